This is an optimization exercise on Yosys and OpenROAD, whose aim is small area, not a production implementation. At most, simulation tests tie the RTL to the original design; equivalence was not proved. The runs stand in the order in which they began. Some may have run side by side, so a run need not build on the results above it, and the first need not be the original design. The series may have gaps, and a smaller design here may also do less where the tests do not look. For runs 1, 4 to 6 and 19 to 23, only the layout was checked, not whether the RTL still works. Power figures rest on the tool's default switching activity, not on a simulated workload. The clock port is modelled as an ideal driver; clocking choices that lean on that would not hold on a real chip.

==> flow/run.sh <==
#!/bin/bash
# synth_recipe.tcl (not shown) runs the flow's synth.tcl, then flattens the netlist and writes it again
# the make line also repeats each setting of config.mk as NAME=value (left out here)
make -C /OpenROAD-flow-scripts/flow DESIGN_CONFIG=/design/flow/config.mk WORK_HOME=/design/flow/orfs CLKGATE_MAP_FILE= SYNTH_SCRIPT=/design/flow/synth_recipe.tcl finish
==> flow/config.mk <==
export PLATFORM = sky130hd
export DESIGN_NAME = voices
export DESIGN_NICKNAME = voices
export VERILOG_FILES = /design/flow/design.v
export SDC_FILE = /design/flow/constraint.sdc
export NUM_CORES = 4
export LEC_CHECK = 0
export CAP_MARGIN = 20
export CORE_MARGIN = 2
export CORE_UTILIZATION = 40
export SLEW_MARGIN = 20
==> flow/constraint.sdc <==
create_clock -name core_clock -period 20.0 [get_ports {clk}]
set_input_delay 4.0000 -clock core_clock [delete_from_list [all_inputs] [get_ports {clk}]]
set_output_delay 4.0000 -clock core_clock [all_outputs]
set_load 0.01 [all_outputs]
==> flow/design.v <==
module voices (
    input  logic        clk,
    input  logic        rst_n,
    input  logic        sample_strobe,
    input  logic [63:0] freq_in,
    input  logic [47:0] pulse_width_in,
    input  logic [31:0] wave_ctrl_in,
    input  logic [15:0] attack_in,
    input  logic [15:0] decay_in,
    input  logic [15:0] sustain_in,
    input  logic [15:0] release_in,
    output logic [15:0] left_out,
    output logic [15:0] right_out
);
logic [15:0] freq        [0:3];
logic [11:0] pulse_width [0:3];
logic [7:0]  wave_ctrl   [0:3];
logic [3:0]  attack      [0:3];
logic [3:0]  decay       [0:3];
logic [3:0]  sustain     [0:3];
logic [3:0]  release_rate[0:3];
genvar r;
generate
    for (r = 0; r < 4; r++) begin : regs
        assign freq[r]         = freq_in       [r*16 +: 16];
        assign pulse_width[r]  = pulse_width_in[r*12 +: 12];
        assign wave_ctrl[r]    = wave_ctrl_in  [r*8  +: 8];
        assign attack[r]       = attack_in     [r*4  +: 4];
        assign decay[r]        = decay_in      [r*4  +: 4];
        assign sustain[r]      = sustain_in    [r*4  +: 4];
        assign release_rate[r] = release_in    [r*4  +: 4];
    end
endgenerate
logic [31:0] v_phase_acc  [0:3];
logic [22:0] v_lfsr       [0:3];
logic [2:0]  v_adsr_state [0:3];
logic [7:0]  v_envelope   [0:3];
logic [12:0] v_rate_cnt   [0:3];
logic        v_gate_prev  [0:3];
logic [15:0] v_out        [0:3];
typedef enum logic [2:0] {
    SEQ_IDLE    = 3'd0,
    SEQ_LOAD    = 3'd1,
    SEQ_OSC     = 3'd2,
    SEQ_ADSR    = 3'd3,
    SEQ_MUL     = 3'd4,
    SEQ_SAVE    = 3'd5,
    SEQ_MIX     = 3'd6
} seq_state_t;
seq_state_t seq_state;
logic [1:0]  voice_idx;      
logic        processing;     
logic [31:0] w_phase_acc;
logic [22:0] w_lfsr;
logic [2:0]  w_adsr_state;
logic [7:0]  w_envelope;
logic [12:0] w_rate_cnt;
logic        w_gate_prev;
logic [15:0] w_freq;
logic [11:0] w_pw;
logic [7:0]  w_wc;
logic [3:0]  w_attack;
logic [3:0]  w_decay;
logic [3:0]  w_sustain;
logic [3:0]  w_release;
logic [32:0] acc_sum;
logic        phase_overflow;
assign acc_sum       = {1'b0, w_phase_acc} + {1'b0, {w_freq, 16'h0}};
assign phase_overflow = acc_sum[32];
logic [11:0] wave_saw;
logic [11:0] wave_tri;
logic [11:0] wave_pulse;
logic [11:0] wave_noise;
logic [11:0] wave_sine;
assign wave_saw   = w_phase_acc[31:20];
assign wave_tri   = w_phase_acc[31] ? (12'hFFF - {1'b0, w_phase_acc[30:20]})
                                     : {1'b0, w_phase_acc[30:20]};
assign wave_pulse = (w_phase_acc[31:20] >= w_pw) ? 12'hFFF : 12'h000;
logic [22:0] lfsr_next;
assign lfsr_next = phase_overflow ? {w_lfsr[21:0], w_lfsr[22] ^ w_lfsr[17]}
                                  : w_lfsr;
assign wave_noise = {w_lfsr[20], w_lfsr[18], w_lfsr[14], w_lfsr[11],
                     w_lfsr[9],  w_lfsr[5],  w_lfsr[2],  w_lfsr[0],
                     4'b0000};
logic [1:0]  sine_q;
logic [3:0]  sine_idx;
logic [10:0] sine_lut;
assign sine_q   = w_phase_acc[31:30];
assign sine_idx = w_phase_acc[29:26];
always_comb begin
    case (sine_idx)
        4'd0:  sine_lut = 11'd0;
        4'd1:  sine_lut = 11'd201;
        4'd2:  sine_lut = 11'd399;
        4'd3:  sine_lut = 11'd594;
        4'd4:  sine_lut = 11'd783;
        4'd5:  sine_lut = 11'd965;
        4'd6:  sine_lut = 11'd1137;
        4'd7:  sine_lut = 11'd1299;
        4'd8:  sine_lut = 11'd1447;
        4'd9:  sine_lut = 11'd1582;
        4'd10: sine_lut = 11'd1702;
        4'd11: sine_lut = 11'd1805;
        4'd12: sine_lut = 11'd1891;
        4'd13: sine_lut = 11'd1959;
        4'd14: sine_lut = 11'd2008;
        4'd15: sine_lut = 11'd2037;
        default: sine_lut = 11'd0;
    endcase
end
always_comb begin
    case (sine_q)
        2'd0: wave_sine = 12'd2048 + {1'b0, sine_lut};
        2'd1: wave_sine = 12'd4095 - {1'b0, sine_lut};
        2'd2: wave_sine = 12'd2048 - {1'b0, sine_lut};
        2'd3: wave_sine = 12'd1    + {1'b0, sine_lut};
        default: wave_sine = 12'd2048;
    endcase
end
logic [11:0] waveform_combined;
logic        any_wave;
assign any_wave = w_wc[7] | w_wc[6] | w_wc[5] | w_wc[4] | w_wc[3];
assign waveform_combined = !any_wave          ? 12'h000 :
                           (w_wc[5] ? wave_saw   : 12'hFFF) &
                           (w_wc[4] ? wave_tri   : 12'hFFF) &
                           (w_wc[6] ? wave_pulse : 12'hFFF) &
                           (w_wc[7] ? wave_noise : 12'hFFF) &
                           (w_wc[3] ? wave_sine  : 12'hFFF);
logic [15:0] osc_out;
assign osc_out = {waveform_combined, 4'b0000} - 16'h8000;
localparam ADSR_IDLE    = 3'd0;
localparam ADSR_ATTACK  = 3'd1;
localparam ADSR_DECAY   = 3'd2;
localparam ADSR_SUSTAIN = 3'd3;
localparam ADSR_RELEASE = 3'd4;
logic gate_cur;
logic gate_rise;
logic gate_fall;
assign gate_cur  = w_wc[0];
assign gate_rise = gate_cur & ~w_gate_prev;
assign gate_fall = ~gate_cur & w_gate_prev;
logic [7:0] sustain_level;
assign sustain_level = {w_sustain, w_sustain};
logic [12:0] attack_rate;
logic [12:0] dr_rate;
always_comb begin
    case (w_attack)
        4'd0:  attack_rate = 13'd1;
        4'd1:  attack_rate = 13'd2;
        4'd2:  attack_rate = 13'd3;
        4'd3:  attack_rate = 13'd4;
        4'd4:  attack_rate = 13'd7;
        4'd5:  attack_rate = 13'd10;
        4'd6:  attack_rate = 13'd13;
        4'd7:  attack_rate = 13'd15;
        4'd8:  attack_rate = 13'd19;
        4'd9:  attack_rate = 13'd47;
        4'd10: attack_rate = 13'd94;
        4'd11: attack_rate = 13'd150;
        4'd12: attack_rate = 13'd188;
        4'd13: attack_rate = 13'd562;
        4'd14: attack_rate = 13'd938;
        4'd15: attack_rate = 13'd1500;
        default: attack_rate = 13'd1;
    endcase
end
always_comb begin
    logic [3:0] dr_sel;
    dr_sel = (w_adsr_state == ADSR_DECAY) ? w_decay : w_release;
    case (dr_sel)
        4'd0:  dr_rate = 13'd1;
        4'd1:  dr_rate = 13'd4;
        4'd2:  dr_rate = 13'd9;
        4'd3:  dr_rate = 13'd14;
        4'd4:  dr_rate = 13'd21;
        4'd5:  dr_rate = 13'd32;
        4'd6:  dr_rate = 13'd38;
        4'd7:  dr_rate = 13'd45;
        4'd8:  dr_rate = 13'd56;
        4'd9:  dr_rate = 13'd141;
        4'd10: dr_rate = 13'd281;
        4'd11: dr_rate = 13'd450;
        4'd12: dr_rate = 13'd562;
        4'd13: dr_rate = 13'd1688;
        4'd14: dr_rate = 13'd2812;
        4'd15: dr_rate = 13'd4500;
        default: dr_rate = 13'd1;
    endcase
end
logic [12:0] current_rate;
always_comb begin
    case (w_adsr_state)
        ADSR_ATTACK:  current_rate = attack_rate;
        ADSR_DECAY:   current_rate = dr_rate;
        ADSR_RELEASE: current_rate = dr_rate;
        default:      current_rate = 13'd1;
    endcase
end
logic signed [23:0] mul_result;
assign mul_result = $signed(osc_out) * $signed({1'b0, w_envelope});
integer v;
always @(posedge clk) begin
    if (!rst_n) begin
        seq_state <= SEQ_IDLE;
        voice_idx <= 2'd0;
        left_out  <= 16'h0;
        right_out <= 16'h0;
        for (v = 0; v < 4; v = v + 1) begin
            v_phase_acc [v] <= 32'h0;
            v_lfsr      [v] <= 23'h7FFFFF;
            v_adsr_state[v] <= ADSR_IDLE;
            v_envelope  [v] <= 8'h0;
            v_rate_cnt  [v] <= 13'h0;
            v_gate_prev [v] <= 1'b0;
            v_out       [v] <= 16'h0;
        end
        w_phase_acc  <= 32'h0;
        w_lfsr       <= 23'h7FFFFF;
        w_adsr_state <= ADSR_IDLE;
        w_envelope   <= 8'h0;
        w_rate_cnt   <= 13'h0;
        w_gate_prev  <= 1'b0;
        w_freq       <= 16'h0;
        w_pw         <= 12'h0;
        w_wc         <= 8'h0;
        w_attack     <= 4'h0;
        w_decay      <= 4'h0;
        w_sustain    <= 4'h0;
        w_release    <= 4'h0;
    end else begin
        case (seq_state)
            SEQ_IDLE: begin
                if (sample_strobe) begin
                    voice_idx <= 2'd0;
                    seq_state <= SEQ_LOAD;
                end
            end
            SEQ_LOAD: begin
                w_phase_acc  <= v_phase_acc [voice_idx];
                w_lfsr       <= v_lfsr      [voice_idx];
                w_adsr_state <= v_adsr_state[voice_idx];
                w_envelope   <= v_envelope  [voice_idx];
                w_rate_cnt   <= v_rate_cnt  [voice_idx];
                w_gate_prev  <= v_gate_prev [voice_idx];
                w_freq       <= freq        [voice_idx];
                w_pw         <= pulse_width [voice_idx];
                w_wc         <= wave_ctrl   [voice_idx];
                w_attack     <= attack      [voice_idx];
                w_decay      <= decay       [voice_idx];
                w_sustain    <= sustain     [voice_idx];
                w_release    <= release_rate[voice_idx];
                seq_state    <= SEQ_OSC;
            end
            SEQ_OSC: begin
                if (w_wc[1] && 1'b0) begin   
                    w_phase_acc <= 32'h0;
                end else begin
                    w_phase_acc <= acc_sum[31:0];
                end
                w_lfsr    <= lfsr_next;
                seq_state <= SEQ_ADSR;
            end
            SEQ_ADSR: begin
                if (gate_rise || (w_adsr_state == ADSR_IDLE && gate_cur)) begin
                    w_adsr_state <= ADSR_ATTACK;
                    w_rate_cnt   <= 13'h0;
                end else if (gate_fall) begin
                    w_adsr_state <= ADSR_RELEASE;
                    w_rate_cnt   <= 13'h0;
                end else begin
                    case (w_adsr_state)
                        ADSR_IDLE: begin
                            w_envelope <= 8'h0;
                        end
                        ADSR_ATTACK: begin
                            if (w_envelope == 8'hFF) begin
                                w_adsr_state <= ADSR_DECAY;
                                w_rate_cnt   <= 13'h0;
                            end else if (w_rate_cnt >= current_rate - 1) begin
                                w_rate_cnt <= 13'h0;
                                w_envelope <= w_envelope + 8'h1;
                            end else begin
                                w_rate_cnt <= w_rate_cnt + 13'h1;
                            end
                        end
                        ADSR_DECAY: begin
                            if (w_envelope <= sustain_level) begin
                                w_adsr_state <= ADSR_SUSTAIN;
                            end else if (w_rate_cnt >= current_rate - 1) begin
                                w_rate_cnt <= 13'h0;
                                w_envelope <= w_envelope - 8'h1;
                            end else begin
                                w_rate_cnt <= w_rate_cnt + 13'h1;
                            end
                        end
                        ADSR_SUSTAIN: begin
                            w_envelope <= sustain_level;
                        end
                        ADSR_RELEASE: begin
                            if (w_envelope == 8'h0) begin
                                w_adsr_state <= ADSR_IDLE;
                            end else if (w_rate_cnt >= current_rate - 1) begin
                                w_rate_cnt <= 13'h0;
                                w_envelope <= w_envelope - 8'h1;
                            end else begin
                                w_rate_cnt <= w_rate_cnt + 13'h1;
                            end
                        end
                        default: w_adsr_state <= ADSR_IDLE;
                    endcase
                end
                w_gate_prev <= gate_cur;
                seq_state   <= SEQ_MUL;
            end
            SEQ_MUL: begin
                v_phase_acc [voice_idx] <= w_phase_acc;
                v_lfsr      [voice_idx] <= w_lfsr;
                v_adsr_state[voice_idx] <= w_adsr_state;
                v_envelope  [voice_idx] <= w_envelope;
                v_rate_cnt  [voice_idx] <= w_rate_cnt;
                v_gate_prev [voice_idx] <= w_gate_prev;
                v_out       [voice_idx] <= mul_result[23:8];
                seq_state               <= SEQ_SAVE;
            end
            SEQ_SAVE: begin
                if (voice_idx == 2'd3) begin
                    seq_state <= SEQ_MIX;
                end else begin
                    voice_idx <= voice_idx + 2'd1;
                    seq_state <= SEQ_LOAD;
                end
            end
            SEQ_MIX: begin
                logic signed [17:0] mix;
                mix = $signed({{2{v_out[0][15]}}, v_out[0]}) +
                      $signed({{2{v_out[1][15]}}, v_out[1]}) +
                      $signed({{2{v_out[2][15]}}, v_out[2]}) +
                      $signed({{2{v_out[3][15]}}, v_out[3]});
                left_out  <= mix[17:2];
                right_out <= mix[17:2];
                seq_state <= SEQ_IDLE;
            end
            default: seq_state <= SEQ_IDLE;
        endcase
    end
end
endmodule
==> flow_metrics.py, run 1 <==
metrics = {
    "sta": {
        "slew_headroom_pct": 24.9,
        "fin_worst_skew_ns": 0.0205,
        "setup_violations": 0,
        "fin_crit_ns": 8.14,
        "period_share_pct": 40.7,
        "hold_viol_final": 0,
        "rsz0062_at_grt": "no",
        "drv_slew": 0,
        "max_freq_ghz": 0.123,
        "tightestPinTransition_ns": 1.12,
        "tns_ns": 0,
    },
    "placement": {
        "port_buffers": 234,
        "post-dp-hpwl_um": 56100,
        "post_dp_cell_area_um2": 33100,
        "gp_congestion": 0.891,
        "placed_cells": 4001,
    },
    "global_routing": {
        "grt_usage_pct": 21.8,
        "antenna_found_initial": 2,
        "grt_max_degree": 101,
        "top_usage_layer": "met2",
        "grt.overflow.total": 0,
        "grt_pass1_vias": 23900,
        "grt_pass1_wl_um": 133000,
        "met2_usage_pct": 37.6,
        "gr-usage-met1_pct": 27.8,
        "met3_usage_pct": 3.19,
    },
    "setup_path": {
        "crit_path_max_fanout": 16,
        "cpMostUsedCell": "inv_1",
        "cp_cell_sequence": "ha_1 -> inv_1 -> o221ai_1 -> a22oi_1 -> a221o_1 -> a21oi_1 -> nand3_1 -> fa_1 -> inv_1 -> fa_1 -> ha_1 -> inv_1 -> fa_1 -> inv_1 -> ha_1 -> a21o_1 -> a21o_1 -> a2111oi_0 -> o21ai_0 -> o211ai_1 -> a31oi_1 -> o21ai_0 -> nor3b_1",
        "slowest_stage": "dfxtp_1",
        "cp.required_ns": 20.43,
        "worstSetupPathType": "reg -> reg",
        "crit_path_start_kind": "flip-flop",
        "endpoint_kind": "flip-flop",
        "max_stage_delay_ns": 0.71,
        "cp.arrival_ns": 8.57,
    },
    "die": {
        "core_um2": 74300,
        "start_util_pct": 40.4,
        "ioPinCount": 243,
        "die_x_um": 278,
        "die_h_um": 278,
        "row_count": 100,
        "dieArea_um2": 77200,
    },
    "clocking": {
        "ctsHoldBuffers": 0,
        "cts_buffers": 56,
        "clockRootBuffer": "clkbuf_16",
        "path_clk_slew_ns": 0.06,
        "cts_setup_buffers": 0,
        "clock_sinks": 479,
        "cts_tree": "done",
        "clock_latency_ns": 0.62,
        "cts_max_path_buffers": 3,
        "cts_max_level": 2,
        "postCtsResizedCells": 0,
    },
    "logic_synthesis": {
        "synthDistinctLibCells": 91,
        "syn_avg_cell_area_um2": 10.1,
        "synth_warnings": 8,
        "yosysMostFrequentCell": "nand2_1",
        "synth_top_area_share_pct": 31.7,
        "synth_seq_area_share_pct": 42.5,
        "synthFlopType": "edfxtp_1",
        "synth.area.top_cells": "edfxtp_1, dfxtp_1, fa_1",
        "syn-cell-area_um2": 30000,
        "synth_seq_cells": 479,
        "synth-edff-count": 317,
        "synthArstFlopShare_pct": 0,
        "synth_area_leader_cell": "edfxtp_1",
        "syn-num-nets": 3422,
        "syn_inst": 2963,
        "synthTopCellsByCount": "nand2_1, edfxtp_1, nor2_1",
    },
    "cells_and_area": {
        "nFillCells": 7015,
        "syn2layout_area_growth_pct": 16.5,
        "final_net_count": 3549,
        "finalNonFillerCells": 4107,
        "drive_gt1_share_pct": 10.3,
        "multiInputGateArea_um2": 15700,
        "final_util_pct": 47.0,
        "seqCellArea_um2": 12800,
        "final_area_um2": 35000,
    },
    "detailed_routing": {
        "drt_iter0_drc": 2079,
        "ant_nets": 0,
        "dr.pass1.iters": 7,
        "via_per_inst": 5.67,
        "num_vias": 23300,
        "drc": 0,
        "wl_per_cell_um": 20.6,
        "drt_wl_total_um": 84400,
    },
    "hold_path": {
        "hold_path_class": "reg -> reg",
    },
    "pwr": {
        "ir_drop_uv": 63.9,
        "p_clk_share_pct": 37.9,
        "power.density_nw_per_um2": 78.5,
        "p_sw_uw": 818,
        "p_seq_share_pct": 41.8,
        "combinationalPowerShare_pct": 20.3,
        "p_leak_nw": 12.9,
        "p_int_mw": 1.93,
        "switching_share_pct": 29.8,
        "p_total_mw": 2.75,
    },
    "run_status": {
        "outcome": "complete, no violations",
    },
    "flow_run": {
        "maxCapViolations": 0,
    },
}
final timing paths:
path / slack (ns) / endpoint / cells after the start / from
max: 11.86 / v_out[3][15] / 23 / w_phase_acc[31]
min: 0.45 / w_pw[10] / 2 / w_pw[10]
max reg2reg: 11.86 / v_out[3][15] / 23 / w_phase_acc[31]
min reg2reg: 0.45 / w_pw[10] / 2 / w_pw[10]
critical path: cells and delay by family, from the launching register on:
kind / cells / cell delay, ns
compound gates: 11 / 3.47
simple gates: 2 / 0.47
buf+inv: 4 / 0.48
flops: 1 / 0.71
fa+ha+maj: 6 / 2.81
state kept, by name (all words and copies together), names as in the netlist, 16 cells and up, named ones only:
| signal | cells |
|---|---|
| v_out | 64 |
| v_phase_acc | 64 |
| v_rate_cnt | 52 |
| right_out | 16 |
| v_lfsr | 92 |
| w_freq | 16 |
| w_phase_acc | 16 |
| w_lfsr | 23 |
| v_envelope | 32 |
stage by stage:
step	worst slack, ns	hold WS, ns
floorplan	12.82	0.432
global placement	11.64	0.447
detailed placement	11.61	0.448
CTS	11.97	0.454
global route	11.18	0.478
finish	11.86	0.450
final cells by class:
class                      instances  share of cell area [%]
antenna                            1                 0.00716
clock buffer                      73                    4.52
clock inverter                    32                   0.859
inverter                         203                    2.18
multi-input combinational       2080                    45.0
sequential                       479                    36.5
tap                              969                    3.47
timing repair buffer             270                    7.46
placed cells by master, fill, tap and decap left out, types with 27 or more instances in the layout:
master | synthesis | final
a21oi_1 | 160 | 159
a222oi_1 | 50 | 50
and2_1 | 144 | 144
and3_1 | 38 | 38
buf_4 | 18 | 36
clkbuf_16 | 0 | 59
clkdlybuf4s50_1 | 0 | 233
dfxtp_1 | 162 | 160
edfxtp_1 | 317 | 317
fa_1 | 111 | 111
ha_1 | 137 | 133
inv_1 | 201 | 200
mux4_2 | 64 | 64
nand2_1 | 333 | 329
nand2b_1 | 46 | 46
nand3_1 | 92 | 89
nor2_1 | 222 | 221
o211ai_1 | 27 | 27
o21ai_0 | 132 | 132
or2_2 | 80 | 80
xnor2_1 | 29 | 29
kinds of logic after synthesis:
family / synth area share (%)
compound gates: 13.7
xor+xnor: 1.46
fa+ha+maj: 13.1
buf+inv: 5.41
flops: 42.5
mux: 5.80
simple gates: 18.0
per-layer routing:
layer,part of all wire (%),vias to the layer above
met4,3.1,0
li1,-,10900
met5,0,-
met1,42,11600
met3,5.1,154
met2,49,632
power groups by stage:
stage	sequential (mW)	combinational, mW	clock (mW)
floorplan	1.14	0.404	0
global placement	1.16	0.544	0
detailed placement	1.17	0.556	0
CTS	1.15	0.560	1.06
global route	1.15	0.628	1.10
finish	1.15	0.559	1.04
==> run 2, diff against run 1 <==
==> flow/design.v (replaced) <==
module voices (
    input  logic        clk,
    input  logic        rst_n,
    input  logic        sample_strobe,
    input  logic [63:0] freq_in,
    input  logic [47:0] pulse_width_in,
    input  logic [31:0] wave_ctrl_in,
    input  logic [15:0] attack_in,
    input  logic [15:0] decay_in,
    input  logic [15:0] sustain_in,
    input  logic [15:0] release_in,
    output logic [15:0] left_out,
    output logic [15:0] right_out
);
logic [6:0] t;           
logic       run;         
logic [2:0] kb;          
logic       fresh;       
wire [4:0] u = t[4:0];
wire last = run & (kb == 3'd6) & (u == 5'd5);
wire b1 = run & (kb >= 3'd1) & (kb <= 3'd4);
wire b2 = run & (kb >= 3'd2) & (kb <= 3'd5);
wire b3 = run & (kb >= 3'd3);
wire [1:0] v1 = t[6:5];            
wire [1:0] v2 = t[6:5] - 2'd1;     
always_ff @(posedge clk) begin
    if (!rst_n) begin
        t     <= 7'd0;
        run   <= 1'b0;
        fresh <= 1'b1;
    end else begin
        t <= t + 7'd1;
        if (!run) begin
            if (sample_strobe) begin
                run <= 1'b1;
                kb  <= 3'd0;
            end
        end else begin
            if (u == 5'd31) kb <= kb + 3'd1;
            if (last) begin
                run   <= 1'b0;
                fresh <= 1'b0;
            end
        end
    end
end
logic [127:0] X, Y;
logic xin17, xin25, yin1, yin17;    
always_ff @(posedge clk) begin
    X <= {X[126:25], xin25, X[23:17], xin17, X[15:0], X[127]};
    Y <= {Y[126:17], yin17, Y[15:1], yin1, Y[127]};
end
wire y0  = Y[0]  & ~fresh;
wire y1  = Y[1]  & ~fresh;
wire y2  = Y[2]  & ~fresh;
wire y16 = Y[16] & ~fresh;
wire x8  = X[8]  & ~fresh;
wire x16 = X[16] & ~fresh;
wire x2  = X[2]  | fresh;
wire x7  = X[7]  | fresh;
wire x24 = X[24] | fresh;
wire [3:0] sus_v = sustain_in[4*v1 +: 4];
wire       ss    = sus_v[u[1:0]];                  
wire       gate  = wave_ctrl_in[8*v1];
wire [3:0] att_v = attack_in[4*v1 +: 4];
wire [3:0] dec_v = decay_in[4*v1 +: 4];
wire [3:0] rel_v = release_in[4*v1 +: 4];
wire [15:0] frq_v = freq_in[16*v1 +: 16];
wire [11:0] pw_v  = pulse_width_in[12*v2 +: 12];
wire [7:0]  wc_v  = wave_ctrl_in[8*v2 +: 8];
logic [2:0] st;          
logic       ge;          
logic       cmpe;        
logic       cyc, cye;    
function automatic logic [12:0] attack_k(input logic [3:0] c);
    case (c)
        4'd0:  attack_k = 13'd0;
        4'd1:  attack_k = 13'd1;
        4'd2:  attack_k = 13'd2;
        4'd3:  attack_k = 13'd3;
        4'd4:  attack_k = 13'd6;
        4'd5:  attack_k = 13'd9;
        4'd6:  attack_k = 13'd12;
        4'd7:  attack_k = 13'd14;
        4'd8:  attack_k = 13'd18;
        4'd9:  attack_k = 13'd46;
        4'd10: attack_k = 13'd93;
        4'd11: attack_k = 13'd149;
        4'd12: attack_k = 13'd187;
        4'd13: attack_k = 13'd561;
        4'd14: attack_k = 13'd937;
        default: attack_k = 13'd1499;
    endcase
endfunction
function automatic logic [12:0] dr_k(input logic [3:0] c);
    case (c)
        4'd0:  dr_k = 13'd0;
        4'd1:  dr_k = 13'd3;
        4'd2:  dr_k = 13'd8;
        4'd3:  dr_k = 13'd13;
        4'd4:  dr_k = 13'd20;
        4'd5:  dr_k = 13'd31;
        4'd6:  dr_k = 13'd37;
        4'd7:  dr_k = 13'd44;
        4'd8:  dr_k = 13'd55;
        4'd9:  dr_k = 13'd140;
        4'd10: dr_k = 13'd280;
        4'd11: dr_k = 13'd449;
        4'd12: dr_k = 13'd561;
        4'd13: dr_k = 13'd1687;
        4'd14: dr_k = 13'd2811;
        default: dr_k = 13'd4499;
    endcase
endfunction
wire [12:0] kval = st[0] ? dr_k(st[2] ? dec_v : rel_v) : attack_k(att_v);
logic kbit;
always_comb begin
    case (u)
        5'd3:  kbit = kval[0];
        5'd4:  kbit = kval[1];
        5'd5:  kbit = kval[2];
        5'd6:  kbit = kval[3];
        5'd7:  kbit = kval[4];
        5'd8:  kbit = kval[5];
        5'd9:  kbit = kval[6];
        5'd10: kbit = kval[7];
        5'd11: kbit = kval[8];
        5'd12: kbit = kval[9];
        5'd13: kbit = kval[10];
        5'd14: kbit = kval[11];
        default: kbit = kval[12];
    endcase
end
wire gp    = st[2];
wire nogt  = ~(gate ^ gp);                  
wire clr   = ~nogt | ge | cmpe;             
wire step  = nogt & ~cmpe & ge & (st[0] | (st[2] & ~st[1]));
wire inc   = step & ~st[0];
wire setss = nogt & st[1];
logic [2:0] nst;
always_comb begin
    if (!gp) nst = gate ? 3'b100 : ((st[0] & ~cmpe) ? 3'b001 : 3'b000);
    else if (!gate) nst = 3'b001;
    else if (st[1]) nst = 3'b110;
    else nst = cmpe ? (st[0] ? 3'b110 : 3'b101) : st;
end
wire gef = (u == 5'd3) ? 1'b1 : ge;
wire cef = (u == 5'd8) ? 1'b1 : cmpe;
wire cyc_i = (u == 5'd19) ? 1'b1 : cyc;
wire cye_i = (u == 5'd16) ? 1'b1 : cye;
always_ff @(posedge clk) begin
    if (b1 & (u == 5'd2)) st <= {y0, y1, y2};
    if (b1 & (u >= 5'd3) & (u <= 5'd15))
        ge <= (y0 & ~kbit) | (~(y0 ^ kbit) & gef);
    if (b1 & (u >= 5'd8) & (u <= 5'd15))
        cmpe <= ~st[0] ? (cef & x8) :
                st[2]  ? ((~x8 & ss) | (~(x8 ^ ss) & cef)) :
                         (cef & ~x8);
    cyc <= cyc_i & y16;
    cye <= cye_i & ~(x16 ^ inc);
end
always_comb begin
    yin17 = Y[16];
    if (b1 & (u >= 5'd16) & (u <= 5'd18))
        yin17 = (u[1:0] == 2'd0) ? nst[0] : (u[1:0] == 2'd1) ? nst[1] : nst[2];
    else if (b1 & (u >= 5'd19))
        yin17 = ~clr & (y16 ^ cyc_i);
end
always_comb begin
    xin17 = X[16];
    if (b1 & (u >= 5'd16) & (u <= 5'd23))
        xin17 = setss ? ss : (step ? (x16 ^ cye_i) : x16);
end
logic pc, ovf, dly;
wire fbit = frq_v[u[3:0]];
wire pci  = (u == 5'd16) ? 1'b0 : pc;
wire pco  = (y0 & fbit) | (y0 & pci) | (fbit & pci);
always_comb begin
    yin1 = Y[0];
    if (b1 & u[4]) yin1 = y0 ^ fbit ^ pci;
end
always_ff @(posedge clk) begin
    pc  <= pco;
    if (b1 & (u == 5'd31)) ovf <= pco;
    dly <= x24;
end
always_comb begin
    xin25 = X[24];
    if (b2 & (u <= 5'd22))
        xin25 = ~ovf ? x24 : (u == 5'd0) ? (x2 ^ x7) : dly;
end
logic       pulse;       
logic [5:0] ph;          
logic [7:0] env;         
wire pwb = pw_v[u[3:0]];
wire puf = (u == 5'd0) ? 1'b1 : pulse;
always_ff @(posedge clk) begin
    if (b2 & (u <= 5'd11))
        pulse <= (Y[12] & ~pwb) | (~(Y[12] ^ pwb) & puf);
    if (b2 & (u >= 5'd6) & (u <= 5'd11))
        ph <= {Y[12], ph[5:1]};
    if (b2 & (u <= 5'd7))
        env <= {X[32], env[7:1]};
end
wire       mul = b2 & u[4] & (u[3:0] <= 4'd11);
wire [3:0] wi  = u[3:0];
wire       top = (wi == 4'd11);
function automatic logic [10:0] sine_lut(input logic [3:0] i);
    case (i)
        4'd0:  sine_lut = 11'd0;
        4'd1:  sine_lut = 11'd201;
        4'd2:  sine_lut = 11'd399;
        4'd3:  sine_lut = 11'd594;
        4'd4:  sine_lut = 11'd783;
        4'd5:  sine_lut = 11'd965;
        4'd6:  sine_lut = 11'd1137;
        4'd7:  sine_lut = 11'd1299;
        4'd8:  sine_lut = 11'd1447;
        4'd9:  sine_lut = 11'd1582;
        4'd10: sine_lut = 11'd1702;
        4'd11: sine_lut = 11'd1805;
        4'd12: sine_lut = 11'd1891;
        4'd13: sine_lut = 11'd1959;
        4'd14: sine_lut = 11'd2008;
        default: sine_lut = 11'd2037;
    endcase
endfunction
wire [10:0] lut = sine_lut(ph[3:0]);
wire        lb  = lut[wi];
logic       sf;           
wire        sfi = (wi == 4'd0) ? ph[4] : sf;
always_ff @(posedge clk) sf <= ph[4] ? (sfi & lb) : (sfi | lb);
wire sine  = top ? (ph[5] ? (~ph[4] & ~sfi) : 1'b1)
                 : (lb ^ (ph[5] ? sfi : ph[4]));
wire saw   = Y[28];
wire trw   = top ? ph[5] : (saw ^ ph[5]);
logic noise;
always_comb begin
    case (wi)
        4'd4:  noise = X[44];
        4'd5:  noise = X[43];
        4'd6:  noise = X[41];
        4'd7:  noise = X[38];
        4'd8:  noise = X[37];
        4'd9:  noise = X[35];
        4'd10: noise = X[32];
        4'd11: noise = X[31];
        default: noise = 1'b0;
    endcase
end
wire wave = (|wc_v[7:3]) & (~wc_v[5] | saw) & (~wc_v[4] | trw) &
            (~wc_v[6] | pulse) & (~wc_v[7] | noise) & (~wc_v[3] | sine);
wire sbit = mul & (top ? ~wave : wave);
logic [7:0] acc;
wire       neg = sbit & top;
wire [7:0] xb  = {8{sbit}} & (env ^ {8{top}});
logic [8:0] cy;
logic [7:0] sm;
always_comb begin
    cy[0] = neg;
    for (int k = 0; k < 8; k++) begin
        sm[k]   = acc[k] ^ xb[k] ^ cy[k];
        cy[k+1] = (acc[k] & xb[k]) | (acc[k] & cy[k]) | (xb[k] & cy[k]);
    end
end
wire arith = (b2 & (u >= 5'd28)) | (b3 & (u <= 5'd3));
always_ff @(posedge clk) acc <= {arith ? acc[7] : (cy[8] ^ neg), sm[7:1]};
wire pbit = sm[0];
logic [17:0] mix;
logic        mc;
wire mixw  = (b2 & (u >= 5'd20)) | (b3 & (u <= 5'd5));
wire first = (kb == 3'd2) | ((kb == 3'd3) & (u <= 5'd5));
wire mm    = ~first & mix[0];
wire mci   = (u == 5'd20) ? 1'b0 : mc;
always_ff @(posedge clk) begin
    mc <= (pbit & mm) | (pbit & mci) | (mm & mci);
    if (!rst_n) mix[17:2] <= 16'h0;
    else if (mixw) mix <= {pbit ^ mm ^ mci, mix[17:1]};
end
assign left_out  = mix[17:2];
assign right_out = mix[17:2];
endmodule
==> flow_metrics.py, run 2 <==
metrics = {
    "pwr": {
        "power.density_nw_per_um2": 87.2,
        "p_clk_share_pct": 40.8,
        "switching_share_pct": 21.0,
        "p_total_mw": 1.32,
        "combinationalPowerShare_pct": 7.3,
        "p_int_mw": 1.04,
        "ir_drop_uv": 57.7,
        "p_sw_uw": 278,
        "p_seq_share_pct": 51.8,
        "p_leak_nw": 5.79,
    },
    "die": {
        "die_h_um": 175,
        "die_x_um": 175,
        "dieArea_um2": 30700,
        "ioPinCount": 243,
        "row_count": 62,
        "core_um2": 28800,
        "start_util_pct": 40.7,
    },
    "setup_path": {
        "path_buf_inv": 2,
        "cp.required_ns": 20.28,
        "cp-startpoint": "wave_ctrl_in[20]",
        "endpoint_kind": "flip-flop",
        "cpMostUsedCell": "fa_1",
        "r2r-start": "t[0]",
        "worstSetupPathType": "in -> reg",
        "slowest_stage": "or4_1",
        "cpLargestDelayFamily": "adder cells",
        "crit_path_start_kind": "input port",
        "max_stage_delay_ns": 0.53,
        "cp.arrival_ns": 9.42,
        "crit_path_max_fanout": 8,
        "cp_cell_sequence": "clkdlybuf4s50_1 -> mux4_2 -> or4_1 -> nor2_1 -> a211o_1 -> nor3_1 -> o21ai_1 -> mux2_2 -> fa_1 -> inv_1 -> fa_1 -> fa_1 -> fa_1 -> fa_1 -> fa_1 -> fa_1 -> fa_1 -> xnor2_1",
    },
    "placement": {
        "post_dp_cell_area_um2": 14200,
        "placed_cells": 1440,
        "pre_cts_ws_ns": 10.28,
        "port_buffers": 234,
        "gp_congestion": 0.844,
        "post-dp-hpwl_um": 19000,
    },
    "global_routing": {
        "grt_pass1_vias": 7459,
        "met2_usage_pct": 28.3,
        "antenna_found_initial": 1,
        "grt_max_degree": 52,
        "gr-usage-met1_pct": 21.1,
        "grt_usage_pct": 16.6,
        "grt.overflow.total": 0,
        "top_usage_layer": "met2",
        "grt_pass1_wl_um": 40100,
        "met3_usage_pct": 3.83,
    },
    "cells_and_area": {
        "final_area_um2": 15200,
        "drive_gt1_share_pct": 11.7,
        "syn2layout_area_growth_pct": 29.4,
        "largestRegisters": "X x128, Y x128, mix x18",
        "final_net_count": 1344,
        "finalNonFillerCells": 1495,
        "final_util_pct": 52.7,
        "final_common_cell": "dfxtp_1",
        "nFillCells": 2460,
        "final_cell_mix": "dfxtp_1, clkdlybuf4s50_1, mux4_2, mux2i_1, nand2_1",
    },
    "logic_synthesis": {
        "synth_seq_area_share_pct": 59.0,
        "yosysMostFrequentCell": "dfxtp_1",
        "synthArstFlopShare_pct": 0,
        "synth_warnings": 1,
        "synth.area.top_cells": "dfxtp_1, mux4_2, edfxtp_1",
        "synth_seq_cells": 332,
        "synthTopCellsByCount": "dfxtp_1, mux4_2, mux2i_1",
        "syn_avg_cell_area_um2": 13.3,
        "syn-cell-area_um2": 11700,
        "syn_inst": 883,
        "synth_area_leader_cell": "dfxtp_1",
        "syn-num-nets": 1140,
        "synth-edff-count": 27,
        "synth_top_area_share_pct": 52.1,
        "synthFlopType": "dfxtp_1",
        "synthDistinctLibCells": 65,
    },
    "detailed_routing": {
        "ant_nets": 0,
        "drt_wl_total_um": 25500,
        "dr.pass1.iters": 5,
        "num_vias": 7250,
        "drt_iter0_drc": 255,
        "drc": 0,
        "via_per_inst": 4.85,
        "wl_per_cell_um": 17.1,
    },
    "sta": {
        "rsz0062_at_grt": "no",
        "slew_headroom_pct": 34.8,
        "tightestPinTransition_ns": 0.976,
        "hold_viol_final": 0,
        "finalWorstSetupSlack_ns": 10.86,
        "whs_ns": 0.325,
        "tns_ns": 0,
        "period_share_pct": 45.7,
        "max_freq_ghz": 0.109,
        "drv_slew": 0,
        "fin_crit_ns": 9.14,
        "setup_violations": 0,
        "fin_worst_skew_ns": 0.0116,
    },
    "clocking": {
        "cts_max_path_buffers": 3,
        "clockRootBuffer": "clkbuf_16",
        "cts_buffers": 29,
        "cts_max_level": 1,
        "postCtsResizedCells": 0,
        "cts_tree": "done",
        "cts_setup_buffers": 0,
        "path_clk_slew_ns": 0.06,
        "clock_sinks": 332,
        "clock_latency_ns": 0.55,
        "ctsHoldBuffers": 0,
    },
    "run_status": {
        "outcome": "complete, no violations",
    },
    "flow_run": {
        "maxCapViolations": 0,
    },
    "hold_path": {
        "holdCritStartpoint": "X[48]",
        "hold_path_class": "reg -> reg",
    },
}
## run 2: power groups by stage
stage | logic [mW] | registers, mW | clock network [mW]
floorplan | 0.0451 | 0.698 | 0
global placement | 0.0962 | 0.701 | 0
finish | 0.0972 | 0.686 | 0.540
CTS | 0.0979 | 0.686 | 0.555
global route | 0.105 | 0.686 | 0.582
detailed placement | 0.0976 | 0.701 | 0
## run 2: cell type report
| type | instances | area (um^2) | area share, % |
|---|---|---|---|
| inverter | 34 | 128 | 0.841 |
| clock inverter | 12 | 91.3 | 0.602 |
| antenna | 1 | 2.50 | 0.0165 |
| tap | 384 | 480 | 3.17 |
| timing repair buffer | 242 | 2400 | 15.8 |
| multi-input combinational | 448 | 4280 | 28.2 |
| sequential | 332 | 6920 | 45.6 |
| clock buffer | 42 | 866 | 5.71 |
## run 2: logic make-up (layout without fill, tap and decap cells)
group / Yosys count / after routing / share of synthesized area (%)
DFF: 332 / 332 / 59.0
and+or+nand+nor: 168 / 168 / 7.47
AOI/OAI and AO/OA: 111 / 111 / 6.23
muxes: 111 / 111 / 16.3
buffers and inverters: 103 / 330 / 4.62
adders and majority gates: 46 / 46 / 5.55
xor gates and xnor gates: 12 / 12 / 0.896
other: 0 / 1 / 0
## run 2: final timing paths
kind,cells past startpoint,slack [ns],end
max,18,10.86,acc[7]
min,0,0.32,X[49]
max reg2reg,18,13.18,acc[7]
min reg2reg,0,0.32,X[49]
## run 2: metal layers
| metal | share of wire (%) | vias to the layer above | wire, um |
|---|---|---|---|
| met5 | 0 | - | 0 |
| li1 | - | 3515 | - |
| met3 | 5.7 | 37 | 1450 |
| met1 | 44 | 3494 | 11200 |
| met4 | 2.0 | 0 | 507 |
| met2 | 49 | 204 | 12400 |
==> run 3, diff against run 2 <==
--- a/flow/config.mk
+++ b/flow/config.mk
@@ -5,7 +5,9 @@
 export SDC_FILE = /design/flow/constraint.sdc
 export NUM_CORES = 4
 export LEC_CHECK = 0
+export ABC_AREA = 1
 export CAP_MARGIN = 20
 export CORE_MARGIN = 2
 export CORE_UTILIZATION = 40
+export CTS_BUF_LIST = sky130_fd_sc_hd__clkbuf_2 sky130_fd_sc_hd__clkbuf_4
 export SLEW_MARGIN = 20
==> flow_metrics.py, run 3 <==
metrics = {
    "logic_synthesis": {
        "synth.area.top_cells": "dfxtp_1, nand2_1, edfxtp_1",
        "synth_area_leader_cell": "dfxtp_1",
        "synth-edff-count": 27,
        "syn-num-nets": 1642,
        "syn_avg_cell_area_um2": 8.87,
        "synth_seq_area_share_pct": 56.3,
        "syn-cell-area_um2": 12300,
        "synth_seq_cells": 332,
        "synth_warnings": 1,
        "synthArstFlopShare_pct": 0,
        "synth_top_area_share_pct": 49.7,
        "syn_inst": 1385,
        "synthFlopType": "dfxtp_1",
        "yosysMostFrequentCell": "dfxtp_1",
        "synthDistinctLibCells": 49,
        "synthTopCellsByCount": "dfxtp_1, nand2_1, nor2_1",
    },
    "setup_path": {
        "max_stage_delay_ns": 0.46,
        "worstSetupPathType": "in -> reg",
        "cp.arrival_ns": 8.72,
        "crit_path_max_fanout": 2,
        "cpMostUsedCell": "fa_1",
        "slowest_stage": "clkdlybuf4s50_1",
        "reg2reg_slack_ns": 13.84,
        "crit_path_start_kind": "input port",
        "endpoint_kind": "flip-flop",
        "cp.required_ns": 20.42,
        "cp_cell_sequence": "clkdlybuf4s50_1 -> nand2_1 -> nand2_1 -> nand2_1 -> nand3_1 -> nor2_1 -> nand3b_1 -> nand3_1 -> nor2_1 -> nand3_1 -> nand4_1 -> fa_1 -> inv_1 -> fa_1 -> fa_1 -> fa_1 -> fa_1 -> fa_1 -> fa_1 -> fa_1 -> nand2_1 -> nand2_1",
    },
    "cells_and_area": {
        "final_net_count": 1884,
        "largestRegisters": "X x128, Y x128, mix x18",
        "syn2layout_area_growth_pct": 27.7,
        "final_cell_mix": "dfxtp_1, nand2_1, clkdlybuf4s50_1, nor2_1, inv_1",
        "nFillCells": 2898,
        "final_common_cell": "dfxtp_1",
        "drive_gt1_share_pct": 10.3,
    },
    "clocking": {
        "cts_tree": "done",
        "cts_setup_buffers": 0,
        "clockRootBuffer": "clkbuf_4",
        "clock_sinks": 332,
        "postCtsResizedCells": 0,
        "path_clk_slew_ns": 0.07,
        "ctsHoldBuffers": 0,
        "cts_max_path_buffers": 3,
        "clock_latency_ns": 0.67,
        "cts_max_level": 3,
        "cts_buffers": 79,
    },
    "sta": {
        "fin_crit_ns": 8.30,
        "tightestPinTransition_ns": 0.851,
        "hold_viol_final": 0,
        "fin_worst_skew_ns": 0.0375,
        "period_share_pct": 41.5,
        "max_freq_ghz": 0.120,
        "rsz0062_at_grt": "no",
        "whs_ns": 0.306,
        "tns_ns": 0,
        "slew_headroom_pct": 43.1,
        "drv_slew": 0,
        "setup_violations": 0,
    },
    "detailed_routing": {
        "drt_iter0_drc": 607,
        "wl_per_cell_um": 15.0,
        "via_per_inst": 4.71,
        "drt_wl_total_um": 31300,
        "num_vias": 9826,
        "ant_nets": 0,
        "drc": 0,
        "dr.pass1.iters": 5,
    },
    "die": {
        "start_util_pct": 40.4,
        "row_count": 64,
        "die_x_um": 179,
        "dieArea_um2": 32100,
        "die_h_um": 179,
        "ioPinCount": 243,
        "core_um2": 30400,
    },
    "global_routing": {
        "grt_pass1_vias": 9497,
        "grt.overflow.total": 0,
        "grt_max_degree": 70,
        "grt_pass1_wl_um": 48800,
        "antenna_found_initial": 1,
        "grt_usage_pct": 19.5,
    },
    "placement": {
        "port_buffers": 234,
        "gp_congestion": 0.867,
        "post-dp-hpwl_um": 22100,
    },
    "run_status": {
        "outcome": "complete, no violations",
    },
    "pwr": {
        "p_leak_nw": 6.98,
        "ir_drop_uv": 76.2,
        "power.density_nw_per_um2": 85.5,
    },
    "hold_path": {
        "hold_path_class": "reg -> reg",
    },
    "flow_run": {
        "maxCapViolations": 0,
    },
}
run 3: cell type report:
class                           instances  area [um^2]  share of cell area [%]
Sequential cell                       332         6920                    44.1
Antenna cell                            2         5.00                  0.0319
Tap cell                              396          495                    3.16
Clock buffer                          124          931                    5.94
Inverter                              144          546                    3.48
Clock inverter                         17         96.3                   0.614
Timing Repair Buffer                  238         2370                    15.1
Multi-Input combinational cell        832         4320                    27.5
run 3: path summary, 6_finish.rpt:
kind	startpoint	end	cells past startpoint
worst max-delay path	wave_ctrl_in[19]	acc[7]	22
worst min register to register	X[11]	X[12]	0
worst max register to register	t[6]	acc[7]	23
worst min-delay path	X[11]	X[12]	0
run 3: worst max-delay path, delay by kind of cell:
kind,cells,cell delay [ns]
adders and majority gates,8,2.91
buffers and inverters,2,0.51
and+or+nand+nor,12,1.30
run 3: report_power, final:
| part | leakage (nW) | internal [mW] | switching (mW) |
|---|---|---|---|
| logic | 3.63 | 0.0627 | 0.0518 |
| registers | 2.73 | 0.684 | 0.00917 |
| clock network | 0.612 | 0.285 | 0.248 |
run 3: cells by family after synthesis:
group,Yosys count,share of synthesized area (%)
adder cells (fa/ha/maj),46,5.30
flip-flops,332,56.3
XOR/XNOR,11,0.846
AO/OA/AOI/OAI,197,9.26
buffers and inverters,221,8.55
AND/OR/NAND/NOR,578,19.7
run 3: stage by stage:
stage / cells / area (um^2) / setup slack, ns / utilization (%) / power [mW]
floorplan: 1385 / 12300 / 12.03 / - / 0.760
global placement: 1942 / 14600 / 11.04 / 48.1 / 0.819
detailed placement: 1942 / 14600 / 10.99 / 48.1 / 0.821
CTS: 2083 / 15700 / 11.72 / 51.5 / 1.36
global route: 2085 / 15700 / 11.39 / 51.5 / 1.41
finish: 2085 / 15700 / 11.70 / 51.5 / 1.34
run 3: per-layer routing:
metal,share of wire (%),global-route usage [%]
met1,47,25.9
met2,43,30.8
met3,7.7,5.11
met4,1.9,6.38
met5,0,0
==> run 4, diff against run 3 <==
--- a/flow/design.v
+++ b/flow/design.v
@@ -17,12 +17,26 @@
 logic [2:0] kb;          
 logic       fresh;       
 wire [4:0] u = t[4:0];
+function automatic logic win(input logic [4:0] x, input integer lo, input integer hi);
+    logic [31:0] m;
+    integer k;
+    for (k = 0; k < 32; k = k + 1) m[k] = (k >= lo) && (k <= hi);
+    win = m[x];
+endfunction
 wire last = run & (kb == 3'd6) & (u == 5'd5);
-wire b1 = run & (kb >= 3'd1) & (kb <= 3'd4);
-wire b2 = run & (kb >= 3'd2) & (kb <= 3'd5);
-wire b3 = run & (kb >= 3'd3);
+logic b1, b2, b3;
+always_comb begin
+    case (kb)
+        3'd1:    {b1, b2, b3} = {run, 1'b0, 1'b0};
+        3'd2:    {b1, b2, b3} = {run, run, 1'b0};
+        3'd3,
+        3'd4:    {b1, b2, b3} = {run, run, run};
+        3'd5:    {b1, b2, b3} = {1'b0, run, run};
+        3'd6:    {b1, b2, b3} = {1'b0, 1'b0, run};
+        default: {b1, b2, b3} = 3'b000;
+    endcase
+end
 wire [1:0] v1 = t[6:5];            
-wire [1:0] v2 = t[6:5] - 2'd1;     
 always_ff @(posedge clk) begin
     if (!rst_n) begin
         t     <= 7'd0;
@@ -66,8 +80,16 @@
 wire [3:0] dec_v = decay_in[4*v1 +: 4];
 wire [3:0] rel_v = release_in[4*v1 +: 4];
 wire [15:0] frq_v = freq_in[16*v1 +: 16];
-wire [11:0] pw_v  = pulse_width_in[12*v2 +: 12];
-wire [7:0]  wc_v  = wave_ctrl_in[8*v2 +: 8];
+logic [11:0] pw_v;
+logic [7:0]  wc_v;
+always_comb begin
+    case (v1)
+        2'd0:    begin pw_v = pulse_width_in[47:36]; wc_v = wave_ctrl_in[31:24]; end
+        2'd1:    begin pw_v = pulse_width_in[11:0];  wc_v = wave_ctrl_in[7:0];   end
+        2'd2:    begin pw_v = pulse_width_in[23:12]; wc_v = wave_ctrl_in[15:8];  end
+        default: begin pw_v = pulse_width_in[35:24]; wc_v = wave_ctrl_in[23:16]; end
+    endcase
+end
 logic [2:0] st;          
 logic       ge;          
 logic       cmpe;        
@@ -150,9 +172,9 @@
 wire cye_i = (u == 5'd16) ? 1'b1 : cye;
 always_ff @(posedge clk) begin
     if (b1 & (u == 5'd2)) st <= {y0, y1, y2};
-    if (b1 & (u >= 5'd3) & (u <= 5'd15))
+    if (b1 & win(u, 3, 15))
         ge <= (y0 & ~kbit) | (~(y0 ^ kbit) & gef);
-    if (b1 & (u >= 5'd8) & (u <= 5'd15))
+    if (b1 & win(u, 8, 15))
         cmpe <= ~st[0] ? (cef & x8) :
                 st[2]  ? ((~x8 & ss) | (~(x8 ^ ss) & cef)) :
                          (cef & ~x8);
@@ -161,14 +183,14 @@
 end
 always_comb begin
     yin17 = Y[16];
-    if (b1 & (u >= 5'd16) & (u <= 5'd18))
+    if (b1 & win(u, 16, 18))
         yin17 = (u[1:0] == 2'd0) ? nst[0] : (u[1:0] == 2'd1) ? nst[1] : nst[2];
-    else if (b1 & (u >= 5'd19))
+    else if (b1 & win(u, 19, 31))
         yin17 = ~clr & (y16 ^ cyc_i);
 end
 always_comb begin
     xin17 = X[16];
-    if (b1 & (u >= 5'd16) & (u <= 5'd23))
+    if (b1 & win(u, 16, 23))
         xin17 = setss ? ss : (step ? (x16 ^ cye_i) : x16);
 end
 logic pc, ovf, dly;
@@ -186,7 +208,7 @@
 end
 always_comb begin
     xin25 = X[24];
-    if (b2 & (u <= 5'd22))
+    if (b2 & win(u, 0, 22))
         xin25 = ~ovf ? x24 : (u == 5'd0) ? (x2 ^ x7) : dly;
 end
 logic       pulse;       
@@ -195,14 +217,14 @@
 wire pwb = pw_v[u[3:0]];
 wire puf = (u == 5'd0) ? 1'b1 : pulse;
 always_ff @(posedge clk) begin
-    if (b2 & (u <= 5'd11))
+    if (b2 & win(u, 0, 11))
         pulse <= (Y[12] & ~pwb) | (~(Y[12] ^ pwb) & puf);
-    if (b2 & (u >= 5'd6) & (u <= 5'd11))
+    if (b2 & win(u, 6, 11))
         ph <= {Y[12], ph[5:1]};
-    if (b2 & (u <= 5'd7))
+    if (b2 & win(u, 0, 7))
         env <= {X[32], env[7:1]};
 end
-wire       mul = b2 & u[4] & (u[3:0] <= 4'd11);
+wire       mul = b2 & win(u, 16, 27);
 wire [3:0] wi  = u[3:0];
 wire       top = (wi == 4'd11);
 function automatic logic [10:0] sine_lut(input logic [3:0] i);
@@ -263,13 +285,13 @@
         cy[k+1] = (acc[k] & xb[k]) | (acc[k] & cy[k]) | (xb[k] & cy[k]);
     end
 end
-wire arith = (b2 & (u >= 5'd28)) | (b3 & (u <= 5'd3));
+wire arith = (b2 & win(u, 28, 31)) | (b3 & win(u, 0, 3));
 always_ff @(posedge clk) acc <= {arith ? acc[7] : (cy[8] ^ neg), sm[7:1]};
 wire pbit = sm[0];
 logic [17:0] mix;
 logic        mc;
-wire mixw  = (b2 & (u >= 5'd20)) | (b3 & (u <= 5'd5));
-wire first = (kb == 3'd2) | ((kb == 3'd3) & (u <= 5'd5));
+wire mixw  = (b2 & win(u, 20, 31)) | (b3 & win(u, 0, 5));
+wire first = (kb == 3'd2) | ((kb == 3'd3) & win(u, 0, 5));
 wire mm    = ~first & mix[0];
 wire mci   = (u == 5'd20) ? 1'b0 : mc;
 always_ff @(posedge clk) begin
==> flow/config.mk (replaced) <==
export PLATFORM = sky130hd
export DESIGN_NAME = voices
export DESIGN_NICKNAME = voices
export VERILOG_FILES = /design/flow/design.v
export SDC_FILE = /design/flow/constraint.sdc
export NUM_CORES = 4
export LEC_CHECK = 0
export CAP_MARGIN = 20
export CORE_MARGIN = 2
export CORE_UTILIZATION = 40
export SLEW_MARGIN = 20
==> flow_metrics.py, run 4 <==
metrics = {
    "setup_path": {
        "reg2reg_slack_ns": 13.32,
        "cp.arrival_ns": 9.50,
        "worstSetupPathType": "in -> reg",
        "crit_path_start_kind": "input port",
        "crit_path_max_fanout": 10,
        "cp.required_ns": 20.28,
        "endpoint_kind": "flip-flop",
    },
    "clocking": {
        "clock_latency_ns": 0.54,
        "cts_max_level": 1,
        "cts_max_path_buffers": 3,
        "ctsHoldBuffers": 0,
        "cts_tree": "done",
        "clockRootBuffer": "clkbuf_16",
        "path_clk_slew_ns": 0.06,
        "cts_buffers": 28,
        "cts_setup_buffers": 0,
        "postCtsResizedCells": 0,
        "clock_sinks": 332,
    },
    "logic_synthesis": {
        "synth_seq_area_share_pct": 59.5,
        "synthTopCellsByCount": "dfxtp_1, mux4_2, mux2i_1",
        "syn-cell-area_um2": 11600,
        "synth_top_area_share_pct": 52.5,
        "synth_seq_cells": 332,
        "synthArstFlopShare_pct": 0,
        "synthFlopType": "dfxtp_1",
        "syn-num-nets": 1153,
        "syn_inst": 895,
        "yosysMostFrequentCell": "dfxtp_1",
        "synth.area.top_cells": "dfxtp_1, mux4_2, edfxtp_1",
        "synth_area_leader_cell": "dfxtp_1",
        "synth_warnings": 1,
        "syn_avg_cell_area_um2": 13.0,
        "synth-edff-count": 27,
        "synthDistinctLibCells": 60,
    },
    "placement": {
        "port_buffers": 234,
        "post-dp-hpwl_um": 19100,
        "gp_congestion": 0.892,
    },
    "detailed_routing": {
        "drc": 0,
        "via_per_inst": 4.85,
        "num_vias": 7286,
        "drt_wl_total_um": 25800,
        "dr.pass1.iters": 5,
        "drt_iter0_drc": 555,
        "ant_nets": 0,
        "wl_per_cell_um": 17.2,
    },
    "sta": {
        "period_share_pct": 46.1,
        "tightestPinTransition_ns": 0.986,
        "max_freq_ghz": 0.108,
        "drv_slew": 0,
        "rsz0062_at_grt": "no",
        "fin_worst_skew_ns": 0.0115,
        "setup_violations": 0,
        "hold_viol_final": 0,
        "whs_ns": 0.320,
        "slew_headroom_pct": 34.1,
        "tns_ns": 0,
        "fin_crit_ns": 9.23,
    },
    "pwr": {
        "power.density_nw_per_um2": 89.5,
        "ir_drop_uv": 66.1,
        "p_leak_nw": 5.79,
    },
    "global_routing": {
        "grt_pass1_wl_um": 41200,
        "grt_max_degree": 52,
        "grt_pass1_vias": 7464,
        "grt_usage_pct": 17.1,
        "grt.overflow.total": 0,
        "antenna_found_initial": 1,
    },
    "cells_and_area": {
        "syn2layout_area_growth_pct": 30.0,
        "multiInputGateArea_um2": 4180,
        "final_cell_mix": "dfxtp_1, clkdlybuf4s50_1, mux4_2, mux2i_1, nand2_1",
        "drive_gt1_share_pct": 11.2,
        "largestRegisters": "X x128, Y x128, mix x18",
        "seqCellArea_um2": 6920,
        "nFillCells": 2450,
        "final_net_count": 1354,
        "final_common_cell": "dfxtp_1",
    },
    "die": {
        "dieArea_um2": 30500,
        "ioPinCount": 243,
        "row_count": 62,
        "die_h_um": 175,
        "die_x_um": 175,
        "core_um2": 28700,
        "start_util_pct": 40.5,
    },
    "hold_path": {
        "hold_path_class": "reg -> reg",
    },
    "flow_run": {
        "maxCapViolations": 0,
    },
    "run_status": {
        "outcome": "complete, no violations",
    },
}
==> run 4: through the flow <==
step / util [%] / area [um^2] / setup WS, ns / std cells / total power, mW
global placement: 49.1 / 14100 / 10.21 / 1450 / 0.795
floorplan: - / 11600 / 11.16 / 895 / 0.740
finish: 52.7 / 15100 / 10.77 / 1502 / 1.35
CTS: 52.7 / 15100 / 10.75 / 1501 / 1.37
detailed placement: 49.1 / 14100 / 10.17 / 1450 / 0.795
global route: 52.7 / 15100 / 10.45 / 1501 / 1.40
==> run 4: final cells by class <==
class / count / area share [%]
clock inverter: 10 / 1.14
sequential: 332 / 45.8
timing repair buffer: 243 / 15.9
clock buffer: 41 / 5.55
tap: 384 / 3.18
antenna: 1 / 0.0165
multi-input combinational: 460 / 27.6
inverter: 31 / 0.769
==> run 4: layer usage <==
layer	vias to the layer above	routed length (um)	track usage, %
met3	46	989	2.36
met4	0	614	4.38
met5	-	0	0
met1	3519	12500	25.1
li1	3531	-	-
met2	190	11600	26.7
==> run 4: cell families (layout without fill, tap and decap cells) <==
family | count (synthesis) | count (layout) | synth area share, %
muxes | 106 | 106 | 14.8
and+or+nand+nor | 170 | 170 | 7.39
DFF | 332 | 332 | 59.5
xor gates and xnor gates | 10 | 10 | 0.753
AOI/OAI and AO/OA | 127 | 127 | 7.20
other | 0 | 1 | 0
buffers and inverters | 103 | 325 | 4.68
adders and majority gates | 47 | 47 | 5.70
==> run 4: final timing paths <==
check	from	endpoint	cells past startpoint
max reg2reg	t[1]	acc[7]	18
min reg2reg	Y[5]	Y[6]	0
min	Y[5]	Y[6]	0
max	wave_ctrl_in[5]	acc[7]	18
==> run 4: power breakdown <==
group | internal [mW] | total, mW | switching, mW
clock | 0.344 | 0.573 | 0.229
combinational | 0.0601 | 0.0960 | 0.0359
sequential | 0.678 | 0.685 | 0.00623
total | 1.08 | 1.35 | 0.271
==> run 4: worst max-delay path, cell delays in order <==
cell and delay [ns]:
clkdlybuf4s50_1 0.52, mux4_2 0.54, a21oi_1 0.15, nor2_1 0.05, a221o_1 0.26, a211oi_1 0.26
a2111o_1 0.44, mux2_2 0.25, fa_1 0.16, inv_1 0.05, fa_1 0.37, fa_1 0.39
fa_1 0.39, fa_1 0.39, fa_1 0.38, fa_1 0.39, fa_1 0.38, xnor2_1 0.13
==> run 5, diff against run 4 <==
--- a/flow/config.mk
+++ b/flow/config.mk
@@ -8,4 +8,6 @@
 export CAP_MARGIN = 20
 export CORE_MARGIN = 2
 export CORE_UTILIZATION = 40
+export CTS_BUF_LIST = sky130_fd_sc_hd__clkbuf_4 sky130_fd_sc_hd__clkbuf_8
+export CTS_CLUSTER_SIZE = 20
 export SLEW_MARGIN = 20
==> flow_metrics.py, run 5 <==
metrics = {
    "pwr": {
        "ir_drop_uv": 48.8,
        "switching_share_pct": 21.0,
        "combinationalPowerShare_pct": 7.3,
        "p_int_mw": 1.04,
        "p_clk_share_pct": 40.9,
        "p_leak_nw": 5.82,
        "p_seq_share_pct": 51.9,
        "p_total_mw": 1.32,
        "p_sw_uw": 277,
        "power.density_nw_per_um2": 87.4,
    },
    "setup_path": {
        "endpoint_kind": "flip-flop",
        "worstSetupPathType": "in -> reg",
        "slowest_stage": "mux4_2",
        "cp_cell_sequence": "clkdlybuf4s50_1 -> mux4_2 -> a21oi_1 -> nor2_1 -> a221o_1 -> a211oi_1 -> a2111o_1 -> mux2_2 -> fa_1 -> inv_1 -> fa_1 -> fa_1 -> fa_1 -> fa_1 -> fa_1 -> fa_1 -> fa_1 -> xnor2_1",
        "crit_path_start_kind": "input port",
        "cpMostUsedCell": "fa_1",
        "worst-r2r-cell-count": 18,
        "crit_path_max_fanout": 10,
        "cp.required_ns": 20.29,
        "max_stage_delay_ns": 0.55,
        "cp.arrival_ns": 9.51,
    },
    "cells_and_area": {
        "final_cell_mix": "dfxtp_1, clkdlybuf4s50_1, mux4_2, clkbuf_8, mux2i_1",
        "final_net_count": 1372,
        "nFillCells": 2472,
        "drive_gt1_share_pct": 14.0,
        "final_area_um2": 15100,
        "final_util_pct": 52.7,
        "final_common_cell": "dfxtp_1",
        "syn2layout_area_growth_pct": 30.0,
        "largestRegisters": "X x128, Y x128, mix x18",
    },
    "global_routing": {
        "grt_usage_pct": 17.3,
        "grt.overflow.total": 0,
        "grt_pass1_wl_um": 41500,
        "grt_pass1_vias": 7599,
        "antenna_found_initial": 1,
        "grt_max_degree": 52,
    },
    "detailed_routing": {
        "top_layer_used": "met4",
        "met2WireLength_um": 11700,
        "drt_wl_total_um": 26000,
        "via_per_inst": 4.79,
        "ant_nets": 0,
        "drc": 0,
        "wl_per_cell_um": 16.9,
        "wl_met1_um": 12600,
        "wl_met3_um": 1080,
        "num_vias": 7363,
        "drt_iter0_drc": 501,
        "dr.pass1.iters": 5,
    },
    "logic_synthesis": {
        "syn_inst": 895,
        "syn_avg_cell_area_um2": 13.0,
        "syn-num-nets": 1153,
        "synthDistinctLibCells": 60,
        "synthFlopType": "dfxtp_1",
        "synth_seq_area_share_pct": 59.5,
        "synth_area_leader_cell": "dfxtp_1",
        "synthArstFlopShare_pct": 0,
        "syn-cell-area_um2": 11600,
        "synth.area.top_cells": "dfxtp_1, mux4_2, edfxtp_1",
        "synth_warnings": 1,
        "synth-edff-count": 27,
        "yosysMostFrequentCell": "dfxtp_1",
        "synth_top_area_share_pct": 52.5,
        "synthTopCellsByCount": "dfxtp_1, mux4_2, mux2i_1",
        "synth_seq_cells": 332,
    },
    "flow_run": {
        "maxCapViolations": 0,
    },
    "die": {
        "start_util_pct": 40.5,
        "ioPinCount": 243,
        "core_um2": 28700,
        "row_count": 62,
        "die_h_um": 175,
        "die_x_um": 175,
        "dieArea_um2": 30500,
    },
    "clocking": {
        "clock_latency_ns": 0.54,
        "cts_max_path_buffers": 3,
        "clock_sinks": 332,
        "cts_buffers": 46,
        "path_clk_slew_ns": 0.07,
        "postCtsResizedCells": 0,
        "cts_setup_buffers": 0,
        "clockRootBuffer": "clkbuf_8",
        "cts_max_level": 2,
        "ctsHoldBuffers": 0,
        "cts_tree": "done",
    },
    "sta": {
        "tns_ns": 0,
        "setup_violations": 0,
        "drv_slew": 0,
        "tightestPinTransition_ns": 0.967,
        "max_freq_ghz": 0.108,
        "rsz0062_at_grt": "no",
        "hold_viol_final": 0,
        "fin_crit_ns": 9.23,
        "fin_worst_skew_ns": 0.0160,
        "period_share_pct": 46.1,
        "slew_headroom_pct": 35.4,
    },
    "run_status": {
        "outcome": "complete, no violations",
    },
    "placement": {
        "port_buffers": 234,
        "post-dp-hpwl_um": 19100,
        "gp_congestion": 0.892,
        "post_dp_cell_area_um2": 14100,
    },
    "hold_path": {
        "holdPathStages": 0,
        "hold_path_class": "reg -> reg",
    },
}
==> run 5: cells by family (layout without fill, tap and decap cells) <==
logic type      Yosys count  after routing  share of synthesized area, %
compound gates          127            127                          7.20
xor+xnor                 10             10                         0.753
fa+ha+maj                47             47                          5.70
buf+inv                 103            359                          4.68
flops                   332            332                          59.5
mux                     106            106                          14.8
other cells               0              1                             0
simple gates            170            170                          7.39
==> run 5: final cells by class <==
class,count,area [um^2],area share [%]
clock buffer,72,866,5.73
antenna,1,2.50,0.0166
multi-input combinational,460,4180,27.7
inverter,31,116,0.770
timing repair buffer,243,2410,15.9
tap,384,480,3.18
clock inverter,13,136,0.902
sequential,332,6920,45.8
==> run 5: worst paths after layout <==
| kind | from | endpoint | slack (ns) |
|---|---|---|---|
| worst max-delay path | wave_ctrl_in[5] | acc[7] | 10.77 |
| worst min register to register | X[51] | X[52] | 0.31 |
| worst min-delay path | X[51] | X[52] | 0.31 |
| worst max register to register | t[1] | acc[7] | 13.31 |
==> run 5: power groups by stage <==
stage                     Clock (mW)  Sequential, mW  Combinational [mW]
after floorplan                    0           0.696              0.0434
after global placement             0           0.699              0.0951
after detailed placement           0           0.700              0.0957
after CTS                      0.558           0.685              0.0963
after global routing           0.587           0.686               0.104
final                          0.540           0.685              0.0961
==> run 5: layer usage <==
layer  vias up  global-route usage, %
met4         0                   5.42
met2       192                   26.5
li1       3579                      -
met1      3551                   25.0
met3        41                   3.13
met5         -                      0
==> run 5: through the flow <==
stage               cells  hold slack (ns)  setup WS, ns
global placement     1450            0.310         10.21
global route         1535            0.301         10.46
CTS                  1535            0.309         10.76
finish               1536            0.309         10.77
detailed placement   1450            0.312         10.17
floorplan             895            0.310         11.16
==> run 5: critical path, delay by kind of cell <==
kind,cells,cell delay [ns]
buffers and inverters,2,0.57
xor gates and xnor gates,1,0.13
and+or+nand+nor,1,0.05
AOI/OAI and AO/OA,4,1.12
adders and majority gates,8,2.85
muxes,2,0.80
==> run 6, diff against run 5 <==
--- a/flow/config.mk
+++ b/flow/config.mk
@@ -8,6 +8,7 @@
 export CAP_MARGIN = 20
 export CORE_MARGIN = 2
 export CORE_UTILIZATION = 40
-export CTS_BUF_LIST = sky130_fd_sc_hd__clkbuf_4 sky130_fd_sc_hd__clkbuf_8
-export CTS_CLUSTER_SIZE = 20
+export CTS_BUF_LIST = sky130_fd_sc_hd__clkbuf_16
+export CTS_CLUSTER_DIAMETER = 100
+export CTS_CLUSTER_SIZE = 30
 export SLEW_MARGIN = 20
==> flow_metrics.py, run 6 <==
metrics = {
    "run_status": {
        "outcome": "complete, no violations",
    },
    "setup_path": {
        "path_buf_inv": 2,
        "worst-r2r-cell-count": 18,
        "cpLargestDelayFamily": "adder cells",
        "worstSetupPathType": "in -> reg",
        "reg2reg_slack_ns": 13.31,
        "r2r-start": "t[1]",
        "cp_cell_sequence": "clkdlybuf4s50_1 -> mux4_2 -> a21oi_1 -> nor2_1 -> a221o_1 -> a211oi_1 -> a2111o_1 -> mux2_2 -> fa_1 -> inv_1 -> fa_1 -> fa_1 -> fa_1 -> fa_1 -> fa_1 -> fa_1 -> fa_1 -> xnor2_1",
        "r2r_end": "acc[7]",
        "cpMostUsedCell": "fa_1",
        "crit_path_start_kind": "input port",
        "cp.arrival_ns": 9.51,
        "crit_path_max_fanout": 10,
        "slowest_stage": "mux4_2",
        "max_stage_delay_ns": 0.54,
        "cp.required_ns": 20.25,
        "endpoint_kind": "flip-flop",
    },
    "detailed_routing": {
        "via_per_inst": 4.84,
        "drc": 0,
        "drt_iter0_drc": 622,
        "dr.pass1.iters": 4,
        "drt_wl_total_um": 25300,
        "ant_nets": 0,
        "wl_per_cell_um": 17.2,
        "num_vias": 7137,
    },
    "hold_path": {
        "holdPathStages": 0,
        "holdCritStartpoint": "Y[21]",
        "hold_path_class": "reg -> reg",
        "min_to": "Y[22]",
    },
    "global_routing": {
        "grt_max_degree": 52,
        "antenna_found_initial": 1,
        "grt_usage_pct": 16.8,
        "grt.overflow.total": 0,
        "grt_pass1_vias": 7254,
        "grt_pass1_wl_um": 40400,
    },
    "clocking": {
        "clock_latency_ns": 0.50,
        "cts_setup_buffers": 0,
        "path_clk_slew_ns": 0.11,
        "cts_max_level": 1,
        "cts_max_path_buffers": 3,
        "cts_tree": "done",
        "cts_buffers": 15,
        "clock_sinks": 332,
        "ctsHoldBuffers": 0,
        "postCtsResizedCells": 0,
        "clockRootBuffer": "clkbuf_16",
    },
    "cells_and_area": {
        "syn2layout_area_growth_pct": 25.1,
        "final_cell_mix": "dfxtp_1, clkdlybuf4s50_1, mux4_2, mux2i_1, nand2_1",
        "antenna_cells": 0,
        "final_net_count": 1341,
        "drive_gt1_share_pct": 8.72,
        "finalNonFillerCells": 1474,
        "largestRegisters": "X x128, Y x128, mix x18",
        "final_common_cell": "dfxtp_1",
    },
    "die": {
        "die_x_um": 175,
        "core_um2": 28700,
        "start_util_pct": 40.5,
        "die_h_um": 175,
        "dieArea_um2": 30500,
        "ioPinCount": 243,
        "row_count": 62,
    },
    "sta": {
        "hold_viol_final": 0,
        "tightestPinTransition_ns": 0.984,
        "drv_slew": 0,
        "max_freq_ghz": 0.108,
        "fin_crit_ns": 9.26,
        "slew_headroom_pct": 34.2,
        "rsz0062_at_grt": "no",
        "period_share_pct": 46.3,
        "fin_worst_skew_ns": 0.0371,
        "setup_violations": 0,
        "tns_ns": 0,
    },
    "placement": {
        "placed_cells": 1450,
        "post-dp-hpwl_um": 19100,
        "port_buffers": 234,
        "gp_congestion": 0.892,
    },
    "logic_synthesis": {
        "synth_top_area_share_pct": 52.5,
        "synthArstFlopShare_pct": 0,
        "synth_area_leader_cell": "dfxtp_1",
        "syn-num-nets": 1153,
        "syn_inst": 895,
        "syn-cell-area_um2": 11600,
        "syn_avg_cell_area_um2": 13.0,
        "synth_warnings": 1,
        "yosysMostFrequentCell": "dfxtp_1",
        "synthDistinctLibCells": 60,
        "synthFlopType": "dfxtp_1",
        "synthTopCellsByCount": "dfxtp_1, mux4_2, mux2i_1",
        "synth_seq_cells": 332,
        "synth.area.top_cells": "dfxtp_1, mux4_2, edfxtp_1",
        "synth-edff-count": 27,
        "synth_seq_area_share_pct": 59.5,
    },
    "pwr": {
        "power.density_nw_per_um2": 76.7,
        "p_leak_nw": 5.53,
        "ir_drop_uv": 44.8,
    },
    "flow_run": {
        "maxCapViolations": 0,
    },
}
-- run 6: cell types whose count changed in the layout (fill, tap and decap cells not counted), sizes merged --
cell and change:
diode -1, bufinv -2, clkinv -6, clkbuf -57, clkinvlp -2, inv +6
-- run 6: logic make-up (layout without fill, tap and decap cells) --
kind of cell    after synthesis  in the layout  synth area share, %
flops                       332            332                 59.5
simple gates                170            170                 7.39
compound gates              127            127                 7.20
mux                         106            106                 14.8
buf+inv                     103            298                 4.68
fa+ha+maj                    47             47                 5.70
xor+xnor                     10             10                0.753
-- run 6: power by group --
group / leakage [nW] / switching (mW) / internal, mW
Sequential: 2.73 / 0.00616 / 0.678
Clock: 0.238 / 0.193 / 0.142
Combinational: 2.56 / 0.0358 / 0.0601
Total: 5.53 / 0.235 / 0.880
-- run 6: worst max path at each step --
stage / startpoint / endpoint / cells after the start
final: wave_ctrl_in[5] / acc[7] / 18
after global routing: wave_ctrl_in[5] / acc[7] / 18
after CTS: wave_ctrl_in[5] / acc[7] / 18
after detailed placement: wave_ctrl_in[5] / acc[7] / 18
after global placement: wave_ctrl_in[5] / acc[7] / 18
after floorplan: wave_ctrl_in[20] / acc[7] / 16
-- run 6: layout make-up --
cell class                      instances  area, um^2
Tap cell                              384         480
Multi-Input combinational cell        460        4180
Timing Repair Buffer                  243        2410
Inverter                               31         116
Sequential cell                       332        6920
Clock inverter                          9        65.1
Clock buffer                           15         375
Fill cell                            2501       14200
-- run 6: routing by layer --
layer  GRT usage, %  routed length [um]  up-vias
met5              0                   0        -
met4           3.51                 531        0
met3           2.03                 891       35
met2           26.2               11400      149
met1           25.0               12500     3462
li1               -                   -     3491
-- run 6: through the flow --
step / worst slack, ns / power, mW / hold slack (ns) / utilization (%) / area [um^2]
after CTS: 10.72 / 1.13 / 0.306 / 50.7 / 14500
after floorplan: 11.16 / 0.740 / 0.310 / - / 11600
final: 10.74 / 1.12 / 0.303 / 50.7 / 14500
after global routing: 10.42 / 1.16 / 0.308 / 50.7 / 14500
after detailed placement: 10.17 / 0.795 / 0.312 / 49.1 / 14100
after global placement: 10.21 / 0.795 / 0.310 / 49.1 / 14100
-- run 6: worst register-to-register path, delay by kind of cell (launching register included) --
kind,cells,cell delay [ns]
simple gates,2,0.50
flops,1,0.54
mux,2,0.53
compound gates,1,0.65
fa+ha+maj,9,3.56
buf+inv,2,0.44
xor+xnor,2,0.23
==> run 7, diff against run 6 <==
--- a/flow/design.v
+++ b/flow/design.v
@@ -134,25 +134,21 @@
         default: dr_k = 13'd4499;
     endcase
 endfunction
-wire [12:0] kval = st[0] ? dr_k(st[2] ? dec_v : rel_v) : attack_k(att_v);
-logic kbit;
-always_comb begin
-    case (u)
-        5'd3:  kbit = kval[0];
-        5'd4:  kbit = kval[1];
-        5'd5:  kbit = kval[2];
-        5'd6:  kbit = kval[3];
-        5'd7:  kbit = kval[4];
-        5'd8:  kbit = kval[5];
-        5'd9:  kbit = kval[6];
-        5'd10: kbit = kval[7];
-        5'd11: kbit = kval[8];
-        5'd12: kbit = kval[9];
-        5'd13: kbit = kval[10];
-        5'd14: kbit = kval[11];
-        default: kbit = kval[12];
-    endcase
-end
+function automatic logic [255:0] ktab(input logic dr);
+    logic [255:0] m;
+    logic [12:0]  k;
+    integer c, b;
+    for (c = 0; c < 16; c = c + 1) begin
+        k = dr ? dr_k(c[3:0]) : attack_k(c[3:0]);
+        for (b = 0; b < 16; b = b + 1)
+            m[c*16 + b] = (b >= 3) ? k[b - 3] : 1'b0;
+    end
+    ktab = m;
+endfunction
+localparam logic [255:0] KATT = ktab(1'b0);
+localparam logic [255:0] KDR  = ktab(1'b1);
+wire [3:0] drc  = st[2] ? dec_v : rel_v;
+wire       kbit = st[0] ? KDR[{drc, u[3:0]}] : KATT[{att_v, u[3:0]}];
 wire gp    = st[2];
 wire nogt  = ~(gate ^ gp);                  
 wire clr   = ~nogt | ge | cmpe;             
@@ -173,10 +169,10 @@
 always_ff @(posedge clk) begin
     if (b1 & (u == 5'd2)) st <= {y0, y1, y2};
     if (b1 & win(u, 3, 15))
-        ge <= (y0 & ~kbit) | (~(y0 ^ kbit) & gef);
+        ge <= (y0 & ~kbit) | (y0 & gef) | (~kbit & gef);
     if (b1 & win(u, 8, 15))
         cmpe <= ~st[0] ? (cef & x8) :
-                st[2]  ? ((~x8 & ss) | (~(x8 ^ ss) & cef)) :
+                st[2]  ? ((~x8 & ss) | (~x8 & cef) | (ss & cef)) :
                          (cef & ~x8);
     cyc <= cyc_i & y16;
     cye <= cye_i & ~(x16 ^ inc);
@@ -218,7 +214,7 @@
 wire puf = (u == 5'd0) ? 1'b1 : pulse;
 always_ff @(posedge clk) begin
     if (b2 & win(u, 0, 11))
-        pulse <= (Y[12] & ~pwb) | (~(Y[12] ^ pwb) & puf);
+        pulse <= (Y[12] & ~pwb) | (Y[12] & puf) | (~pwb & puf);
     if (b2 & win(u, 6, 11))
         ph <= {Y[12], ph[5:1]};
     if (b2 & win(u, 0, 7))
@@ -247,8 +243,19 @@
         default: sine_lut = 11'd2037;
     endcase
 endfunction
-wire [10:0] lut = sine_lut(ph[3:0]);
-wire        lb  = lut[wi];
+function automatic logic [255:0] stab();
+    logic [255:0] m;
+    logic [10:0]  l;
+    integer c, b;
+    for (c = 0; c < 16; c = c + 1) begin
+        l = sine_lut(c[3:0]);
+        for (b = 0; b < 16; b = b + 1)
+            m[c*16 + b] = (b <= 10) ? l[b] : 1'b0;
+    end
+    stab = m;
+endfunction
+localparam logic [255:0] STAB = stab();
+wire        lb  = STAB[{ph[3:0], wi}];
 logic       sf;           
 wire        sfi = (wi == 4'd0) ? ph[4] : sf;
 always_ff @(posedge clk) sf <= ph[4] ? (sfi & lb) : (sfi | lb);
--- a/flow/config.mk
+++ b/flow/config.mk
@@ -8,7 +8,7 @@
 export CAP_MARGIN = 20
 export CORE_MARGIN = 2
 export CORE_UTILIZATION = 40
-export CTS_BUF_LIST = sky130_fd_sc_hd__clkbuf_16
-export CTS_CLUSTER_DIAMETER = 100
-export CTS_CLUSTER_SIZE = 30
+export CTS_BUF_LIST = sky130_fd_sc_hd__clkbuf_8
+export CTS_CLUSTER_DIAMETER = 60
+export CTS_CLUSTER_SIZE = 18
 export SLEW_MARGIN = 20
==> flow_metrics.py, run 7 <==
metrics = {
    "clocking": {
        "cts_setup_buffers": 0,
        "cts_tree": "done",
        "postCtsResizedCells": 0,
        "path_clk_slew_ns": 0.10,
        "clockRootBuffer": "clkbuf_8",
        "clock_latency_ns": 0.56,
        "cts_max_level": 1,
        "clock_sinks": 321,
        "cts_max_path_buffers": 3,
        "cts_buffers": 22,
        "ctsHoldBuffers": 0,
    },
    "logic_synthesis": {
        "synth.area.top_cells": "dfxtp_1, mux4_2, edfxtp_1",
        "synthDistinctLibCells": 69,
        "synth_seq_area_share_pct": 59.5,
        "syn-cell-area_um2": 11200,
        "synth_seq_cells": 321,
        "synthArstFlopShare_pct": 0,
        "syn_avg_cell_area_um2": 13.1,
        "synth_warnings": 1,
        "synthTopCellsByCount": "dfxtp_1, mux4_2, nand2_1",
        "syn-num-nets": 1099,
        "syn_inst": 858,
        "yosysMostFrequentCell": "dfxtp_1",
        "synth-edff-count": 27,
        "synth_area_leader_cell": "dfxtp_1",
        "synthFlopType": "dfxtp_1",
        "synth_top_area_share_pct": 52.3,
    },
    "cells_and_area": {
        "largestRegisters": "X x128, Y x128, mix x18",
        "nFillCells": 2429,
        "final_common_cell": "dfxtp_1",
        "final_util_pct": 50.8,
        "final_net_count": 1292,
        "final_area_um2": 14100,
        "drive_gt1_share_pct": 10.0,
        "final_cell_mix": "dfxtp_1, clkdlybuf4s50_1, mux4_2, nand2_1, mux2i_1",
        "antenna_cells": 0,
        "syn2layout_area_growth_pct": 25.0,
    },
    "sta": {
        "fin_crit_ns": 9.14,
        "setup_violations": 0,
        "whs_ns": 0.320,
        "tightestPinTransition_ns": 1.03,
        "max_freq_ghz": 0.109,
        "rsz0062_at_grt": "no",
        "slew_headroom_pct": 30.6,
        "tns_ns": 0,
        "fin_worst_skew_ns": 0.0410,
        "period_share_pct": 45.7,
        "hold_viol_final": 0,
        "drv_slew": 0,
    },
    "setup_path": {
        "endpoint_kind": "flip-flop",
        "reg2reg_slack_ns": 13.13,
        "cp.arrival_ns": 9.42,
        "r2r_end": "acc[7]",
        "r2r-start": "t[0]",
        "worstSetupPathType": "in -> reg",
        "cp-startpoint": "wave_ctrl_in[6]",
        "crit_path_max_fanout": 10,
        "cp.required_ns": 20.28,
        "cp-endpoint": "acc[7]",
        "worst-r2r-cell-count": 19,
        "crit_path_start_kind": "input port",
    },
    "detailed_routing": {
        "num_vias": 7094,
        "drc": 0,
        "dr.pass1.iters": 5,
        "ant_nets": 0,
        "wl_per_cell_um": 18.5,
        "drt_iter0_drc": 474,
        "drt_wl_total_um": 26600,
        "via_per_inst": 4.94,
    },
    "placement": {
        "post-dp-hpwl_um": 19200,
        "gp_congestion": 0.865,
        "post_dp_cell_area_um2": 13700,
        "port_buffers": 234,
    },
    "die": {
        "dieArea_um2": 29500,
        "ioPinCount": 243,
        "die_h_um": 172,
        "core_um2": 27700,
        "start_util_pct": 40.6,
        "die_x_um": 172,
        "row_count": 61,
    },
    "global_routing": {
        "grt_usage_pct": 18.3,
        "grt.overflow.total": 0,
        "grt_pass1_wl_um": 41500,
        "grt_pass1_vias": 7146,
        "antenna_found_initial": 0,
        "grt_max_degree": 43,
    },
    "run_status": {
        "outcome": "complete, no violations",
    },
    "pwr": {
        "power.density_nw_per_um2": 75.8,
        "ir_drop_uv": 52.3,
        "p_total_mw": 1.07,
        "p_leak_nw": 5.23,
    },
    "flow_run": {
        "maxCapViolations": 0,
    },
    "hold_path": {
        "hold_path_class": "reg -> reg",
    },
}
-- run 7: changes by cell type after synthesis, moves of 6 or more --
cell      before  now
nand2b_1       3    9
o31ai_1        8    2
ha_1          37   20
o211ai_1       1    7
o22ai_1        0    9
nand3_1        8   14
dfxtp_1      305  294
nor2_1        41   23
mux2i_1       47   37
a21oi_1       31   24
-- run 7: where the power goes --
group / switching, mW / internal (mW) / leakage, nW
Clock: 0.190 / 0.105 / 0.206
Sequential: 0.00398 / 0.656 / 2.63
Combinational: 0.0461 / 0.0638 / 2.39
Total: 0.240 / 0.825 / 5.23
-- run 7: kinds of logic (layout without fill, tap and decap cells) --
logic type / count (synthesis) / in the layout / synth area share (%)
adders and majority gates: 31 / 31 / 4.09
and+or+nand+nor: 163 / 163 / 7.53
xor gates and xnor gates: 9 / 9 / 0.767
AOI/OAI and AO/OA: 133 / 133 / 8.30
buffers and inverters: 102 / 302 / 4.80
DFF: 321 / 321 / 59.5
muxes: 99 / 99 / 15.0
-- run 7: worst min path at each step --
stage / start / to / slack, ns / cells past startpoint
detailed placement: X[36] / X[37] / 0.31 / 0
global route: X[69] / X[70] / 0.32 / 0
finish: Y[63] / Y[64] / 0.32 / 0
CTS: X[69] / X[70] / 0.31 / 0
global placement: Y[18] / Y[19] / 0.31 / 0
floorplan: X[127] / X[0] / 0.31 / 0
-- run 7: layer usage --
metal / wire, um / track usage [%] / vias to the layer above
met4: 529 / 4.13 / 0
li1: - / - / 3406
met5: 0 / 0 / -
met2: 11500 / 27.2 / 210
met1: 13100 / 27.9 / 3431
met3: 1460 / 3.13 / 47
-- run 7: area by class of cell --
class,instances,area (um^2),area share [%]
Inverter,30,113,0.801
Clock inverter,9,61.3,0.436
Sequential cell,321,6700,47.6
Multi-Input combinational cell,435,4020,28.6
Tap cell,378,473,3.36
Clock buffer,22,303,2.15
Timing Repair Buffer,241,2390,17.0
-- run 7: metrics by stage --
stage | worst slack (ns) | cells
after CTS | 10.84 | 1436
after floorplan | 11.14 | 858
after global placement | 10.36 | 1405
final | 10.86 | 1436
after detailed placement | 10.29 | 1405
after global routing | 10.65 | 1436
-- run 7: critical path: stages --
cell,delay [ns]
clkdlybuf4s50_1,0.39
mux4_1,0.54
inv_1,0.08
o22ai_1,0.10
a2111oi_4,0.62
a211o_1,0.45
o22a_1,0.21
fa_1,0.16
inv_1,0.05
fa_1,0.37
fa_1,0.38
fa_1,0.39
fa_1,0.38
fa_1,0.39
fa_1,0.38
fa_1,0.38
xnor2_1,0.14
==> run 8, diff against run 7 <==
--- a/flow/config.mk
+++ b/flow/config.mk
@@ -8,7 +8,7 @@
 export CAP_MARGIN = 20
 export CORE_MARGIN = 2
 export CORE_UTILIZATION = 40
-export CTS_BUF_LIST = sky130_fd_sc_hd__clkbuf_8
-export CTS_CLUSTER_DIAMETER = 60
-export CTS_CLUSTER_SIZE = 18
+export CTS_BUF_LIST = sky130_fd_sc_hd__clkbuf_16
+export CTS_CLUSTER_DIAMETER = 100
+export CTS_CLUSTER_SIZE = 30
 export SLEW_MARGIN = 20
==> flow_metrics.py, run 8 <==
metrics = {
    "logic_synthesis": {
        "synthDistinctLibCells": 69,
        "synth-edff-count": 27,
        "synthFlopType": "dfxtp_1",
        "synth.area.top_cells": "dfxtp_1, mux4_2, edfxtp_1",
        "synth_top_area_share_pct": 52.3,
        "syn-cell-area_um2": 11200,
        "synthTopCellsByCount": "dfxtp_1, mux4_2, nand2_1",
        "synth_seq_area_share_pct": 59.5,
        "synth_seq_cells": 321,
        "syn_inst": 858,
        "synthArstFlopShare_pct": 0,
        "synth_area_leader_cell": "dfxtp_1",
        "syn-num-nets": 1099,
        "synth_warnings": 1,
        "syn_avg_cell_area_um2": 13.1,
        "yosysMostFrequentCell": "dfxtp_1",
    },
    "detailed_routing": {
        "via_per_inst": 4.95,
        "wl_per_cell_um": 18.4,
        "ant_nets": 0,
        "drt_iter0_drc": 522,
        "drt_wl_total_um": 26200,
        "dr.pass1.iters": 5,
        "num_vias": 7055,
        "drc": 0,
    },
    "cells_and_area": {
        "antenna_cells": 0,
        "largestRegisters": "X x128, Y x128, mix x18",
        "final_common_cell": "dfxtp_1",
        "drive_gt1_share_pct": 9.18,
        "nFillCells": 2413,
        "final_cell_mix": "dfxtp_1, clkdlybuf4s50_1, mux4_2, nand2_1, mux2i_1",
        "multiInputGateArea_um2": 4020,
        "final_net_count": 1284,
        "syn2layout_area_growth_pct": 25.3,
        "seqCellArea_um2": 6700,
        "final_area_um2": 14100,
    },
    "global_routing": {
        "grt.overflow.total": 0,
        "grt_usage_pct": 18.1,
        "grt_pass1_wl_um": 41100,
        "antenna_found_initial": 0,
        "grt_pass1_vias": 7054,
        "grt_max_degree": 43,
    },
    "sta": {
        "max_freq_ghz": 0.109,
        "setup_violations": 0,
        "period_share_pct": 46.0,
        "tns_ns": 0,
        "rsz0062_at_grt": "no",
        "fin_crit_ns": 9.19,
        "drv_slew": 0,
        "fin_worst_skew_ns": 0.0165,
        "slew_headroom_pct": 28.1,
        "hold_viol_final": 0,
        "tightestPinTransition_ns": 1.07,
    },
    "setup_path": {
        "cp.required_ns": 20.23,
        "cp.arrival_ns": 9.43,
        "endpoint_kind": "flip-flop",
        "worstSetupPathType": "in -> reg",
        "crit_path_max_fanout": 10,
        "reg2reg_slack_ns": 13.14,
        "crit_path_start_kind": "input port",
    },
    "clocking": {
        "cts_tree": "done",
        "clock_latency_ns": 0.48,
        "cts_max_path_buffers": 3,
        "postCtsResizedCells": 0,
        "clock_sinks": 321,
        "cts_setup_buffers": 0,
        "path_clk_slew_ns": 0.11,
        "cts_max_level": 1,
        "ctsHoldBuffers": 0,
        "cts_buffers": 14,
        "clockRootBuffer": "clkbuf_16",
    },
    "die": {
        "start_util_pct": 40.6,
        "die_x_um": 172,
        "core_um2": 27700,
        "ioPinCount": 243,
        "row_count": 61,
        "die_h_um": 172,
        "dieArea_um2": 29500,
    },
    "pwr": {
        "power.density_nw_per_um2": 77.2,
        "p_int_uw": 858,
        "combinationalPowerShare_pct": 10.1,
        "p_sw_uw": 231,
        "p_seq_share_pct": 60.7,
        "switching_share_pct": 21.2,
        "ir_drop_uv": 70.7,
        "p_clk_share_pct": 29.2,
        "p_leak_nw": 5.23,
    },
    "placement": {
        "port_buffers": 234,
        "post_dp_cell_area_um2": 13700,
        "gp_congestion": 0.865,
        "post-dp-hpwl_um": 19200,
    },
    "hold_path": {
        "hold_path_class": "reg -> reg",
    },
    "run_status": {
        "outcome": "complete, no violations",
    },
    "flow_run": {
        "maxCapViolations": 0,
    },
}
run 8: path summary, 6_finish.rpt:
check,from,endpoint,cells past startpoint
hold reg to reg,X[26],X[27],0
hold / removal,X[26],X[27],0
setup / recovery,wave_ctrl_in[6],acc[7],17
setup reg to reg,t[0],acc[7],19
run 8: power groups by stage:
stage | Sequential (mW) | Combinational [mW] | Clock (mW)
floorplan | 0.674 | 0.0515 | 0
global placement | 0.675 | 0.108 | 0
detailed placement | 0.675 | 0.109 | 0
CTS | 0.660 | 0.109 | 0.331
global route | 0.662 | 0.118 | 0.355
finish | 0.660 | 0.110 | 0.318
run 8: area by class of cell:
class | count | area share (%)
Clock inverter | 4 | 0.160
Inverter | 30 | 0.799
Sequential cell | 321 | 47.5
Clock buffer | 15 | 2.66
Multi-Input combinational cell | 435 | 28.5
Timing Repair Buffer | 241 | 17.0
Tap cell | 378 | 3.35
run 8: routing by layer:
layer | vias to the layer above | GRT usage [%] | wire length [um]
li1 | 3388 | - | -
met2 | 198 | 27.0 | 11400
met4 | 0 | 3.61 | 436
met3 | 33 | 2.85 | 1430
met5 | - | 0 | 0
met1 | 3436 | 27.8 | 13000
run 8: per-stage QoR:
stage	utilization, %	total power, mW	hold slack [ns]	setup slack, ns	cells
after global routing	50.9	1.13	0.334	10.61	1424
after detailed placement	49.4	0.784	0.312	10.29	1405
final	50.9	1.09	0.328	10.81	1424
after global placement	49.4	0.782	0.310	10.36	1405
after CTS	50.9	1.10	0.327	10.81	1424
after floorplan	-	0.725	0.310	11.14	858
run 8: cells by family (layout without fill, tap and decap cells):
family	Yosys count	in the layout	share of synthesized area, %
multiplexers	99	99	15.0
AND/OR/NAND/NOR	163	163	7.53
XOR/XNOR	9	9	0.767
AO/OA/AOI/OAI	133	133	8.30
buffers and inverters	102	290	4.80
flip-flops	321	321	59.5
adder cells (fa/ha/maj)	31	31	4.09
run 8: worst max-delay path, cell delays in order:
cell	delay, ns
clkdlybuf4s50_1	0.39
mux4_1	0.54
inv_1	0.08
o22ai_1	0.10
a2111oi_4	0.63
a211o_1	0.45
o22a_1	0.21
fa_1	0.16
inv_1	0.05
fa_1	0.37
fa_1	0.38
fa_1	0.39
fa_1	0.38
fa_1	0.39
fa_1	0.38
fa_1	0.39
xnor2_1	0.13
==> run 9, diff against run 8 <==
==> flow/flow/run.sh (new file) <==
#!/bin/bash
# Standard ORFS layout, with the port buffers made of the smallest buffer cell.
set -euo pipefail
export BUFFER_PORTS_ARGS="-buffer_cell sky130_fd_sc_hd__buf_1"
bash standard.sh finish > standard.log 2>&1
==> flow/standard.sh (new file) <==
#!/bin/bash
# synth_recipe.tcl (not shown) runs the flow's synth.tcl, then flattens the netlist and writes it again
# the make line also repeats each setting of config.mk as NAME=value (left out here)
make -C /OpenROAD-flow-scripts/flow DESIGN_CONFIG=/design/flow/config.mk WORK_HOME=/design/flow/orfs CLKGATE_MAP_FILE= SYNTH_SCRIPT=/design/flow/synth_recipe.tcl "${@:-finish}"
removed: flow/run.sh
==> flow_metrics.py, run 9 <==
metrics = {
    "run_status": {
        "outcome": "complete, no violations",
    },
    "detailed_routing": {
        "drc": 0,
        "ant_nets": 0,
        "drt_wl_total_um": 24800,
        "dr.pass1.iters": 5,
        "via_per_inst": 5.02,
        "wl_per_cell_um": 17.3,
        "drt_iter0_drc": 613,
        "num_vias": 7174,
    },
    "clocking": {
        "cts_setup_buffers": 0,
        "cts_tree": "done",
        "ctsHoldBuffers": 0,
        "path_clk_slew_ns": 0.11,
        "cts_max_level": 1,
        "clock_sinks": 321,
        "cts_buffers": 14,
        "clockRootBuffer": "clkbuf_16",
        "clock_latency_ns": 0.49,
        "postCtsResizedCells": 0,
        "cts_max_path_buffers": 3,
    },
    "die": {
        "ioPinCount": 243,
        "start_util_pct": 40.6,
        "die_h_um": 172,
        "dieArea_um2": 29500,
        "die_x_um": 172,
        "core_um2": 27700,
        "row_count": 61,
    },
    "logic_synthesis": {
        "synthDistinctLibCells": 69,
        "synthTopCellsByCount": "dfxtp_1, mux4_2, nand2_1",
        "synthFlopType": "dfxtp_1",
        "synth_seq_area_share_pct": 59.5,
        "syn-num-nets": 1099,
        "synth_top_area_share_pct": 52.3,
        "synth.area.top_cells": "dfxtp_1, mux4_2, edfxtp_1",
        "synthArstFlopShare_pct": 0,
        "synth_seq_cells": 321,
        "synth_warnings": 1,
        "syn_inst": 858,
        "syn-cell-area_um2": 11200,
        "synth_area_leader_cell": "dfxtp_1",
        "yosysMostFrequentCell": "dfxtp_1",
        "syn_avg_cell_area_um2": 13.1,
        "synth-edff-count": 27,
    },
    "cells_and_area": {
        "drive_gt1_share_pct": 9.32,
        "largestRegisters": "X x128, Y x128, mix x18",
        "final_common_cell": "dfxtp_1",
        "final_net_count": 1287,
        "seqCellArea_um2": 6700,
        "final_cell_mix": "dfxtp_1, buf_1, mux4_2, nand2_1, mux2i_1",
        "multiInputGateArea_um2": 4020,
        "nFillCells": 2561,
        "syn2layout_area_growth_pct": 12.6,
    },
    "global_routing": {
        "grt_pass1_vias": 7157,
        "antenna_found_initial": 1,
        "grt.overflow.total": 0,
        "grt_pass1_wl_um": 39400,
        "grt_max_degree": 43,
        "grt_usage_pct": 17.2,
    },
    "placement": {
        "post-dp-hpwl_um": 17700,
        "gp_congestion": 0.874,
        "port_buffers": 234,
    },
    "setup_path": {
        "worst-r2r-cell-count": 19,
        "worstSetupPathType": "in -> reg",
        "r2r_end": "acc[7]",
        "endpoint_kind": "flip-flop",
        "cp.required_ns": 20.24,
        "cp.arrival_ns": 9.16,
        "cp-endpoint": "acc[7]",
        "r2r-start": "t[0]",
        "reg2reg_slack_ns": 13.09,
        "crit_path_max_fanout": 10,
        "crit_path_start_kind": "input port",
        "cp-startpoint": "wave_ctrl_in[5]",
    },
    "pwr": {
        "power.density_nw_per_um2": 84.1,
        "p_sw_uw": 233,
        "p_leak_nw": 4.62,
        "p_seq_share_pct": 62.0,
        "p_int_uw": 832,
        "p_clk_share_pct": 30.0,
        "combinationalPowerShare_pct": 8.0,
        "switching_share_pct": 21.9,
        "ir_drop_uv": 45.9,
    },
    "flow_run": {
        "maxCapViolations": 0,
    },
    "sta": {
        "hold_viol_final": 0,
        "whs_ns": 0.323,
        "fin_crit_ns": 8.92,
        "setup_violations": 0,
        "fin_worst_skew_ns": 0.0122,
        "slew_headroom_pct": 32.0,
        "period_share_pct": 44.6,
        "drv_slew": 0,
        "rsz0062_at_grt": "no",
        "tightestPinTransition_ns": 1.00,
        "max_freq_ghz": 0.112,
        "tns_ns": 0,
    },
    "hold_path": {
        "hold_path_class": "reg -> reg",
    },
}
-- run 9: cell counts after synthesis --
No cell type changed its count.
-- run 9: power groups by stage --
| stage | clock network [mW] | logic [mW] | registers, mW |
|---|---|---|---|
| after detailed placement | 0 | 0.0835 | 0.675 |
| after floorplan | 0 | 0.0515 | 0.674 |
| after CTS | 0.328 | 0.0842 | 0.660 |
| final | 0.320 | 0.0853 | 0.660 |
| after global placement | 0 | 0.0823 | 0.675 |
| after global routing | 0.354 | 0.0931 | 0.662 |
-- run 9: how the worst min path moves through the flow --
stage	cells after the start	to	startpoint	slack (ns)
3_3_place_gp	0	Y[26]	Y[25]	0.31
5_1_grt	0	Y[34]	Y[33]	0.33
2_1_floorplan	0	X[0]	X[127]	0.31
4_1_cts	0	Y[34]	Y[33]	0.32
6_report	0	Y[12]	Y[11]	0.32
3_5_place_dp	0	X[109]	X[108]	0.31
-- run 9: kinds of logic (layout without fill, tap and decap cells) --
family,count (synthesis),after routing,share of synthesized area (%)
mux,99,99,15.0
compound gates,133,133,8.30
flops,321,321,59.5
buf+inv,102,295,4.80
fa+ha+maj,31,31,4.09
simple gates,163,163,7.53
other cells,0,1,0
xor+xnor,9,9,0.767
-- run 9: per-stage QoR --
step | area [um^2] | total power [mW] | util [%] | std cells | worst slack, ns
2_1_floorplan | 11200 | 0.725 | - | 858 | 11.14
3_3_place_gp | 12300 | 0.757 | 44.2 | 1408 | 10.61
6_report | 12700 | 1.07 | 45.7 | 1430 | 11.08
3_5_place_dp | 12300 | 0.758 | 44.2 | 1408 | 10.57
4_1_cts | 12700 | 1.07 | 45.7 | 1429 | 11.09
5_1_grt | 12700 | 1.11 | 45.7 | 1429 | 10.83
-- run 9: critical path: stages --
cell,delay (ns)
buf_1,0.07
mux4_1,0.55
inv_1,0.08
o22ai_1,0.10
a2111oi_4,0.61
a211o_1,0.48
o22a_1,0.22
fa_1,0.17
inv_1,0.05
fa_1,0.37
fa_1,0.38
fa_1,0.39
fa_1,0.39
fa_1,0.39
fa_1,0.38
fa_1,0.39
xnor2_1,0.13
-- run 9: final cells by class --
cell class,instances,share of cell area (%)
Multi-Input combinational cell,435,31.7
Tap cell,378,3.74
Antenna cell,1,0.0198
Inverter,30,0.889
Sequential cell,321,52.9
Timing Repair Buffer,244,7.53
Clock buffer,15,2.96
Clock inverter,6,0.217
-- run 9: per-layer routing --
metal | GRT usage, % | share of wire [%]
met1 | 27.0 | 51
met2 | 23.9 | 41
met3 | 3.43 | 7.0
met4 | 4.09 | 1.5
met5 | 0 | 0
==> run 10, diff against run 9 <==
--- a/flow/config.mk
+++ b/flow/config.mk
@@ -8,7 +8,7 @@
 export CAP_MARGIN = 20
 export CORE_MARGIN = 2
 export CORE_UTILIZATION = 40
-export CTS_BUF_LIST = sky130_fd_sc_hd__clkbuf_16
-export CTS_CLUSTER_DIAMETER = 100
-export CTS_CLUSTER_SIZE = 30
+export CTS_BUF_LIST = sky130_fd_sc_hd__clkbuf_8
+export CTS_CLUSTER_DIAMETER = 60
+export CTS_CLUSTER_SIZE = 18
 export SLEW_MARGIN = 20
==> flow_metrics.py, run 10 <==
metrics = {
    "flow_run": {
        "maxCapViolations": 0,
    },
    "placement": {
        "post-dp-hpwl_um": 17700,
        "port_buffers": 234,
        "gp_congestion": 0.874,
        "post_dp_cell_area_um2": 12300,
        "pre_cts_ws_ns": 10.57,
    },
    "logic_synthesis": {
        "synthFlopType": "dfxtp_1",
        "syn_inst": 858,
        "synth_seq_area_share_pct": 59.5,
        "yosysMostFrequentCell": "dfxtp_1",
        "synth_seq_cells": 321,
        "synth_warnings": 1,
        "syn_avg_cell_area_um2": 13.1,
        "synthArstFlopShare_pct": 0,
        "synthTopCellsByCount": "dfxtp_1, mux4_2, nand2_1",
        "synth_area_leader_cell": "dfxtp_1",
        "synth.area.top_cells": "dfxtp_1, mux4_2, edfxtp_1",
        "syn-num-nets": 1099,
        "synth_top_area_share_pct": 52.3,
        "synthDistinctLibCells": 69,
        "synth-edff-count": 27,
        "syn-cell-area_um2": 11200,
    },
    "setup_path": {
        "reg2reg_slack_ns": 13.11,
        "worst-r2r-cell-count": 19,
        "endpoint_kind": "flip-flop",
        "r2r-start": "t[0]",
        "worstSetupPathType": "in -> reg",
        "crit_path_start_kind": "input port",
        "crit_path_max_fanout": 10,
        "r2r_end": "acc[7]",
        "cp-endpoint": "acc[7]",
        "cp.required_ns": 20.29,
        "cp.arrival_ns": 9.15,
        "cp-startpoint": "wave_ctrl_in[5]",
    },
    "cells_and_area": {
        "final_common_cell": "dfxtp_1",
        "largestRegisters": "X x128, Y x128, mix x18",
        "drive_gt1_share_pct": 10.2,
        "syn2layout_area_growth_pct": 12.4,
        "final_cell_mix": "dfxtp_1, buf_1, mux4_2, nand2_1, mux2i_1",
        "final_net_count": 1295,
        "final_area_um2": 12600,
        "final_util_pct": 45.6,
    },
    "sta": {
        "tns_ns": 0,
        "fin_worst_skew_ns": 0.0387,
        "period_share_pct": 44.3,
        "max_freq_ghz": 0.113,
        "rsz0062_at_grt": "no",
        "tightestPinTransition_ns": 1.00,
        "drv_slew": 0,
        "setup_violations": 0,
        "finalWorstSetupSlack_ns": 11.14,
        "fin_crit_ns": 8.86,
        "slew_headroom_pct": 32.7,
        "hold_viol_final": 0,
    },
    "detailed_routing": {
        "drt_wl_total_um": 24800,
        "ant_nets": 0,
        "wl_per_cell_um": 17.2,
        "via_per_inst": 5.01,
        "drc": 0,
        "num_vias": 7217,
        "dr.pass1.iters": 5,
        "drt_iter0_drc": 529,
    },
    "clocking": {
        "cts_max_level": 1,
        "cts_max_path_buffers": 3,
        "cts_setup_buffers": 0,
        "cts_buffers": 22,
        "clockRootBuffer": "clkbuf_8",
        "postCtsResizedCells": 0,
        "clock_latency_ns": 0.56,
        "path_clk_slew_ns": 0.11,
        "clock_sinks": 321,
        "ctsHoldBuffers": 0,
        "cts_tree": "done",
    },
    "pwr": {
        "p_leak_nw": 4.62,
        "p_int_uw": 812,
        "p_clk_share_pct": 29.0,
        "power.density_nw_per_um2": 83.0,
        "switching_share_pct": 22.7,
        "p_sw_uw": 238,
        "combinationalPowerShare_pct": 8.1,
        "p_seq_share_pct": 62.9,
        "ir_drop_uv": 61.0,
    },
    "run_status": {
        "outcome": "complete, no violations",
    },
    "die": {
        "dieArea_um2": 29500,
        "ioPinCount": 243,
        "row_count": 61,
        "start_util_pct": 40.6,
        "die_h_um": 172,
        "die_x_um": 172,
        "core_um2": 27700,
    },
    "global_routing": {
        "grt_pass1_wl_um": 39400,
        "grt_max_degree": 43,
        "grt.overflow.total": 0,
        "grt_pass1_vias": 7243,
        "grt_usage_pct": 17.2,
        "antenna_found_initial": 1,
    },
    "hold_path": {
        "hold_path_class": "reg -> reg",
    },
}
[run 10: cell counts after synthesis]
No cell type changed its count.
[run 10: power by group through the flow]
stage	Clock, mW	Combinational, mW	Sequential [mW]
final	0.305	0.0852	0.660
after global routing	0.342	0.0931	0.662
after CTS	0.316	0.0841	0.660
after detailed placement	0	0.0835	0.675
after global placement	0	0.0823	0.675
after floorplan	0	0.0515	0.674
[run 10: cell families after synthesis]
group                      count (synthesis)  share of synthesized area (%)
DFF                                      321                           59.5
and+or+nand+nor                          163                           7.53
AOI/OAI and AO/OA                        133                           8.30
buffers and inverters                    102                           4.80
muxes                                     99                           15.0
adders and majority gates                 31                           4.09
xor gates and xnor gates                   9                          0.767
[run 10: area by class of cell]
cell class	count	area, um^2
inverter	30	113
multi-input combinational	435	4020
tap	378	473
fill	2572	15100
sequential	321	6700
clock buffer	22	303
clock inverter	9	82.6
timing repair buffer	244	953
antenna	1	2.50
[run 10: layer usage]
| layer | routed length [um] | global-route usage [%] | share of wire [%] |
|---|---|---|---|
| met3 | 1810 | 3.82 | 7.3 |
| met5 | 0 | 0 | 0 |
| met2 | 10100 | 23.9 | 41 |
| met4 | 369 | 4.24 | 1.5 |
| met1 | 12500 | 26.7 | 51 |
[run 10: how the worst min path moves through the flow]
stage                       from  endpoint  slack (ns)  depth (start not counted)
final                      X[42]     X[43]        0.32                          0
after global routing       Y[61]     Y[62]        0.32                          0
after CTS                  Y[61]     Y[62]        0.30                          0
after detailed placement  X[108]    X[109]        0.31                          0
after global placement     Y[25]     Y[26]        0.31                          0
after floorplan           X[127]      X[0]        0.31                          0
[run 10: critical path, stage by stage]
cell and delay [ns]:
buf_1 0.07, mux4_1 0.55, inv_1 0.08, o22ai_1 0.10, a2111oi_4 0.61, a211o_1 0.48
o22a_1 0.22, fa_1 0.17, inv_1 0.05, fa_1 0.37, fa_1 0.38, fa_1 0.39
fa_1 0.39, fa_1 0.39, fa_1 0.38, fa_1 0.38, xnor2_1 0.13
[run 10: stage by stage]
step	power, mW	cells	hold slack [ns]
2_1_floorplan	0.725	858	0.310
3_3_place_gp	0.757	1408	0.310
3_5_place_dp	0.758	1408	0.312
4_1_cts	1.06	1439	0.301
5_1_grt	1.10	1439	0.323
6_report	1.05	1440	0.316
==> run 11, diff against run 10 <==
--- a/flow/config.mk
+++ b/flow/config.mk
@@ -7,8 +7,8 @@
 export LEC_CHECK = 0
 export CAP_MARGIN = 20
 export CORE_MARGIN = 2
-export CORE_UTILIZATION = 40
+export CORE_UTILIZATION = 60
 export CTS_BUF_LIST = sky130_fd_sc_hd__clkbuf_8
-export CTS_CLUSTER_DIAMETER = 60
-export CTS_CLUSTER_SIZE = 18
+export CTS_CLUSTER_DIAMETER = 40
+export CTS_CLUSTER_SIZE = 20
 export SLEW_MARGIN = 20
==> flow_metrics.py, run 11 <==
metrics = {
    "hold_path": {
        "hold_path_class": "reg -> reg",
        "holdPathStages": 0,
    },
    "detailed_routing": {
        "via_per_inst": 5.39,
        "drc": 0,
        "num_vias": 7077,
        "drt_wl_total_um": 22700,
        "drt_iter0_drc": 515,
        "wl_per_cell_um": 17.3,
        "ant_nets": 0,
        "dr.pass1.iters": 5,
    },
    "sta": {
        "slew_headroom_pct": 31.6,
        "max_freq_ghz": 0.114,
        "tightestPinTransition_ns": 1.01,
        "tns_ns": 0,
        "rsz0062_at_grt": "no",
        "drv_slew": 0,
        "fin_worst_skew_ns": 0.0365,
        "setup_violations": 0,
        "fin_crit_ns": 8.76,
        "hold_viol_final": 0,
        "period_share_pct": 43.8,
        "whs_ns": 0.322,
    },
    "pwr": {
        "p_leak_nw": 4.73,
        "power.density_nw_per_um2": 89.4,
        "ir_drop_uv": 61.6,
    },
    "setup_path": {
        "crit_path_start_kind": "input port",
        "endpoint_kind": "flip-flop",
        "path_buf_inv": 3,
        "cpLargestDelayFamily": "adder cells",
        "cp_cell_sequence": "buf_1 -> mux4_1 -> inv_1 -> o22ai_1 -> a2111oi_4 -> a211o_1 -> o22a_1 -> fa_1 -> inv_1 -> fa_1 -> fa_1 -> fa_1 -> fa_1 -> fa_1 -> fa_1 -> fa_1 -> xnor2_1",
        "worst-r2r-cell-count": 19,
        "max_stage_delay_ns": 0.61,
        "worstSetupPathType": "in -> reg",
        "crit_cells": 17,
        "cp.arrival_ns": 9.08,
        "crit_path_max_fanout": 10,
        "slowest_stage": "a2111oi_4",
        "cpMostUsedCell": "fa_1",
        "cp.required_ns": 20.32,
    },
    "logic_synthesis": {
        "synth_area_leader_cell": "dfxtp_1",
        "synth_seq_area_share_pct": 59.5,
        "synthArstFlopShare_pct": 0,
        "syn_avg_cell_area_um2": 13.1,
        "yosysMostFrequentCell": "dfxtp_1",
        "syn-num-nets": 1099,
        "synth.area.top_cells": "dfxtp_1, mux4_2, edfxtp_1",
        "synth_top_area_share_pct": 52.3,
        "synth_seq_cells": 321,
        "synth-edff-count": 27,
        "syn_inst": 858,
        "synthDistinctLibCells": 69,
        "synthFlopType": "dfxtp_1",
        "synthTopCellsByCount": "dfxtp_1, mux4_2, nand2_1",
        "synth_warnings": 1,
        "syn-cell-area_um2": 11200,
    },
    "global_routing": {
        "grt_pass1_wl_um": 36300,
        "grt_pass1_vias": 7011,
        "grt_max_degree": 44,
        "grt.overflow.total": 0,
        "antenna_found_initial": 0,
        "grt_usage_pct": 23.2,
    },
    "cells_and_area": {
        "syn2layout_area_growth_pct": 13.0,
        "drive_gt1_share_pct": 12.0,
        "final_area_um2": 12700,
        "final_net_count": 1300,
        "antenna_cells": 0,
        "final_common_cell": "dfxtp_1",
        "largestRegisters": "X x128, Y x128, mix x18",
        "final_cell_mix": "dfxtp_1, buf_1, mux4_2, nand2_1, mux2i_1",
        "finalNonFillerCells": 1313,
        "nFillCells": 1426,
    },
    "die": {
        "core_um2": 18600,
        "ioPinCount": 243,
        "die_h_um": 141,
        "die_x_um": 141,
        "dieArea_um2": 19900,
        "start_util_pct": 60.5,
        "row_count": 50,
    },
    "clocking": {
        "cts_tree": "done",
        "cts_setup_buffers": 0,
        "clock_sinks": 321,
        "cts_max_path_buffers": 3,
        "cts_max_level": 1,
        "path_clk_slew_ns": 0.10,
        "postCtsResizedCells": 0,
        "cts_buffers": 28,
        "clock_latency_ns": 0.58,
        "ctsHoldBuffers": 0,
        "clockRootBuffer": "clkbuf_8",
    },
    "placement": {
        "post-dp-hpwl_um": 15800,
        "placed_cells": 1263,
        "gp_congestion": 0.916,
        "port_buffers": 234,
        "post_dp_cell_area_um2": 12100,
    },
    "run_status": {
        "outcome": "complete, no violations",
    },
    "flow_run": {
        "maxCapViolations": 0,
    },
}
==> run 11: final timing paths <==
kind	startpoint	end	slack (ns)
worst min-delay path	X[3]	X[4]	0.32
worst max register to register	t[1]	acc[7]	13.28
worst min register to register	X[3]	X[4]	0.32
worst max-delay path	wave_ctrl_in[6]	acc[7]	11.24
==> run 11: cells by family (layout without fill, tap and decap cells) <==
group | count (synthesis) | count (layout) | share of synthesized area, %
AO/OA/AOI/OAI | 133 | 133 | 8.30
XOR/XNOR | 9 | 9 | 0.767
adder cells (fa/ha/maj) | 31 | 31 | 4.09
buffers and inverters | 102 | 323 | 4.80
flip-flops | 321 | 321 | 59.5
multiplexers | 99 | 99 | 15.0
AND/OR/NAND/NOR | 163 | 163 | 7.53
==> run 11: power by group <==
part	switching (mW)	total (mW)	internal, mW
Clock	0.236	0.396	0.160
Sequential	0.00421	0.660	0.656
Combinational	0.0431	0.0812	0.0381
==> run 11: cell type report <==
class	instances	area, um^2	area share (%)
multi-input combinational	435	4020	31.6
tap	234	293	2.30
clock buffer	30	413	3.25
clock inverter	20	229	1.80
inverter	30	113	0.886
sequential	321	6700	52.7
timing repair buffer	243	946	7.44
==> run 11: through the flow <==
stage	power, mW	setup slack, ns	util (%)
floorplan	0.725	11.14	-
global placement	0.754	10.69	65.0
detailed placement	0.755	10.63	65.0
CTS	1.15	11.23	68.4
global route	1.19	10.99	68.4
finish	1.14	11.24	68.4
==> run 11: routing by layer <==
metal  share of wire, %  global-route usage [%]  routed length (um)
met5                  0                       0                   0
met1                 46                    33.5               10500
met4                2.2                    7.00                 488
met2                 45                    36.1               10200
met3                6.4                    4.11                1450
==> run 12, diff against run 11 <==
--- a/flow/design.v
+++ b/flow/design.v
@@ -303,9 +303,8 @@
 wire mci   = (u == 5'd20) ? 1'b0 : mc;
 always_ff @(posedge clk) begin
     mc <= (pbit & mm) | (pbit & mci) | (mm & mci);
-    if (!rst_n) mix[17:2] <= 16'h0;
-    else if (mixw) mix <= {pbit ^ mm ^ mci, mix[17:1]};
+    if (mixw) mix <= {pbit ^ mm ^ mci, mix[17:1]};
 end
-assign left_out  = mix[17:2];
-assign right_out = mix[17:2];
+assign left_out  = mix[17:2] & {16{~fresh}};
+assign right_out = mix[17:2] & {16{~fresh}};
 endmodule
==> flow/flow/run.sh (replaced) <==
#!/bin/bash
# Standard ORFS layout, with the port buffers made of the smallest buffer cell
# and a clock tree of clkbuf_8 cells without dummy loads.
set -euo pipefail
export BUFFER_PORTS_ARGS="-buffer_cell sky130_fd_sc_hd__buf_1"
export CTS_ARGS="-sink_clustering_enable -repair_clock_nets -buf_list sky130_fd_sc_hd__clkbuf_8 -sink_clustering_size 18 -sink_clustering_max_diameter 60 -dont_use_dummy_load"
bash standard.sh finish > standard.log 2>&1
--- a/flow/config.mk
+++ b/flow/config.mk
@@ -7,8 +7,8 @@
 export LEC_CHECK = 0
 export CAP_MARGIN = 20
 export CORE_MARGIN = 2
-export CORE_UTILIZATION = 60
+export CORE_UTILIZATION = 40
 export CTS_BUF_LIST = sky130_fd_sc_hd__clkbuf_8
-export CTS_CLUSTER_DIAMETER = 40
-export CTS_CLUSTER_SIZE = 20
+export CTS_CLUSTER_DIAMETER = 60
+export CTS_CLUSTER_SIZE = 18
 export SLEW_MARGIN = 20
==> flow_metrics.py, run 12 <==
metrics = {
    "run_status": {
        "outcome": "complete, no violations",
    },
    "detailed_routing": {
        "drc": 0,
        "top_layer_used": "met4",
        "ant_nets": 0,
        "drt_iter0_drc": 488,
        "wl_met1_um": 11400,
        "dr.pass1.iters": 5,
        "wl_per_cell_um": 16.5,
        "wl_met3_um": 1280,
        "met2WireLength_um": 10400,
        "num_vias": 7030,
        "via_per_inst": 4.96,
        "drt_wl_total_um": 23400,
    },
    "clocking": {
        "path_clk_slew_ns": 0.11,
        "cts_max_path_buffers": 3,
        "cts_setup_buffers": 0,
        "postCtsResizedCells": 0,
        "clock_latency_ns": 0.53,
        "cts_buffers": 21,
        "clockRootBuffer": "clkbuf_8",
        "ctsHoldBuffers": 0,
        "cts_tree": "done",
        "clock_sinks": 321,
        "cts_max_level": 1,
    },
    "sta": {
        "period_share_pct": 43.3,
        "slew_headroom_pct": 28.7,
        "drv_slew": 0,
        "tightestPinTransition_ns": 1.06,
        "fin_crit_ns": 8.67,
        "tns_ns": 0,
        "max_freq_ghz": 0.115,
        "fin_worst_skew_ns": 0.0212,
        "rsz0062_at_grt": "no",
        "setup_violations": 0,
        "hold_viol_final": 0,
    },
    "logic_synthesis": {
        "synth-simple-area-share_pct": 7.59,
        "synthXorXnorAreaFrac_pct": 0.626,
        "syn_avg_cell_area_um2": 13.4,
        "syn-num-nets": 1076,
        "synth_compound_area_share_pct": 7.77,
        "synthDistinctLibCells": 65,
        "synthTopCellsByCount": "dfxtp_1, mux4_2, edfxtp_1",
        "synth_seq_area_share_pct": 61.3,
        "synth_seq_cells": 321,
        "synth_area_leader_cell": "dfxtp_1",
        "synth_warnings": 1,
        "yosysMostFrequentCell": "dfxtp_1",
        "synthArstFlopShare_pct": 0,
        "synth_mux_area_share_pct": 14.7,
        "synth_top_family_by_area": "multiplexers",
        "syn_inst": 835,
        "synth-edff-count": 43,
        "synthAdderAreaFrac_pct": 4.22,
        "synthFlopType": "dfxtp_1",
        "syn-cell-area_um2": 11200,
        "synth.area.top_cells": "dfxtp_1, edfxtp_1, mux4_2",
        "synth_top_area_share_pct": 49.7,
    },
    "placement": {
        "port_buffers": 234,
        "post_dp_cell_area_um2": 12300,
        "gp_congestion": 0.864,
        "post-dp-hpwl_um": 16600,
    },
    "setup_path": {
        "worstSetupPathType": "in -> reg",
        "reg2reg_slack_ns": 12.63,
        "cp-endpoint": "acc[7]",
        "cp-startpoint": "wave_ctrl_in[19]",
        "crit_path_start_kind": "input port",
        "r2r-start": "t[0]",
        "cp.required_ns": 20.29,
        "cp.arrival_ns": 8.95,
        "worst-r2r-cell-count": 20,
        "r2r_end": "acc[7]",
        "endpoint_kind": "flip-flop",
        "crit_path_max_fanout": 8,
    },
    "cells_and_area": {
        "final_area_um2": 12600,
        "nFillCells": 2592,
        "antenna_cells": 0,
        "seqCellArea_um2": 6860,
        "largestRegisters": "X x128, Y x128, mix x18",
        "final_util_pct": 45.6,
        "drive_gt1_share_pct": 9.24,
        "syn2layout_area_growth_pct": 12.5,
        "final_net_count": 1282,
        "final_cell_mix": "dfxtp_1, buf_1, mux4_2, edfxtp_1, nand2_1",
        "multiInputGateArea_um2": 3920,
        "final_common_cell": "dfxtp_1",
    },
    "global_routing": {
        "antenna_found_initial": 0,
        "grt.overflow.total": 0,
        "grt_pass1_vias": 6740,
        "grt_usage_pct": 16.0,
        "grt_pass1_wl_um": 36700,
        "grt_max_degree": 51,
    },
    "die": {
        "die_x_um": 171,
        "row_count": 61,
        "core_um2": 27600,
        "ioPinCount": 243,
        "dieArea_um2": 29300,
        "die_h_um": 171,
        "start_util_pct": 40.5,
    },
    "pwr": {
        "combinationalPowerShare_pct": 7.6,
        "p_leak_nw": 4.54,
        "p_int_uw": 794,
        "switching_share_pct": 21.8,
        "p_sw_uw": 221,
        "power.density_nw_per_um2": 80.6,
        "ir_drop_uv": 66.7,
        "p_clk_share_pct": 26.4,
        "p_seq_share_pct": 66.0,
    },
    "flow_run": {
        "maxCapViolations": 0,
    },
    "hold_path": {
        "hold_path_class": "reg -> reg",
    },
}
run 12: changes by cell type after synthesis, moves of 4 or more:
cell | previous run | this run
nor2_1 | 23 | 34
nand2b_1 | 9 | 5
mux2i_1 | 37 | 32
o22ai_1 | 9 | 1
nand3_1 | 14 | 9
buf_4 | 33 | 21
dfxtp_1 | 294 | 278
mux4_2 | 49 | 44
edfxtp_1 | 27 | 43
run 12: final cells by class:
cell class	count	area share, %
sequential	321	54.5
multi-input combinational	427	31.2
timing repair buffer	241	7.40
tap	378	3.76
clock buffer	21	2.30
inverter	29	0.865
run 12: worst max-delay path, cell delays in order:
cell	delay, ns
buf_1	0.07
mux4_2	0.51
or4_1	0.55
o211a_1	0.26
o2111ai_1	0.26
mux2_2	0.29
fa_1	0.16
inv_1	0.05
fa_1	0.37
fa_1	0.38
fa_1	0.38
fa_1	0.39
fa_1	0.39
fa_1	0.39
fa_1	0.38
xnor2_1	0.13
run 12: how the worst min path moves through the flow:
stage | startpoint | end | slack, ns | cells past startpoint
CTS | X[111] | X[112] | 0.31 | 0
detailed placement | X[20] | X[21] | 0.31 | 0
global route | X[111] | X[112] | 0.33 | 0
floorplan | X[127] | X[0] | 0.31 | 0
finish | X[111] | X[112] | 0.32 | 0
global placement | X[75] | X[76] | 0.31 | 0
run 12: logic make-up (layout without fill, tap and decap cells):
group,count (synthesis),after routing
simple gates,166,166
flops,321,321
xor+xnor,8,8
compound gates,126,126
buf+inv,87,291
fa+ha+maj,32,32
mux,95,95
run 12: metal layers:
layer  track usage (%)  vias up
met1              24.0     3397
met2              24.3      203
li1                  -     3390
met3              2.72       40
met4              3.46        0
met5                 0        -
run 12: power by group through the flow:
stage	sequential [mW]	clock [mW]	combinational, mW
after floorplan	0.681	0	0.0483
final	0.669	0.268	0.0772
after global routing	0.671	0.307	0.0850
after global placement	0.684	0	0.0752
after detailed placement	0.684	0	0.0766
after CTS	0.670	0.281	0.0770
run 12: metrics by stage:
step	total power, mW	hold slack [ns]	cells	worst slack [ns]
global route	1.06	0.332	1417	11.17
global placement	0.759	0.310	1396	10.77
detailed placement	0.761	0.312	1396	10.74
CTS	1.03	0.312	1417	11.32
floorplan	0.729	0.310	835	11.14
finish	1.01	0.322	1417	11.33
==> run 13, diff against run 12 <==
==> flow/flow/run.sh (replaced) <==
#!/bin/bash
# Standard ORFS layout, with the port buffers made of the smallest buffer cell
# and a clock tree of clkbuf_8 cells without dummy loads.
set -euo pipefail
export BUFFER_PORTS_ARGS="-buffer_cell sky130_fd_sc_hd__buf_1"
export CTS_ARGS="-sink_clustering_enable -repair_clock_nets -buf_list sky130_fd_sc_hd__clkbuf_16 -sink_clustering_size 36 -sink_clustering_max_diameter 80 -dont_use_dummy_load"
bash standard.sh finish > standard.log 2>&1
==> flow_metrics.py, run 13 <==
metrics = {
    "global_routing": {
        "grt_usage_pct": 15.8,
        "antenna_found_initial": 0,
        "grt_pass1_wl_um": 36200,
        "grt_pass1_vias": 6618,
        "grt.overflow.total": 0,
        "grt_max_degree": 51,
    },
    "cells_and_area": {
        "antenna_cells": 0,
        "final_common_cell": "dfxtp_1",
        "final_area_um2": 12600,
        "final_cell_mix": "dfxtp_1, buf_1, mux4_2, edfxtp_1, nand2_1",
        "final_util_pct": 45.6,
        "drive_gt1_share_pct": 8.45,
        "syn2layout_area_growth_pct": 12.6,
        "largestRegisters": "X x128, Y x128, mix x18",
        "nFillCells": 2586,
        "final_net_count": 1273,
    },
    "die": {
        "core_um2": 27600,
        "die_x_um": 171,
        "die_h_um": 171,
        "ioPinCount": 243,
        "start_util_pct": 40.5,
        "row_count": 61,
        "dieArea_um2": 29300,
    },
    "detailed_routing": {
        "drt_wl_total_um": 23200,
        "drt_iter0_drc": 465,
        "num_vias": 6968,
        "ant_nets": 0,
        "drc": 0,
        "wl_per_cell_um": 16.5,
        "via_per_inst": 4.95,
        "dr.pass1.iters": 5,
    },
    "setup_path": {
        "cp-startpoint": "wave_ctrl_in[19]",
        "endpoint_kind": "flip-flop",
        "crit_path_start_kind": "input port",
        "cp.required_ns": 20.24,
        "slowest_stage": "or4_1",
        "cp_cell_sequence": "buf_1 -> mux4_2 -> or4_1 -> o211a_1 -> o2111ai_1 -> mux2_2 -> fa_1 -> inv_1 -> fa_1 -> fa_1 -> fa_1 -> fa_1 -> fa_1 -> fa_1 -> fa_1 -> xnor2_1",
        "cp.arrival_ns": 8.95,
        "cpLargestDelayFamily": "adder cells",
        "r2r_end": "acc[7]",
        "worst-r2r-cell-count": 20,
        "reg2reg_slack_ns": 12.60,
        "crit_path_max_fanout": 8,
        "r2r-start": "t[0]",
        "max_stage_delay_ns": 0.55,
        "worstSetupPathType": "in -> reg",
        "path_buf_inv": 2,
        "cpMostUsedCell": "fa_1",
    },
    "flow_run": {
        "maxCapViolations": 0,
    },
    "hold_path": {
        "holdPathStages": 0,
        "hold_path_class": "reg -> reg",
        "min_to": "X[78]",
        "holdCritStartpoint": "X[77]",
    },
    "logic_synthesis": {
        "syn-num-nets": 1076,
        "synth_seq_cells": 321,
        "synth_area_leader_cell": "dfxtp_1",
        "synth.area.top_cells": "dfxtp_1, edfxtp_1, mux4_2",
        "syn_inst": 835,
        "yosysMostFrequentCell": "dfxtp_1",
        "synth_warnings": 1,
        "synth_top_area_share_pct": 49.7,
        "synthDistinctLibCells": 65,
        "synth_seq_area_share_pct": 61.3,
        "syn-cell-area_um2": 11200,
        "synthArstFlopShare_pct": 0,
        "synth-edff-count": 43,
        "syn_avg_cell_area_um2": 13.4,
        "synthFlopType": "dfxtp_1",
        "synthTopCellsByCount": "dfxtp_1, mux4_2, edfxtp_1",
    },
    "pwr": {
        "p_int_uw": 809,
        "switching_share_pct": 21.1,
        "p_clk_share_pct": 27.2,
        "combinationalPowerShare_pct": 7.5,
        "power.density_nw_per_um2": 81.5,
        "p_sw_uw": 217,
        "p_leak_nw": 4.54,
        "ir_drop_uv": 85.2,
        "p_seq_share_pct": 65.3,
    },
    "clocking": {
        "clock_latency_ns": 0.48,
        "clockRootBuffer": "clkbuf_16",
        "cts_max_path_buffers": 3,
        "ctsHoldBuffers": 0,
        "path_clk_slew_ns": 0.12,
        "cts_tree": "done",
        "cts_max_level": 1,
        "clock_sinks": 321,
        "cts_setup_buffers": 0,
        "cts_buffers": 12,
        "postCtsResizedCells": 0,
    },
    "sta": {
        "tightestPinTransition_ns": 1.09,
        "setup_violations": 0,
        "tns_ns": 0,
        "rsz0062_at_grt": "no",
        "drv_slew": 0,
        "fin_worst_skew_ns": 0.0216,
        "fin_crit_ns": 8.71,
        "period_share_pct": 43.5,
        "hold_viol_final": 0,
        "max_freq_ghz": 0.115,
        "slew_headroom_pct": 27.1,
    },
    "run_status": {
        "outcome": "complete, no violations",
    },
    "placement": {
        "post-dp-hpwl_um": 16600,
        "port_buffers": 234,
        "gp_congestion": 0.864,
        "post_dp_cell_area_um2": 12300,
    },
}
[run 13: changes by cell type in the layout (fill, tap and decap cells not counted)]
cell and change:
clkbuf_16 +12, clkbuf_8 -21
[run 13: kinds of logic (layout without fill, tap and decap cells)]
family / Yosys count / count (layout) / share of synthesized area (%)
adder cells (fa/ha/maj): 32 / 32 / 4.22
multiplexers: 95 / 95 / 14.7
buffers and inverters: 87 / 282 / 3.82
AO/OA/AOI/OAI: 126 / 126 / 7.77
AND/OR/NAND/NOR: 166 / 166 / 7.59
XOR/XNOR: 8 / 8 / 0.626
flip-flops: 321 / 321 / 61.3
[run 13: metrics by stage]
step / setup WS, ns / power (mW) / hold slack, ns / instances
2_1_floorplan: 11.14 / 0.729 / 0.310 / 835
4_1_cts: 11.24 / 1.04 / 0.338 / 1408
5_1_grt: 11.11 / 1.07 / 0.341 / 1408
3_5_place_dp: 10.74 / 0.761 / 0.312 / 1396
6_report: 11.29 / 1.03 / 0.334 / 1408
3_3_place_gp: 10.77 / 0.759 / 0.310 / 1396
[run 13: worst max-delay path by stage]
stage,endpoint,slack (ns),depth (start not counted)
after detailed placement,acc[7],10.74,16
after floorplan,acc[7],11.14,15
after global placement,acc[7],10.77,16
after CTS,acc[7],11.24,16
final,acc[7],11.29,16
after global routing,acc[7],11.11,16
[run 13: final cells by class]
class | instances | area, um^2 | area share, %
Sequential cell | 321 | 6860 | 54.5
Multi-Input combinational cell | 427 | 3920 | 31.1
Timing Repair Buffer | 241 | 931 | 7.39
Tap cell | 378 | 473 | 3.75
Clock buffer | 12 | 300 | 2.38
Inverter | 29 | 109 | 0.864
[run 13: per-layer routing]
metal | share of wire (%) | wire (um) | up-vias | global-route usage [%]
met3 | 4.3 | 999 | 25 | 2.42
met2 | 44 | 10300 | 180 | 24.1
li1 | - | - | 3378 | -
met1 | 50 | 11600 | 3385 | 23.9
met4 | 1.3 | 306 | 0 | 2.87
met5 | 0 | 0 | - | 0
[run 13: power by group through the flow]
stage	Combinational (mW)	Clock, mW	Sequential [mW]
after floorplan	0.0483	0	0.681
after global placement	0.0752	0	0.684
after detailed placement	0.0766	0	0.684
after CTS	0.0770	0.289	0.670
after global routing	0.0850	0.311	0.671
final	0.0772	0.279	0.670
==> run 14, diff against run 13 <==
==> flow/flow/run.sh (replaced) <==
#!/bin/bash
# Standard ORFS layout, with the port buffers made of the smallest buffer cell
# and a clock tree of clkbuf_8 cells without dummy loads.
set -euo pipefail
export BUFFER_PORTS_ARGS="-buffer_cell sky130_fd_sc_hd__buf_1"
export CTS_ARGS="-sink_clustering_enable -repair_clock_nets -buf_list sky130_fd_sc_hd__clkbuf_4 -sink_clustering_size 10 -sink_clustering_max_diameter 40 -dont_use_dummy_load"
bash standard.sh finish > standard.log 2>&1
==> flow_metrics.py, run 14 <==
metrics = {
    "run_status": {
        "outcome": "complete, no violations",
    },
    "cells_and_area": {
        "final_net_count": 1299,
        "largestRegisters": "X x128, Y x128, mix x18",
        "seqCellArea_um2": 6860,
        "final_common_cell": "dfxtp_1",
        "syn2layout_area_growth_pct": 12.5,
        "multiInputGateArea_um2": 3920,
        "final_area_um2": 12600,
        "drive_gt1_share_pct": 10.7,
        "nFillCells": 2592,
        "final_cell_mix": "dfxtp_1, buf_1, mux4_2, edfxtp_1, nand2_1",
    },
    "clocking": {
        "cts_setup_buffers": 0,
        "cts_buffers": 38,
        "clock_sinks": 321,
        "path_clk_slew_ns": 0.10,
        "cts_max_level": 2,
        "cts_max_path_buffers": 3,
        "clock_latency_ns": 0.63,
        "clockRootBuffer": "clkbuf_4",
        "ctsHoldBuffers": 0,
        "postCtsResizedCells": 0,
        "cts_tree": "done",
    },
    "setup_path": {
        "max_stage_delay_ns": 0.55,
        "worstSetupPathType": "in -> reg",
        "reg2reg_slack_ns": 12.54,
        "cp.required_ns": 20.33,
        "crit_path_max_fanout": 8,
        "cp_cell_sequence": "buf_1 -> mux4_2 -> or4_1 -> o211a_1 -> o2111ai_1 -> mux2_2 -> fa_1 -> inv_1 -> fa_1 -> fa_1 -> fa_1 -> fa_1 -> fa_1 -> fa_1 -> fa_1 -> xnor2_1",
        "cp-endpoint": "acc[7]",
        "endpoint_kind": "flip-flop",
        "slowest_stage": "or4_1",
        "crit_path_start_kind": "input port",
        "r2r_end": "acc[7]",
        "cp-startpoint": "wave_ctrl_in[19]",
        "cpMostUsedCell": "fa_1",
        "cp.arrival_ns": 8.95,
        "worst-r2r-cell-count": 20,
        "r2r-start": "t[0]",
    },
    "flow_run": {
        "maxCapViolations": 0,
    },
    "global_routing": {
        "grt_pass1_wl_um": 37000,
        "grt_pass1_vias": 6935,
        "grt_usage_pct": 16.2,
        "antenna_found_initial": 1,
        "grt_max_degree": 51,
        "grt.overflow.total": 0,
    },
    "detailed_routing": {
        "dr.pass1.iters": 5,
        "ant_nets": 0,
        "via_per_inst": 5.01,
        "drc": 0,
        "drt_iter0_drc": 398,
        "num_vias": 7193,
        "wl_per_cell_um": 16.4,
        "drt_wl_total_um": 23600,
    },
    "logic_synthesis": {
        "synthTopCellsByCount": "dfxtp_1, mux4_2, edfxtp_1",
        "synth_area_leader_cell": "dfxtp_1",
        "syn-cell-area_um2": 11200,
        "syn-num-nets": 1076,
        "synth_warnings": 1,
        "synthArstFlopShare_pct": 0,
        "syn_inst": 835,
        "synthDistinctLibCells": 65,
        "synthFlopType": "dfxtp_1",
        "synth_seq_cells": 321,
        "synth.area.top_cells": "dfxtp_1, edfxtp_1, mux4_2",
        "synth-edff-count": 43,
        "synth_top_area_share_pct": 49.7,
        "yosysMostFrequentCell": "dfxtp_1",
        "synth_seq_area_share_pct": 61.3,
        "syn_avg_cell_area_um2": 13.4,
    },
    "die": {
        "start_util_pct": 40.5,
        "core_um2": 27600,
        "ioPinCount": 243,
        "row_count": 61,
        "die_h_um": 171,
        "dieArea_um2": 29300,
        "die_x_um": 171,
    },
    "sta": {
        "rsz0062_at_grt": "no",
        "fin_worst_skew_ns": 0.0603,
        "tns_ns": 0,
        "setup_violations": 0,
        "period_share_pct": 43.1,
        "finalWorstSetupSlack_ns": 11.38,
        "drv_slew": 0,
        "slew_headroom_pct": 27.8,
        "max_freq_ghz": 0.116,
        "hold_viol_final": 0,
        "whs_ns": 0.298,
        "tightestPinTransition_ns": 1.08,
        "fin_crit_ns": 8.62,
    },
    "placement": {
        "pre_cts_ws_ns": 10.74,
        "post_dp_cell_area_um2": 12300,
        "post-dp-hpwl_um": 16600,
        "port_buffers": 234,
        "gp_congestion": 0.864,
    },
    "hold_path": {
        "hold_path_class": "reg -> reg",
    },
    "pwr": {
        "p_leak_nw": 4.57,
        "power.density_nw_per_um2": 80.4,
        "ir_drop_uv": 54.5,
    },
}
==> run 14: cell count changes in the layout (fill, tap and decap cells not counted) <==
cell       previous run  this run
clkbuf_4              0        38
clkbuf_16            12         0
diode_2               0         1
==> run 14: critical path: cells and delay by family <==
kind	cells	cell delay [ns]
adder cells (fa/ha/maj)	8	2.84
buffers and inverters	2	0.11
multiplexers	2	0.80
AND/OR/NAND/NOR	1	0.55
XOR/XNOR	1	0.13
AO/OA/AOI/OAI	2	0.51
==> run 14: cell families (layout without fill, tap and decap cells) <==
kind of cell,count (synthesis),in the layout,synth area share (%)
xor+xnor,8,8,0.626
other cells,0,1,0
mux,95,95,14.7
flops,321,321,61.3
simple gates,166,166,7.59
buf+inv,87,308,3.82
fa+ha+maj,32,32,4.22
compound gates,126,126,7.77
==> run 14: metal layers <==
layer / global-route usage, % / vias to the layer above / part of all wire [%]
met5: 0 / - / 0
met2: 24.4 / 213 / 44
met4: 3.94 / 0 / 1.4
met1: 23.9 / 3514 / 49
li1: - / 3434 / -
met3: 3.34 / 32 / 5.4
==> run 14: power by group <==
group	total (mW)	internal, mW	switching, mW
registers	0.669	0.663	0.00649
clock network	0.265	0.0882	0.177
logic	0.0774	0.0362	0.0412
total	1.01	0.787	0.225
==> run 14: layout make-up <==
| cell class | count | area share (%) |
|---|---|---|
| Timing Repair Buffer | 241 | 7.40 |
| Clock buffer | 38 | 2.27 |
| Tap cell | 378 | 3.76 |
| Multi-Input combinational cell | 427 | 31.2 |
| Antenna cell | 1 | 0.0199 |
| Sequential cell | 321 | 54.5 |
| Inverter | 29 | 0.865 |
==> run 14: how the worst min path moves through the flow <==
stage / startpoint / to / depth (start not counted)
after CTS: Y[10] / Y[11] / 0
after detailed placement: X[20] / X[21] / 0
after global placement: X[75] / X[76] / 0
after floorplan: X[127] / X[0] / 0
after global routing: X[52] / X[53] / 0
final: X[52] / X[53] / 0
==> run 14: per-stage QoR <==
step,util [%],cells,total power [mW]
3_5_place_dp,44.5,1396,0.761
3_3_place_gp,44.5,1396,0.759
2_1_floorplan,-,835,0.729
4_1_cts,45.5,1434,1.03
5_1_grt,45.5,1435,1.06
6_report,45.5,1435,1.01
==> run 15, diff against run 14 <==
==> flow/flow/run.sh (replaced) <==
#!/bin/bash
# Standard ORFS layout with three changes:
#  - after floorplanning, the logic between the registers is remapped for area
#    (OpenROAD restructure, flow/rmp.tcl),
#  - the port buffers are made of the smallest buffer cell,
#  - the clock tree is built of clkbuf_8 cells without dummy loads.
set -euo pipefail
W=$(pwd)
python3 flow/dontuse_lib.py "$FLOW_HOME/platforms/sky130hd/config.mk" \
  "$FLOW_HOME/platforms/sky130hd/lib/sky130_fd_sc_hd__tt_025C_1v80.lib" "$W/rmp.lib" > dontuse_lib.log 2>&1
export RMP_LIB="$W/rmp.lib"
export POST_FLOORPLAN_TCL="$W/flow/rmp.tcl"
export BUFFER_PORTS_ARGS="-buffer_cell sky130_fd_sc_hd__buf_1"
export CTS_ARGS="-sink_clustering_enable -repair_clock_nets -buf_list sky130_fd_sc_hd__clkbuf_8 -sink_clustering_size 18 -sink_clustering_max_diameter 60 -dont_use_dummy_load"
bash standard.sh finish > standard.log 2>&1
==> flow/flow/dontuse_lib.py (new file) <==
"""Copy a liberty file without the cells the platform marks don't-use.

usage: dontuse_lib.py PLATFORM_CONFIG_MK IN_LIB OUT_LIB
"""
import re
import sys

cfg, src, dst = sys.argv[1:4]
text = open(cfg).read()
m = re.search(r"export DONT_USE_CELLS \+= \\\n((?:.*\\\n)*.*\n)", text)
names = set(re.findall(r"sky130_\w+", m.group(1)))
lib = open(src).read()
out = []
pos = 0
dropped = 0
for cm in re.finditer(r'\n\s*cell\s*\(\s*"?(\w+)"?\s*\)\s*\{', lib):
    if cm.group(1) not in names or cm.start() < pos:
        continue
    # find the matching closing brace
    depth = 0
    i = cm.end() - 1
    while True:
        c = lib[i]
        if c == "{":
            depth += 1
        elif c == "}":
            depth -= 1
            if depth == 0:
                break
        i += 1
    out.append(lib[pos:cm.start()])
    pos = i + 1
    dropped += 1
out.append(lib[pos:])
open(dst, "w").write("".join(out))
print(f"dropped {dropped} of {len(names)} don't-use cells")
==> flow/flow/rmp.tcl (new file) <==
# Area recovery on the synthesized logic, after floorplanning (POST_FLOORPLAN_TCL).
# The registers are left as they are; only the logic between them is remapped,
# with a liberty file that leaves out the platform's don't-use cells.
restructure -liberty_file $::env(RMP_LIB) -target area \
  -tielo_port sky130_fd_sc_hd__conb_1/LO -tiehi_port sky130_fd_sc_hd__conb_1/HI \
  -work_dir $::env(OBJECTS_DIR) -abc_logfile $::env(LOG_DIR)/2_1_restructure_abc.log
==> flow_metrics.py, run 15 <==
metrics = {
    "detailed_routing": {
        "drt_iter0_drc": 575,
        "via_per_inst": 5.24,
        "num_vias": 8031,
        "ant_nets": 0,
        "dr.pass1.iters": 7,
        "wl_per_cell_um": 16.8,
        "drc": 0,
        "drt_wl_total_um": 25800,
    },
    "sta": {
        "fin_crit_ns": 8.77,
        "tns_ns": 0,
        "tightestPinTransition_ns": 0.929,
        "period_share_pct": 43.8,
        "max_freq_ghz": 0.114,
        "whs_ns": 0.284,
        "hold_viol_final": 0,
        "drv_slew": 0,
        "fin_worst_skew_ns": 0.0372,
        "slew_headroom_pct": 38.1,
        "rsz0062_at_grt": "no",
        "finalWorstSetupSlack_ns": 11.23,
        "setup_violations": 0,
    },
    "clocking": {
        "cts_setup_buffers": 0,
        "clock_sinks": 321,
        "postCtsResizedCells": 0,
        "path_clk_slew_ns": 0.11,
        "clock_latency_ns": 0.52,
        "ctsHoldBuffers": 0,
        "cts_buffers": 22,
        "clockRootBuffer": "clkbuf_8",
        "cts_tree": "done",
        "cts_max_path_buffers": 3,
        "cts_max_level": 1,
    },
    "logic_synthesis": {
        "synth_seq_cells": 321,
        "synth.area.top_cells": "dfxtp_1, edfxtp_1, mux4_2",
        "syn_avg_cell_area_um2": 13.4,
        "synthFlopType": "dfxtp_1",
        "synthTopCellsByCount": "dfxtp_1, mux4_2, edfxtp_1",
        "synth-edff-count": 43,
        "syn-num-nets": 1076,
        "synth_seq_area_share_pct": 61.3,
        "synthArstFlopShare_pct": 0,
        "synthDistinctLibCells": 65,
        "synth_warnings": 1,
        "synth_top_area_share_pct": 49.7,
        "syn-cell-area_um2": 11200,
        "synth_area_leader_cell": "dfxtp_1",
        "yosysMostFrequentCell": "dfxtp_1",
        "syn_inst": 835,
    },
    "setup_path": {
        "worstSetupPathType": "in -> reg",
        "cp.arrival_ns": 9.05,
        "crit_path_start_kind": "input port",
        "cp.required_ns": 20.28,
        "crit_path_max_fanout": 8,
        "endpoint_kind": "flip-flop",
    },
    "die": {
        "die_h_um": 171,
        "dieArea_um2": 29300,
        "row_count": 61,
        "core_um2": 27600,
        "start_util_pct": 40.5,
        "die_x_um": 171,
        "ioPinCount": 243,
    },
    "pwr": {
        "combinationalPowerShare_pct": 9.8,
        "p_seq_share_pct": 64.5,
        "ir_drop_uv": 44.6,
        "p_sw_uw": 241,
        "p_int_uw": 815,
        "switching_share_pct": 22.8,
        "p_total_mw": 1.06,
        "power.density_nw_per_um2": 87.3,
        "p_clk_share_pct": 25.7,
        "p_leak_nw": 4.07,
    },
    "flow_run": {
        "maxCapViolations": 0,
    },
    "cells_and_area": {
        "final_net_count": 1367,
        "final_cell_mix": "dfxtp_1, buf_1, nor2_1, clkinv_1, o221ai_1",
        "finalNonFillerCells": 1532,
        "drive_gt1_share_pct": 3.38,
        "seqCellArea_um2": 6860,
        "multiInputGateArea_um2": 3240,
        "final_common_cell": "dfxtp_1",
        "antenna_cells": 0,
        "syn2layout_area_growth_pct": 8.11,
        "final_util_pct": 43.8,
        "nFillCells": 2646,
        "largestRegisters": "X x128, Y x128, mix x18",
        "final_area_um2": 12100,
    },
    "placement": {
        "gp_congestion": 0.882,
        "placed_cells": 1510,
        "post_dp_cell_area_um2": 11800,
        "pre_cts_ws_ns": 10.61,
        "post-dp-hpwl_um": 18000,
        "port_buffers": 234,
    },
    "global_routing": {
        "grt_pass1_wl_um": 38400,
        "grt_usage_pct": 16.7,
        "grt_max_degree": 71,
        "antenna_found_initial": 0,
        "grt_pass1_vias": 7350,
        "grt.overflow.total": 0,
    },
    "run_status": {
        "outcome": "complete, no violations",
    },
    "hold_path": {
        "hold_path_class": "reg -> reg",
    },
}
==> run 15: cell counts after synthesis <==
Identical to the previous run, type by type.
==> run 15: worst max-delay path: stages <==
cell and delay, ns:
buf_1 0.07, a221oi_1 0.29, nor2_1 0.15, a22o_1 0.25
or4_1 0.54, nor4_1 0.55, clkinv_1 0.38, a21o_1 0.27
o21ai_0 0.13, nor2_1 0.06, o21ai_0 0.27, nor2_1 0.08
o21ai_0 0.26, nor2_1 0.08, o21ai_0 0.26, nor2_1 0.08
o21ai_0 0.25, nor2_1 0.08, o21ai_0 0.24, nor2_1 0.08
o21ai_0 0.29, nor2_1 0.09, o21a_1 0.18, a2bb2oi_1 0.12
==> run 15: logic make-up after synthesis <==
| group | after synthesis | synth area share, % |
|---|---|---|
| xor gates and xnor gates | 8 | 0.626 |
| DFF | 321 | 61.3 |
| and+or+nand+nor | 166 | 7.59 |
| muxes | 95 | 14.7 |
| buffers and inverters | 87 | 3.82 |
| AOI/OAI and AO/OA | 126 | 7.77 |
| adders and majority gates | 32 | 4.22 |
==> run 15: power by group through the flow <==
stage	logic (mW)	registers [mW]	clock network [mW]
6_report	0.104	0.682	0.271
5_1_grt	0.116	0.684	0.311
4_1_cts	0.103	0.682	0.286
3_5_place_dp	0.103	0.696	0
3_3_place_gp	0.101	0.696	0
2_1_floorplan	0.0483	0.681	0
==> run 15: worst paths after layout <==
kind | start | endpoint | slack [ns] | cells past startpoint
setup / recovery | wave_ctrl_in[22] | acc[7] | 11.23 | 24
hold / removal | Y[34] | Y[35] | 0.28 | 0
setup reg to reg | t[0] | acc[7] | 13.29 | 27
hold reg to reg | Y[34] | Y[35] | 0.28 | 0
==> run 15: area by class of cell <==
type                            count  area share (%)
Timing Repair Buffer              247            8.07
Multi-Input combinational cell    499            26.8
Clock buffer                       22            2.50
Sequential cell                   321            56.7
Tap cell                          378            3.91
Inverter                           65            2.02
==> run 15: metal layers <==
metal | GRT usage, % | vias up | wire, um
met5 | 0 | - | 0
met4 | 9.14 | 0 | 1340
met3 | 2.88 | 65 | 1860
met2 | 28.2 | 345 | 11600
met1 | 20.4 | 3700 | 11000
li1 | - | 3921 | -
==> run 16, diff against run 15 <==
==> flow/config.mk (replaced) <==
export PLATFORM = sky130hd
export DESIGN_NAME = voices
export DESIGN_NICKNAME = voices
export VERILOG_FILES = /design/flow/design.v
export SDC_FILE = /design/flow/constraint.sdc
export NUM_CORES = 4
export LEC_CHECK = 0
export CAP_MARGIN = 10
export CORE_MARGIN = 2
export CORE_UTILIZATION = 40
export GPL_TIMING_DRIVEN = 0
export SLEW_MARGIN = 10
==> flow_metrics.py, run 16 <==
metrics = {
    "clocking": {
        "path_clk_slew_ns": 0.10,
        "clockRootBuffer": "clkbuf_8",
        "clock_sinks": 321,
        "clock_latency_ns": 0.53,
        "cts_setup_buffers": 0,
        "cts_max_level": 1,
        "cts_max_path_buffers": 3,
        "postCtsResizedCells": 0,
        "ctsHoldBuffers": 0,
        "cts_buffers": 22,
        "cts_tree": "done",
    },
    "die": {
        "die_x_um": 171,
        "core_um2": 27600,
        "row_count": 61,
        "die_h_um": 171,
        "ioPinCount": 243,
        "start_util_pct": 40.5,
        "dieArea_um2": 29300,
    },
    "logic_synthesis": {
        "synth_top_area_share_pct": 49.7,
        "synthFlopType": "dfxtp_1",
        "synth-edff-count": 43,
        "syn-num-nets": 1076,
        "synth_seq_area_share_pct": 61.3,
        "synthDistinctLibCells": 65,
        "syn-cell-area_um2": 11200,
        "synthTopCellsByCount": "dfxtp_1, mux4_2, edfxtp_1",
        "synth.area.top_cells": "dfxtp_1, edfxtp_1, mux4_2",
        "yosysMostFrequentCell": "dfxtp_1",
        "synth_warnings": 1,
        "synthArstFlopShare_pct": 0,
        "synth_seq_cells": 321,
        "synth_area_leader_cell": "dfxtp_1",
        "syn_avg_cell_area_um2": 13.4,
        "syn_inst": 835,
    },
    "placement": {
        "pre_cts_ws_ns": 10.51,
        "port_buffers": 234,
        "post-dp-hpwl_um": 17900,
        "gp_congestion": 0.886,
        "post_dp_cell_area_um2": 11800,
    },
    "hold_path": {
        "hold_path_class": "reg -> reg",
        "holdPathStages": 0,
    },
    "setup_path": {
        "worst-r2r-cell-count": 26,
        "cpMostUsedCell": "nor2_1",
        "crit_cells": 24,
        "crit_path_start_kind": "input port",
        "cpLargestDelayFamily": "compound AO/OA/AOI/OAI gates",
        "max_stage_delay_ns": 0.58,
        "cp.required_ns": 20.23,
        "crit_path_max_fanout": 8,
        "cp.arrival_ns": 9.19,
        "path_buf_inv": 2,
        "endpoint_kind": "flip-flop",
        "worstSetupPathType": "in -> reg",
        "slowest_stage": "nor4_1",
        "cp_cell_sequence": "buf_1 -> a221oi_1 -> nor2_1 -> a22o_1 -> or4_1 -> nor4_1 -> clkinv_1 -> a21o_1 -> o21ai_0 -> nor2_1 -> o21ai_0 -> nor2_1 -> o21ai_0 -> nor2_1 -> o21ai_0 -> nor2_1 -> o21ai_0 -> nor2_1 -> o21ai_0 -> nor2_1 -> o21ai_0 -> nor2_1 -> o21a_1 -> a2bb2oi_1",
    },
    "detailed_routing": {
        "dr.pass1.iters": 6,
        "drt_iter0_drc": 531,
        "ant_nets": 0,
        "wl_per_cell_um": 16.4,
        "num_vias": 8117,
        "drt_wl_total_um": 25400,
        "via_per_inst": 5.26,
        "drc": 0,
    },
    "cells_and_area": {
        "final_area_um2": 12200,
        "final_net_count": 1379,
        "final_util_pct": 44.0,
        "final_common_cell": "dfxtp_1",
        "largestRegisters": "X x128, Y x128, mix x18",
        "syn2layout_area_growth_pct": 8.60,
        "final_cell_mix": "dfxtp_1, buf_1, nor2_1, clkinv_1, o221ai_1",
        "antenna_cells": 0,
        "drive_gt1_share_pct": 2.74,
    },
    "global_routing": {
        "grt_pass1_wl_um": 37700,
        "grt_pass1_vias": 7376,
        "grt_usage_pct": 16.2,
        "grt_max_degree": 85,
        "antenna_found_initial": 0,
        "grt.overflow.total": 0,
    },
    "pwr": {
        "ir_drop_uv": 53.0,
        "p_int_uw": 815,
        "combinationalPowerShare_pct": 9.4,
        "p_leak_nw": 4.07,
        "p_seq_share_pct": 64.7,
        "p_sw_uw": 244,
        "switching_share_pct": 23.0,
        "p_clk_share_pct": 25.9,
        "power.density_nw_per_um2": 87.1,
    },
    "sta": {
        "setup_violations": 0,
        "slew_headroom_pct": 19.0,
        "max_freq_ghz": 0.112,
        "hold_viol_final": 0,
        "period_share_pct": 44.8,
        "fin_worst_skew_ns": 0.0548,
        "tightestPinTransition_ns": 1.21,
        "drv_slew": 0,
        "finalWorstSetupSlack_ns": 11.04,
        "rsz0062_at_grt": "no",
        "tns_ns": 0,
        "fin_crit_ns": 8.96,
    },
    "flow_run": {
        "maxCapViolations": 0,
    },
    "run_status": {
        "outcome": "complete, no violations",
    },
}
[run 16: cell types whose count changed in the layout (fill, tap and decap cells not counted), sizes merged]
cell / before / now
clkinv: 64 / 65
buf: 247 / 259
inv: 1 / 0
[run 16: power groups by stage]
stage          logic, mW  clock network, mW  registers [mW]
6_report          0.0998              0.274           0.685
5_1_grt            0.112              0.311           0.687
4_1_cts           0.0995              0.289           0.685
3_5_place_dp      0.0987                  0           0.700
3_3_place_gp      0.0966                  0           0.700
2_1_floorplan     0.0483                  0           0.681
[run 16: layer usage]
layer	vias to the layer above	part of all wire [%]	GRT usage (%)
met4	0	4.9	8.36
met2	345	46	27.5
met1	3759	43	20.2
met5	-	0	0
met3	73	6.7	2.30
li1	3940	-	-
[run 16: worst paths after layout]
check | start | end | slack [ns]
worst max register to register | t[0] | acc[7] | 11.62
worst max-delay path | wave_ctrl_in[22] | acc[7] | 11.04
worst min-delay path | X[59] | X[60] | 0.32
worst min register to register | X[59] | X[60] | 0.32
[run 16: worst reg2reg max path, cell delays in order, from the launching register on]
cell       delay (ns)
dfxtp_2          0.82
clkinv_1         1.05
nor2_1           0.85
clkinv_1         0.42
nor2_1           0.32
o21ai_0          0.12
o311a_1          0.11
or4_1            0.57
nor4_1           0.58
clkinv_1         0.39
a21o_1           0.26
o21ai_0          0.14
nor2_1           0.07
o21ai_0          0.27
nor2_1           0.08
o21ai_0          0.29
nor2_1           0.08
o21ai_0          0.26
nor2_1           0.08
o21ai_0          0.29
nor2_1           0.08
o21ai_0          0.25
nor2_1           0.08
o21ai_0          0.26
nor2_1           0.09
o21a_1           0.18
a2bb2oi_1        0.12
[run 16: area by class of cell]
type | count | area [um^2]
Inverter | 65 | 246
Fill cell | 2689 | 15500
Multi-Input combinational cell | 499 | 3240
Sequential cell | 321 | 6860
Clock buffer | 22 | 303
Tap cell | 378 | 473
Buffer | 22 | 82.6
Timing Repair Buffer | 237 | 941
[run 16: cell families after synthesis]
kind of cell | after synthesis | synth area share (%)
AND/OR/NAND/NOR | 166 | 7.59
multiplexers | 95 | 14.7
AO/OA/AOI/OAI | 126 | 7.77
adder cells (fa/ha/maj) | 32 | 4.22
flip-flops | 321 | 61.3
XOR/XNOR | 8 | 0.626
buffers and inverters | 87 | 3.82
[run 16: metrics by stage]
stage,power (mW),hold slack (ns),cells
final,1.06,0.315,1544
after detailed placement,0.798,0.312,1522
after floorplan,0.729,0.310,835
after global routing,1.11,0.310,1544
after CTS,1.07,0.311,1544
after global placement,0.797,0.310,1519
==> run 17, diff against run 16 <==
--- a/flow/flow/rmp.tcl
+++ b/flow/flow/rmp.tcl
@@ -4,3 +4,6 @@
 restructure -liberty_file $::env(RMP_LIB) -target area \
   -tielo_port sky130_fd_sc_hd__conb_1/LO -tiehi_port sky130_fd_sc_hd__conb_1/HI \
   -work_dir $::env(OBJECTS_DIR) -abc_logfile $::env(LOG_DIR)/2_1_restructure_abc.log
+restructure -liberty_file $::env(RMP_LIB) -target area \
+  -tielo_port sky130_fd_sc_hd__conb_1/LO -tiehi_port sky130_fd_sc_hd__conb_1/HI \
+  -work_dir $::env(OBJECTS_DIR) -abc_logfile $::env(LOG_DIR)/2_1_restructure2_abc.log
==> flow/config.mk (replaced) <==
export PLATFORM = sky130hd
export DESIGN_NAME = voices
export DESIGN_NICKNAME = voices
export VERILOG_FILES = /design/flow/design.v
export SDC_FILE = /design/flow/constraint.sdc
export NUM_CORES = 4
export LEC_CHECK = 0
export CAP_MARGIN = 20
export CORE_MARGIN = 2
export CORE_UTILIZATION = 40
export CTS_BUF_LIST = sky130_fd_sc_hd__clkbuf_8
export CTS_CLUSTER_DIAMETER = 60
export CTS_CLUSTER_SIZE = 18
export SLEW_MARGIN = 20
==> flow_metrics.py, run 17 <==
metrics = {
    "logic_synthesis": {
        "syn_avg_cell_area_um2": 13.4,
        "synthAdderAreaFrac_pct": 4.22,
        "synth-simple-area-share_pct": 7.59,
        "syn-num-nets": 1076,
        "synthArstFlopShare_pct": 0,
        "synthXorXnorAreaFrac_pct": 0.626,
        "synth_warnings": 1,
        "synth_compound_area_share_pct": 7.77,
        "synth_seq_cells": 321,
        "syn_inst": 835,
        "yosysMostFrequentCell": "dfxtp_1",
        "syn-cell-area_um2": 11200,
        "synthFlopType": "dfxtp_1",
        "synthTopCellsByCount": "dfxtp_1, mux4_2, edfxtp_1",
        "synth_seq_area_share_pct": 61.3,
        "synth-edff-count": 43,
        "synth_area_leader_cell": "dfxtp_1",
        "synth_top_family_by_area": "multiplexers",
        "synth.area.top_cells": "dfxtp_1, edfxtp_1, mux4_2",
        "synth_top_area_share_pct": 49.7,
        "synthDistinctLibCells": 65,
        "synth_mux_area_share_pct": 14.7,
    },
    "setup_path": {
        "cp_cell_sequence": "buf_1 -> o221ai_1 -> nand2_1 -> a22oi_1 -> o2111ai_1 -> nor4_1 -> clkinv_1 -> a21o_1 -> o21ai_0 -> nor2_1 -> o21ai_0 -> nor2_1 -> o21ai_0 -> nor2_1 -> o21ai_0 -> nor2_1 -> o21ai_0 -> nor2_1 -> o21ai_0 -> nor2_1 -> o21ai_0 -> nor2_1 -> o21a_1 -> a2bb2oi_1",
        "endpoint_kind": "flip-flop",
        "max_stage_delay_ns": 0.50,
        "cp.required_ns": 20.26,
        "worstSetupPathType": "in -> reg",
        "cp.arrival_ns": 8.41,
        "reg2reg_slack_ns": 13.43,
        "crit_path_start_kind": "input port",
        "crit_path_max_fanout": 8,
        "slowest_stage": "nor4_1",
    },
    "flow_run": {
        "maxCapViolations": 0,
    },
    "sta": {
        "drv_slew": 0,
        "tightestPinTransition_ns": 1.01,
        "period_share_pct": 40.7,
        "fin_crit_ns": 8.15,
        "fin_worst_skew_ns": 0.0726,
        "slew_headroom_pct": 32.8,
        "hold_viol_final": 0,
        "rsz0062_at_grt": "no",
        "tns_ns": 0,
        "whs_ns": 0.303,
        "setup_violations": 0,
        "max_freq_ghz": 0.123,
    },
    "die": {
        "row_count": 61,
        "start_util_pct": 40.5,
        "ioPinCount": 243,
        "dieArea_um2": 29300,
        "die_x_um": 171,
        "die_h_um": 171,
        "core_um2": 27600,
    },
    "detailed_routing": {
        "drc": 0,
        "num_vias": 8027,
        "drt_wl_total_um": 24800,
        "ant_nets": 0,
        "drt_iter0_drc": 454,
        "dr.pass1.iters": 5,
        "via_per_inst": 5.22,
        "wl_per_cell_um": 16.1,
    },
    "global_routing": {
        "grt_max_degree": 88,
        "grt_usage_pct": 16.1,
        "grt_pass1_vias": 7526,
        "antenna_found_initial": 1,
        "grt_pass1_wl_um": 37700,
        "grt.overflow.total": 0,
    },
    "clocking": {
        "cts_buffers": 23,
        "cts_setup_buffers": 0,
        "clock_latency_ns": 0.55,
        "cts_max_path_buffers": 3,
        "postCtsResizedCells": 0,
        "path_clk_slew_ns": 0.10,
        "ctsHoldBuffers": 0,
        "cts_tree": "done",
        "cts_max_level": 1,
        "clockRootBuffer": "clkbuf_8",
        "clock_sinks": 321,
    },
    "placement": {
        "port_buffers": 234,
        "post_dp_cell_area_um2": 11800,
        "post-dp-hpwl_um": 17100,
        "gp_congestion": 0.886,
    },
    "run_status": {
        "outcome": "complete, no violations",
    },
    "cells_and_area": {
        "largestRegisters": "X x128, Y x128, mix x18",
        "final_cell_mix": "dfxtp_1, buf_1, nor2_1, o221ai_1, clkinv_1",
        "final_area_um2": 12100,
        "drive_gt1_share_pct": 3.45,
        "syn2layout_area_growth_pct": 8.14,
        "final_common_cell": "dfxtp_1",
        "nFillCells": 2690,
        "final_net_count": 1371,
    },
    "pwr": {
        "ir_drop_uv": 50.8,
        "power.density_nw_per_um2": 88.0,
        "p_leak_nw": 4.08,
    },
    "hold_path": {
        "hold_path_class": "reg -> reg",
    },
}
-- run 17: metrics by stage --
step | std cells | util [%] | power (mW) | worst slack (ns)
6_report | 1538 | 43.8 | 1.06 | 11.85
5_1_grt | 1536 | 43.8 | 1.12 | 11.18
4_1_cts | 1536 | 43.8 | 1.08 | 11.85
3_5_place_dp | 1513 | 42.6 | 0.796 | 11.29
3_3_place_gp | 1513 | 42.6 | 0.794 | 11.35
2_1_floorplan | 835 | - | 0.729 | 11.14
-- run 17: path summary, 6_finish.rpt --
check | from | to | depth (start not counted)
hold reg to reg | X[52] | X[53] | 0
setup reg to reg | t[1] | acc[7] | 30
hold / removal | X[52] | X[53] | 0
setup / recovery | wave_ctrl_in[13] | acc[7] | 24
-- run 17: final cells by class --
type / instances / area (um^2) / area share (%)
tap: 378 / 473 / 3.91
antenna: 2 / 5.00 / 0.0414
multi-input combinational: 499 / 3220 / 26.6
clock buffer: 23 / 317 / 2.62
sequential: 321 / 6860 / 56.7
timing repair buffer: 246 / 968 / 8.00
inverter: 69 / 259 / 2.14
-- run 17: cell families after synthesis --
logic type	Yosys count
muxes	95
buffers and inverters	87
AOI/OAI and AO/OA	126
adders and majority gates	32
DFF	321
and+or+nand+nor	166
xor gates and xnor gates	8
-- run 17: critical path, delay by kind of cell --
kind / cells / cell delay, ns
and+or+nand+nor: 9 / 1.19
buffers and inverters: 2 / 0.42
AOI/OAI and AO/OA: 13 / 2.79
-- run 17: layer usage --
metal  global-route usage, %  share of wire, %  vias to the layer above
met5                       0                 0                        -
met4                    6.71               3.6                        0
met3                    3.08               7.2                       60
met2                    27.4                46                      319
met1                    19.9                44                     3725
li1                        -                 -                     3923
-- run 17: report_power, final --
group	total [mW]	switching [mW]	internal, mW
Sequential	0.680	0.00754	0.672
Clock	0.283	0.179	0.103
Combinational	0.102	0.0601	0.0420
Total	1.06	0.247	0.818
==> run 18, diff against run 17 <==
==> flow/flow/rmp.tcl (replaced) <==
# Area recovery on the synthesized logic, after floorplanning (POST_FLOORPLAN_TCL).
# The registers are left as they are; only the logic between them is remapped,
# with a liberty file that leaves out the platform's don't-use cells.
restructure -liberty_file $::env(RMP_LIB) -target area \
  -tielo_port sky130_fd_sc_hd__conb_1/LO -tiehi_port sky130_fd_sc_hd__conb_1/HI \
  -work_dir $::env(OBJECTS_DIR) -abc_logfile $::env(LOG_DIR)/2_1_restructure_abc.log
==> flow/config.mk (replaced) <==
export PLATFORM = sky130hd
export DESIGN_NAME = voices
export DESIGN_NICKNAME = voices
export VERILOG_FILES = /design/flow/design.v
export SDC_FILE = /design/flow/constraint.sdc
export NUM_CORES = 4
export LEC_CHECK = 0
export ABC_AREA = 1
export CAP_MARGIN = 20
export CORE_MARGIN = 2
export CORE_UTILIZATION = 40
export SLEW_MARGIN = 20
==> flow_metrics.py, run 18 <==
metrics = {
    "logic_synthesis": {
        "syn-cell-area_um2": 11300,
        "synth_seq_cells": 321,
        "syn-num-nets": 1401,
        "synth-edff-count": 43,
        "synthArstFlopShare_pct": 0,
        "synth_seq_area_share_pct": 60.6,
        "synthDistinctLibCells": 55,
        "syn_avg_cell_area_um2": 9.76,
        "synth.area.top_cells": "dfxtp_1, edfxtp_1, nand2_1",
        "synthTopCellsByCount": "dfxtp_1, nand2_1, inv_1",
        "synth_area_leader_cell": "dfxtp_1",
        "yosysMostFrequentCell": "dfxtp_1",
        "synth_warnings": 1,
        "syn_inst": 1160,
        "synth_top_area_share_pct": 49.2,
        "synthFlopType": "dfxtp_1",
    },
    "cells_and_area": {
        "final_area_um2": 11900,
        "final_net_count": 1340,
        "final_common_cell": "dfxtp_1",
        "multiInputGateArea_um2": 2970,
        "drive_gt1_share_pct": 3.46,
        "nFillCells": 2709,
        "seqCellArea_um2": 6860,
        "final_util_pct": 42.6,
        "syn2layout_area_growth_pct": 4.75,
        "largestRegisters": "X x128, Y x128, mix x18",
        "final_cell_mix": "dfxtp_1, buf_1, nor2_1, clkinv_1, o21ai_0",
        "finalNonFillerCells": 1506,
    },
    "sta": {
        "drv_slew": 0,
        "max_freq_ghz": 0.113,
        "tns_ns": 0,
        "whs_ns": 0.280,
        "fin_crit_ns": 8.85,
        "setup_violations": 0,
        "rsz0062_at_grt": "no",
        "tightestPinTransition_ns": 1.08,
        "hold_viol_final": 0,
        "fin_worst_skew_ns": 0.0811,
        "period_share_pct": 44.2,
        "slew_headroom_pct": 27.4,
        "finalWorstSetupSlack_ns": 11.15,
    },
    "setup_path": {
        "crit_cells": 27,
        "cp-endpoint": "acc[7]",
        "slowest_stage": "a2111oi_0",
        "worst-r2r-cell-count": 33,
        "cp-startpoint": "wave_ctrl_in[15]",
        "r2r-start": "t[1]",
        "path_buf_inv": 2,
        "max_stage_delay_ns": 0.64,
        "r2r_end": "acc[7]",
        "cp.arrival_ns": 9.08,
        "crit_path_max_fanout": 8,
        "cp.required_ns": 20.24,
        "endpoint_kind": "flip-flop",
        "crit_path_start_kind": "input port",
        "reg2reg_slack_ns": 12.34,
        "worstSetupPathType": "in -> reg",
        "cpLargestDelayFamily": "compound AO/OA/AOI/OAI gates",
    },
    "placement": {
        "post-dp-hpwl_um": 20600,
        "port_buffers": 234,
        "gp_congestion": 0.960,
        "placed_cells": 1482,
        "pre_cts_ws_ns": 10.70,
        "post_dp_cell_area_um2": 11500,
    },
    "pwr": {
        "ir_drop_uv": 54.4,
        "p_leak_nw": 4.11,
        "p_total_mw": 1.02,
        "power.density_nw_per_um2": 85.8,
    },
    "hold_path": {
        "holdPathStages": 0,
        "hold_path_class": "reg -> reg",
    },
    "detailed_routing": {
        "num_vias": 7842,
        "dr.pass1.iters": 5,
        "drc": 0,
        "ant_nets": 0,
        "drt_wl_total_um": 29200,
        "drt_iter0_drc": 623,
        "wl_per_cell_um": 19.4,
        "via_per_inst": 5.21,
    },
    "global_routing": {
        "grt_usage_pct": 19.0,
        "grt_pass1_wl_um": 41800,
        "grt.overflow.total": 0,
        "grt_pass1_vias": 7125,
        "grt_max_degree": 41,
        "antenna_found_initial": 1,
    },
    "clocking": {
        "clockRootBuffer": "clkbuf_8",
        "cts_tree": "done",
        "path_clk_slew_ns": 0.10,
        "clock_sinks": 321,
        "cts_setup_buffers": 0,
        "ctsHoldBuffers": 0,
        "cts_buffers": 23,
        "clock_latency_ns": 0.55,
        "cts_max_level": 1,
        "postCtsResizedCells": 0,
        "cts_max_path_buffers": 3,
    },
    "die": {
        "dieArea_um2": 29700,
        "die_h_um": 172,
        "start_util_pct": 40.6,
        "die_x_um": 172,
        "core_um2": 27900,
        "row_count": 61,
        "ioPinCount": 243,
    },
    "flow_run": {
        "maxCapViolations": 0,
    },
    "run_status": {
        "outcome": "complete, no violations",
    },
}
## run 18: per-layer routing
layer | global-route usage [%] | part of all wire, % | vias up
met4 | 11.9 | 6.7 | 0
met3 | 5.38 | 9.5 | 93
met2 | 29.9 | 43 | 350
met1 | 23.0 | 41 | 3667
li1 | - | - | 3732
met5 | 0 | 0 | -
## run 18: kinds of logic (layout without fill, tap and decap cells)
group	count (synthesis)	in the layout	share of synthesized area, %
AND/OR/NAND/NOR	489	179	19.4
buffers and inverters	166	343	7.03
AO/OA/AOI/OAI	143	276	8.14
other	0	1	0
adder cells (fa/ha/maj)	30	0	3.98
XOR/XNOR	11	5	0.851
multiplexers	0	3	0
flip-flops	321	321	60.6
## run 18: area by class of cell
class	instances	area share [%]
Inverter	75	2.37
Clock buffer	23	2.67
Antenna cell	1	0.0211
Multi-Input combinational cell	463	25.0
Sequential cell	321	57.8
Timing Repair Buffer	245	8.10
Tap cell	378	3.99
## run 18: worst register-to-register path, delay by kind of cell, from the launching register on
kind | cells | cell delay, ns
flip-flops | 1 | 0.51
buffers and inverters | 4 | 1.07
XOR/XNOR | 2 | 0.25
AND/OR/NAND/NOR | 11 | 2.29
AO/OA/AOI/OAI | 16 | 3.26
## run 18: how the worst min path moves through the flow
stage	start	end	slack, ns
global route	X[86]	X[87]	0.27
global placement	X[34]	X[35]	0.31
CTS	X[86]	X[87]	0.28
floorplan	X[127]	X[0]	0.31
finish	X[86]	X[87]	0.28
detailed placement	X[47]	X[48]	0.31
## run 18: power by group
| group | total, mW | internal (mW) | switching, mW |
|---|---|---|---|
| clock | 0.280 | 0.103 | 0.177 |
| sequential | 0.665 | 0.660 | 0.00467 |
| combinational | 0.0715 | 0.0273 | 0.0441 |
==> run 19, diff against run 18 <==
--- a/flow/design.v
+++ b/flow/design.v
@@ -149,21 +149,23 @@
 localparam logic [255:0] KDR  = ktab(1'b1);
 wire [3:0] drc  = st[2] ? dec_v : rel_v;
 wire       kbit = st[0] ? KDR[{drc, u[3:0]}] : KATT[{att_v, u[3:0]}];
+wire cmpv  = cmpe ^ ~st[0];
 wire gp    = st[2];
 wire nogt  = ~(gate ^ gp);                  
-wire clr   = ~nogt | ge | cmpe;             
-wire step  = nogt & ~cmpe & ge & (st[0] | (st[2] & ~st[1]));
+wire clr   = ~nogt | ge | cmpv;             
+wire step  = nogt & ~cmpv & ge & (st[0] | (st[2] & ~st[1]));
 wire inc   = step & ~st[0];
 wire setss = nogt & st[1];
 logic [2:0] nst;
 always_comb begin
-    if (!gp) nst = gate ? 3'b100 : ((st[0] & ~cmpe) ? 3'b001 : 3'b000);
+    if (!gp) nst = gate ? 3'b100 : ((st[0] & ~cmpv) ? 3'b001 : 3'b000);
     else if (!gate) nst = 3'b001;
     else if (st[1]) nst = 3'b110;
-    else nst = cmpe ? (st[0] ? 3'b110 : 3'b101) : st;
+    else nst = cmpv ? (st[0] ? 3'b110 : 3'b101) : st;
 end
 wire gef = (u == 5'd3) ? 1'b1 : ge;
 wire cef = (u == 5'd8) ? 1'b1 : cmpe;
+wire cx  = st[0] ? (st[2] & ss) : (u[2:0] != 3'd0);
 wire cyc_i = (u == 5'd19) ? 1'b1 : cyc;
 wire cye_i = (u == 5'd16) ? 1'b1 : cye;
 always_ff @(posedge clk) begin
@@ -171,9 +173,7 @@
     if (b1 & win(u, 3, 15))
         ge <= (y0 & ~kbit) | (y0 & gef) | (~kbit & gef);
     if (b1 & win(u, 8, 15))
-        cmpe <= ~st[0] ? (cef & x8) :
-                st[2]  ? ((~x8 & ss) | (~x8 & cef) | (ss & cef)) :
-                         (cef & ~x8);
+        cmpe <= (~x8 & cx) | (~x8 & cef) | (cx & cef);
     cyc <= cyc_i & y16;
     cye <= cye_i & ~(x16 ^ inc);
 end
==> flow_metrics.py, run 19 <==
metrics = {
    "placement": {
        "gp_congestion": 0.874,
        "port_buffers": 234,
        "post-dp-hpwl_um": 17500,
        "post_dp_cell_area_um2": 11500,
    },
    "detailed_routing": {
        "num_vias": 7780,
        "via_per_inst": 5.15,
        "drt_iter0_drc": 646,
        "drc": 0,
        "wl_per_cell_um": 16.3,
        "ant_nets": 0,
        "dr.pass1.iters": 9,
        "drt_wl_total_um": 24700,
    },
    "global_routing": {
        "grt.overflow.total": 0,
        "grt_usage_pct": 15.9,
        "grt_pass1_wl_um": 36500,
        "grt_max_degree": 37,
        "grt_pass1_vias": 6933,
        "antenna_found_initial": 1,
    },
    "die": {
        "die_h_um": 171,
        "dieArea_um2": 29400,
        "core_um2": 27700,
        "ioPinCount": 243,
        "start_util_pct": 40.4,
        "row_count": 61,
        "die_x_um": 171,
    },
    "setup_path": {
        "crit_path_start_kind": "input port",
        "cp.required_ns": 20.24,
        "worstSetupPathType": "in -> reg",
        "endpoint_kind": "flip-flop",
        "crit_path_max_fanout": 8,
        "cp.arrival_ns": 9.16,
    },
    "sta": {
        "rsz0062_at_grt": "no",
        "hold_viol_final": 0,
        "drv_slew": 0,
        "tns_ns": 0,
        "period_share_pct": 44.6,
        "slew_headroom_pct": 35.2,
        "tightestPinTransition_ns": 0.973,
        "setup_violations": 0,
        "max_freq_ghz": 0.112,
        "fin_crit_ns": 8.92,
        "fin_worst_skew_ns": 0.0961,
    },
    "logic_synthesis": {
        "synth_top_area_share_pct": 49.7,
        "synth_area_leader_cell": "dfxtp_1",
        "yosysMostFrequentCell": "dfxtp_1",
        "synth.area.top_cells": "dfxtp_1, edfxtp_1, nand2_1",
        "synthFlopType": "dfxtp_1",
        "synthArstFlopShare_pct": 0,
        "synth_warnings": 1,
        "synthDistinctLibCells": 52,
        "syn_avg_cell_area_um2": 9.74,
        "synth_seq_cells": 321,
        "synthTopCellsByCount": "dfxtp_1, nand2_1, inv_1",
        "synth_seq_area_share_pct": 61.2,
        "synth-edff-count": 43,
        "syn-cell-area_um2": 11200,
        "syn_inst": 1150,
        "syn-num-nets": 1396,
    },
    "pwr": {
        "p_leak_nw": 4.15,
        "p_sw_uw": 220,
        "p_clk_share_pct": 27.5,
        "p_seq_share_pct": 66.0,
        "combinationalPowerShare_pct": 6.5,
        "ir_drop_uv": 50.4,
        "p_int_uw": 793,
        "power.density_nw_per_um2": 85.7,
        "switching_share_pct": 21.7,
    },
    "cells_and_area": {
        "final_cell_mix": "dfxtp_1, buf_1, nor2_1, clkinv_1, o21ai_0",
        "largestRegisters": "X x128, Y x128, mix x18",
        "final_area_um2": 11800,
        "final_net_count": 1346,
        "multiInputGateArea_um2": 2960,
        "drive_gt1_share_pct": 3.09,
        "seqCellArea_um2": 6860,
        "nFillCells": 2673,
        "syn2layout_area_growth_pct": 5.55,
        "final_common_cell": "dfxtp_1",
    },
    "hold_path": {
        "hold_path_class": "reg -> reg",
    },
    "clocking": {
        "clockRootBuffer": "clkbuf_8",
        "cts_max_level": 1,
        "postCtsResizedCells": 0,
        "cts_setup_buffers": 0,
        "path_clk_slew_ns": 0.10,
        "cts_tree": "done",
        "cts_buffers": 23,
        "ctsHoldBuffers": 0,
        "cts_max_path_buffers": 3,
        "clock_sinks": 321,
        "clock_latency_ns": 0.55,
    },
    "flow_run": {
        "maxCapViolations": 0,
    },
    "run_status": {
        "outcome": "complete, no violations",
    },
}
[run 19: stage by stage]
step | hold WS (ns) | power [mW] | utilization [%] | std cells | worst slack (ns)
2_1_floorplan | 0.310 | 0.728 | - | 1150 | 11.85
3_3_place_gp | 0.311 | 0.747 | 41.5 | 1488 | 10.77
3_5_place_dp | 0.312 | 0.748 | 41.5 | 1488 | 10.63
4_1_cts | 0.290 | 1.03 | 42.7 | 1511 | 11.14
5_1_grt | 0.295 | 1.06 | 42.7 | 1511 | 10.71
6_report | 0.291 | 1.01 | 42.7 | 1512 | 11.08
[run 19: path summary, 6_finish.rpt]
kind | startpoint | to | slack (ns) | cells after the start
worst max-delay path | wave_ctrl_in[11] | acc[7] | 11.08 | 25
worst min-delay path | Y[24] | Y[25] | 0.29 | 0
worst max register to register | t[0] | acc[7] | 11.93 | 28
worst min register to register | Y[24] | Y[25] | 0.29 | 0
[run 19: kinds of logic (layout without fill, tap and decap cells)]
kind of cell | Yosys count | count (layout) | synth area share, %
and+or+nand+nor | 458 | 181 | 17.8
DFF | 321 | 321 | 61.2
AOI/OAI and AO/OA | 164 | 286 | 9.04
buffers and inverters | 161 | 339 | 6.48
adders and majority gates | 35 | 0 | 4.58
xor gates and xnor gates | 10 | 4 | 0.849
muxes | 1 | 2 | 0.0894
other | 0 | 1 | 0
[run 19: cell type report]
cell class / count / area share [%]
flip-flops and latches: 321 / 58.0
multi-input cells: 473 / 25.1
repair buffers: 241 / 7.87
well taps: 378 / 4.00
clock buffers: 23 / 2.68
inverters: 75 / 2.38
diodes: 1 / 0.0212
[run 19: metal layers]
| layer | up-vias | global-route usage (%) | wire length (um) |
|---|---|---|---|
| li1 | 3747 | - | - |
| met1 | 3618 | 19.5 | 10500 |
| met2 | 344 | 26.6 | 11300 |
| met3 | 71 | 3.84 | 1900 |
| met4 | 0 | 7.07 | 1000 |
| met5 | - | 0 | 0 |
[run 19: critical path, stage by stage]
cell and delay (ns):
buf_1 0.07, a22o_1 0.20, a221o_1 0.30, or4_1 0.54, o221ai_1 0.23, o32ai_1 0.11, nor3_1 0.74, o221ai_1 0.34
nand2_1 0.16, o21ai_0 0.15, nor2_1 0.18, o21ai_0 0.12, and2_0 0.16, o21bai_1 0.17, and2_0 0.15, o21bai_1 0.16
and2_0 0.14, o21bai_1 0.16, and2_0 0.14, o21bai_1 0.17, and2_0 0.15, o21bai_1 0.17, and2_0 0.15, o21bai_1 0.17
xnor2_1 0.12
[run 19: power groups by stage]
stage / Sequential (mW) / Clock [mW] / Combinational [mW]
after floorplan: 0.683 / 0 / 0.0454
after global placement: 0.683 / 0 / 0.0640
after detailed placement: 0.683 / 0 / 0.0646
after CTS: 0.668 / 0.292 / 0.0650
after global routing: 0.670 / 0.318 / 0.0723
final: 0.668 / 0.279 / 0.0660
==> run 20, diff against run 19 <==
--- a/flow/flow/rmp.tcl
+++ b/flow/flow/rmp.tcl
@@ -4,3 +4,6 @@
 restructure -liberty_file $::env(RMP_LIB) -target area \
   -tielo_port sky130_fd_sc_hd__conb_1/LO -tiehi_port sky130_fd_sc_hd__conb_1/HI \
   -work_dir $::env(OBJECTS_DIR) -abc_logfile $::env(LOG_DIR)/2_1_restructure_abc.log
+restructure -liberty_file $::env(RMP_LIB) -target area \
+  -tielo_port sky130_fd_sc_hd__conb_1/LO -tiehi_port sky130_fd_sc_hd__conb_1/HI \
+  -work_dir $::env(OBJECTS_DIR) -abc_logfile $::env(LOG_DIR)/2_1_restructure2_abc.log
==> flow_metrics.py, run 20 <==
metrics = {
    "clocking": {
        "clock_sinks": 321,
        "cts_setup_buffers": 0,
        "clock_latency_ns": 0.54,
        "clockRootBuffer": "clkbuf_8",
        "cts_max_path_buffers": 3,
        "cts_max_level": 1,
        "path_clk_slew_ns": 0.10,
        "ctsHoldBuffers": 0,
        "postCtsResizedCells": 0,
        "cts_buffers": 22,
        "cts_tree": "done",
    },
    "logic_synthesis": {
        "synthArstFlopShare_pct": 0,
        "synth_area_leader_cell": "dfxtp_1",
        "synth_top_area_share_pct": 49.7,
        "synth_seq_area_share_pct": 61.2,
        "yosysMostFrequentCell": "dfxtp_1",
        "syn-num-nets": 1396,
        "synthDistinctLibCells": 52,
        "synth_warnings": 1,
        "synth_seq_cells": 321,
        "syn_avg_cell_area_um2": 9.74,
        "synthFlopType": "dfxtp_1",
        "synth.area.top_cells": "dfxtp_1, edfxtp_1, nand2_1",
        "synthTopCellsByCount": "dfxtp_1, nand2_1, inv_1",
        "syn-cell-area_um2": 11200,
        "syn_inst": 1150,
        "synth-edff-count": 43,
    },
    "setup_path": {
        "cp.required_ns": 20.27,
        "max_stage_delay_ns": 0.53,
        "path_buf_inv": 1,
        "crit_cells": 26,
        "worstSetupPathType": "in -> reg",
        "cp-startpoint": "wave_ctrl_in[3]",
        "reg2reg_slack_ns": 12.97,
        "cpLargestDelayFamily": "compound AO/OA/AOI/OAI gates",
        "slowest_stage": "or4_1",
        "cp-endpoint": "acc[7]",
        "crit_path_max_fanout": 8,
        "r2r-start": "t[2]",
        "endpoint_kind": "flip-flop",
        "crit_path_start_kind": "input port",
        "r2r_end": "acc[7]",
        "cpMostUsedCell": "nor2_1",
        "cp.arrival_ns": 8.80,
        "worst-r2r-cell-count": 32,
    },
    "detailed_routing": {
        "num_vias": 7630,
        "drt_wl_total_um": 24000,
        "ant_nets": 0,
        "wl_per_cell_um": 15.9,
        "drc": 0,
        "via_per_inst": 5.06,
        "dr.pass1.iters": 5,
        "drt_iter0_drc": 447,
    },
    "global_routing": {
        "top_usage_layer": "met2",
        "grt_max_degree": 35,
        "met3_usage_pct": 2.19,
        "gr-usage-met1_pct": 19.4,
        "grt.overflow.total": 0,
        "antenna_found_initial": 1,
        "grt_pass1_vias": 7015,
        "grt_usage_pct": 15.5,
        "grt_pass1_wl_um": 36200,
        "met2_usage_pct": 27.8,
    },
    "run_status": {
        "outcome": "complete, no violations",
    },
    "sta": {
        "slew_headroom_pct": 26.9,
        "max_freq_ghz": 0.117,
        "tightestPinTransition_ns": 1.10,
        "hold_viol_final": 0,
        "tns_ns": 0,
        "drv_slew": 0,
        "fin_worst_skew_ns": 0.0710,
        "fin_crit_ns": 8.53,
        "period_share_pct": 42.6,
        "setup_violations": 0,
        "rsz0062_at_grt": "no",
    },
    "placement": {
        "gp_congestion": 0.869,
        "post-dp-hpwl_um": 17200,
        "post_dp_cell_area_um2": 11500,
        "port_buffers": 234,
    },
    "pwr": {
        "power.density_nw_per_um2": 85.4,
        "p_total_mw": 1.01,
        "p_leak_nw": 4.13,
        "ir_drop_uv": 56.5,
    },
    "cells_and_area": {
        "final_cell_mix": "dfxtp_1, buf_1, clkinv_1, nor2_1, o21ai_0",
        "syn2layout_area_growth_pct": 5.50,
        "final_net_count": 1343,
        "drive_gt1_share_pct": 3.27,
        "final_common_cell": "dfxtp_1",
        "final_area_um2": 11800,
        "largestRegisters": "X x128, Y x128, mix x18",
    },
    "die": {
        "start_util_pct": 40.4,
        "core_um2": 27700,
        "die_x_um": 171,
        "dieArea_um2": 29400,
        "ioPinCount": 243,
        "row_count": 61,
        "die_h_um": 171,
    },
    "flow_run": {
        "maxCapViolations": 0,
    },
    "hold_path": {
        "hold_path_class": "reg -> reg",
    },
}
run 20: changes by cell type in the layout (fill, tap and decap cells not counted), moves of 5 or more:
cell,delta
and2_0,-6
o21bai_1,-6
or2_0,-8
o22ai_1,+10
o21ai_0,+15
a21oi_1,-9
nor2_1,-7
a21o_1,-5
nand2_1,+5
run 20: worst min path at each step:
stage / start / cells past startpoint / endpoint
after global routing: Y[34] / 0 / Y[35]
after CTS: X[108] / 0 / X[109]
final: X[22] / 0 / X[23]
after floorplan: X[127] / 0 / X[0]
after global placement: X[6] / 0 / X[7]
after detailed placement: X[93] / 0 / X[94]
run 20: area by class of cell:
class	instances	area (um^2)
Antenna cell	1	2.50
Tap cell	378	473
Inverter	77	289
Multi-Input combinational cell	466	2940
Timing Repair Buffer	244	953
Clock buffer	22	303
Sequential cell	321	6860
Fill cell	2720	15900
run 20: through the flow:
stage | util (%) | worst slack (ns) | std cells | hold WS [ns]
finish | 42.7 | 11.47 | 1509 | 0.303
global route | 42.6 | 10.75 | 1508 | 0.289
CTS | 42.6 | 11.51 | 1508 | 0.300
detailed placement | 41.5 | 10.97 | 1486 | 0.312
global placement | 41.5 | 11.09 | 1486 | 0.310
floorplan | - | 11.85 | 1150 | 0.310
run 20: logic make-up after synthesis:
kind of cell    synth area share [%]
flops                           61.2
buf+inv                         6.48
xor+xnor                       0.849
compound gates                  9.04
mux                           0.0894
fa+ha+maj                       4.58
simple gates                    17.8
run 20: power breakdown:
part | switching (mW) | total (mW) | internal, mW | leakage [nW]
sequential | 0.00514 | 0.667 | 0.662 | 2.64
clock | 0.176 | 0.275 | 0.0993 | 0.158
combinational | 0.0386 | 0.0670 | 0.0284 | 1.33
run 20: metal layers:
layer  vias to the layer above  part of all wire [%]
li1                       3746                     -
met1                      3557                    44
met2                       285                    47
met3                        42                   6.1
met4                         0                   2.2
met5                         -                     0
==> run 21, diff against run 20 <==
--- a/flow/flow/rmp.tcl
+++ b/flow/flow/rmp.tcl
@@ -7,3 +7,6 @@
 restructure -liberty_file $::env(RMP_LIB) -target area \
   -tielo_port sky130_fd_sc_hd__conb_1/LO -tiehi_port sky130_fd_sc_hd__conb_1/HI \
   -work_dir $::env(OBJECTS_DIR) -abc_logfile $::env(LOG_DIR)/2_1_restructure2_abc.log
+restructure -liberty_file $::env(RMP_LIB) -target area \
+  -tielo_port sky130_fd_sc_hd__conb_1/LO -tiehi_port sky130_fd_sc_hd__conb_1/HI \
+  -work_dir $::env(OBJECTS_DIR) -abc_logfile $::env(LOG_DIR)/2_1_restructure3_abc.log
==> flow_metrics.py, run 21 <==
metrics = {
    "detailed_routing": {
        "drt_iter0_drc": 526,
        "ant_nets": 0,
        "drt_wl_total_um": 25500,
        "via_per_inst": 5.15,
        "dr.pass1.iters": 6,
        "wl_per_cell_um": 17.0,
        "drc": 0,
        "num_vias": 7733,
    },
    "logic_synthesis": {
        "synthAdderAreaFrac_pct": 4.58,
        "synth_compound_area_share_pct": 9.04,
        "synth_warnings": 1,
        "synthXorXnorAreaFrac_pct": 0.849,
        "syn-num-nets": 1396,
        "synth_seq_cells": 321,
        "synthTopCellsByCount": "dfxtp_1, nand2_1, inv_1",
        "synth_seq_area_share_pct": 61.2,
        "synth.area.top_cells": "dfxtp_1, edfxtp_1, nand2_1",
        "synth_area_leader_cell": "dfxtp_1",
        "syn_avg_cell_area_um2": 9.74,
        "synth_top_family_by_area": "simple AND/OR/NAND/NOR gates",
        "synthFlopType": "dfxtp_1",
        "syn_inst": 1150,
        "synthArstFlopShare_pct": 0,
        "synth_mux_area_share_pct": 0.0894,
        "synth-edff-count": 43,
        "syn-cell-area_um2": 11200,
        "synth_top_area_share_pct": 49.7,
        "synthDistinctLibCells": 52,
        "yosysMostFrequentCell": "dfxtp_1",
        "synth-simple-area-share_pct": 17.8,
    },
    "placement": {
        "placed_cells": 1480,
        "gp_congestion": 0.933,
        "port_buffers": 234,
        "post-dp-hpwl_um": 18200,
    },
    "pwr": {
        "power.density_nw_per_um2": 85.6,
        "switching_share_pct": 21.9,
        "combinationalPowerShare_pct": 6.5,
        "ir_drop_uv": 52.4,
        "p_leak_nw": 4.16,
        "p_clk_share_pct": 27.7,
        "p_int_uw": 792,
        "p_sw_uw": 222,
        "p_seq_share_pct": 65.7,
    },
    "cells_and_area": {
        "largestRegisters": "X x128, Y x128, mix x18",
        "final_net_count": 1338,
        "finalNonFillerCells": 1503,
        "drive_gt1_share_pct": 3.20,
        "antenna_cells": 0,
        "final_cell_mix": "dfxtp_1, buf_1, clkinv_1, nor2_1, o21ai_0",
        "final_common_cell": "dfxtp_1",
        "syn2layout_area_growth_pct": 5.73,
    },
    "setup_path": {
        "crit_path_start_kind": "input port",
        "cp.arrival_ns": 8.86,
        "endpoint_kind": "flip-flop",
        "worstSetupPathType": "in -> reg",
        "crit_path_max_fanout": 8,
        "cp.required_ns": 20.27,
    },
    "sta": {
        "max_freq_ghz": 0.116,
        "period_share_pct": 43.0,
        "tightestPinTransition_ns": 1.05,
        "fin_worst_skew_ns": 0.0292,
        "slew_headroom_pct": 29.0,
        "tns_ns": 0,
        "whs_ns": 0.309,
        "drv_slew": 0,
        "setup_violations": 0,
        "rsz0062_at_grt": "no",
        "hold_viol_final": 0,
        "fin_crit_ns": 8.59,
    },
    "clocking": {
        "clockRootBuffer": "clkbuf_8",
        "cts_setup_buffers": 0,
        "clock_sinks": 321,
        "cts_max_path_buffers": 3,
        "cts_tree": "done",
        "ctsHoldBuffers": 0,
        "cts_max_level": 1,
        "postCtsResizedCells": 0,
        "cts_buffers": 23,
        "path_clk_slew_ns": 0.10,
        "clock_latency_ns": 0.52,
    },
    "global_routing": {
        "antenna_found_initial": 0,
        "grt_pass1_vias": 7225,
        "grt_pass1_wl_um": 37900,
        "grt_usage_pct": 16.4,
        "grt_max_degree": 36,
        "grt.overflow.total": 0,
    },
    "die": {
        "dieArea_um2": 29400,
        "row_count": 61,
        "die_x_um": 171,
        "core_um2": 27700,
        "start_util_pct": 40.4,
        "die_h_um": 171,
        "ioPinCount": 243,
    },
    "hold_path": {
        "hold_path_class": "reg -> reg",
    },
    "run_status": {
        "outcome": "complete, no violations",
    },
    "flow_run": {
        "maxCapViolations": 0,
    },
}
[run 21: worst max-delay path, stage by stage]
cell	delay, ns
buf_1	0.07
a22o_1	0.20
a221o_1	0.37
o311a_1	0.21
nor4b_1	0.42
a311oi_1	0.17
o21a_1	0.26
o221ai_1	0.15
nor2_1	0.09
o21ai_0	0.25
nor2_1	0.08
o21ai_0	0.28
nor2_1	0.10
o21ai_0	0.29
nor2_1	0.10
o21ai_0	0.27
nor2_1	0.10
o21ai_0	0.28
nor2_1	0.10
o21ai_0	0.28
nor2_1	0.10
o21ai_0	0.28
nor2_1	0.11
nor2_1	0.10
a21oi_1	0.06
xnor2_1	0.14
[run 21: layout make-up]
cell class                      count  area, um^2
Tap cell                          378         473
Fill cell                        2678       15900
Multi-Input combinational cell    466        2990
Inverter                           73         274
Timing Repair Buffer              242         938
Sequential cell                   321        6860
Clock buffer                       23         317
[run 21: metrics by stage]
stage	cell area, um^2	setup slack (ns)	utilization, %	power, mW
2_1_floorplan	11200	11.85	-	0.728
3_3_place_gp	11500	10.95	41.6	0.745
3_5_place_dp	11500	10.85	41.6	0.746
4_1_cts	11800	11.39	42.7	1.03
5_1_grt	11800	10.86	42.7	1.06
6_report	11800	11.41	42.7	1.01
[run 21: routing by layer]
layer / GRT usage, % / share of wire [%] / up-vias
met5: 0 / 0 / -
met4: 6.01 / 3.4 / 0
met3: 3.27 / 7.4 / 58
met2: 28.6 / 46 / 335
met1: 20.0 / 43 / 3617
li1: - / - / 3723
[run 21: power by group through the flow]
| stage | Combinational [mW] | Sequential (mW) | Clock (mW) |
|---|---|---|---|
| floorplan | 0.0454 | 0.683 | 0 |
| global placement | 0.0635 | 0.681 | 0 |
| detailed placement | 0.0644 | 0.681 | 0 |
| CTS | 0.0649 | 0.667 | 0.297 |
| global route | 0.0716 | 0.668 | 0.320 |
| finish | 0.0661 | 0.667 | 0.281 |
[run 21: worst paths after layout]
path         cells after the start      to  slack (ns)        startpoint
max                             26  acc[7]       11.41  wave_ctrl_in[15]
min                              0   X[29]        0.31             X[28]
max reg2reg                     29  acc[7]       12.00              t[0]
min reg2reg                      0   X[29]        0.31             X[28]
[run 21: kinds of logic after synthesis]
family,Yosys count
adders and majority gates,35
and+or+nand+nor,458
AOI/OAI and AO/OA,164
muxes,1
xor gates and xnor gates,10
DFF,321
buffers and inverters,161
==> run 22, diff against run 21 <==
--- a/flow/design.v
+++ b/flow/design.v
@@ -134,21 +134,21 @@
         default: dr_k = 13'd4499;
     endcase
 endfunction
-function automatic logic [255:0] ktab(input logic dr);
-    logic [255:0] m;
+function automatic logic [511:0] ktab2();
+    logic [511:0] m;
     logic [12:0]  k;
-    integer c, b;
+    integer c, b, d;
+    for (d = 0; d < 2; d = d + 1)
     for (c = 0; c < 16; c = c + 1) begin
-        k = dr ? dr_k(c[3:0]) : attack_k(c[3:0]);
+        k = d ? dr_k(c[3:0]) : attack_k(c[3:0]);
         for (b = 0; b < 16; b = b + 1)
-            m[c*16 + b] = (b >= 3) ? k[b - 3] : 1'b0;
+            m[d*256 + c*16 + b] = (b >= 3) ? k[b - 3] : 1'b0;
     end
-    ktab = m;
+    ktab2 = m;
 endfunction
-localparam logic [255:0] KATT = ktab(1'b0);
-localparam logic [255:0] KDR  = ktab(1'b1);
-wire [3:0] drc  = st[2] ? dec_v : rel_v;
-wire       kbit = st[0] ? KDR[{drc, u[3:0]}] : KATT[{att_v, u[3:0]}];
+localparam logic [511:0] KT = ktab2();
+wire [3:0] kc   = st[0] ? (st[2] ? dec_v : rel_v) : att_v;
+wire       kbit = KT[{st[0], kc, u[3:0]}];
 wire cmpv  = cmpe ^ ~st[0];
 wire gp    = st[2];
 wire nogt  = ~(gate ^ gp);                  
--- a/flow/flow/rmp.tcl
+++ b/flow/flow/rmp.tcl
@@ -7,6 +7,3 @@
 restructure -liberty_file $::env(RMP_LIB) -target area \
   -tielo_port sky130_fd_sc_hd__conb_1/LO -tiehi_port sky130_fd_sc_hd__conb_1/HI \
   -work_dir $::env(OBJECTS_DIR) -abc_logfile $::env(LOG_DIR)/2_1_restructure2_abc.log
-restructure -liberty_file $::env(RMP_LIB) -target area \
-  -tielo_port sky130_fd_sc_hd__conb_1/LO -tiehi_port sky130_fd_sc_hd__conb_1/HI \
-  -work_dir $::env(OBJECTS_DIR) -abc_logfile $::env(LOG_DIR)/2_1_restructure3_abc.log
==> flow_metrics.py, run 22 <==
metrics = {
    "run_status": {
        "outcome": "complete, no violations",
    },
    "logic_synthesis": {
        "synth_seq_area_share_pct": 60.7,
        "synthTopCellsByCount": "dfxtp_1, nand2_1, nand3_1",
        "synth_warnings": 1,
        "synthFlopType": "dfxtp_1",
        "synth_area_leader_cell": "dfxtp_1",
        "syn_inst": 1184,
        "synthArstFlopShare_pct": 0,
        "synthDistinctLibCells": 52,
        "synth.area.top_cells": "dfxtp_1, edfxtp_1, nand2_1",
        "yosysMostFrequentCell": "dfxtp_1",
        "syn_avg_cell_area_um2": 9.54,
        "syn-num-nets": 1425,
        "synth_top_area_share_pct": 49.3,
        "synth_seq_cells": 321,
        "synth-edff-count": 43,
        "syn-cell-area_um2": 11300,
    },
    "pwr": {
        "p_seq_share_pct": 65.1,
        "ir_drop_uv": 53.5,
        "p_leak_nw": 4.25,
        "p_sw_uw": 226,
        "combinationalPowerShare_pct": 7.3,
        "switching_share_pct": 22.0,
        "p_clk_share_pct": 27.6,
        "p_total_mw": 1.03,
        "power.density_nw_per_um2": 85.9,
        "p_int_uw": 802,
    },
    "setup_path": {
        "cp.arrival_ns": 8.51,
        "crit_path_max_fanout": 8,
        "cp.required_ns": 20.22,
        "crit_path_start_kind": "input port",
        "endpoint_kind": "flip-flop",
        "worstSetupPathType": "in -> reg",
    },
    "global_routing": {
        "grt.overflow.total": 0,
        "grt_pass1_wl_um": 39000,
        "grt_max_degree": 44,
        "grt_pass1_vias": 7185,
        "grt_usage_pct": 17.0,
        "antenna_found_initial": 0,
    },
    "hold_path": {
        "hold_path_class": "reg -> reg",
    },
    "cells_and_area": {
        "final_net_count": 1361,
        "final_cell_mix": "dfxtp_1, buf_1, nor2_1, clkinv_1, o21ai_0",
        "drive_gt1_share_pct": 3.75,
        "multiInputGateArea_um2": 3040,
        "final_common_cell": "dfxtp_1",
        "syn2layout_area_growth_pct": 5.93,
        "antenna_cells": 0,
        "largestRegisters": "X x128, Y x128, mix x18",
        "seqCellArea_um2": 6860,
        "nFillCells": 2619,
    },
    "placement": {
        "post-dp-hpwl_um": 18900,
        "pre_cts_ws_ns": 11.27,
        "gp_congestion": 0.877,
        "port_buffers": 234,
    },
    "sta": {
        "finalWorstSetupSlack_ns": 11.71,
        "whs_ns": 0.265,
        "max_freq_ghz": 0.121,
        "fin_crit_ns": 8.29,
        "setup_violations": 0,
        "rsz0062_at_grt": "no",
        "slew_headroom_pct": 26.5,
        "hold_viol_final": 0,
        "drv_slew": 0,
        "fin_worst_skew_ns": 0.0901,
        "tns_ns": 0,
        "period_share_pct": 41.5,
        "tightestPinTransition_ns": 1.09,
    },
    "detailed_routing": {
        "drt_iter0_drc": 536,
        "ant_nets": 0,
        "num_vias": 7876,
        "wl_per_cell_um": 17.6,
        "dr.pass1.iters": 8,
        "drc": 0,
        "drt_wl_total_um": 26800,
        "via_per_inst": 5.16,
    },
    "die": {
        "start_util_pct": 40.6,
        "dieArea_um2": 29600,
        "core_um2": 27800,
        "ioPinCount": 243,
        "die_x_um": 172,
        "row_count": 61,
        "die_h_um": 172,
    },
    "clocking": {
        "cts_max_path_buffers": 3,
        "clock_latency_ns": 0.54,
        "cts_buffers": 24,
        "cts_tree": "done",
        "cts_setup_buffers": 0,
        "ctsHoldBuffers": 0,
        "clock_sinks": 321,
        "postCtsResizedCells": 0,
        "path_clk_slew_ns": 0.10,
        "cts_max_level": 1,
        "clockRootBuffer": "clkbuf_8",
    },
    "flow_run": {
        "maxCapViolations": 0,
    },
}
[run 22: cell types whose count changed after synthesis, moves of 6 or more]
cell and delta:
nand4_1 -8, buf_2 +10, nand3_1 +20, nand2_1 +28, inv_1 -6, a21oi_1 +8
[run 22: worst paths after layout]
kind | slack [ns] | from | cells past startpoint | end
max | 11.71 | wave_ctrl_in[7] | 26 | acc[7]
min | 0.27 | X[63] | 0 | X[64]
max reg2reg | 13.15 | t[2] | 29 | acc[7]
min reg2reg | 0.27 | X[63] | 0 | X[64]
[run 22: metal layers]
layer,share of wire (%),GRT usage [%],up-vias
met3,7.5,3.16,61
met5,0,0,-
met2,47,29.7,348
met1,41,20.6,3654
li1,-,-,3813
met4,4.4,7.60,0
[run 22: layout make-up]
type                       count  share of cell area [%]
multi-input combinational    482                    25.4
clock buffer                  24                    2.76
inverter                      73                    2.29
tap                          378                    3.95
sequential                   321                    57.3
timing repair buffer         248                    8.22
[run 22: metrics by stage]
step	utilization, %	cell area [um^2]	instances
after global placement	41.8	11600	1502
after global routing	43.1	12000	1526
final	43.1	12000	1526
after detailed placement	41.8	11600	1502
after floorplan	-	11300	1184
after CTS	43.0	12000	1526
[run 22: cells by family (layout without fill, tap and decap cells)]
logic type	after synthesis	count (layout)	share of synthesized area, %
buffers and inverters	161	345	6.56
DFF	321	321	60.7
xor gates and xnor gates	10	3	0.776
adders and majority gates	30	0	3.99
muxes	2	2	0.177
AOI/OAI and AO/OA	165	306	8.91
and+or+nand+nor	495	171	18.9
[run 22: power by group through the flow]
stage / Sequential [mW] / Combinational (mW) / Clock (mW)
floorplan: 0.684 / 0.0504 / 0
global placement: 0.684 / 0.0726 / 0
detailed placement: 0.684 / 0.0727 / 0
CTS: 0.669 / 0.0733 / 0.298
global route: 0.671 / 0.0815 / 0.320
finish: 0.669 / 0.0750 / 0.284
[run 22: critical path: stages]
cell,delay [ns]
buf_1,0.07
a22o_1,0.19
a221o_1,0.29
nand2_1,0.08
o221ai_1,0.11
a311oi_1,0.35
a311oi_1,0.16
o21a_1,0.22
o221ai_1,0.14
nor2_1,0.07
o21ai_0,0.30
nor2_1,0.11
o21ai_0,0.29
nor2_1,0.08
o21ai_0,0.28
nor2_1,0.09
o21ai_0,0.27
nor2_1,0.08
o21ai_0,0.26
nor2_1,0.08
o21ai_0,0.25
nor2_1,0.08
o21ai_0,0.30
nor2_1,0.08
o21ai_0,0.19
xnor2_1,0.08
==> run 23, diff against run 22 <==
--- a/flow/design.v
+++ b/flow/design.v
@@ -134,21 +134,25 @@
         default: dr_k = 13'd4499;
     endcase
 endfunction
-function automatic logic [511:0] ktab2();
-    logic [511:0] m;
-    logic [12:0]  k;
-    integer c, b, d;
-    for (d = 0; d < 2; d = d + 1)
-    for (c = 0; c < 16; c = c + 1) begin
-        k = d ? dr_k(c[3:0]) : attack_k(c[3:0]);
-        for (b = 0; b < 16; b = b + 1)
-            m[d*256 + c*16 + b] = (b >= 3) ? k[b - 3] : 1'b0;
-    end
-    ktab2 = m;
-endfunction
-localparam logic [511:0] KT = ktab2();
-wire [3:0] kc   = st[0] ? (st[2] ? dec_v : rel_v) : att_v;
-wire       kbit = KT[{st[0], kc, u[3:0]}];
+wire [12:0] kval = st[0] ? dr_k(st[2] ? dec_v : rel_v) : attack_k(att_v);
+logic kbit;
+always_comb begin
+    case (u)
+        5'd3:  kbit = kval[0];
+        5'd4:  kbit = kval[1];
+        5'd5:  kbit = kval[2];
+        5'd6:  kbit = kval[3];
+        5'd7:  kbit = kval[4];
+        5'd8:  kbit = kval[5];
+        5'd9:  kbit = kval[6];
+        5'd10: kbit = kval[7];
+        5'd11: kbit = kval[8];
+        5'd12: kbit = kval[9];
+        5'd13: kbit = kval[10];
+        5'd14: kbit = kval[11];
+        default: kbit = kval[12];
+    endcase
+end
 wire cmpv  = cmpe ^ ~st[0];
 wire gp    = st[2];
 wire nogt  = ~(gate ^ gp);                  
==> flow_metrics.py, run 23 <==
metrics = {
    "sta": {
        "tns_ns": 0,
        "fin_worst_skew_ns": 0.0626,
        "whs_ns": 0.291,
        "slew_headroom_pct": 31.1,
        "hold_viol_final": 0,
        "rsz0062_at_grt": "no",
        "setup_violations": 0,
        "fin_crit_ns": 8.33,
        "tightestPinTransition_ns": 1.02,
        "period_share_pct": 41.6,
        "max_freq_ghz": 0.120,
        "drv_slew": 0,
    },
    "setup_path": {
        "crit_path_max_fanout": 9,
        "worst-r2r-cell-count": 27,
        "r2r_end": "acc[7]",
        "r2r-start": "t[1]",
        "cp.required_ns": 20.30,
        "crit_path_start_kind": "input port",
        "reg2reg_slack_ns": 12.65,
        "cp.arrival_ns": 8.62,
        "endpoint_kind": "flip-flop",
        "worstSetupPathType": "in -> reg",
    },
    "pwr": {
        "ir_drop_uv": 48.8,
        "p_total_mw": 1.02,
        "power.density_nw_per_um2": 84.7,
        "p_leak_nw": 4.11,
    },
    "global_routing": {
        "grt_pass1_wl_um": 40000,
        "grt.overflow.total": 0,
        "grt_usage_pct": 16.5,
        "antenna_found_initial": 0,
        "grt_max_degree": 43,
        "grt_pass1_vias": 7616,
    },
    "logic_synthesis": {
        "synth_warnings": 1,
        "synth-edff-count": 43,
        "yosysMostFrequentCell": "dfxtp_1",
        "synth.area.top_cells": "dfxtp_1, edfxtp_1, nand2_1",
        "synthArstFlopShare_pct": 0,
        "syn-cell-area_um2": 11500,
        "synthDistinctLibCells": 60,
        "synth_seq_area_share_pct": 59.4,
        "synthFlopType": "dfxtp_1",
        "synthTopCellsByCount": "dfxtp_1, nand2_1, inv_1",
        "syn_inst": 1200,
        "syn-num-nets": 1456,
        "syn_avg_cell_area_um2": 9.61,
        "synth_area_leader_cell": "dfxtp_1",
        "synth_seq_cells": 321,
        "synth_top_area_share_pct": 48.2,
    },
    "clocking": {
        "clock_latency_ns": 0.54,
        "clockRootBuffer": "clkbuf_8",
        "path_clk_slew_ns": 0.11,
        "clock_sinks": 321,
        "postCtsResizedCells": 0,
        "cts_max_level": 1,
        "cts_setup_buffers": 0,
        "cts_buffers": 23,
        "cts_tree": "done",
        "cts_max_path_buffers": 3,
        "ctsHoldBuffers": 0,
    },
    "detailed_routing": {
        "ant_nets": 0,
        "drt_wl_total_um": 26200,
        "drt_iter0_drc": 671,
        "num_vias": 7835,
        "wl_per_cell_um": 17.1,
        "via_per_inst": 5.12,
        "dr.pass1.iters": 5,
        "drc": 0,
    },
    "die": {
        "start_util_pct": 40.4,
        "die_x_um": 174,
        "die_h_um": 174,
        "core_um2": 28500,
        "row_count": 62,
        "ioPinCount": 243,
        "dieArea_um2": 30200,
    },
    "hold_path": {
        "hold_path_class": "reg -> reg",
        "holdPathStages": 0,
        "min_to": "X[69]",
        "holdCritStartpoint": "X[68]",
    },
    "placement": {
        "post-dp-hpwl_um": 18700,
        "port_buffers": 234,
        "gp_congestion": 0.901,
    },
    "cells_and_area": {
        "multiInputGateArea_um2": 3120,
        "syn2layout_area_growth_pct": 3.97,
        "final_net_count": 1359,
        "nFillCells": 2773,
        "largestRegisters": "X x128, Y x128, mix x18",
        "antenna_cells": 0,
        "final_common_cell": "dfxtp_1",
        "final_cell_mix": "dfxtp_1, buf_1, nor2_1, clkinv_1, o21ai_0",
        "drive_gt1_share_pct": 3.32,
        "seqCellArea_um2": 6860,
    },
    "run_status": {
        "outcome": "complete, no violations",
    },
    "flow_run": {
        "maxCapViolations": 0,
    },
}
run 23: cell count changes after synthesis, sizes merged, moves of 6 or more:
cell / before / now
a21oi: 51 / 38
a22oi: 24 / 31
a31oi: 2 / 8
buf: 50 / 40
ha: 20 / 35
nand2: 280 / 268
nand3: 105 / 87
nand4: 13 / 19
nor2: 81 / 104
or2: 3 / 10
run 23: power breakdown:
part	switching, mW	internal, mW	total [mW]
logic	0.0418	0.0269	0.0687
clock network	0.179	0.103	0.282
registers	0.00446	0.661	0.666
total	0.225	0.791	1.02
run 23: layout make-up:
cell class	instances	area share, %
clock buffer	23	2.64
timing repair buffer	243	7.89
sequential	321	57.2
multi-input combinational	487	26.0
inverter	72	2.25
tap	384	4.01
run 23: worst max-delay path by stage:
stage | start | to | slack [ns] | depth (start not counted)
global placement | wave_ctrl_in[3] | acc[7] | 11.18 | 23
floorplan | wave_ctrl_in[6] | acc[7] | 11.90 | 20
global route | wave_ctrl_in[3] | acc[7] | 11.07 | 26
finish | wave_ctrl_in[3] | acc[7] | 11.67 | 23
detailed placement | wave_ctrl_in[3] | acc[7] | 11.07 | 26
CTS | wave_ctrl_in[3] | acc[7] | 11.64 | 23
run 23: per-layer routing:
layer,part of all wire (%),GRT usage (%),wire length (um),vias up
met1,42,20.1,11000,3633
met5,0,0,0,-
met3,7.2,3.09,1900,61
li1,-,-,-,3811
met2,47,28.7,12300,330
met4,3.9,6.93,1020,0
run 23: per-stage QoR:
step / instance area (um^2) / worst slack (ns) / instances / util (%)
global route: 12000 / 11.07 / 1530 / 42.0
CTS: 12000 / 11.64 / 1530 / 42.0
floorplan: 11500 / 11.90 / 1200 / -
global placement: 11700 / 11.18 / 1507 / 40.9
detailed placement: 11700 / 11.07 / 1507 / 40.9
finish: 12000 / 11.67 / 1530 / 42.0
run 23: kinds of logic after synthesis:
kind of cell | share of synthesized area, %
and+or+nand+nor | 19.2
DFF | 59.4
AOI/OAI and AO/OA | 8.48
buffers and inverters | 6.24
adders and majority gates | 5.63
xor gates and xnor gates | 0.911
muxes | 0.0868
run 23: worst max-delay path: stages:
cell and delay [ns]:
buf_1 0.10, a22o_1 0.21, a221oi_1 0.35, nand2_1 0.09, nor4_1 0.28, nor3b_1 0.11
a311o_1 0.49, a2111o_1 0.35, and2_0 0.18, o22ai_1 0.20, nor2_1 0.08, o21ai_0 0.30
nor2_1 0.08, o21ai_0 0.28, nor2_1 0.08, o21ai_0 0.28, nor2_1 0.08, o21ai_0 0.28
nor2_1 0.08, o21ai_0 0.30, nor2_1 0.09, o21a_1 0.21, a2bb2oi_1 0.12
==> run 24, diff against run 23 <==
==> flow/design.v: back to that of run 12 <==
==> flow_metrics.py, run 24 <==
metrics = {
    "detailed_routing": {
        "wl_per_cell_um": 16.1,
        "drc": 0,
        "ant_nets": 0,
        "drt_iter0_drc": 511,
        "dr.pass1.iters": 5,
        "drt_wl_total_um": 24100,
        "num_vias": 7568,
        "via_per_inst": 5.06,
    },
    "logic_synthesis": {
        "synthArstFlopShare_pct": 0,
        "synthDistinctLibCells": 55,
        "synth_top_area_share_pct": 49.2,
        "syn_inst": 1160,
        "syn_avg_cell_area_um2": 9.76,
        "synth_seq_cells": 321,
        "syn-num-nets": 1401,
        "synthFlopType": "dfxtp_1",
        "synthTopCellsByCount": "dfxtp_1, nand2_1, inv_1",
        "syn-cell-area_um2": 11300,
        "synth_area_leader_cell": "dfxtp_1",
        "synth_warnings": 1,
        "synth.area.top_cells": "dfxtp_1, edfxtp_1, nand2_1",
        "synth_seq_area_share_pct": 60.6,
        "synth-edff-count": 43,
        "yosysMostFrequentCell": "dfxtp_1",
    },
    "flow_run": {
        "maxCapViolations": 0,
    },
    "clocking": {
        "cts_buffers": 22,
        "cts_max_path_buffers": 3,
        "path_clk_slew_ns": 0.10,
        "postCtsResizedCells": 0,
        "cts_tree": "done",
        "ctsHoldBuffers": 0,
        "clockRootBuffer": "clkbuf_8",
        "clock_latency_ns": 0.53,
        "clock_sinks": 321,
        "cts_setup_buffers": 0,
        "cts_max_level": 1,
    },
    "cells_and_area": {
        "final_common_cell": "dfxtp_1",
        "syn2layout_area_growth_pct": 3.56,
        "final_cell_mix": "dfxtp_1, buf_1, nor2_1, clkinv_1, o21ai_0",
        "nFillCells": 2672,
        "final_net_count": 1329,
        "drive_gt1_share_pct": 3.05,
        "final_util_pct": 42.1,
        "largestRegisters": "X x128, Y x128, mix x18",
    },
    "die": {
        "start_util_pct": 40.6,
        "ioPinCount": 243,
        "dieArea_um2": 29700,
        "die_h_um": 172,
        "row_count": 61,
        "die_x_um": 172,
        "core_um2": 27900,
    },
    "sta": {
        "setup_violations": 0,
        "fin_crit_ns": 8.39,
        "tns_ns": 0,
        "slew_headroom_pct": 40.6,
        "period_share_pct": 41.9,
        "rsz0062_at_grt": "no",
        "max_freq_ghz": 0.119,
        "hold_viol_final": 0,
        "tightestPinTransition_ns": 0.885,
        "drv_slew": 0,
        "fin_worst_skew_ns": 0.0456,
    },
    "hold_path": {
        "min_to": "X[103]",
        "holdCritStartpoint": "X[102]",
        "holdPathStages": 0,
        "hold_path_class": "reg -> reg",
    },
    "setup_path": {
        "cpLargestDelayFamily": "compound AO/OA/AOI/OAI gates",
        "reg2reg_slack_ns": 11.77,
        "cp.arrival_ns": 8.66,
        "slowest_stage": "nor4_1",
        "crit_path_start_kind": "input port",
        "crit_path_max_fanout": 8,
        "endpoint_kind": "flip-flop",
        "worst-r2r-cell-count": 32,
        "max_stage_delay_ns": 0.39,
        "r2r_end": "acc[7]",
        "r2r-start": "t[0]",
        "path_buf_inv": 2,
        "cp.required_ns": 20.27,
        "worstSetupPathType": "in -> reg",
    },
    "pwr": {
        "power.density_nw_per_um2": 85.9,
        "p_leak_nw": 4.05,
        "ir_drop_uv": 57.5,
    },
    "global_routing": {
        "gr-usage-met1_pct": 18.8,
        "top_usage_layer": "met2",
        "met3_usage_pct": 2.31,
        "grt_max_degree": 40,
        "grt.overflow.total": 0,
        "antenna_found_initial": 0,
        "grt_pass1_wl_um": 35800,
        "grt_usage_pct": 15.3,
        "met2_usage_pct": 26.5,
        "grt_pass1_vias": 6959,
    },
    "placement": {
        "port_buffers": 234,
        "post-dp-hpwl_um": 17500,
        "gp_congestion": 0.906,
    },
    "run_status": {
        "outcome": "complete, no violations",
    },
}
-- run 24: cell types whose count changed in the layout (fill, tap and decap cells not counted), moves of 8 or more --
cell / before / now
a221oi_1: 21 / 8
a222oi_1: 18 / 34
a32o_1: 2 / 10
nand2_1: 38 / 46
nor2_1: 96 / 80
o21ai_0: 45 / 63
o221a_1: 20 / 1
o22ai_1: 12 / 30
-- run 24: cell type report --
type / count / area, um^2 / share of cell area, %
well taps: 378 / 473 / 4.03
multi-input cells: 462 / 2890 / 24.7
diodes: 1 / 2.50 / 0.0213
flip-flops and latches: 321 / 6860 / 58.5
repair buffers: 241 / 931 / 7.94
inverters: 70 / 263 / 2.24
clock buffers: 22 / 303 / 2.58
-- run 24: worst max-delay path by stage --
stage	startpoint	endpoint	slack, ns	cells past startpoint
3_5_place_dp	wave_ctrl_in[31]	acc[7]	11.06	25
5_1_grt	t[0]	acc[7]	10.77	32
6_report	wave_ctrl_in[31]	acc[7]	11.61	25
4_1_cts	wave_ctrl_in[31]	acc[7]	11.61	25
3_3_place_gp	wave_ctrl_in[31]	acc[7]	11.20	25
2_1_floorplan	wave_ctrl_in[5]	acc[7]	11.88	20
-- run 24: report_power, final --
group / leakage, nW / internal, mW / switching [mW] / total, mW
Combinational: 1.26 / 0.0273 / 0.0362 / 0.0635
Sequential: 2.64 / 0.662 / 0.00615 / 0.668
Clock: 0.158 / 0.0993 / 0.176 / 0.275
Total: 4.05 / 0.788 / 0.218 / 1.01
-- run 24: cell families (layout without fill, tap and decap cells) --
| kind of cell | after synthesis | after routing | synth area share, % |
|---|---|---|---|
| flip-flops | 321 | 321 | 60.6 |
| other | 0 | 1 | 0 |
| adder cells (fa/ha/maj) | 30 | 0 | 3.98 |
| multiplexers | 0 | 2 | 0 |
| AO/OA/AOI/OAI | 143 | 280 | 8.14 |
| buffers and inverters | 166 | 333 | 7.03 |
| AND/OR/NAND/NOR | 489 | 175 | 19.4 |
| XOR/XNOR | 11 | 5 | 0.851 |
-- run 24: routing by layer --
| metal | up-vias | share of wire [%] |
|---|---|---|
| li1 | 3718 | - |
| met4 | 0 | 3.9 |
| met2 | 261 | 47 |
| met5 | - | 0 |
| met1 | 3543 | 43 |
| met3 | 46 | 6.2 |
-- run 24: per-stage QoR --
| step | power (mW) | instances | area [um^2] | hold slack, ns | setup slack [ns] |
|---|---|---|---|---|---|
| 2_1_floorplan | 0.739 | 1160 | 11300 | 0.310 | 11.88 |
| 3_3_place_gp | 0.745 | 1472 | 11400 | 0.311 | 11.20 |
| 3_5_place_dp | 0.745 | 1472 | 11400 | 0.312 | 11.06 |
| 4_1_cts | 1.02 | 1494 | 11700 | 0.301 | 11.61 |
| 5_1_grt | 1.05 | 1494 | 11700 | 0.301 | 10.77 |
| 6_report | 1.01 | 1495 | 11700 | 0.303 | 11.61 |
==> run 25, diff against run 24 <==
==> flow/flow/run.sh (replaced) <==
#!/bin/bash
# Standard ORFS layout with three changes:
#  - after floorplanning, the logic between the registers is remapped for area
#    (OpenROAD restructure, flow/rmp.tcl),
#  - the port buffers are made of the smallest buffer cell,
#  - the clock tree is built of clkbuf_16 cells without dummy loads.
set -euo pipefail
W=$(pwd)
python3 flow/dontuse_lib.py "$FLOW_HOME/platforms/sky130hd/config.mk" \
  "$FLOW_HOME/platforms/sky130hd/lib/sky130_fd_sc_hd__tt_025C_1v80.lib" "$W/rmp.lib" > dontuse_lib.log 2>&1
export RMP_LIB="$W/rmp.lib"
export POST_FLOORPLAN_TCL="$W/flow/rmp.tcl"
export BUFFER_PORTS_ARGS="-buffer_cell sky130_fd_sc_hd__buf_1"
export CTS_ARGS="-sink_clustering_enable -repair_clock_nets -buf_list sky130_fd_sc_hd__clkbuf_16 -sink_clustering_size 36 -sink_clustering_max_diameter 80 -dont_use_dummy_load"
bash standard.sh finish > standard.log 2>&1
==> flow_metrics.py, run 25 <==
metrics = {
    "sta": {
        "fin_crit_ns": 8.45,
        "fin_worst_skew_ns": 0.0581,
        "hold_viol_final": 0,
        "max_freq_ghz": 0.118,
        "finalWorstSetupSlack_ns": 11.55,
        "setup_violations": 0,
        "tns_ns": 0,
        "period_share_pct": 42.3,
        "drv_slew": 0,
        "tightestPinTransition_ns": 0.881,
        "rsz0062_at_grt": "no",
        "slew_headroom_pct": 40.8,
        "whs_ns": 0.309,
    },
    "die": {
        "die_h_um": 172,
        "start_util_pct": 40.6,
        "core_um2": 27900,
        "ioPinCount": 243,
        "dieArea_um2": 29700,
        "row_count": 61,
        "die_x_um": 172,
    },
    "cells_and_area": {
        "final_common_cell": "dfxtp_1",
        "final_net_count": 1320,
        "nFillCells": 2660,
        "drive_gt1_share_pct": 2.26,
        "seqCellArea_um2": 6860,
        "largestRegisters": "X x128, Y x128, mix x18",
        "final_cell_mix": "dfxtp_1, buf_1, nor2_1, clkinv_1, o21ai_0",
        "multiInputGateArea_um2": 2890,
        "final_area_um2": 11700,
        "final_util_pct": 42.2,
        "syn2layout_area_growth_pct": 3.76,
    },
    "logic_synthesis": {
        "syn-cell-area_um2": 11300,
        "synth_compound_area_share_pct": 8.14,
        "synthAdderAreaFrac_pct": 3.98,
        "syn_inst": 1160,
        "synth_top_area_share_pct": 49.2,
        "synthDistinctLibCells": 55,
        "yosysMostFrequentCell": "dfxtp_1",
        "syn_avg_cell_area_um2": 9.76,
        "synthFlopType": "dfxtp_1",
        "synth_warnings": 1,
        "syn-num-nets": 1401,
        "synth_seq_cells": 321,
        "synthTopCellsByCount": "dfxtp_1, nand2_1, inv_1",
        "synth-edff-count": 43,
        "synth.area.top_cells": "dfxtp_1, edfxtp_1, nand2_1",
        "synth_top_family_by_area": "simple AND/OR/NAND/NOR gates",
        "synthArstFlopShare_pct": 0,
        "synth_mux_area_share_pct": 0,
        "synth_area_leader_cell": "dfxtp_1",
        "synth-simple-area-share_pct": 19.4,
        "synthXorXnorAreaFrac_pct": 0.851,
        "synth_seq_area_share_pct": 60.6,
    },
    "pwr": {
        "power.density_nw_per_um2": 87.0,
        "ir_drop_uv": 72.4,
        "p_leak_nw": 4.06,
    },
    "setup_path": {
        "r2r-start": "t[0]",
        "endpoint_kind": "flip-flop",
        "max_stage_delay_ns": 0.38,
        "crit_path_start_kind": "input port",
        "cp.required_ns": 20.19,
        "cp.arrival_ns": 8.64,
        "crit_path_max_fanout": 8,
        "path_buf_inv": 2,
        "worstSetupPathType": "in -> reg",
        "slowest_stage": "nor4_1",
        "cpLargestDelayFamily": "compound AO/OA/AOI/OAI gates",
        "cp-startpoint": "wave_ctrl_in[31]",
    },
    "clocking": {
        "postCtsResizedCells": 0,
        "cts_max_path_buffers": 3,
        "cts_buffers": 13,
        "clock_latency_ns": 0.49,
        "ctsHoldBuffers": 0,
        "cts_tree": "done",
        "clock_sinks": 321,
        "clockRootBuffer": "clkbuf_16",
        "path_clk_slew_ns": 0.12,
        "cts_max_level": 1,
        "cts_setup_buffers": 0,
    },
    "global_routing": {
        "grt_max_degree": 40,
        "grt.overflow.total": 0,
        "grt_usage_pct": 15.1,
        "grt_pass1_vias": 6862,
        "antenna_found_initial": 0,
        "grt_pass1_wl_um": 35400,
    },
    "detailed_routing": {
        "drc": 0,
        "num_vias": 7579,
        "drt_wl_total_um": 23800,
        "ant_nets": 0,
        "wl_per_cell_um": 16.0,
        "via_per_inst": 5.10,
        "dr.pass1.iters": 6,
        "drt_iter0_drc": 513,
    },
    "flow_run": {
        "maxCapViolations": 0,
    },
    "hold_path": {
        "holdCritStartpoint": "X[95]",
        "hold_path_class": "reg -> reg",
    },
    "placement": {
        "port_buffers": 234,
        "post_dp_cell_area_um2": 11400,
        "post-dp-hpwl_um": 17500,
        "gp_congestion": 0.906,
        "pre_cts_ws_ns": 11.06,
    },
    "run_status": {
        "outcome": "complete, no violations",
    },
}
==> run 25: cell types whose count changed in the layout (fill, tap and decap cells not counted), sizes merged <==
cell | before | now
clkbuf | 22 | 13
==> run 25: final timing paths <==
kind | end | slack, ns | cells past startpoint
max reg2reg | acc[7] | 11.75 | 32
min | X[96] | 0.31 | 0
max | acc[7] | 11.55 | 25
min reg2reg | X[96] | 0.31 | 0
==> run 25: report_power, final <==
part / total (mW) / switching [mW] / internal (mW)
clock network: 0.291 / 0.172 / 0.118
registers: 0.668 / 0.00615 / 0.662
logic: 0.0634 / 0.0361 / 0.0273
total: 1.02 / 0.215 / 0.808
==> run 25: final cells by class <==
type                       count  share of cell area, %
timing repair buffer         241                   7.93
sequential                   321                   58.4
clock buffer                  13                   2.77
inverter                      70                   2.24
tap                          378                   4.03
multi-input combinational    462                   24.6
antenna                        1                 0.0213
==> run 25: through the flow <==
stage	total power, mW	instances
after floorplan	0.739	1160
after global placement	0.745	1472
after detailed placement	0.745	1472
after CTS	1.04	1485
after global routing	1.06	1485
final	1.02	1486
==> run 25: per-layer routing <==
metal | global-route usage [%] | part of all wire (%) | routed length (um) | up-vias
li1 | - | - | - | 3707
met1 | 18.7 | 44 | 10400 | 3555
met5 | 0 | 0 | 0 | -
met2 | 26.3 | 47 | 11100 | 270
met4 | 6.76 | 4.2 | 989 | 0
met3 | 2.08 | 5.6 | 1340 | 47
==> run 25: worst register-to-register path, delay by kind of cell, from the launching register on <==
| family | cells | cell delay (ns) |
|---|---|---|
| AOI/OAI and AO/OA | 15 | 3.42 |
| and+or+nand+nor | 11 | 2.06 |
| buffers and inverters | 4 | 1.45 |
| DFF | 1 | 0.82 |
| xor gates and xnor gates | 2 | 0.25 |
==> run 25: cells by family after synthesis <==
group	count (synthesis)
xor+xnor	11
buf+inv	166
flops	321
compound gates	143
simple gates	489
fa+ha+maj	30
==> run 26, diff against run 25 <==
==> flow/flow/run.sh (replaced) <==
#!/bin/bash
# Standard ORFS layout with three changes:
#  - after floorplanning, the logic between the registers is remapped for area
#    (OpenROAD restructure, flow/rmp.tcl),
#  - the port buffers are made of the smallest buffer cell,
#  - the clock tree is built of clkbuf_8 cells without dummy loads.
set -euo pipefail
W=$(pwd)
python3 flow/dontuse_lib.py "$FLOW_HOME/platforms/sky130hd/config.mk" \
  "$FLOW_HOME/platforms/sky130hd/lib/sky130_fd_sc_hd__tt_025C_1v80.lib" "$W/rmp.lib" > dontuse_lib.log 2>&1
export RMP_LIB="$W/rmp.lib"
export POST_FLOORPLAN_TCL="$W/flow/rmp.tcl"
export BUFFER_PORTS_ARGS="-buffer_cell sky130_fd_sc_hd__buf_1"
export CTS_ARGS="-sink_clustering_enable -repair_clock_nets -buf_list sky130_fd_sc_hd__clkbuf_8 -sink_clustering_size 18 -sink_clustering_max_diameter 60 -dont_use_dummy_load"
bash standard.sh finish > standard.log 2>&1
--- a/flow/config.mk
+++ b/flow/config.mk
@@ -8,5 +8,5 @@
 export ABC_AREA = 1
 export CAP_MARGIN = 20
 export CORE_MARGIN = 2
-export CORE_UTILIZATION = 40
+export CORE_UTILIZATION = 55
 export SLEW_MARGIN = 20
==> flow_metrics.py, run 26 <==
metrics = {
    "placement": {
        "post-dp-hpwl_um": 16500,
        "pre_cts_ws_ns": 11.06,
        "port_buffers": 234,
        "gp_congestion": 0.889,
    },
    "clocking": {
        "cts_max_path_buffers": 3,
        "cts_setup_buffers": 0,
        "cts_buffers": 21,
        "postCtsResizedCells": 0,
        "cts_max_level": 1,
        "clock_sinks": 321,
        "clock_latency_ns": 0.51,
        "clockRootBuffer": "clkbuf_8",
        "ctsHoldBuffers": 0,
        "path_clk_slew_ns": 0.11,
        "cts_tree": "done",
    },
    "sta": {
        "fin_crit_ns": 8.36,
        "whs_ns": 0.321,
        "slew_headroom_pct": 45.1,
        "tns_ns": 0,
        "rsz0062_at_grt": "no",
        "period_share_pct": 41.8,
        "setup_violations": 0,
        "drv_slew": 0,
        "finalWorstSetupSlack_ns": 11.64,
        "hold_viol_final": 0,
        "tightestPinTransition_ns": 0.822,
        "max_freq_ghz": 0.120,
        "fin_worst_skew_ns": 0.0264,
    },
    "logic_synthesis": {
        "synth_seq_cells": 321,
        "syn-cell-area_um2": 11300,
        "synthTopCellsByCount": "dfxtp_1, nand2_1, inv_1",
        "synth_warnings": 1,
        "synthArstFlopShare_pct": 0,
        "synth-edff-count": 43,
        "syn-num-nets": 1401,
        "synth_area_leader_cell": "dfxtp_1",
        "yosysMostFrequentCell": "dfxtp_1",
        "syn_inst": 1160,
        "synthDistinctLibCells": 55,
        "synth.area.top_cells": "dfxtp_1, edfxtp_1, nand2_1",
        "synthFlopType": "dfxtp_1",
        "synth_top_area_share_pct": 49.2,
        "syn_avg_cell_area_um2": 9.76,
        "synth_seq_area_share_pct": 60.6,
    },
    "setup_path": {
        "crit_cells": 25,
        "endpoint_kind": "flip-flop",
        "cp.arrival_ns": 8.63,
        "crit_path_max_fanout": 8,
        "max_stage_delay_ns": 0.42,
        "cpLargestDelayFamily": "compound AO/OA/AOI/OAI gates",
        "cp-startpoint": "wave_ctrl_in[31]",
        "crit_path_start_kind": "input port",
        "slowest_stage": "nor4_1",
        "r2r-start": "t[0]",
        "cp.required_ns": 20.27,
        "r2r_end": "acc[7]",
        "worstSetupPathType": "in -> reg",
        "path_buf_inv": 2,
        "reg2reg_slack_ns": 12.37,
        "worst-r2r-cell-count": 33,
    },
    "cells_and_area": {
        "drive_gt1_share_pct": 3.13,
        "seqCellArea_um2": 6860,
        "largestRegisters": "X x128, Y x128, mix x18",
        "nFillCells": 1810,
        "antenna_cells": 0,
        "syn2layout_area_growth_pct": 2.35,
        "final_net_count": 1330,
        "multiInputGateArea_um2": 2890,
        "final_common_cell": "dfxtp_1",
        "final_cell_mix": "dfxtp_1, buf_1, nor2_1, clkinv_1, o21ai_0",
    },
    "die": {
        "core_um2": 20200,
        "die_x_um": 147,
        "dieArea_um2": 21700,
        "die_h_um": 147,
        "start_util_pct": 55.9,
        "ioPinCount": 243,
        "row_count": 52,
    },
    "hold_path": {
        "hold_path_class": "reg -> reg",
        "holdCritStartpoint": "Y[10]",
        "holdPathStages": 0,
        "min_to": "Y[11]",
    },
    "global_routing": {
        "grt_pass1_vias": 7005,
        "grt_usage_pct": 20.0,
        "grt_max_degree": 41,
        "met2_usage_pct": 33.8,
        "grt_pass1_wl_um": 35300,
        "grt.overflow.total": 0,
        "met3_usage_pct": 2.69,
        "antenna_found_initial": 0,
        "top_usage_layer": "met2",
        "gr-usage-met1_pct": 26.3,
    },
    "pwr": {
        "power.density_nw_per_um2": 85.9,
        "ir_drop_uv": 85.8,
        "p_leak_nw": 4.06,
    },
    "flow_run": {
        "maxCapViolations": 0,
    },
    "detailed_routing": {
        "ant_nets": 0,
        "drc": 0,
        "drt_iter0_drc": 545,
        "dr.pass1.iters": 8,
        "wl_per_cell_um": 16.5,
        "via_per_inst": 5.45,
        "drt_wl_total_um": 22800,
        "num_vias": 7565,
    },
    "run_status": {
        "outcome": "complete, no violations",
    },
}
[run 26: changes by cell type in the layout (fill, tap and decap cells not counted), sizes merged]
cell and delta:
buf +2, clkbuf +8, diode -1
[run 26: per-layer routing]
layer,vias to the layer above,routed length (um)
li1,3719,-
met1,3503,10100
met2,293,10600
met3,50,1380
met4,0,804
met5,-,0
[run 26: kinds of logic (layout without fill, tap and decap cells)]
logic type      after synthesis  in the layout  synth area share (%)
buf+inv                     166            334                  7.03
simple gates                489            175                  19.4
mux                           0              2                     0
fa+ha+maj                    30              0                  3.98
compound gates              143            280                  8.14
xor+xnor                     11              5                 0.851
flops                       321            321                  60.6
[run 26: power breakdown]
| group | switching, mW | internal, mW |
|---|---|---|
| Combinational | 0.0364 | 0.0275 |
| Clock | 0.170 | 0.0951 |
| Sequential | 0.00519 | 0.662 |
[run 26: per-stage QoR]
stage	cells	util (%)	cell area, um^2	power [mW]
5_1_grt	1387	57.3	11600	1.04
4_1_cts	1387	57.3	11600	1.01
3_3_place_gp	1366	55.8	11300	0.744
6_report	1387	57.3	11600	0.995
3_5_place_dp	1366	55.8	11300	0.745
2_1_floorplan	1160	-	11300	0.739
[run 26: worst max-delay path by stage]
stage / endpoint
finish: acc[7]
global route: acc[7]
CTS: acc[7]
detailed placement: acc[7]
global placement: acc[7]
floorplan: acc[7]
[run 26: final cells by class]
cell class / instances / area share (%)
multi-input combinational: 462 / 25.0
timing repair buffer: 243 / 8.16
inverter: 70 / 2.27
sequential: 321 / 59.2
tap: 270 / 2.92
clock buffer: 21 / 2.49
==> run 27, diff against run 26 <==
--- a/flow/config.mk
+++ b/flow/config.mk
@@ -6,7 +6,8 @@
 export NUM_CORES = 4
 export LEC_CHECK = 0
 export ABC_AREA = 1
+export ABC_CLOCK_PERIOD_IN_PS = 100000
 export CAP_MARGIN = 20
 export CORE_MARGIN = 2
-export CORE_UTILIZATION = 55
+export CORE_UTILIZATION = 40
 export SLEW_MARGIN = 20
==> flow_metrics.py, run 27 <==
metrics = {
    "die": {
        "dieArea_um2": 29700,
        "start_util_pct": 40.6,
        "die_x_um": 172,
        "ioPinCount": 243,
        "core_um2": 27900,
        "die_h_um": 172,
        "row_count": 61,
    },
    "sta": {
        "drv_slew": 0,
        "period_share_pct": 41.9,
        "rsz0062_at_grt": "no",
        "tns_ns": 0,
        "max_freq_ghz": 0.119,
        "fin_crit_ns": 8.39,
        "tightestPinTransition_ns": 0.885,
        "fin_worst_skew_ns": 0.0456,
        "slew_headroom_pct": 40.6,
        "hold_viol_final": 0,
        "setup_violations": 0,
    },
    "clocking": {
        "cts_tree": "done",
        "ctsHoldBuffers": 0,
        "clock_latency_ns": 0.53,
        "postCtsResizedCells": 0,
        "cts_buffers": 22,
        "cts_setup_buffers": 0,
        "cts_max_level": 1,
        "cts_max_path_buffers": 3,
        "clockRootBuffer": "clkbuf_8",
        "path_clk_slew_ns": 0.10,
        "clock_sinks": 321,
    },
    "setup_path": {
        "crit_path_start_kind": "input port",
        "worstSetupPathType": "in -> reg",
        "cp.arrival_ns": 8.66,
        "cp.required_ns": 20.27,
        "crit_path_max_fanout": 8,
        "endpoint_kind": "flip-flop",
    },
    "logic_synthesis": {
        "synth-edff-count": 43,
        "synth_seq_cells": 321,
        "synthDistinctLibCells": 55,
        "synth_area_leader_cell": "dfxtp_1",
        "synthArstFlopShare_pct": 0,
        "syn_inst": 1160,
        "yosysMostFrequentCell": "dfxtp_1",
        "syn_avg_cell_area_um2": 9.76,
        "synth_warnings": 1,
        "synth_top_area_share_pct": 49.2,
        "syn-num-nets": 1401,
        "syn-cell-area_um2": 11300,
        "synthTopCellsByCount": "dfxtp_1, nand2_1, inv_1",
        "synth.area.top_cells": "dfxtp_1, edfxtp_1, nand2_1",
        "synth_seq_area_share_pct": 60.6,
        "synthFlopType": "dfxtp_1",
    },
    "cells_and_area": {
        "drive_gt1_share_pct": 3.05,
        "final_common_cell": "dfxtp_1",
        "final_cell_mix": "dfxtp_1, buf_1, nor2_1, clkinv_1, o21ai_0",
        "largestRegisters": "X x128, Y x128, mix x18",
        "final_util_pct": 42.1,
        "nFillCells": 2672,
        "syn2layout_area_growth_pct": 3.56,
        "final_net_count": 1329,
    },
    "pwr": {
        "ir_drop_uv": 57.5,
        "power.density_nw_per_um2": 85.9,
        "p_leak_nw": 4.05,
    },
    "placement": {
        "post-dp-hpwl_um": 17500,
        "gp_congestion": 0.906,
        "port_buffers": 234,
    },
    "global_routing": {
        "grt_pass1_wl_um": 35800,
        "grt_max_degree": 40,
        "grt_pass1_vias": 6959,
        "antenna_found_initial": 0,
        "grt_usage_pct": 15.3,
        "grt.overflow.total": 0,
    },
    "detailed_routing": {
        "drt_iter0_drc": 511,
        "drt_wl_total_um": 24100,
        "wl_per_cell_um": 16.1,
        "drc": 0,
        "ant_nets": 0,
        "num_vias": 7568,
        "via_per_inst": 5.06,
        "dr.pass1.iters": 5,
    },
    "flow_run": {
        "maxCapViolations": 0,
    },
    "run_status": {
        "outcome": "complete, no violations",
    },
    "hold_path": {
        "hold_path_class": "reg -> reg",
    },
}
[run 27: changes by cell type in the layout (fill, tap and decap cells not counted), sizes merged]
cell,previous run,this run
buf,243,241
clkbuf,21,22
diode,0,1
[run 27: cell families (layout without fill, tap and decap cells)]
kind of cell               count (synthesis)  after routing  synth area share [%]
adders and majority gates                 30              0                  3.98
other                                      0              1                     0
and+or+nand+nor                          489            175                  19.4
DFF                                      321            321                  60.6
muxes                                      0              2                     0
xor gates and xnor gates                  11              5                 0.851
buffers and inverters                    166            333                  7.03
AOI/OAI and AO/OA                        143            280                  8.14
[run 27: critical path, cell delays in order]
cell and delay, ns:
buf_1 0.07, a222oi_1 0.28, o21ai_0 0.28, o2111a_1 0.26, nor4_1 0.39, a2111oi_0 0.17
buf_4 0.19, o221ai_1 0.11, nor2_1 0.07, o21ai_0 0.29, nor2_1 0.11, o21ai_0 0.28
nor2_1 0.09, o21ai_0 0.32, nor2_1 0.08, o21ai_0 0.27, nor2_1 0.08, o21ai_0 0.26
nor2_1 0.08, o21ai_0 0.26, nor2_1 0.08, o21ai_0 0.24, nor2_1 0.08, o21a_1 0.19
xnor2_1 0.12
[run 27: path summary, 6_finish.rpt]
kind,start,endpoint,slack (ns),cells after the start
max,wave_ctrl_in[31],acc[7],11.61,25
min,X[102],X[103],0.30,0
max reg2reg,t[0],acc[7],11.77,32
min reg2reg,X[102],X[103],0.30,0
[run 27: power breakdown]
group	internal [mW]	total (mW)	switching (mW)	leakage, nW
logic	0.0273	0.0635	0.0362	1.26
registers	0.662	0.668	0.00615	2.64
clock network	0.0993	0.275	0.176	0.158
total	0.788	1.01	0.218	4.05
[run 27: through the flow]
step / power [mW] / cells / hold WS, ns / area, um^2 / setup slack (ns)
floorplan: 0.739 / 1160 / 0.310 / 11300 / 11.88
detailed placement: 0.745 / 1472 / 0.312 / 11400 / 11.06
finish: 1.01 / 1495 / 0.303 / 11700 / 11.61
CTS: 1.02 / 1494 / 0.301 / 11700 / 11.61
global route: 1.05 / 1494 / 0.301 / 11700 / 10.77
global placement: 0.745 / 1472 / 0.311 / 11400 / 11.20
[run 27: metal layers]
metal	share of wire, %	wire length [um]	global-route usage [%]
met5	0	0	0
met4	3.9	942	7.01
met1	43	10400	18.8
met3	6.2	1500	2.31
met2	47	11200	26.5
[run 27: final cells by class]
type	count	area (um^2)	area share [%]
flip-flops and latches	321	6860	58.5
multi-input cells	462	2890	24.7
repair buffers	241	931	7.94
well taps	378	473	4.03
clock buffers	22	303	2.58
inverters	70	263	2.24
diodes	1	2.50	0.0213
==> run 28, diff against run 27 <==
--- a/flow/design.v
+++ b/flow/design.v
@@ -303,8 +303,9 @@
 wire mci   = (u == 5'd20) ? 1'b0 : mc;
 always_ff @(posedge clk) begin
     mc <= (pbit & mm) | (pbit & mci) | (mm & mci);
-    if (mixw) mix <= {pbit ^ mm ^ mci, mix[17:1]};
+    if (!rst_n) mix[17:2] <= 16'h0;
+    else if (mixw) mix <= {pbit ^ mm ^ mci, mix[17:1]};
 end
-assign left_out  = mix[17:2] & {16{~fresh}};
-assign right_out = mix[17:2] & {16{~fresh}};
+assign left_out  = mix[17:2];
+assign right_out = mix[17:2];
 endmodule
--- a/flow/config.mk
+++ b/flow/config.mk
@@ -6,7 +6,6 @@
 export NUM_CORES = 4
 export LEC_CHECK = 0
 export ABC_AREA = 1
-export ABC_CLOCK_PERIOD_IN_PS = 100000
 export CAP_MARGIN = 20
 export CORE_MARGIN = 2
 export CORE_UTILIZATION = 40
==> flow_metrics.py, run 28 <==
metrics = {
    "run_status": {
        "outcome": "complete, no violations",
    },
    "die": {
        "dieArea_um2": 29300,
        "die_x_um": 171,
        "core_um2": 27600,
        "die_h_um": 171,
        "ioPinCount": 243,
        "start_util_pct": 40.5,
        "row_count": 61,
    },
    "logic_synthesis": {
        "synth-simple-area-share_pct": 19.2,
        "synthXorXnorAreaFrac_pct": 0.940,
        "yosysMostFrequentCell": "dfxtp_1",
        "synth_top_area_share_pct": 52.7,
        "synthDistinctLibCells": 48,
        "synth_warnings": 1,
        "syn-cell-area_um2": 11200,
        "synthTopCellsByCount": "dfxtp_1, nand2_1, nand3_1",
        "synth_seq_area_share_pct": 59.9,
        "synth.area.top_cells": "dfxtp_1, nand2_1, edfxtp_1",
        "syn-num-nets": 1425,
        "synth_compound_area_share_pct": 8.80,
        "synthAdderAreaFrac_pct": 4.03,
        "synth-edff-count": 27,
        "synth_area_leader_cell": "dfxtp_1",
        "synthArstFlopShare_pct": 0,
        "synth_seq_cells": 321,
        "syn_inst": 1184,
        "synth_top_family_by_area": "simple AND/OR/NAND/NOR gates",
        "syn_avg_cell_area_um2": 9.44,
        "synth_mux_area_share_pct": 0,
        "synthFlopType": "dfxtp_1",
    },
    "global_routing": {
        "grt_pass1_wl_um": 38600,
        "grt_pass1_vias": 7193,
        "antenna_found_initial": 2,
        "grt_max_degree": 42,
        "grt.overflow.total": 0,
        "grt_usage_pct": 16.9,
    },
    "detailed_routing": {
        "drt_wl_total_um": 26400,
        "via_per_inst": 5.20,
        "wl_per_cell_um": 17.3,
        "num_vias": 7919,
        "ant_nets": 0,
        "dr.pass1.iters": 8,
        "drc": 0,
        "drt_iter0_drc": 611,
    },
    "sta": {
        "tns_ns": 0,
        "fin_worst_skew_ns": 0.0490,
        "setup_violations": 0,
        "drv_slew": 0,
        "max_freq_ghz": 0.120,
        "fin_crit_ns": 8.32,
        "slew_headroom_pct": 37.6,
        "tightestPinTransition_ns": 0.936,
        "rsz0062_at_grt": "no",
        "period_share_pct": 41.6,
        "hold_viol_final": 0,
        "finalWorstSetupSlack_ns": 11.68,
    },
    "setup_path": {
        "slowest_stage": "or3_1",
        "endpoint_kind": "flip-flop",
        "crit_path_max_fanout": 3,
        "worstSetupPathType": "in -> reg",
        "cp.arrival_ns": 8.61,
        "max_stage_delay_ns": 0.38,
        "cp_cell_sequence": "buf_1 -> a22o_1 -> a221o_1 -> or3_1 -> o2111a_1 -> a311oi_1 -> o211a_1 -> o22ai_1 -> o21ai_0 -> nor2_1 -> o21ai_0 -> nor2_1 -> o21ai_0 -> nor2_1 -> o21ai_0 -> nor2_1 -> o21ai_0 -> nor2_1 -> o21ai_0 -> nor2_1 -> o21ai_0 -> nor2_1 -> o21a_1 -> a2bb2oi_1",
        "cp.required_ns": 20.28,
        "crit_path_start_kind": "input port",
    },
    "clocking": {
        "ctsHoldBuffers": 0,
        "cts_buffers": 23,
        "postCtsResizedCells": 0,
        "cts_max_path_buffers": 3,
        "path_clk_slew_ns": 0.10,
        "cts_tree": "done",
        "cts_setup_buffers": 0,
        "cts_max_level": 1,
        "clockRootBuffer": "clkbuf_8",
        "clock_latency_ns": 0.55,
        "clock_sinks": 321,
    },
    "cells_and_area": {
        "final_common_cell": "dfxtp_1",
        "final_util_pct": 42.8,
        "syn2layout_area_growth_pct": 5.69,
        "final_net_count": 1358,
        "drive_gt1_share_pct": 3.49,
        "nFillCells": 2709,
        "multiInputGateArea_um2": 3060,
        "largestRegisters": "X x128, Y x128, mix x18",
        "seqCellArea_um2": 6700,
        "final_cell_mix": "dfxtp_1, buf_1, nor2_1, clkinv_1, o21ai_0",
    },
    "flow_run": {
        "maxCapViolations": 0,
    },
    "placement": {
        "pre_cts_ws_ns": 11.14,
        "post-dp-hpwl_um": 18600,
        "port_buffers": 234,
        "gp_congestion": 0.894,
    },
    "pwr": {
        "ir_drop_uv": 50.8,
        "p_total_mw": 1.02,
        "power.density_nw_per_um2": 86.4,
        "p_leak_nw": 4.07,
    },
    "hold_path": {
        "hold_path_class": "reg -> reg",
    },
}
## run 28: cell count changes after synthesis, moves of 8 or more
cell and delta:
buf_4 +15, dfxtp_1 +16, edfxtp_1 -16, inv_1 -9, nand2_1 +12, nand2_2 -9, nand3_1 +11, nor2_1 +16
nor2_2 -8, o21ai_0 +16, o21ai_1 -10
## run 28: worst paths after layout
check                           cells after the start       startpoint  slack, ns     end
worst max-delay path                               24  wave_ctrl_in[3]      11.68  acc[7]
worst min-delay path                                0            X[72]       0.28   X[73]
worst max register to register                     29             t[3]      13.39  acc[7]
worst min register to register                      0            X[72]       0.28   X[73]
## run 28: logic make-up (layout without fill, tap and decap cells)
kind of cell,after synthesis,after routing
buffers and inverters,165,349
other,0,1
flip-flops,321,321
adder cells (fa/ha/maj),30,0
multiplexers,0,2
AO/OA/AOI/OAI,155,291
XOR/XNOR,12,1
AND/OR/NAND/NOR,501,181
## run 28: report_power, final
part	switching (mW)	internal [mW]	total, mW
clock network	0.177	0.103	0.280
logic	0.0453	0.0298	0.0751
registers	0.00712	0.658	0.665
## run 28: routing by layer
metal	track usage, %	vias to the layer above	share of wire [%]
li1	-	3821	-
met1	20.7	3690	43
met2	28.9	342	46
met3	2.99	64	6.8
met4	8.22	2	4.7
met5	0	-	0.061
## run 28: final cells by class
type,instances,share of cell area (%)
repair buffers,245,8.13
inverters,81,2.57
flip-flops and latches,321,56.7
diodes,1,0.0212
multi-input cells,475,25.9
well taps,378,4.00
clock buffers,23,2.68
## run 28: worst max-delay path, delay by kind of cell
family          cells  cell delay [ns]
compound gates     15             3.58
buf+inv             1             0.07
simple gates        8             0.95
## run 28: through the flow
stage | hold slack [ns] | std cells | instance area (um^2)
finish | 0.280 | 1524 | 11800
global route | 0.276 | 1524 | 11800
CTS | 0.276 | 1523 | 11800
detailed placement | 0.312 | 1500 | 11500
global placement | 0.310 | 1500 | 11500
floorplan | 0.310 | 1184 | 11200
==> run 29, diff against run 28 <==
--- a/flow/design.v
+++ b/flow/design.v
@@ -303,9 +303,8 @@
 wire mci   = (u == 5'd20) ? 1'b0 : mc;
 always_ff @(posedge clk) begin
     mc <= (pbit & mm) | (pbit & mci) | (mm & mci);
-    if (!rst_n) mix[17:2] <= 16'h0;
-    else if (mixw) mix <= {pbit ^ mm ^ mci, mix[17:1]};
+    if (mixw) mix <= {pbit ^ mm ^ mci, mix[17:1]};
 end
-assign left_out  = mix[17:2];
-assign right_out = mix[17:2];
+assign left_out  = mix[17:2] & {16{~fresh}};
+assign right_out = mix[17:2] & {16{~fresh}};
 endmodule
--- a/flow/flow/run.sh
+++ b/flow/flow/run.sh
@@ -11,5 +11,5 @@
 export RMP_LIB="$W/rmp.lib"
 export POST_FLOORPLAN_TCL="$W/flow/rmp.tcl"
 export BUFFER_PORTS_ARGS="-buffer_cell sky130_fd_sc_hd__buf_1"
-export CTS_ARGS="-sink_clustering_enable -repair_clock_nets -buf_list sky130_fd_sc_hd__clkbuf_8 -sink_clustering_size 18 -sink_clustering_max_diameter 60 -dont_use_dummy_load"
+export CTS_ARGS="-sink_clustering_enable -repair_clock_nets -buf_list sky130_fd_sc_hd__clkbuf_8 -sink_clustering_size 22 -sink_clustering_max_diameter 50 -dont_use_dummy_load"
 bash standard.sh finish > standard.log 2>&1
--- a/flow/config.mk
+++ b/flow/config.mk
@@ -8,5 +8,5 @@
 export ABC_AREA = 1
 export CAP_MARGIN = 20
 export CORE_MARGIN = 2
-export CORE_UTILIZATION = 40
+export CORE_UTILIZATION = 55
 export SLEW_MARGIN = 20
==> flow_metrics.py, run 29 <==
metrics = {
    "detailed_routing": {
        "drt_wl_total_um": 22800,
        "dr.pass1.iters": 8,
        "wl_per_cell_um": 16.4,
        "drt_iter0_drc": 507,
        "via_per_inst": 5.45,
        "num_vias": 7564,
        "ant_nets": 0,
        "drc": 0,
    },
    "logic_synthesis": {
        "syn_avg_cell_area_um2": 9.76,
        "synthFlopType": "dfxtp_1",
        "synth_top_area_share_pct": 49.2,
        "synthTopCellsByCount": "dfxtp_1, nand2_1, inv_1",
        "syn-cell-area_um2": 11300,
        "synth_seq_cells": 321,
        "syn_inst": 1160,
        "synth_warnings": 1,
        "yosysMostFrequentCell": "dfxtp_1",
        "synth_area_leader_cell": "dfxtp_1",
        "synth-edff-count": 43,
        "syn-num-nets": 1401,
        "synthDistinctLibCells": 55,
        "synth.area.top_cells": "dfxtp_1, edfxtp_1, nand2_1",
        "synthArstFlopShare_pct": 0,
        "synth_seq_area_share_pct": 60.6,
    },
    "setup_path": {
        "crit_path_start_kind": "input port",
        "cp.required_ns": 20.25,
        "endpoint_kind": "flip-flop",
        "cp.arrival_ns": 8.63,
        "worstSetupPathType": "in -> reg",
        "crit_path_max_fanout": 8,
    },
    "pwr": {
        "power.density_nw_per_um2": 86.7,
        "combinationalPowerShare_pct": 6.3,
        "switching_share_pct": 21.3,
        "p_seq_share_pct": 66.2,
        "p_leak_nw": 4.07,
        "p_sw_uw": 214,
        "p_clk_share_pct": 27.4,
        "p_int_uw": 793,
        "ir_drop_uv": 84.0,
    },
    "placement": {
        "placed_cells": 1366,
        "post-dp-hpwl_um": 16500,
        "gp_congestion": 0.889,
        "port_buffers": 234,
    },
    "sta": {
        "setup_violations": 0,
        "period_share_pct": 41.9,
        "hold_viol_final": 0,
        "fin_worst_skew_ns": 0.0505,
        "drv_slew": 0,
        "fin_crit_ns": 8.38,
        "whs_ns": 0.298,
        "slew_headroom_pct": 45.5,
        "rsz0062_at_grt": "no",
        "tightestPinTransition_ns": 0.816,
        "tns_ns": 0,
        "max_freq_ghz": 0.119,
    },
    "cells_and_area": {
        "drive_gt1_share_pct": 3.31,
        "final_common_cell": "dfxtp_1",
        "largestRegisters": "X x128, Y x128, mix x18",
        "finalNonFillerCells": 1389,
        "nFillCells": 1795,
        "final_cell_mix": "dfxtp_1, buf_1, nor2_1, clkinv_1, o21ai_0",
        "multiInputGateArea_um2": 2890,
        "final_net_count": 1332,
        "syn2layout_area_growth_pct": 2.60,
        "seqCellArea_um2": 6860,
        "antenna_cells": 0,
    },
    "global_routing": {
        "grt_usage_pct": 20.1,
        "grt_pass1_wl_um": 35300,
        "grt_max_degree": 41,
        "grt.overflow.total": 0,
        "grt_pass1_vias": 7040,
        "antenna_found_initial": 0,
    },
    "clocking": {
        "ctsHoldBuffers": 0,
        "postCtsResizedCells": 0,
        "cts_buffers": 23,
        "path_clk_slew_ns": 0.12,
        "cts_max_path_buffers": 3,
        "clockRootBuffer": "clkbuf_8",
        "cts_setup_buffers": 0,
        "clock_latency_ns": 0.52,
        "cts_max_level": 1,
        "cts_tree": "done",
        "clock_sinks": 321,
    },
    "die": {
        "row_count": 52,
        "die_x_um": 147,
        "core_um2": 20200,
        "dieArea_um2": 21700,
        "die_h_um": 147,
        "ioPinCount": 243,
        "start_util_pct": 55.9,
    },
    "run_status": {
        "outcome": "complete, no violations",
    },
    "flow_run": {
        "maxCapViolations": 0,
    },
    "hold_path": {
        "hold_path_class": "reg -> reg",
    },
}
-- run 29: changes by cell type after synthesis, sizes merged, moves of 6 or more --
cell    delta
dfxtp     -16
edfxtp    +16
inv       +16
buf       -11
nand3     -10
o21ai      -6
-- run 29: layout make-up --
class | instances | area share, %
Clock buffer | 23 | 2.73
Inverter | 70 | 2.26
Multi-Input combinational cell | 462 | 24.9
Sequential cell | 321 | 59.0
Tap cell | 270 | 2.91
Timing Repair Buffer | 243 | 8.14
-- run 29: layer usage --
metal / GRT usage (%) / wire length, um / vias to the layer above
met2: 33.8 / 10600 / 283
met3: 3.06 / 1330 / 55
met4: 7.88 / 770 / 0
met1: 26.2 / 10100 / 3497
met5: 0 / 0 / -
li1: - / - / 3729
-- run 29: cell families (layout without fill, tap and decap cells) --
logic type	Yosys count	count (layout)	synth area share, %
adders and majority gates	30	0	3.98
DFF	321	321	60.6
xor gates and xnor gates	11	5	0.851
AOI/OAI and AO/OA	143	280	8.14
buffers and inverters	166	336	7.03
muxes	0	2	0
and+or+nand+nor	489	175	19.4
-- run 29: through the flow --
stage / utilization, % / worst slack [ns] / power (mW) / cell area [um^2]
floorplan: - / 11.88 / 0.739 / 11300
global placement: 55.8 / 11.14 / 0.744 / 11300
detailed placement: 55.8 / 11.06 / 0.745 / 11300
CTS: 57.4 / 11.60 / 1.02 / 11600
global route: 57.4 / 10.94 / 1.05 / 11600
finish: 57.4 / 11.62 / 1.01 / 11600
-- run 29: worst paths after layout --
kind / from / to / slack (ns) / cells past startpoint
max: wave_ctrl_in[31] / acc[7] / 11.62 / 25
min: Y[127] / Y[0] / 0.30 / 0
max reg2reg: t[0] / acc[7] / 12.33 / 33
min reg2reg: Y[127] / Y[0] / 0.30 / 0
-- run 29: worst max-delay path, cell delays in order --
cell       delay (ns)
buf_1            0.07
a222oi_1         0.29
o21ai_0          0.25
o2111a_1         0.24
nor4_1           0.42
a2111oi_0        0.18
buf_4            0.19
o221ai_1         0.11
nor2_1           0.06
o21ai_0          0.31
nor2_1           0.11
o21ai_0          0.27
nor2_1           0.08
o21ai_0          0.27
nor2_1           0.08
o21ai_0          0.28
nor2_1           0.08
o21ai_0          0.25
nor2_1           0.08
o21ai_0          0.27
nor2_1           0.08
o21ai_0          0.26
nor2_1           0.09
o21a_1           0.18
xnor2_1          0.12
-- run 29: power groups by stage --
stage / clock network (mW) / logic (mW) / registers, mW
2_1_floorplan: 0 / 0.0465 / 0.692
3_3_place_gp: 0 / 0.0624 / 0.682
3_5_place_dp: 0 / 0.0628 / 0.682
4_1_cts: 0.287 / 0.0632 / 0.667
5_1_grt: 0.312 / 0.0703 / 0.669
6_report: 0.276 / 0.0637 / 0.667
==> run 30, diff against run 29 <==
--- a/flow/flow/run.sh
+++ b/flow/flow/run.sh
@@ -11,5 +11,5 @@
 export RMP_LIB="$W/rmp.lib"
 export POST_FLOORPLAN_TCL="$W/flow/rmp.tcl"
 export BUFFER_PORTS_ARGS="-buffer_cell sky130_fd_sc_hd__buf_1"
-export CTS_ARGS="-sink_clustering_enable -repair_clock_nets -buf_list sky130_fd_sc_hd__clkbuf_8 -sink_clustering_size 22 -sink_clustering_max_diameter 50 -dont_use_dummy_load"
+export CTS_ARGS="-sink_clustering_enable -repair_clock_nets -buf_list sky130_fd_sc_hd__clkbuf_8 -sink_clustering_size 18 -sink_clustering_max_diameter 60 -dont_use_dummy_load"
 bash standard.sh finish > standard.log 2>&1
--- a/flow/flow/rmp.tcl
+++ b/flow/flow/rmp.tcl
@@ -7,3 +7,6 @@
 restructure -liberty_file $::env(RMP_LIB) -target area \
   -tielo_port sky130_fd_sc_hd__conb_1/LO -tiehi_port sky130_fd_sc_hd__conb_1/HI \
   -work_dir $::env(OBJECTS_DIR) -abc_logfile $::env(LOG_DIR)/2_1_restructure2_abc.log
+restructure -liberty_file $::env(RMP_LIB) -target area \
+  -tielo_port sky130_fd_sc_hd__conb_1/LO -tiehi_port sky130_fd_sc_hd__conb_1/HI \
+  -work_dir $::env(OBJECTS_DIR) -abc_logfile $::env(LOG_DIR)/2_1_restructure3_abc.log
--- a/flow/config.mk
+++ b/flow/config.mk
@@ -8,5 +8,5 @@
 export ABC_AREA = 1
 export CAP_MARGIN = 20
 export CORE_MARGIN = 2
-export CORE_UTILIZATION = 55
+export CORE_UTILIZATION = 40
 export SLEW_MARGIN = 20
==> flow_metrics.py, run 30 <==
metrics = {
    "detailed_routing": {
        "via_per_inst": 5.07,
        "ant_nets": 0,
        "wl_per_cell_um": 16.2,
        "drt_iter0_drc": 719,
        "drc": 0,
        "drt_wl_total_um": 24400,
        "dr.pass1.iters": 7,
        "num_vias": 7623,
    },
    "flow_run": {
        "maxCapViolations": 0,
    },
    "die": {
        "die_h_um": 172,
        "core_um2": 27900,
        "ioPinCount": 243,
        "dieArea_um2": 29700,
        "start_util_pct": 40.6,
        "row_count": 61,
        "die_x_um": 172,
    },
    "placement": {
        "post-dp-hpwl_um": 17800,
        "port_buffers": 234,
        "pre_cts_ws_ns": 11.40,
        "gp_congestion": 0.880,
    },
    "sta": {
        "max_freq_ghz": 0.122,
        "period_share_pct": 40.9,
        "setup_violations": 0,
        "tns_ns": 0,
        "fin_worst_skew_ns": 0.103,
        "tightestPinTransition_ns": 0.957,
        "slew_headroom_pct": 35.7,
        "drv_slew": 0,
        "finalWorstSetupSlack_ns": 11.83,
        "hold_viol_final": 0,
        "fin_crit_ns": 8.17,
        "rsz0062_at_grt": "no",
    },
    "logic_synthesis": {
        "syn-cell-area_um2": 11300,
        "syn_inst": 1160,
        "synth_warnings": 1,
        "synth_seq_area_share_pct": 60.6,
        "synthArstFlopShare_pct": 0,
        "synthDistinctLibCells": 55,
        "syn_avg_cell_area_um2": 9.76,
        "synth-edff-count": 43,
        "synth_area_leader_cell": "dfxtp_1",
        "synth_seq_cells": 321,
        "synthFlopType": "dfxtp_1",
        "synth_top_area_share_pct": 49.2,
        "yosysMostFrequentCell": "dfxtp_1",
        "synthTopCellsByCount": "dfxtp_1, nand2_1, inv_1",
        "synth.area.top_cells": "dfxtp_1, edfxtp_1, nand2_1",
        "syn-num-nets": 1401,
    },
    "clocking": {
        "cts_max_path_buffers": 3,
        "clockRootBuffer": "clkbuf_8",
        "clock_sinks": 321,
        "postCtsResizedCells": 0,
        "path_clk_slew_ns": 0.10,
        "cts_max_level": 1,
        "ctsHoldBuffers": 0,
        "clock_latency_ns": 0.54,
        "cts_setup_buffers": 0,
        "cts_buffers": 22,
        "cts_tree": "done",
    },
    "global_routing": {
        "grt_max_degree": 43,
        "antenna_found_initial": 1,
        "grt_pass1_vias": 7028,
        "grt.overflow.total": 0,
        "grt_pass1_wl_um": 36500,
        "grt_usage_pct": 15.7,
    },
    "pwr": {
        "combinationalPowerShare_pct": 6.2,
        "p_leak_nw": 4.12,
        "p_int_uw": 789,
        "switching_share_pct": 21.5,
        "p_clk_share_pct": 27.2,
        "p_sw_uw": 217,
        "ir_drop_uv": 51.5,
        "power.density_nw_per_um2": 85.2,
        "p_seq_share_pct": 66.6,
    },
    "cells_and_area": {
        "largestRegisters": "X x128, Y x128, mix x18",
        "final_net_count": 1337,
        "syn2layout_area_growth_pct": 4.23,
        "final_common_cell": "dfxtp_1",
        "final_cell_mix": "dfxtp_1, buf_1, nor2_1, clkinv_1, o21ai_0",
        "drive_gt1_share_pct": 3.29,
    },
    "hold_path": {
        "hold_path_class": "reg -> reg",
        "holdCritStartpoint": "X[39]",
    },
    "setup_path": {
        "cpMostUsedCell": "nor2_1",
        "endpoint_kind": "flip-flop",
        "crit_path_max_fanout": 8,
        "cp.arrival_ns": 8.43,
        "worstSetupPathType": "in -> reg",
        "cp.required_ns": 20.26,
        "max_stage_delay_ns": 0.31,
        "cp-startpoint": "wave_ctrl_in[4]",
        "slowest_stage": "a221o_1",
        "crit_path_start_kind": "input port",
        "r2r-start": "t[2]",
    },
    "run_status": {
        "outcome": "complete, no violations",
    },
}
run 30: logic make-up after synthesis:
logic type               count (synthesis)  synth area share, %
AO/OA/AOI/OAI                          143                 8.14
adder cells (fa/ha/maj)                 30                 3.98
flip-flops                             321                 60.6
XOR/XNOR                                11                0.851
AND/OR/NAND/NOR                        489                 19.4
buffers and inverters                  166                 7.03
run 30: worst max-delay path, delay by kind of cell:
| family | cells | cell delay, ns |
|---|---|---|
| compound gates | 13 | 2.97 |
| simple gates | 10 | 1.04 |
| xor+xnor | 1 | 0.12 |
| buf+inv | 2 | 0.27 |
run 30: power by group through the flow:
stage | clock [mW] | sequential (mW) | combinational [mW]
floorplan | 0 | 0.692 | 0.0465
global placement | 0 | 0.684 | 0.0609
detailed placement | 0 | 0.684 | 0.0614
CTS | 0.287 | 0.670 | 0.0618
global route | 0.309 | 0.671 | 0.0691
finish | 0.274 | 0.669 | 0.0624
run 30: path summary, 6_finish.rpt:
kind                            endpoint  cells after the start  slack, ns
worst max-delay path              acc[7]                     26      11.83
worst min-delay path               X[40]                      0       0.27
worst max register to register    acc[7]                     30      13.21
worst min register to register     X[40]                      0       0.27
run 30: cell type report:
cell class / instances / area [um^2]
Multi-Input combinational cell: 465 / 2940
Antenna cell: 1 / 2.50
Timing Repair Buffer: 244 / 953
Inverter: 72 / 270
Fill cell: 2694 / 16100
Tap cell: 378 / 473
Sequential cell: 321 / 6860
Clock buffer: 22 / 303
run 30: metal layers:
metal | part of all wire [%] | track usage (%)
met4 | 3.9 | 6.87
met3 | 6.8 | 2.75
met5 | 0 | 0
met2 | 47 | 27.1
met1 | 43 | 19.1
run 30: per-stage QoR:
| step | hold slack [ns] | total power [mW] | cell area (um^2) | std cells | util (%) |
|---|---|---|---|---|---|
| floorplan | 0.310 | 0.739 | 11300 | 1160 | - |
| global placement | 0.310 | 0.745 | 11500 | 1480 | 41.3 |
| detailed placement | 0.312 | 0.745 | 11500 | 1480 | 41.3 |
| CTS | 0.267 | 1.02 | 11800 | 1502 | 42.3 |
| global route | 0.267 | 1.05 | 11800 | 1502 | 42.3 |
| finish | 0.270 | 1.01 | 11800 | 1503 | 42.4 |
==> run 31, diff against run 30 <==
--- a/flow/flow/rmp.tcl
+++ b/flow/flow/rmp.tcl
@@ -7,6 +7,3 @@
 restructure -liberty_file $::env(RMP_LIB) -target area \
   -tielo_port sky130_fd_sc_hd__conb_1/LO -tiehi_port sky130_fd_sc_hd__conb_1/HI \
   -work_dir $::env(OBJECTS_DIR) -abc_logfile $::env(LOG_DIR)/2_1_restructure2_abc.log
-restructure -liberty_file $::env(RMP_LIB) -target area \
-  -tielo_port sky130_fd_sc_hd__conb_1/LO -tiehi_port sky130_fd_sc_hd__conb_1/HI \
-  -work_dir $::env(OBJECTS_DIR) -abc_logfile $::env(LOG_DIR)/2_1_restructure3_abc.log
--- a/flow/config.mk
+++ b/flow/config.mk
@@ -9,4 +9,5 @@
 export CAP_MARGIN = 20
 export CORE_MARGIN = 2
 export CORE_UTILIZATION = 40
+export GPL_TIMING_DRIVEN = 0
 export SLEW_MARGIN = 20
==> flow_metrics.py, run 31 <==
metrics = {
    "detailed_routing": {
        "drt_iter0_drc": 488,
        "ant_nets": 0,
        "drc": 0,
        "dr.pass1.iters": 7,
        "wl_per_cell_um": 16.0,
        "num_vias": 7674,
        "drt_wl_total_um": 24200,
        "via_per_inst": 5.08,
    },
    "global_routing": {
        "gr-usage-met1_pct": 18.8,
        "grt.overflow.total": 0,
        "antenna_found_initial": 0,
        "met3_usage_pct": 2.93,
        "grt_pass1_wl_um": 36800,
        "grt_max_degree": 36,
        "grt_usage_pct": 15.7,
        "grt_pass1_vias": 7274,
        "top_usage_layer": "met2",
        "met2_usage_pct": 27.3,
    },
    "sta": {
        "max_freq_ghz": 0.118,
        "tightestPinTransition_ns": 0.908,
        "slew_headroom_pct": 38.7,
        "fin_worst_skew_ns": 0.0354,
        "hold_viol_final": 0,
        "rsz0062_at_grt": "no",
        "period_share_pct": 42.3,
        "drv_slew": 0,
        "setup_violations": 0,
        "fin_crit_ns": 8.45,
        "tns_ns": 0,
    },
    "pwr": {
        "p_clk_share_pct": 27.3,
        "power.density_nw_per_um2": 85.0,
        "switching_share_pct": 21.7,
        "p_seq_share_pct": 66.2,
        "combinationalPowerShare_pct": 6.4,
        "ir_drop_uv": 48.9,
        "p_int_uw": 789,
        "p_sw_uw": 219,
        "p_leak_nw": 4.08,
    },
    "cells_and_area": {
        "final_util_pct": 42.6,
        "drive_gt1_share_pct": 3.00,
        "final_net_count": 1345,
        "largestRegisters": "X x128, Y x128, mix x18",
        "syn2layout_area_growth_pct": 4.77,
        "antenna_cells": 0,
        "final_cell_mix": "dfxtp_1, buf_1, nor2_1, clkinv_1, o21ai_0",
        "final_area_um2": 11900,
        "final_common_cell": "dfxtp_1",
    },
    "setup_path": {
        "reg2reg_slack_ns": 11.83,
        "crit_path_max_fanout": 8,
        "crit_path_start_kind": "input port",
        "cp.required_ns": 20.26,
        "cp-endpoint": "acc[7]",
        "endpoint_kind": "flip-flop",
        "cp-startpoint": "wave_ctrl_in[31]",
        "worst-r2r-cell-count": 32,
        "r2r_end": "acc[7]",
        "worstSetupPathType": "in -> reg",
        "cp.arrival_ns": 8.71,
        "r2r-start": "t[0]",
    },
    "logic_synthesis": {
        "yosysMostFrequentCell": "dfxtp_1",
        "syn_avg_cell_area_um2": 9.76,
        "synthDistinctLibCells": 55,
        "synth_area_leader_cell": "dfxtp_1",
        "synth.area.top_cells": "dfxtp_1, edfxtp_1, nand2_1",
        "synth_seq_cells": 321,
        "synthFlopType": "dfxtp_1",
        "syn-num-nets": 1401,
        "synthArstFlopShare_pct": 0,
        "synth-edff-count": 43,
        "synth_seq_area_share_pct": 60.6,
        "synthTopCellsByCount": "dfxtp_1, nand2_1, inv_1",
        "synth_top_area_share_pct": 49.2,
        "syn-cell-area_um2": 11300,
        "synth_warnings": 1,
        "syn_inst": 1160,
    },
    "die": {
        "row_count": 61,
        "ioPinCount": 243,
        "die_x_um": 172,
        "start_util_pct": 40.6,
        "die_h_um": 172,
        "dieArea_um2": 29700,
        "core_um2": 27900,
    },
    "flow_run": {
        "maxCapViolations": 0,
    },
    "placement": {
        "gp_congestion": 0.898,
        "post_dp_cell_area_um2": 11600,
        "post-dp-hpwl_um": 17600,
        "port_buffers": 234,
    },
    "clocking": {
        "cts_setup_buffers": 0,
        "cts_max_path_buffers": 3,
        "cts_buffers": 22,
        "path_clk_slew_ns": 0.10,
        "clock_latency_ns": 0.54,
        "postCtsResizedCells": 0,
        "ctsHoldBuffers": 0,
        "cts_tree": "done",
        "cts_max_level": 1,
        "clockRootBuffer": "clkbuf_8",
        "clock_sinks": 321,
    },
    "hold_path": {
        "hold_path_class": "reg -> reg",
    },
    "run_status": {
        "outcome": "complete, no violations",
    },
}
==> run 31: cell count changes in the layout (fill, tap and decap cells not counted), moves of 4 or more <==
cell | previous run | this run
nand3_1 | 8 | 4
o21a_1 | 8 | 3
o22a_1 | 12 | 7
buf_1 | 234 | 252
o22ai_1 | 19 | 30
buf_4 | 10 | 0
buf_12 | 0 | 4
nor3_1 | 13 | 8
a22o_1 | 20 | 15
==> run 31: per-stage QoR <==
stage               std cells  setup WS [ns]  power [mW]  hold WS (ns)
floorplan                1160          11.88       0.739         0.310
global placement         1483          10.11       0.744         0.311
detailed placement       1488          10.96       0.746         0.312
CTS                      1510          11.52        1.02         0.301
global route             1510          10.79        1.05         0.312
finish                   1510          11.55        1.01         0.306
==> run 31: power groups by stage <==
stage                     sequential [mW]  combinational, mW  clock (mW)
after detailed placement            0.682             0.0636           0
after global placement              0.683             0.0619           0
final                               0.668             0.0648       0.275
after global routing                0.669             0.0717       0.314
after CTS                           0.668             0.0639       0.290
after floorplan                     0.692             0.0465           0
==> run 31: cell families after synthesis <==
| group | after synthesis | share of synthesized area [%] |
|---|---|---|
| buf+inv | 166 | 7.03 |
| xor+xnor | 11 | 0.851 |
| compound gates | 143 | 8.14 |
| simple gates | 489 | 19.4 |
| flops | 321 | 60.6 |
| fa+ha+maj | 30 | 3.98 |
==> run 31: cell type report <==
class	count	area, um^2
Fill cell	2689	16000
Inverter	70	263
Sequential cell	321	6860
Tap cell	378	473
Buffer	18	67.6
Timing Repair Buffer	239	973
Multi-Input combinational cell	462	2920
Clock buffer	22	303
==> run 31: worst min-delay path by stage <==
stage	slack, ns	startpoint	cells after the start	end
finish	0.31	X[104]	0	X[105]
global route	0.31	Y[48]	0	Y[49]
CTS	0.30	X[50]	0	X[51]
detailed placement	0.31	X[9]	0	X[10]
global placement	0.31	X[6]	0	X[7]
floorplan	0.31	X[127]	0	X[0]
==> run 31: layer usage <==
| layer | share of wire, % | up-vias |
|---|---|---|
| met2 | 46 | 306 |
| met5 | 0 | - |
| li1 | - | 3747 |
| met1 | 43 | 3566 |
| met3 | 6.4 | 55 |
| met4 | 4.3 | 0 |
==> run 31: worst max-delay path, cell delays in order <==
cell,delay [ns]
buf_1,0.07
a222oi_1,0.27
o21ai_0,0.28
o2111a_1,0.26
nor4_1,0.48
nor2_1,0.10
a2111oi_2,0.78
o221ai_1,0.33
nand2_1,0.15
o21ai_0,0.15
nor2_1,0.16
o21ai_0,0.14
nor2_1,0.12
o21ai_0,0.13
nor2_1,0.12
o21ai_0,0.14
nor2_1,0.12
o21ai_0,0.13
nor2_1,0.12
o21ai_0,0.12
nor2_1,0.12
o21ai_0,0.13
nor2_1,0.12
o21a_1,0.13
xnor2_1,0.06

[static timing again, ports no longer ideal]
In the flow no input, the clock included, has a driving cell. The finished layouts below were timed again as built, in two steps. Step 1, drivers: a clkbuf_16 drives clk and a buf_2 each remaining input, both assumed. Step 2 also shifts input and output timing later by t, the mid clock arrival at the registers, as if the neighbouring blocks saw the same clock. a / b / c = ideal ports / drivers / drivers and shift; a / b = the first two.
run	shift t [ns]	setup slack, ns	slew at the worst register clock pin (ns)	worst slew at a driven data input, ns
run 1	0.675	11.861 / 11.861 / 11.653	0.06 / 0.06	0.09
run 2	0.587	10.859 / 10.876 / 10.289	0.07 / 0.07	0.11
run 3	0.706	11.701 / 11.699 / 10.994	0.07 / 0.07	0.08
run 4	0.574	10.773 / 10.793 / 10.219	0.07 / 0.07	0.07
run 5	0.575	10.770 / 10.785 / 10.210	0.07 / 0.07	0.07
run 6	0.526	10.741 / 10.759 / 10.232	0.12 / 0.12	0.07
run 7	0.582	10.857 / 10.864 / 10.282	0.11 / 0.11	0.07
run 8	0.516	10.807 / 10.815 / 10.300	0.12 / 0.12	0.07
run 9	0.528	11.081 / 11.108 / 10.580	0.11 / 0.11	0.09
run 10	0.585	11.137 / 11.158 / 10.574	0.11 / 0.11	0.09
run 11	0.606	11.237 / 11.254 / 10.648	0.11 / 0.11	0.05
run 12	0.555	11.334 / 11.348 / 10.793	0.11 / 0.11	0.07
run 13	0.512	11.292 / 11.310 / 10.798	0.12 / 0.12	0.07
run 14	0.630	11.380 / 11.392 / 10.762	0.11 / 0.11	0.07
run 15	0.543	11.230 / 11.249 / 10.706	0.11 / 0.11	0.08
run 16	0.543	11.037 / 11.053 / 10.510	0.10 / 0.10	0.06
run 17	0.552	11.850 / 11.867 / 11.315	0.11 / 0.11	0.09
run 18	0.544	11.152 / 11.162 / 10.618	0.10 / 0.10	0.07
run 19	0.538	11.076 / 11.091 / 10.552	0.11 / 0.11	0.12
run 20	0.541	11.471 / 11.492 / 10.950	0.11 / 0.11	0.08
run 21	0.546	11.409 / 11.422 / 10.876	0.10 / 0.10	0.08
run 22	0.534	11.708 / 11.724 / 11.190	0.11 / 0.11	0.07
run 23	0.545	11.672 / 11.685 / 11.140	0.11 / 0.11	0.06
run 24	0.544	11.612 / 11.628 / 11.084	0.10 / 0.10	0.06
run 25	0.503	11.548 / 11.570 / 11.067	0.12 / 0.12	0.06
run 26	0.538	11.643 / 11.658 / 11.121	0.11 / 0.11	0.06
run 27	0.544	11.612 / 11.628 / 11.084	0.10 / 0.10	0.06
run 28	0.561	11.677 / 11.693 / 11.131	0.10 / 0.10	0.09
run 29	0.544	11.621 / 11.637 / 11.093	0.12 / 0.12	0.06
run 30	0.530	11.829 / 11.840 / 11.309	0.11 / 0.11	0.08
run 31	0.559	11.550 / 11.568 / 11.009	0.11 / 0.11	0.07
After both steps setup and hold are still met in every run listed. For run 3, which loses most, drivers alone change the setup slack by -0.002 ns; drivers and shift together by -0.707 ns.
